Context: an optimization exercise on an open-source flow, tuned for small area. The choices shown serve that exercise and are no tape-out recipe. At most, simulation tests tie the RTL to the original design; equivalence was not proved. Order is by start time. A run may have started before the one above it ended, and the first run may already hold edits. Some runs may be left out. An edit can pass the tests and still lose a function that they never use. The RTL of runs 2 to 6 was laid out without a check of its function. Power and IR drop assume default switching activity.

## config.mk

```make
export PLATFORM = sky130hd
export DESIGN_NAME = top_stopwatch
export DESIGN_NICKNAME = top_stopwatch
export VERILOG_FILES = /design/flow/design.v
export SDC_FILE = /design/flow/constraint.sdc
export NUM_CORES = 4
export LEC_CHECK = 0
export CAP_MARGIN = 20
export CORE_MARGIN = 2
export CORE_UTILIZATION = 40
export SLEW_MARGIN = 20
```

## design.v

```verilog
module bcd_counter #(
  parameter integer MAX = 9
)(
  input wire clk,
  input wire rst,
  input wire en,
  output reg [3:0] q,
  output wire carry
);
  assign carry = en && (q==MAX);
  always @(posedge clk) begin
    if (rst) q <= 0;
    else if (en) q <= (q==MAX) ? 0 : (q+1'b1);
  end
endmodule
module clock_divider #(
  parameter integer DIV_1HZ = 100_000_000,
  parameter integer DIV_2HZ = 50_000_000,
  parameter integer DIV_FAST = 500_000,
  parameter integer DIV_BLINK = 33_333_333
)(
  input wire clk,
  input wire rst,
  output reg tick_1hz,
  output reg tick_2hz,
  output reg tick_fast,
  output reg tick_blink
);
  localparam W1=$clog2(DIV_1HZ), W2=$clog2(DIV_2HZ),
  WF=$clog2(DIV_FAST), WB=$clog2(DIV_BLINK);
  reg [W1-1:0] c1; reg [W2-1:0] c2; reg [WF-1:0] cf; reg [WB-1:0] cb;
  always @(posedge clk) begin
    if (rst) begin
      c1<=0; c2<=0; cf<=0; cb<=0;
      tick_1hz<=0; tick_2hz<=0; tick_fast<=0; tick_blink<=0;
    end else begin
      tick_1hz<=0; tick_2hz<=0; tick_fast<=0; tick_blink<=0;
      if (c1==DIV_1HZ-1) begin c1<=0; tick_1hz<=1; end else c1<=c1+1;
      if (c2==DIV_2HZ-1) begin c2<=0; tick_2hz<=1; end else c2<=c2+1;
      if (cf==DIV_FAST-1) begin cf<=0; tick_fast<=1; end else cf<=cf+1;
      if (cb==DIV_BLINK-1) begin cb<=0; tick_blink<=1; end else cb<=cb+1;
    end
  end
endmodule
module debounce_sync #(
  parameter integer STABLE_COUNT = 10
)(
  input wire clk,
  input wire rst,
  input wire tick_fast,
  input wire in_raw,
  output reg out_deb
);
  reg s1,s2;
  always @(posedge clk) begin
    if (rst) begin s1<=1'b0; s2<=1'b0; end
    else begin s1<=in_raw; s2<=s1; end
  end
  reg prev; reg [$clog2(STABLE_COUNT+1)-1:0] cnt;
  always @(posedge clk) begin
    if (rst) begin prev<=1'b0; cnt<=0; out_deb<=1'b0; end
    else if (tick_fast) begin
      if (s2!=prev) begin prev<=s2; cnt<=0; end
      else begin
        if (cnt<STABLE_COUNT) cnt<=cnt+1;
        if (cnt==STABLE_COUNT) out_deb<=s2;
      end
    end
  end
endmodule
module edge_detect(
  input wire clk,
  input wire rst,
  input wire in_level,
  output reg rise_pulse
);
  reg d;
  always @(posedge clk) begin
    if (rst) begin d<=0; rise_pulse<=0; end
    else begin rise_pulse <= in_level & ~d; d <= in_level; end
  end
endmodule
module control_fsm(
  input wire clk, rst,
  input wire adj,
  input wire sel,
  input wire pause_tog,
  output reg use_1hz,
  output reg use_2hz,
  output reg sel_minutes,
  output reg sel_seconds,
  output reg blink_enable,
  output reg count_enable
);
  localparam RUN=2'd0, PAUSE=2'd1, AMIN=2'd2, ASEC=2'd3;
  reg [1:0] cur, nxt;
  reg resume_to_pause;
  always @(posedge clk) begin
    if (rst) begin
      cur <= RUN;
      resume_to_pause <= 1'b0;
    end else begin
      cur <= nxt;
      if (cur==PAUSE && adj)
        resume_to_pause <= 1'b1;
      else if (cur==RUN && adj)
        resume_to_pause <= 1'b0;
      else if (cur==RUN && pause_tog)
        resume_to_pause <= 1'b1;
      else if (cur==PAUSE && pause_tog)
        resume_to_pause <= 1'b0;
    end
  end
  always @(*) begin
    nxt=cur;
    case(cur)
      RUN: begin
        if (pause_tog) nxt=PAUSE;
        else if (adj && ~sel) nxt=AMIN;
        else if (adj &&  sel) nxt=ASEC;
      end
      PAUSE: begin
        if (pause_tog) nxt=RUN;
        else if (adj && ~sel) nxt=AMIN;
        else if (adj &&  sel) nxt=ASEC;
      end
      AMIN: begin
        if (!adj) nxt = resume_to_pause ? PAUSE : RUN;
        else if (sel) nxt=ASEC;
      end
      ASEC: begin
        if (!adj) nxt = resume_to_pause ? PAUSE : RUN;
        else if (!sel) nxt=AMIN;
      end
    endcase
  end
  always @(*) begin
    use_1hz=0; use_2hz=0; sel_minutes=0; sel_seconds=0; blink_enable=0; count_enable=0;
    case(cur)
      RUN: begin
        use_1hz=1;
        count_enable = adj ? 1'b0 : 1'b1;
      end
      PAUSE: begin use_1hz=1; count_enable=1'b0; end
      AMIN: begin use_2hz=1; sel_minutes=1; blink_enable=1; count_enable=1'b0; end
      ASEC: begin use_2hz=1; sel_seconds=1; blink_enable=1; count_enable=1'b0; end
    endcase
  end
endmodule
module time_core(
  input  wire clk,
  input  wire rst,
  input  wire tick_active,
  input  wire count_enable,
  input  wire use_2hz,
  input  wire sel_minutes,
  input  wire sel_seconds,
  output wire [3:0] min_tens,
  output wire [3:0] min_ones,
  output wire [3:0] sec_tens,
  output wire [3:0] sec_ones
);
  reg base_sec_ones, base_min_ones;
  always @(posedge clk) begin
    if (rst) begin base_sec_ones<=0; base_min_ones<=0; end
    else begin
      base_sec_ones<=0; base_min_ones<=0;
      if (tick_active) begin
        if (!use_2hz) begin
          if (count_enable) base_sec_ones<=1;
        end else begin
          if (sel_seconds) base_sec_ones<=1;
          else if (sel_minutes) base_min_ones<=1;
        end
      end
    end
  end
  wire c_s_ones, c_s_tens, c_m_ones;
  bcd_counter #(.MAX(9)) u_so (.clk(clk), .rst(rst), .en(base_sec_ones),
    .q(sec_ones), .carry(c_s_ones));
  bcd_counter #(.MAX(5)) u_st (.clk(clk), .rst(rst), .en(c_s_ones),
    .q(sec_tens), .carry(c_s_tens));
  wire en_m_ones = base_min_ones | (c_s_tens & ~use_2hz);
  bcd_counter #(.MAX(9)) u_mo (.clk(clk), .rst(rst), .en(en_m_ones),
    .q(min_ones), .carry(c_m_ones));
  bcd_counter #(.MAX(5)) u_mt (.clk(clk), .rst(rst), .en(c_m_ones),
    .q(min_tens), .carry( ));
endmodule
module display_mux(
  input wire clk,
  input wire rst,
  input wire tick_fast,
  input wire blink_enable,
  input wire blink_state,
  input wire sel_minutes,
  input wire sel_seconds,
  input wire [3:0] mt, mo, st, so,
  output reg [6:0] seg,
  output reg [3:0] an,
  output reg dp
);
  reg [1:0] idx;
  always @(posedge clk) begin
    if (rst) idx<=0;
    else if (tick_fast) idx<=idx+1;
  end
  reg [3:0] bcd;
  always @(*) begin
    case(idx)
      2'd0: bcd=so;
      2'd1: bcd=st;
      2'd2: bcd=mo;
      2'd3: bcd=mt;
    endcase
  end
  wire is_min = (idx==2'd2)||(idx==2'd3);
  wire is_sec = (idx==2'd0)||(idx==2'd1);
  wire blank  = blink_enable && ~blink_state &&
                ((sel_minutes && is_min) || (sel_seconds && is_sec));
  reg [6:0] seg_n;
  always @(*) begin
    case (bcd)
      4'd0: seg_n=7'b1000000;
      4'd1: seg_n=7'b1111001;
      4'd2: seg_n=7'b0100100;
      4'd3: seg_n=7'b0110000;
      4'd4: seg_n=7'b0011001;
      4'd5: seg_n=7'b0010010;
      4'd6: seg_n=7'b0000010;
      4'd7: seg_n=7'b1111000;
      4'd8: seg_n=7'b0000000;
      4'd9: seg_n=7'b0010000;
      default: seg_n=7'b1111111;
    endcase
  end
  always @(*) begin
    case(idx)
      2'd0: an=4'b1110;
      2'd1: an=4'b1101;
      2'd2: an=4'b1011;
      2'd3: an=4'b0111;
    endcase
    seg = blank ? 7'b1111111 : seg_n;
    dp  = 1'b1;
  end
endmodule
module top_stopwatch(
  input wire clk_100mhz,
  input wire rst,
  input wire btn_reset_raw,
  input wire btn_pause_raw,
  input wire sw_adj_raw,
  input wire sw_sel_raw,
  output wire [6:0] seg,
  output wire [3:0] an,
  output wire dp,
  output wire [3:0] led
);
  wire tick_1hz, tick_2hz, tick_fast, tick_blink;
  wire sys_rst;
  wire sw_adj, sw_sel, btn_reset, btn_pause_deb;
  wire pause_tog;
  wire use_1hz, use_2hz, sel_minutes, sel_seconds, blink_enable, count_enable;
  wire [3:0] mt, mo, st, so;
  clock_divider #(
    .DIV_1HZ(10_000), .DIV_2HZ(5_000),
    .DIV_FAST(50), .DIV_BLINK(3_333)
  ) u_div (.clk(clk_100mhz), .rst(rst),
           .tick_1hz(tick_1hz), .tick_2hz(tick_2hz),
           .tick_fast(tick_fast), .tick_blink(tick_blink));
  debounce_sync #(.STABLE_COUNT(10)) u_db_adj
    (.clk(clk_100mhz), .rst(rst), .tick_fast(tick_fast), .in_raw(sw_adj_raw), .out_deb(sw_adj));
  debounce_sync #(.STABLE_COUNT(10)) u_db_sel
    (.clk(clk_100mhz), .rst(rst), .tick_fast(tick_fast), .in_raw(sw_sel_raw), .out_deb(sw_sel));
  debounce_sync #(.STABLE_COUNT(10)) u_db_rst
    (.clk(clk_100mhz), .rst(rst), .tick_fast(tick_fast), .in_raw(btn_reset_raw), .out_deb(btn_reset));
  debounce_sync #(.STABLE_COUNT(10)) u_db_pause
    (.clk(clk_100mhz), .rst(rst), .tick_fast(tick_fast), .in_raw(btn_pause_raw), .out_deb(btn_pause_deb));
  assign sys_rst = rst | btn_reset;
  edge_detect u_ed_pause (.clk(clk_100mhz), .rst(sys_rst), .in_level(btn_pause_deb), .rise_pulse(pause_tog));
  control_fsm u_fsm(
    .clk(clk_100mhz), .rst(sys_rst),
    .adj(sw_adj), .sel(sw_sel), .pause_tog(pause_tog),
    .use_1hz(use_1hz), .use_2hz(use_2hz),
    .sel_minutes(sel_minutes), .sel_seconds(sel_seconds),
    .blink_enable(blink_enable), .count_enable(count_enable)
  );
  wire tick_active = use_2hz ? tick_2hz : tick_1hz;
  time_core u_time(
    .clk(clk_100mhz), .rst(sys_rst),
    .tick_active(tick_active), .count_enable(count_enable),
    .use_2hz(use_2hz), .sel_minutes(sel_minutes), .sel_seconds(sel_seconds),
    .min_tens(mt), .min_ones(mo), .sec_tens(st), .sec_ones(so)
  );
  reg hb_1hz, hb_2hz, hb_blink;
  always @(posedge clk_100mhz) begin
    if (sys_rst) begin
      hb_1hz <= 1'b0;
      hb_2hz <= 1'b0;
      hb_blink <= 1'b0;
    end else begin
      if (tick_1hz) hb_1hz <= ~hb_1hz;
      if (tick_2hz) hb_2hz <= ~hb_2hz;
      if (tick_blink) hb_blink <= ~hb_blink;
    end
  end
  assign led[0] = hb_1hz;
  assign led[1] = hb_2hz;
  assign led[2] = hb_blink;
  assign led[3] = ~count_enable;
  reg blink_state;
  always @(posedge clk_100mhz) begin
    if (sys_rst) blink_state<=1'b0;
    else if (tick_blink) blink_state<=~blink_state;
  end
  display_mux u_disp(
    .clk(clk_100mhz), .rst(sys_rst), .tick_fast(tick_fast),
    .blink_enable(blink_enable), .blink_state(blink_state),
    .sel_minutes(sel_minutes), .sel_seconds(sel_seconds),
    .mt(mt), .mo(mo), .st(st), .so(so),
    .seg(seg), .an(an), .dp(dp)
  );
endmodule
```

## constraint.sdc

```tcl
create_clock -name core_clock -period 10.0 [get_ports {clk_100mhz}]
set_input_delay 2.0000 -clock core_clock [delete_from_list [all_inputs] [get_ports {clk_100mhz}]]
set_output_delay 2.0000 -clock core_clock [all_outputs]
set_load 0.01 [all_outputs]
```

## run.sh

```bash
#!/bin/bash
# synth_recipe.tcl (not shown) runs the flow's synth.tcl, then flattens the netlist and writes it again
# the make line also repeats each setting of config.mk as NAME=value (left out here)
make -C /OpenROAD-flow-scripts/flow DESIGN_CONFIG=/design/flow/config.mk WORK_HOME=/design/flow/orfs CLKGATE_MAP_FILE= SYNTH_SCRIPT=/design/flow/synth_recipe.tcl finish
```

==> impl_metrics.toml, run 1 <==
[global_route]
antenna_found_initial = 0
grt_max_degree = 44
overflow = 0
grt_pass1_wl_um = 16900
grtUsageTotal_pct = 14.4
grt_pass1_vias = 3873

[yosys]
ys_seq_area_share_pct = 42.7
synth-async-reset-ratio_pct = 0
syn-cell-area_mm2 = 0.00516
synth-main-ff-cell = "dfxtp_1"
synth-seq-cells = 110
ys_types = 52
postSynthAreaPerCell_um2 = 8.57
syn-num-nets = 631
ys_warn_count = 9
syn_inst = 602
synth-edff-count = 0

[setup_path]
cp.required_ns = 8.00
endpoint_kind = "primary output"
regToRegStartpoint = "u_div.c2[5]$_SDFF_PP0_"
crit_arrival_ns = 3.22
worst_path_max_delay_cell = "clkdlybuf4s50_1"
worstSetupStartpoint = "u_disp.idx[0]$_SDFFE_PP0P_"
startpoint_type = "register"
path_cells = "inv_1 -> ha_1 -> nor2b_1 -> a21oi_1 -> inv_1 -> ha_1 -> a211oi_1 -> a211oi_1 -> o21ai_0 -> clkdlybuf4s50_1"
cp_max_fo = 8
cp_slowest_stage_delay_ns = 0.55
critPathKind = "register to primary output"

[place]
gp_congestion = 0.820
dpl.cell_count = 774
io_buffer_count = 20
dpl.hpwl_um = 6780
preCtsSetupSlack_ns = 5.17

[clocking]
clk_latency_ns = 0.34
htreeDepth = 3
cts_made_buffers = 9
cts_max_path_buffers = 2
clk_pin_slew_ns = 0.07
ctsHoldBuffers = 0
post-cts-setup-buffers = 0
cts_resized = 0
cts.sinks = 110
cts_root_buffer = "clkbuf_16"
cts_tree = "yes"

[die]
start_util_pct = 40.9
die_y_um = 118
die_w_um = 118
coreArea_mm2 = 0.0126
ioPinCount = 22
die_area_mm2 = 0.0138
row_count = 41

[route]
drc = 0
avgRoutedWirePerCell_um = 12.1
drt-total-wl_um = 9570
via_per_inst = 5.12
vias = 4046
first_pass_iters = 4
drtIter0Drc = 228
postRouteAntennaNets = 0

[sta]
finClkSkew_ns = 0.00808
rsz0062_at_grt = "no"
fmax_mhz = 192
period_share_pct = 52.2
maxSlewViolCount = 0
tightestPinTransition_ns = 0.651
hold_viol_final = 0
setup_tns_ns = 0
setup_viol = 0
layout_min_cycle_time_ns = 5.22
worst_slack_ns = 4.78
relSlewSlack_pct = 56.6

[pwr]
netSwitchingPower_uw = 180
combPwrFrac_pct = 2.6
sequentialPowerShare_pct = 52.7
power_uw = 850
ir_drop_v = 0.000106
leakagePower_nw = 2.00
p_per_area_mw_per_mm2 = 146
internal-power_uw = 670
swShare_pct = 21.1
pwr-share-clk_pct = 44.7

[layout]
mostFrequentLayoutCell = "dfxtp_1"
mostFrequentLayoutCells = "dfxtp_1, nor2_1, xnor2_1"
fin_nets = 642
fin_util_pct = 46.0
instances_no_fill = 790
insertedDiodeCount = 0
areaGrowthSynthToFinish_pct = 12.6
drive_above_1_share_pct = 4.05

[min_path]
hold_class = "register to register"
hp-start = "u_ed_pause.d$_SDFF_PP0_"

[flow_run]
cap_violations = 0

[outcome]
status = "timing/DRC/antenna clean"
-- power groups by stage --
| stage | registers [mW] | clock network [mW] | logic [mW] |
|---|---|---|---|
| 4_1_cts | 0.448 | 0.393 | 0.0226 |
| 2_1_floorplan | 0.458 | 0 | 0.0174 |
| 3_3_place_gp | 0.458 | 0 | 0.0219 |
| 3_5_place_dp | 0.459 | 0 | 0.0225 |
| 5_1_grt | 0.449 | 0.412 | 0.0260 |
| 6_report | 0.448 | 0.380 | 0.0220 |
-- critical path, delay by kind of cell, from the launching register on --
kind / cells / cell delay, ns
buf+inv: 3 / 0.82
fa+ha+maj: 2 / 0.51
simple gates: 1 / 0.15
compound gates: 4 / 0.97
flops: 1 / 0.40
-- cell usage after synthesis, types with 3 or more instances --
library cell	count	area share, %
nand2b_1	6	0.73
dfxtp_1	110	43
o21ai_0	31	3.0
and2_1	5	0.61
nor2_1	93	6.8
xor2_1	16	2.7
a222oi_1	3	0.58
nor4b_1	4	0.68
nand2_1	28	2.0
nand4_1	19	2.3
nor4_1	8	0.97
nand4b_1	5	0.85
buf_4	4	0.58
a41oi_1	5	0.85
nor3_1	22	2.1
mux2i_1	11	2.1
clkbuf_1	13	0.95
a21oi_1	32	3.1
a31oi_1	4	0.49
buf_1	3	0.22
ha_1	23	5.6
a2bb2oi_1	4	0.68
nor2b_1	16	1.9
nand3_1	22	2.1
xnor2_1	38	6.5
a22oi_1	3	0.44
inv_1	37	2.7
a211oi_1	7	1.0
-- metal layers --
layer	wire length, um	vias to the layer above	GRT usage [%]
met3	405	6	4.55
met1	4450	1888	17.6
li1	-	2096	-
met4	46	0	4.22
met2	4670	56	24.3
met5	0	-	0
-- registers in the layout (all words and copies together) (netlist names), 2 cells and up --
| name | count |
|---|---|
| u_div.cb | 12 |
| u_div.cf | 6 |
| u_time.u_st.q | 4 |
| u_div.c2 | 13 |
| u_disp.idx | 2 |
| u_db_adj.cnt | 4 |
| u_db_rst.cnt | 4 |
| u_db_sel.cnt | 4 |
| u_time.u_mo.q | 4 |
| u_div.c1 | 14 |
| u_time.u_mt.q | 4 |
| u_db_pause.cnt | 4 |
| u_fsm.cur | 2 |
| u_time.u_so.q | 4 |
-- metrics by stage --
step	hold slack (ns)	cell area, um^2
6_report	0.403	5810
5_1_grt	0.419	5810
4_1_cts	0.416	5810
3_5_place_dp	0.404	5480
3_3_place_gp	0.400	5480
2_1_floorplan	0.367	5160
-- kinds of logic after synthesis --
group | share of synthesized area [%]
AOI/OAI and AO/OA | 12.1
xor gates and xnor gates | 9.17
adders and majority gates | 5.58
buffers and inverters | 4.83
DFF | 42.7
muxes | 2.35
other | 0.0727
and+or+nand+nor | 23.2
-- path summary, 6_finish.rpt --
path	end	slack [ns]	cells past startpoint
hold / removal	u_ed_pause.rise_pulse$_SDFF_PP0_	0.40	1
setup reg to reg	u_div.c2[6]$_SDFF_PP0_	8.17	4
setup / recovery	seg[4]	4.78	10
hold reg to reg	u_ed_pause.rise_pulse$_SDFF_PP0_	0.40	1
-- layout make-up --
class                           count  area, um^2
Clock buffer                       12         267
Clock inverter                      4        58.8
Fill cell                        1292        6810
Inverter                           38         143
Multi-Input combinational cell    432        2710
Sequential cell                   110        2200
Tap cell                          172         215
Timing Repair Buffer               22         215
==> inputs of run 2 (changes only) <==
==> design.v (replaced) <==
module top_stopwatch(
  input wire clk_100mhz,
  input wire rst,
  input wire btn_reset_raw,
  input wire btn_pause_raw,
  input wire sw_adj_raw,
  input wire sw_sel_raw,
  output wire [6:0] seg,
  output wire [3:0] an,
  output wire dp,
  output wire [3:0] led
);
  localparam [5:0] F_R = 6'b011011, F_S1 = 6'b001001, F_S2 = 6'b101101,
                   F_S48 = 6'b001110, F_S49 = 6'b100010, F_J = 6'b111011;
  localparam [6:0] L_R = 7'b0001001, L_S99 = 7'b0011011, L_J = 7'b1001001;
  localparam [11:0] B_R = 12'b011110100011, B_J = 12'b111110100011;
  reg [5:0] f;
  reg [6:0] l;
  reg h;
  reg [11:0] b;
  wire tick_fast = (f == F_J);
  wire upd       = (f == F_S48);               
  wire late      = (f == F_S49) | (f == F_J);  
  wire f1        = (f == F_S1);
  wire f2        = (f == F_S2);
  wire l99       = (l == L_S99);
  wire tick_2hz  = tick_fast & l99;
  wire tick_1hz  = tick_2hz & h;
  wire tick_blink = (b == B_J);
  wire after_2hz = f1 & (l == L_J);
  wire after_1hz = after_2hz & ~h;
  always @(posedge clk_100mhz) begin
    if (rst) begin
      f <= F_R; l <= L_R; h <= 1'b0; b <= B_R;
    end else begin
      f <= {~f[4:0], f[5] ^ f[0] ^ tick_fast};
      if (tick_fast) l <= {~l[5:0], l[6] ^ l[0] ^ (l == L_J)};
      if (tick_2hz) h <= ~h;
      b <= {~b[10:0], b[11] ^ b[2] ^ b[0] ^ tick_blink};
    end
  end
  localparam [3:0] C_S = 4'd12, C_JC = 4'd11, C_10 = 4'd10;
  function [3:0] c_next;
    input [3:0] c;
    input x;
    begin
      if (!x) c_next = C_S;
      else if (c == C_S || c == C_JC) c_next = 4'd0;
      else c_next = c + 4'd1;
    end
  endfunction
  reg o_adj, o_sel, o_rst, o_pau;
  reg [3:0] c_adj, c_sel, c_rst, c_pau;
  wire x_adj = sw_adj_raw ^ o_adj, x_sel = sw_sel_raw ^ o_sel;
  wire x_rst = btn_reset_raw ^ o_rst, x_pau = btn_pause_raw ^ o_pau;
  always @(posedge clk_100mhz) begin
    if (rst) begin
      o_adj <= 1'b0; o_sel <= 1'b0; o_rst <= 1'b0; o_pau <= 1'b0;
      c_adj <= C_S; c_sel <= C_S; c_rst <= C_S; c_pau <= C_S;
    end else if (upd) begin
      c_adj <= c_next(c_adj, x_adj); if (x_adj && c_adj == C_10) o_adj <= ~o_adj;
      c_sel <= c_next(c_sel, x_sel); if (x_sel && c_sel == C_10) o_sel <= ~o_sel;
      c_rst <= c_next(c_rst, x_rst); if (x_rst && c_rst == C_10) o_rst <= ~o_rst;
      c_pau <= c_next(c_pau, x_pau); if (x_pau && c_pau == C_10) o_pau <= ~o_pau;
    end
  end
  wire jc_adj = (c_adj == C_JC), jc_sel = (c_sel == C_JC);
  wire jc_rst = (c_rst == C_JC), jc_pau = (c_pau == C_JC);
  wire sw_adj    = o_adj ^ (late & jc_adj);
  wire sw_sel    = o_sel ^ (late & jc_sel);
  wire btn_reset = o_rst ^ (late & jc_rst);
  wire sys_rst   = rst | btn_reset;
  wire adj_before = o_adj ^ jc_adj;
  wire rst_before = o_rst ^ jc_rst;
  wire pause_tog = f2 & o_pau & ~o_rst & (jc_pau | jc_rst);
  localparam RUN=2'd0, PAUSE=2'd1, AMIN=2'd2, ASEC=2'd3;
  reg [1:0] cur;
  reg resume_to_pause;
  reg [1:0] nxt;
  always @(*) begin
    nxt = cur;
    case (cur)
      RUN, PAUSE: begin
        if (pause_tog) nxt = (cur == RUN) ? PAUSE : RUN;
        else if (sw_adj) nxt = sw_sel ? ASEC : AMIN;
      end
      AMIN: begin
        if (!sw_adj) nxt = resume_to_pause ? PAUSE : RUN;
        else if (sw_sel) nxt = ASEC;
      end
      ASEC: begin
        if (!sw_adj) nxt = resume_to_pause ? PAUSE : RUN;
        else if (!sw_sel) nxt = AMIN;
      end
    endcase
  end
  always @(posedge clk_100mhz) begin
    if (sys_rst) begin
      cur <= RUN; resume_to_pause <= 1'b0;
    end else begin
      cur <= nxt;
      if (cur == PAUSE && sw_adj) resume_to_pause <= 1'b1;
      else if (cur == RUN && sw_adj) resume_to_pause <= 1'b0;
      else if (cur == RUN && pause_tog) resume_to_pause <= 1'b1;
      else if (cur == PAUSE && pause_tog) resume_to_pause <= 1'b0;
    end
  end
  wire use_2hz = cur[1];
  wire sel_minutes = (cur == AMIN);
  wire sel_seconds = (cur == ASEC);
  wire is_run = (cur == RUN);
  wire count_enable = is_run & ~sw_adj;
  wire ok_before = f1 & ~rst_before;
  wire base_sec_ones = ok_before &
    (use_2hz ? (sel_seconds & after_2hz) : (is_run & ~adj_before & after_1hz));
  wire base_min_ones = ok_before & sel_minutes & after_2hz;
  reg [3:0] so, mo;
  reg [2:0] st, mt;
  wire c_so = base_sec_ones & (so == 4'd9);
  wire c_st = c_so & (st == 3'd5);
  wire en_mo = base_min_ones | (c_st & ~use_2hz);
  wire c_mo = en_mo & (mo == 4'd9);
  always @(posedge clk_100mhz) begin
    if (sys_rst) begin so <= 4'd0; st <= 3'd0; mo <= 4'd0; mt <= 3'd0; end
    else begin
      if (base_sec_ones) so <= (so == 4'd9) ? 4'd0 : so + 4'd1;
      if (c_so) st <= (st == 3'd5) ? 3'd0 : st + 3'd1;
      if (en_mo) mo <= (mo == 4'd9) ? 4'd0 : mo + 4'd1;
      if (c_mo) mt <= (mt == 3'd5) ? 3'd0 : mt + 3'd1;
    end
  end
  reg hb_1hz, hb_2hz, hb_blink;
  always @(posedge clk_100mhz) begin
    if (sys_rst) begin hb_1hz <= 1'b0; hb_2hz <= 1'b0; hb_blink <= 1'b0; end
    else begin
      if (tick_1hz) hb_1hz <= ~hb_1hz;
      if (tick_2hz) hb_2hz <= ~hb_2hz;
      if (tick_blink) hb_blink <= ~hb_blink;
    end
  end
  assign led = {~count_enable, hb_blink, hb_2hz, hb_1hz};
  reg [1:0] idx;
  always @(posedge clk_100mhz) begin
    if (sys_rst) idx <= 2'd0;
    else if (tick_fast) idx <= idx + 2'd1;
  end
  reg [3:0] bcd;
  always @(*) begin
    case (idx)
      2'd0: bcd = so;
      2'd1: bcd = {1'b0, st};
      2'd2: bcd = mo;
      default: bcd = {1'b0, mt};
    endcase
  end
  wire blank = use_2hz & ~hb_blink & (sel_minutes ? idx[1] : ~idx[1]);
  reg [6:0] seg_n;
  always @(*) begin
    case (bcd)
      4'd0: seg_n = 7'b1000000;
      4'd1: seg_n = 7'b1111001;
      4'd2: seg_n = 7'b0100100;
      4'd3: seg_n = 7'b0110000;
      4'd4: seg_n = 7'b0011001;
      4'd5: seg_n = 7'b0010010;
      4'd6: seg_n = 7'b0000010;
      4'd7: seg_n = 7'b1111000;
      4'd8: seg_n = 7'b0000000;
      4'd9: seg_n = 7'b0010000;
      default: seg_n = 7'b1111111;
    endcase
  end
  assign seg = blank ? 7'b1111111 : seg_n;
  assign an = ~(4'b0001 << idx);
  assign dp = 1'b1;
endmodule
--- a/config.mk
+++ b/config.mk
@@ -7,2 +7,3 @@
 export LEC_CHECK = 0
+export ABC_AREA = 1
 export CAP_MARGIN = 20
@@ -10,2 +11,4 @@
 export CORE_UTILIZATION = 40
+export CTS_BUF_LIST = sky130_fd_sc_hd__clkbuf_8
+export CTS_CLUSTER_SIZE = 20
 export SLEW_MARGIN = 20
==> run 2 against run 1 <==
  * Global-route usage grew 1.3 points
  * Clock power shrank 38%
  * Register-to-register slack lost 0.51 ns
  * Flip-flop and latch count shrank 42
  * Clock skew grew 0.00083 ns
  * Worst hold slack lost 0.0076 ns
  * Synthesized area shrank 28%
  * Synthesized cell count shrank 15%
  * Fmax grew 9.9%
  * Core utilization shrank 0.34 points
  * Critical path type unchanged
  * Critical endpoint is now seg[3]
  * Largest cell class unchanged
  * Largest power group unchanged
==> impl_metrics.toml, run 2 <==
[outcome]
status = "timing/DRC/antenna clean"

[yosys]
synth.top_cells.by_area = "dfxtp_1, nand2_1, ha_1"
synth-adder-area-share_pct = 7.42
synth_xor_area_share_pct = 3.78
yosysMostFrequentCell = "nand2_1"
ys_seq_area_share_pct = 36.7
yosys.area.top_type_share_pct = 36.7
ys_warn_count = 1
yosys.area.top_type = "dfxtp_1"
synth-main-ff-cell = "dfxtp_1"
syn-num-nets = 538
ys_types = 44
synth-edff-count = 0
syn_inst = 510
syn-cell-area_mm2 = 0.00371
synth_top_family_by_area = "simple AND/OR/NAND/NOR gates"
postSynthAreaPerCell_um2 = 7.27
synth_common_cells = "nand2_1, dfxtp_1, inv_1"
synth_compound_area_share_pct = 15.3
synth-async-reset-ratio_pct = 0
synthSimpleGateAreaFrac_pct = 26.3
synthMuxAreaShare_pct = 0.304
synth-seq-cells = 68

[die]
row_count = 35
coreArea_mm2 = 0.00911
start_util_pct = 40.7
die_y_um = 100
die_area_mm2 = 0.0101
ioPinCount = 22
die_w_um = 100

[sta]
maxSlewViolCount = 0
hold_viol_final = 0
layout_min_cycle_time_ns = 4.75
fmax_mhz = 211
rsz0062_at_grt = "no"
finClkSkew_ns = 0.00892
setup_viol = 0
setup_tns_ns = 0
tightestPinTransition_ns = 0.829
period_share_pct = 47.5
relSlewSlack_pct = 44.6

[global_route]
grt_pass1_wl_um = 13100
grt_pass1_vias = 2998
antenna_found_initial = 0
grtUsageTotal_pct = 15.7
overflow = 0
grt_max_degree = 27

[route]
vias = 3168
first_pass_iters = 4
avgRoutedWirePerCell_um = 11.5
drc = 0
via_per_inst = 4.94
postRouteAntennaNets = 0
drt-total-wl_um = 7360
drtIter0Drc = 119

[layout]
top_regs = "b: 12 flops, l: 7 flops, f: 6 flops"
regMostFlops = "b"
fin_nets = 553
areaGrowthSynthToFinish_pct = 12.2
drive_above_1_share_pct = 8.30
mostFrequentLayoutCells = "nand2_1, dfxtp_1, inv_1"
seq_area_mm2 = 0.00136
insertedDiodeCount = 0
num-fill-cells = 936
largest_register_ffs = 12
multiInputGateArea_mm2 = 0.00197
mostFrequentLayoutCell = "nand2_1"

[place]
dpl.hpwl_um = 5390
io_buffer_count = 20
gp_congestion = 0.870

[clocking]
post-cts-setup-buffers = 0
ctsHoldBuffers = 0
clk_latency_ns = 0.35
cts_resized = 0
cts_root_buffer = "clkbuf_8"
htreeDepth = 3
cts.sinks = 68
clk_pin_slew_ns = 0.08
cts_tree = "yes"
cts_max_path_buffers = 2
cts_made_buffers = 9

[setup_path]
path_cells = "inv_1 -> ha_1 -> inv_1 -> o21ai_0 -> nor2_1 -> a21oi_1 -> ha_1 -> or2_2 -> nand2_1 -> nand2_1 -> clkdlybuf4s50_1"
cp.required_ns = 8.00
crit_arrival_ns = 2.75
cp_max_fo = 5
endpoint_kind = "primary output"
critPathKind = "register to primary output"
cp_slowest_stage_delay_ns = 0.48
startpoint_type = "register"
worst_path_max_delay_cell = "clkdlybuf4s50_1"

[pwr]
ir_drop_v = 0.000106
p_per_area_mw_per_mm2 = 133
leakagePower_nw = 1.84
power_uw = 552

[flow_run]
cap_violations = 0

[min_path]
hold_class = "register to register"
==> run 2: cell types whose count changed in the layout (fill, tap and decap cells not counted), moves of 7 or more <==
cell	delta
nor2b_1	-16
dfxtp_1	-42
xnor2_1	-32
nor2_1	-43
inv_1	+30
nor4_1	-7
nand2_1	+62
clkbuf_16	-9
nand3_1	+18
nand4_1	-11
mux2i_1	-11
nor3_1	-16
==> run 2: through the flow <==
stage               util (%)  area (um^2)  hold slack, ns  std cells  setup slack (ns)
global route            45.7         4160           0.415        641              4.97
floorplan                  -         3710           0.366        510              6.21
detailed placement      43.4         3960           0.380        625              5.62
finish                  45.7         4160           0.396        641              5.25
global placement        43.4         3960           0.373        625              5.70
CTS                     45.7         4160           0.401        641              5.22
==> run 2: final cells by class <==
type | instances | share of cell area, %
Sequential cell | 68 | 32.7
Multi-Input combinational cell | 351 | 47.4
Inverter | 74 | 6.68
Timing Repair Buffer | 21 | 4.99
Clock inverter | 7 | 1.92
Tap cell | 111 | 3.34
Clock buffer | 9 | 2.98
==> run 2: final timing paths <==
| path | startpoint | slack [ns] | cells after the start | endpoint |
|---|---|---|---|---|
| worst max-delay path | idx[1]$_SDFFE_PP0P_ | 5.25 | 11 | seg[3] |
| worst min-delay path | b[7]$_SDFF_PP1_ | 0.40 | 1 | b[8]$_SDFF_PP1_ |
| worst max register to register | f[1]$_SDFF_PP1_ | 7.66 | 6 | c_rst[2]$_SDFFE_PP1P_ |
| worst min register to register | b[7]$_SDFF_PP1_ | 0.40 | 1 | b[8]$_SDFF_PP1_ |
==> run 2: layer usage <==
layer	vias up	GRT usage [%]	wire, um
met3	6	4.25	286
li1	1692	-	-
met5	-	0	0
met1	1429	20.6	3650
met4	0	3.69	72
met2	41	25.9	3350
==> run 2: worst max-delay path: cells and delay by family (launching register included) <==
kind	cells	cell delay, ns
buf+inv	3	0.67
simple gates	4	0.48
compound gates	2	0.38
flops	1	0.36
fa+ha+maj	2	0.50
==> run 2: cell families after synthesis <==
| family | Yosys count |
|---|---|
| mux | 1 |
| compound gates | 98 |
| xor+xnor | 16 |
| buf+inv | 91 |
| fa+ha+maj | 22 |
| simple gates | 213 |
| flops | 68 |
| other cells | 1 |
==> run 2: where the power goes <==
| part | switching (mW) | leakage (nW) | internal, mW |
|---|---|---|---|
| combinational | 0.0206 | 1.19 | 0.0131 |
| clock | 0.116 | 0.0973 | 0.119 |
| sequential | 0.00597 | 0.553 | 0.278 |
| total | 0.142 | 1.84 | 0.409 |
==> inputs of run 3 (changes only) <==
==> flow/run.sh (new file) <==
#!/bin/bash
# Own layout flow: the standard flow, with three changes:
#  1. after the standard synthesis (kept as is, registers untouched), the
#     combinational logic between the registers is re-mapped by ABC with an
#     area-oriented script (flip-flop instances, names and cells are kept);
#  2. ports are buffered with the smallest buffer (buf_1);
#  3. clock tree synthesis without dummy loads, with small clock buffers.
# Each tool's output goes to a log file of its own in the work folder.
set -euo pipefail
W=$(pwd)
R=$W/orfs/results/${FLOW_PLATFORM:-sky130hd}/top_stopwatch/base
LIB=$FLOW_HOME/platforms/sky130hd/lib/sky130_fd_sc_hd__tt_025C_1v80.lib
source $W/flow/knobs.sh

bash standard.sh synth > $W/log_1_standard_synth.log 2>&1

# cell functions of the combinational cells (sequential cells stay black boxes)
yosys -q -p "read_liberty -ignore_miss_func $LIB; write_verilog -noattr $W/cells_all.v" > $W/log_2_cells.log 2>&1
awk '/^module /{buf=""; keep=1} {buf=buf $0 "\n"} /always|reg /{keep=0} /^endmodule/{if(keep) printf "%s\n", buf; buf=""}' \
  $W/cells_all.v > $W/cells_comb.v
DU=$(sed -n '/DONT_USE_CELLS += /,/^#/p' $FLOW_HOME/platforms/sky130hd/config.mk | grep -o "sky130_fd_sc_hd__[a-z0-9_]*" | sed 's/^/-dont_use /' | tr '\n' ' ')
cp $R/1_2_yosys.v $W/synth_standard.v
cp $W/flow/remap.abc $W/remap.abc
yosys -p "read_liberty -lib $LIB; read_verilog -overwrite $W/cells_comb.v; read_verilog $W/synth_standard.v; \
  hierarchy -top $FLOW_TOP; flatten; proc; techmap; opt -fast -purge; \
  abc -liberty $LIB $DU -script $W/remap.abc; opt_clean -purge; \
  hilomap -singleton -hicell sky130_fd_sc_hd__conb_1 HI -locell sky130_fd_sc_hd__conb_1 LO; \
  splitnets; opt_clean -purge; stat -liberty $LIB; write_verilog -noattr -nohex -nodec $W/synth_remapped.v" \
  > $W/log_3_remap.log 2>&1
cp $W/synth_remapped.v $R/1_2_yosys.v
rm -f $R/1_synth.odb $R/1_synth.sdc

bash standard.sh > $W/log_4_standard_rest.log 2>&1
==> flow/knobs.sh (new file) <==
export BUFFER_PORTS_ARGS="-buffer_cell sky130_fd_sc_hd__buf_1"
export CTS_ARGS="-sink_clustering_enable -repair_clock_nets -sink_clustering_size 20 -buf_list sky130_fd_sc_hd__clkbuf_8 -dont_use_dummy_load"
==> flow/remap.abc (new file) <==
strash; &get -n; &fraig -x; &put; balance -l; resub -K 6 -l; rewrite -l; resub -K 6 -N 2 -l; refactor -l; resub -K 8 -l; balance -l; resub -K 8 -N 2 -l; rewrite -l; resub -K 10 -l; rewrite -z -l; resub -K 10 -N 2 -l; balance -l; resub -K 12 -l; refactor -z -l; resub -K 12 -N 2 -l; rewrite -z -l; balance -l; balance -l; resub -K 6 -l; rewrite -l; resub -K 6 -N 2 -l; refactor -l; resub -K 8 -l; balance -l; resub -K 8 -N 2 -l; rewrite -l; resub -K 10 -l; rewrite -z -l; resub -K 10 -N 2 -l; balance -l; resub -K 12 -l; refactor -z -l; resub -K 12 -N 2 -l; rewrite -z -l; balance -l; strash; &get -n; &dch -f; &nf -R 1000; &put
==> standard.sh (new file) <==
#!/bin/bash
# synth_recipe.tcl (not shown) runs the flow's synth.tcl, then flattens the netlist and writes it again
# the make line also repeats each setting of config.mk as NAME=value (left out here)
make -C /OpenROAD-flow-scripts/flow DESIGN_CONFIG=/design/flow/config.mk WORK_HOME=/design/flow/orfs CLKGATE_MAP_FILE= SYNTH_SCRIPT=/design/flow/synth_recipe.tcl "${@:-finish}"
--- a/config.mk
+++ b/config.mk
@@ -11,4 +11,2 @@
 export CORE_UTILIZATION = 40
-export CTS_BUF_LIST = sky130_fd_sc_hd__clkbuf_8
-export CTS_CLUSTER_SIZE = 20
 export SLEW_MARGIN = 20
removed: run.sh
==> run 3 against run 2 <==
  * Total power is 14% lower
  * Synthesized area is 19% lower
  * Core utilization is 0.26 points higher
  * Routed wire length is 20% lower
  * Combinational power is 28% lower
  * Critical path depth is 3 lower
  * Critical path type unchanged
  * Largest power group unchanged
==> impl_metrics.toml, run 3 <==
[outcome]
status = "timing/DRC/antenna clean"

[sta]
setup_viol = 0
hold_viol_final = 0
relSlewSlack_pct = 40.9
maxSlewViolCount = 0
worst_slack_ns = 5.26
fmax_mhz = 211
period_share_pct = 47.4
rsz0062_at_grt = "no"
tightestPinTransition_ns = 0.886
setup_tns_ns = 0
finClkSkew_ns = 0.0317
layout_min_cycle_time_ns = 4.74

[layout]
fin_nets = 382
insertedDiodeCount = 0
mostFrequentLayoutCells = "dfxtp_1, nor2_1, nand2_1"
areaGrowthSynthToFinish_pct = 11.4
mostFrequentLayoutCell = "dfxtp_1"
drive_above_1_share_pct = 4.28
top_regs = "b: 12 flops, l: 7 flops, f: 6 flops"
fin_util_pct = 45.9
largest_register_ffs = 12
regMostFlops = "b"

[clocking]
cts.sinks = 68
cts_root_buffer = "clkbuf_8"
cts_tree = "yes"
cts_max_path_buffers = 2
ctsHoldBuffers = 0
post-cts-setup-buffers = 0
clk_pin_slew_ns = 0.08
cts_resized = 0
cts_made_buffers = 9
clk_latency_ns = 0.35
htreeDepth = 3

[route]
postRouteAntennaNets = 0
wl_met2_um = 2630
drtIter0Drc = 67
drt-total-wl_um = 5900
via_per_inst = 5.26
drt-met1-wl_um = 3000
avgRoutedWirePerCell_um = 12.5
first_pass_iters = 4
vias = 2486
maxUsedRoutingLayer = "met4"
drc = 0
wl_met3_um = 169

[setup_path]
worst_path_max_delay_cell = "nor2_2"
reg2regPathDepth = 19
critPathTopFamily = "simple AND/OR/NAND/NOR gates"
startpoint_type = "register"
endpoint_kind = "primary output"
path_cells = "nor2b_1 -> nand3_1 -> nor2_2 -> clkinv_1 -> o41ai_1 -> mux2i_1 -> nand2_1 -> buf_1"
reg2reg_to = "mt[2]$_SDFFE_PP0P_"
critPathKind = "register to primary output"
r2r_setup_slack_ns = 6.48
regToRegStartpoint = "c_adj[3]$_SDFFE_PP1P_"
cp.required_ns = 8.00
cp_max_fo = 19
crit_buf_inv = 2
cp_slowest_stage_delay_ns = 0.57
crit_arrival_ns = 2.74

[pwr]
ir_drop_v = 0.0000732
p_per_area_mw_per_mm2 = 143
leakagePower_nw = 1.10
power_uw = 476

[global_route]
antenna_found_initial = 0
grt_pass1_vias = 2350
grt_max_degree = 47
grtUsageTotal_pct = 16.0
grt_pass1_wl_um = 10700
overflow = 0

[min_path]
min_path_cells = 1
hold_end = "b[5]$_SDFF_PP1_"
hp-start = "b[4]$_SDFF_PP0_"
hold_class = "register to register"

[yosys]
postSynthAreaPerCell_um2 = 8.70
syn-num-nets = 350
syn_inst = 344
syn-cell-area_mm2 = 0.00299
ys_warn_count = 1

[flow_run]
cap_violations = 0

[die]
die_w_um = 90.5
coreArea_mm2 = 0.00725
die_y_um = 90.5
start_util_pct = 41.2
ioPinCount = 22
die_area_mm2 = 0.00819
row_count = 31

[place]
preCtsSetupSlack_ns = 5.33
io_buffer_count = 20
gp_congestion = 0.799
dpl.hpwl_um = 4140
-- run 3: worst reg2reg max path, stage by stage, from the launching register on --
cell and delay, ns:
dfxtp_1 0.40, nand2_1 0.07, nor2_1 0.17, nand2_1 0.12, xnor2_1 0.24, nor4_1 0.08
a21oi_1 0.12, nor2_1 0.07, and2_0 0.23, a21oi_1 0.21, and2_0 0.27, nand2_1 0.11
nor2_1 0.13, nand3_1 0.09, o31ai_1 0.21, nor2b_1 0.27, and2_0 0.25, o21a_1 0.18
nor2_1 0.04, a211oi_1 0.18
-- run 3: where the power goes --
part	switching [mW]	internal, mW	total, mW
logic	0.0144	0.00991	0.0243
registers	0.00633	0.278	0.284
clock network	0.0880	0.0800	0.168
total	0.109	0.367	0.476
-- run 3: worst max path at each step --
| stage | from | endpoint | slack, ns | cells after the start |
|---|---|---|---|---|
| 3_3_place_gp | f[3]$_SDFF_PP1_ | led[3] | 5.41 | 8 |
| 3_5_place_dp | f[3]$_SDFF_PP1_ | led[3] | 5.33 | 8 |
| 6_report | f[3]$_SDFF_PP1_ | led[3] | 5.26 | 8 |
| 5_1_grt | f[3]$_SDFF_PP1_ | led[3] | 4.96 | 8 |
| 2_1_floorplan | f[3]$_SDFF_PP1_ | led[3] | 5.90 | 7 |
| 4_1_cts | f[3]$_SDFF_PP1_ | led[3] | 4.88 | 8 |
-- run 3: stage by stage --
stage	area (um^2)	cells	hold slack, ns
floorplan	2990	344	0.364
global placement	3210	464	0.377
detailed placement	3210	464	0.382
CTS	3330	473	0.401
global route	3330	473	0.414
finish	3330	473	0.400
-- run 3: final cells by class --
class,count,area [um^2]
clock buffers,9,124
multi-input cells,268,1610
fillers,715,3920
repair buffers,21,83.8
well taps,99,124
inverters,8,30.0
flip-flops and latches,68,1360
-- run 3: layer usage --
layer	GRT usage, %	vias up
met1	20.5	1131
met3	4.84	9
met4	5.77	0
met2	25.3	26
li1	-	1320
met5	0	-
==> inputs of run 4 (changes only) <==
--- a/design.v
+++ b/design.v
@@ -41,11 +41,19 @@
   end
-  localparam [3:0] C_S = 4'd12, C_JC = 4'd11, C_10 = 4'd10;
-  function [3:0] c_next;
+  localparam [3:0] C_S = 4'b1111;
+  function [3:0] c_adv;
     input [3:0] c;
-    input x;
     begin
-      if (!x) c_next = C_S;
-      else if (c == C_S || c == C_JC) c_next = 4'd0;
-      else c_next = c + 4'd1;
+      c_adv[0] = ~c[0];
+      c_adv[1] = c[1] ^ c[0];
+      c_adv[2] = ~c[3] & (c[2] ^ (c[1] & c[0]));
+      c_adv[3] = (c[2] & c[1] & c[0]) | (c[3] & ~(c[1] & c[0]));
     end
+  endfunction
+  function is_jc;
+    input [3:0] c;
+    is_jc = c[3] & ~c[2] & c[1] & c[0];
+  endfunction
+  function is_10;
+    input [3:0] c;
+    is_10 = c[3] & c[1] & ~c[0];
   endfunction
@@ -55,2 +63,4 @@
   wire x_rst = btn_reset_raw ^ o_rst, x_pau = btn_pause_raw ^ o_pau;
+  wire [3:0] a_adj = c_adv(c_adj), a_sel = c_adv(c_sel);
+  wire [3:0] a_rst = c_adv(c_rst), a_pau = c_adv(c_pau);
   always @(posedge clk_100mhz) begin
@@ -60,10 +70,10 @@
     end else if (upd) begin
-      c_adj <= c_next(c_adj, x_adj); if (x_adj && c_adj == C_10) o_adj <= ~o_adj;
-      c_sel <= c_next(c_sel, x_sel); if (x_sel && c_sel == C_10) o_sel <= ~o_sel;
-      c_rst <= c_next(c_rst, x_rst); if (x_rst && c_rst == C_10) o_rst <= ~o_rst;
-      c_pau <= c_next(c_pau, x_pau); if (x_pau && c_pau == C_10) o_pau <= ~o_pau;
+      c_adj <= x_adj ? a_adj : C_S; if (x_adj && is_10(c_adj)) o_adj <= ~o_adj;
+      c_sel <= x_sel ? a_sel : C_S; if (x_sel && is_10(c_sel)) o_sel <= ~o_sel;
+      c_rst <= x_rst ? a_rst : C_S; if (x_rst && is_10(c_rst)) o_rst <= ~o_rst;
+      c_pau <= x_pau ? a_pau : C_S; if (x_pau && is_10(c_pau)) o_pau <= ~o_pau;
     end
   end
-  wire jc_adj = (c_adj == C_JC), jc_sel = (c_sel == C_JC);
-  wire jc_rst = (c_rst == C_JC), jc_pau = (c_pau == C_JC);
+  wire jc_adj = is_jc(c_adj), jc_sel = is_jc(c_sel);
+  wire jc_rst = is_jc(c_rst), jc_pau = is_jc(c_pau);
   wire sw_adj    = o_adj ^ (late & jc_adj);
==> flow/knobs.sh (replaced) <==
export BUFFER_PORTS_ARGS="-buffer_cell sky130_fd_sc_hd__buf_1"
export CTS_ARGS="-sink_clustering_enable -repair_clock_nets -sink_clustering_size 35 -buf_list sky130_fd_sc_hd__clkbuf_16 -dont_use_dummy_load"
==> run 4 against run 3 <==
  * Routed wire length decreased by 2.7%
  * Clock skew decreased by 0.013 ns
  * Global-route usage increased by 0.47 points
  * Cell area increased by 1.4%
  * Combinational power decreased by 6%
==> impl_metrics.toml, run 4 <==
[outcome]
status = "timing/DRC/antenna clean"

[clocking]
cts.sinks = 68
clk_pin_slew_ns = 0.05
post-cts-setup-buffers = 0
cts_max_path_buffers = 2
ctsHoldBuffers = 0
cts_made_buffers = 9
htreeDepth = 3
cts_root_buffer = "clkbuf_16"
clk_latency_ns = 0.33
cts_resized = 0
cts_tree = "yes"

[setup_path]
crit_buf_inv = 1
cp_slowest_stage_delay_ns = 0.88
cp_max_fo = 20
path_cells = "nand4_1 -> nor3b_2 -> a31o_1 -> mux2i_1 -> nand3b_1 -> buf_1"
startpoint_type = "register"
reg2reg_to = "mt[2]$_SDFFE_PP0P_"
r2r_setup_slack_ns = 6.05
endpoint_kind = "primary output"
cp.required_ns = 8.00
critPathKind = "register to primary output"
regToRegStartpoint = "l[3]$_SDFFE_PP1P_"
critPathTopFamily = "simple AND/OR/NAND/NOR gates"
crit_arrival_ns = 2.83
reg2regPathDepth = 17
worst_path_max_delay_cell = "nor3b_2"

[pwr]
ir_drop_v = 0.0000914
leakagePower_nw = 1.21
netSwitchingPower_uw = 117
swShare_pct = 20.8
pwr-share-clk_pct = 45.2
sequentialPowerShare_pct = 50.7
internal-power_uw = 445
p_per_area_mw_per_mm2 = 166
combPwrFrac_pct = 4.1

[yosys]
ys_warn_count = 1
syn-cell-area_mm2 = 0.00292
syn_inst = 331
postSynthAreaPerCell_um2 = 8.83
syn-num-nets = 337

[sta]
period_share_pct = 48.3
setup_viol = 0
fmax_mhz = 207
maxSlewViolCount = 0
hold_viol_final = 0
rsz0062_at_grt = "no"
finClkSkew_ns = 0.0190
setup_tns_ns = 0
worst_slack_ns = 5.17
relSlewSlack_pct = 29.6
layout_min_cycle_time_ns = 4.83
tightestPinTransition_ns = 1.05

[layout]
largest_register_ffs = 12
fin_nets = 371
mostFrequentLayoutCells = "dfxtp_1, nor2_1, nand2_1"
top_regs = "b: 12 flops, l: 7 flops, f: 6 flops"
regMostFlops = "b"
drive_above_1_share_pct = 4.68
insertedDiodeCount = 0
areaGrowthSynthToFinish_pct = 15.7
mostFrequentLayoutCell = "dfxtp_1"

[die]
ioPinCount = 22
row_count = 31
die_w_um = 89.5
die_area_mm2 = 0.00800
start_util_pct = 40.7
coreArea_mm2 = 0.00718
die_y_um = 89.5

[place]
gp_congestion = 0.815
dpl.hpwl_um = 4010
preCtsSetupSlack_ns = 5.49
io_buffer_count = 20

[route]
drc = 0
via_per_inst = 5.19
first_pass_iters = 4
drt-total-wl_um = 5740
avgRoutedWirePerCell_um = 12.4
postRouteAntennaNets = 0
vias = 2399
drtIter0Drc = 76

[flow_run]
cap_violations = 0

[global_route]
grt_pass1_wl_um = 10000
overflow = 0
grtUsageTotal_pct = 16.4
grt_max_degree = 42
grt_pass1_vias = 2209
antenna_found_initial = 0

[min_path]
hold_end = "b[7]$_SDFF_PP1_"
hp-start = "b[6]$_SDFF_PP0_"
hold_class = "register to register"
min_path_cells = 1
run 4: power groups by stage:
stage                     sequential [mW]  clock, mW  combinational, mW
final                               0.285      0.254             0.0229
after global routing                0.286      0.273             0.0256
after CTS                           0.285      0.260             0.0231
after detailed placement            0.290          0             0.0229
after global placement              0.290          0             0.0228
after floorplan                     0.289          0             0.0156
run 4: layer usage:
metal	wire [um]	track usage (%)
met2	2540	25.1
met1	2830	20.5
met3	180	3.51
met5	0	0
met4	193	11.7
run 4: worst max path at each step:
stage	start	to	slack (ns)	depth (start not counted)
3_3_place_gp	f[4]$_SDFF_PP1_	led[3]	5.55	6
4_1_cts	f[4]$_SDFF_PP1_	led[3]	5.13	6
3_5_place_dp	f[4]$_SDFF_PP1_	led[3]	5.49	6
2_1_floorplan	f[4]$_SDFF_PP1_	led[3]	5.48	5
6_report	f[4]$_SDFF_PP1_	led[3]	5.17	6
5_1_grt	f[5]$_SDFF_PP0_	led[3]	4.87	6
run 4: final cells by class:
| class | count | area (um^2) |
|---|---|---|
| clock buffer | 9 | 225 |
| fill | 720 | 3800 |
| inverter | 6 | 22.5 |
| multi-input combinational | 257 | 1550 |
| sequential | 68 | 1360 |
| tap | 99 | 124 |
| timing repair buffer | 23 | 97.6 |
run 4: per-stage QoR:
stage | instance area [um^2] | std cells | util [%] | total power, mW | hold slack, ns
final | 3380 | 462 | 47.1 | 0.562 | 0.390
after detailed placement | 3150 | 453 | 44.0 | 0.313 | 0.378
after floorplan | 2920 | 331 | - | 0.304 | 0.364
after global placement | 3150 | 453 | 44.0 | 0.313 | 0.375
after global routing | 3380 | 462 | 47.1 | 0.584 | 0.410
after CTS | 3380 | 462 | 47.1 | 0.568 | 0.393
==> inputs of run 5 (changes only) <==
==> flow/knobs.sh (replaced) <==
export BUFFER_PORTS_ARGS="-buffer_cell sky130_fd_sc_hd__buf_1"
export CTS_ARGS="-sink_clustering_enable -repair_clock_nets -sink_clustering_size 30 -sink_clustering_max_diameter 100 -buf_list sky130_fd_sc_hd__clkbuf_8 -dont_use_dummy_load"
==> run 5 against run 4 <==
  * Synthesized area unchanged
  * Final cell count did not move
  * Synthesized cell count is the same
  * Clock skew rose by 0.0084 ns
  * Worst hold slack better by 0.0044 ns
  * Register-to-register slack is essentially flat
  * Sequential power about the same
  * Fmax fell by 0.12%
  * Still clean
  * Global-route usage down 0.56 points
  * Core utilization decreased by 1.4 points
  * Combinational power hardly changed
==> impl_metrics.toml, run 5 <==
[outcome]
status = "timing/DRC/antenna clean"

[die]
die_w_um = 89.5
start_util_pct = 40.7
coreArea_mm2 = 0.00718
ioPinCount = 22
die_y_um = 89.5
die_area_mm2 = 0.00800
row_count = 31

[setup_path]
cp_slowest_stage_delay_ns = 0.88
startpoint_type = "register"
regToRegStartpoint = "l[3]$_SDFFE_PP1P_"
path_cells = "nand4_1 -> nor3b_2 -> a31o_1 -> mux2i_1 -> nand3b_1 -> buf_1"
crit_arrival_ns = 2.84
reg2regPathDepth = 17
r2r_setup_slack_ns = 6.04
worst_path_max_delay_cell = "nor3b_2"
critPathKind = "register to primary output"
endpoint_kind = "primary output"
reg2reg_to = "mt[2]$_SDFFE_PP0P_"
cp_max_fo = 20
cp.required_ns = 8.00

[global_route]
grt_pass1_wl_um = 9810
grt_pass1_vias = 2201
antenna_found_initial = 0
overflow = 0
grtUsageTotal_pct = 15.9
grt_max_degree = 42

[layout]
mostFrequentLayoutCell = "dfxtp_1"
regMostFlops = "b"
drive_above_1_share_pct = 4.68
design_area_mm2 = 0.00328
top_regs = "b: 12 flops, l: 7 flops, f: 6 flops"
insertedDiodeCount = 0
largest_register_ffs = 12
areaGrowthSynthToFinish_pct = 12.2
mostFrequentLayoutCells = "dfxtp_1, nor2_1, nand2_1"
fin_nets = 371

[route]
maxUsedRoutingLayer = "met4"
drt-total-wl_um = 5640
postRouteAntennaNets = 0
drt-met1-wl_um = 2790
drc = 0
wl_met3_um = 217
drtIter0Drc = 93
first_pass_iters = 4
vias = 2401
avgRoutedWirePerCell_um = 12.2
wl_met2_um = 2500
via_per_inst = 5.20

[sta]
setup_viol = 0
maxSlewViolCount = 0
layout_min_cycle_time_ns = 4.84
rsz0062_at_grt = "no"
tightestPinTransition_ns = 1.05
setup_tns_ns = 0
relSlewSlack_pct = 29.5
finClkSkew_ns = 0.0274
fmax_mhz = 207
hold_viol_final = 0
period_share_pct = 48.4

[min_path]
min_path_cells = 1
hold_end = "b[7]$_SDFF_PP1_"
hp-start = "b[6]$_SDFF_PP0_"
hold_class = "register to register"

[pwr]
pwr-share-clk_pct = 35.0
internal-power_uw = 367
sequentialPowerShare_pct = 60.2
netSwitchingPower_uw = 105
combPwrFrac_pct = 4.8
leakagePower_nw = 1.17
ir_drop_v = 0.0000652
p_per_area_mw_per_mm2 = 144
swShare_pct = 22.2

[place]
io_buffer_count = 20
gp_congestion = 0.815
placed_cell_area_mm2 = 0.00315
dpl.hpwl_um = 4010

[clocking]
clk_latency_ns = 0.33
cts_max_path_buffers = 2
cts_tree = "yes"
ctsHoldBuffers = 0
cts_made_buffers = 9
cts_root_buffer = "clkbuf_8"
htreeDepth = 3
post-cts-setup-buffers = 0
clk_pin_slew_ns = 0.07
cts.sinks = 68
cts_resized = 0

[yosys]
ys_warn_count = 1
postSynthAreaPerCell_um2 = 8.83
syn-num-nets = 337
syn_inst = 331
syn-cell-area_mm2 = 0.00292

[flow_run]
cap_violations = 0
-- run 5: how the worst max path moves through the flow --
stage | slack [ns] | depth (start not counted) | start | end
final | 5.16 | 6 | f[4]$_SDFF_PP1_ | led[3]
after CTS | 5.12 | 6 | f[4]$_SDFF_PP1_ | led[3]
after global routing | 4.85 | 6 | f[5]$_SDFF_PP0_ | led[3]
after floorplan | 5.48 | 5 | f[4]$_SDFF_PP1_ | led[3]
after detailed placement | 5.49 | 6 | f[4]$_SDFF_PP1_ | led[3]
after global placement | 5.55 | 6 | f[4]$_SDFF_PP1_ | led[3]
-- run 5: layout make-up --
type | count | area, um^2
inverter | 6 | 22.5
tap | 99 | 124
sequential | 68 | 1360
timing repair buffer | 23 | 97.6
clock buffer | 9 | 124
fill | 737 | 3900
multi-input combinational | 257 | 1550
-- run 5: critical path, delay by kind of cell (launching register included) --
kind | cells | cell delay [ns]
muxes | 1 | 0.49
and+or+nand+nor | 3 | 1.17
AOI/OAI and AO/OA | 1 | 0.26
DFF | 1 | 0.44
buffers and inverters | 1 | 0.15
-- run 5: layer usage --
| metal | global-route usage, % | vias up |
|---|---|---|
| met1 | 20.1 | 1088 |
| li1 | - | 1267 |
| met4 | 8.41 | 0 |
| met2 | 25.0 | 35 |
| met5 | 0 | - |
| met3 | 3.79 | 11 |
-- run 5: power groups by stage --
stage	Clock, mW	Sequential (mW)	Combinational (mW)
after floorplan	0	0.289	0.0156
after global placement	0	0.290	0.0228
after detailed placement	0	0.290	0.0229
after CTS	0.171	0.284	0.0230
after global routing	0.183	0.286	0.0255
final	0.165	0.284	0.0228
-- run 5: per-stage QoR --
| step | setup WS, ns | cells | util [%] | hold slack [ns] | total power [mW] |
|---|---|---|---|---|---|
| after floorplan | 5.48 | 331 | - | 0.364 | 0.304 |
| after global placement | 5.55 | 453 | 44.0 | 0.375 | 0.313 |
| after detailed placement | 5.49 | 453 | 44.0 | 0.378 | 0.313 |
| after CTS | 5.12 | 462 | 45.7 | 0.397 | 0.479 |
| after global routing | 4.85 | 462 | 45.7 | 0.415 | 0.494 |
| final | 5.16 | 462 | 45.7 | 0.394 | 0.472 |
==> inputs of run 6 (changes only) <==
--- a/design.v
+++ b/design.v
@@ -48,3 +48,3 @@
       c_adv[2] = ~c[3] & (c[2] ^ (c[1] & c[0]));
-      c_adv[3] = (c[2] & c[1] & c[0]) | (c[3] & ~(c[1] & c[0]));
+      c_adv[3] = (~c[3] & c[2] & c[1] & c[0]) | (c[3] & ~(c[1] & c[0]));
     end
@@ -85,38 +85,16 @@
   wire pause_tog = f2 & o_pau & ~o_rst & (jc_pau | jc_rst);
-  localparam RUN=2'd0, PAUSE=2'd1, AMIN=2'd2, ASEC=2'd3;
-  reg [1:0] cur;
-  reg resume_to_pause;
-  reg [1:0] nxt;
-  always @(*) begin
-    nxt = cur;
-    case (cur)
-      RUN, PAUSE: begin
-        if (pause_tog) nxt = (cur == RUN) ? PAUSE : RUN;
-        else if (sw_adj) nxt = sw_sel ? ASEC : AMIN;
-      end
-      AMIN: begin
-        if (!sw_adj) nxt = resume_to_pause ? PAUSE : RUN;
-        else if (sw_sel) nxt = ASEC;
-      end
-      ASEC: begin
-        if (!sw_adj) nxt = resume_to_pause ? PAUSE : RUN;
-        else if (!sw_sel) nxt = AMIN;
-      end
-    endcase
-  end
+  reg m, s, p;
   always @(posedge clk_100mhz) begin
     if (sys_rst) begin
-      cur <= RUN; resume_to_pause <= 1'b0;
+      m <= 1'b0; s <= 1'b0; p <= 1'b0;
     end else begin
-      cur <= nxt;
-      if (cur == PAUSE && sw_adj) resume_to_pause <= 1'b1;
-      else if (cur == RUN && sw_adj) resume_to_pause <= 1'b0;
-      else if (cur == RUN && pause_tog) resume_to_pause <= 1'b1;
-      else if (cur == PAUSE && pause_tog) resume_to_pause <= 1'b0;
+      m <= sw_adj & (m | ~pause_tog);
+      s <= sw_sel;
+      if (~m & pause_tog) p <= ~p;
     end
   end
-  wire use_2hz = cur[1];
-  wire sel_minutes = (cur == AMIN);
-  wire sel_seconds = (cur == ASEC);
-  wire is_run = (cur == RUN);
+  wire use_2hz = m;
+  wire sel_minutes = m & ~s;
+  wire sel_seconds = m & s;
+  wire is_run = ~m & ~p;
   wire count_enable = is_run & ~sw_adj;
@@ -165,3 +143,3 @@
   end
-  wire blank = use_2hz & ~hb_blink & (sel_minutes ? idx[1] : ~idx[1]);
+  wire blank = m & ~hb_blink & (s ? ~idx[1] : idx[1]);
   reg [6:0] seg_n;
==> flow/knobs.sh (replaced) <==
export BUFFER_PORTS_ARGS="-buffer_cell sky130_fd_sc_hd__buf_1"
export CTS_ARGS="-sink_clustering_enable -repair_clock_nets -buf_list sky130_fd_sc_hd__clkbuf_2 -root_buf sky130_fd_sc_hd__clkbuf_4 -dont_use_dummy_load"
==> run 6 against run 5 <==
  * Fmax is 6.6% higher
  * Critical path type unchanged
  * Synthesized cell count is 1.2% higher
  * Combinational power shrank 5%
  * Largest power group unchanged
  * Still clean on timing, DRC and antenna
  * Register-to-register slack gained 1.1 ns
  * Die area decreased by 0.61%
  * Critical path depth grew 4
  * Via count rose by 2.4%
  * Cell area shrank 2.7%
  * Clock-buffer cell count did not move
==> impl_metrics.toml, run 6 <==
[outcome]
status = "timing/DRC/antenna clean"

[route]
drtIter0Drc = 130
drt-total-wl_um = 5810
drc = 0
vias = 2459
postRouteAntennaNets = 0
first_pass_iters = 4
avgRoutedWirePerCell_um = 12.5
via_per_inst = 5.29

[layout]
design_area_mm2 = 0.00319
areaGrowthSynthToFinish_pct = 9.87
top_regs = "b: 12 flops, l: 7 flops, f: 6 flops"
num-fill-cells = 755
mostFrequentLayoutCells = "dfxtp_1, nor2_1, nand2_1"
multiInputGateArea_mm2 = 0.00151
fin_util_pct = 44.7
largest_register_ffs = 12
regMostFlops = "b"
drive_above_1_share_pct = 3.55
mostFrequentLayoutCell = "dfxtp_1"
insertedDiodeCount = 0
seq_area_mm2 = 0.00136
instances_no_fill = 465
fin_nets = 374

[die]
ioPinCount = 22
die_y_um = 89.2
coreArea_mm2 = 0.00714
die_w_um = 89.2
row_count = 31
die_area_mm2 = 0.00795
start_util_pct = 40.7

[clocking]
clk_latency_ns = 0.40
htreeDepth = 3
cts.sinks = 68
cts_resized = 0
cts_root_buffer = "clkbuf_4"
post-cts-setup-buffers = 0
ctsHoldBuffers = 0
cts_max_path_buffers = 2
cts_made_buffers = 9
clk_pin_slew_ns = 0.10
cts_tree = "yes"

[pwr]
power_uw = 428
leakagePower_nw = 1.14
ir_drop_v = 0.0000712
p_per_area_mw_per_mm2 = 134

[setup_path]
critPathTopFamily = "simple AND/OR/NAND/NOR gates"
reg2regPathDepth = 9
cp_max_fo = 9
cp_slowest_stage_delay_ns = 0.47
worst_path_max_delay_cell = "dfxtp_1"
crit_buf_inv = 1
crit_arrival_ns = 2.54
regToRegStartpoint = "l[5]$_SDFFE_PP0N_"
path_cells = "nor2b_1 -> a22oi_1 -> nand2_1 -> o21ai_0 -> nor2b_1 -> a21boi_0 -> nand2_1 -> o21ai_0 -> nand2b_1 -> buf_1"
r2r_setup_slack_ns = 7.14
cp.required_ns = 8.00
startpoint_type = "register"
endpoint_kind = "primary output"
critPathKind = "register to primary output"
reg2reg_to = "st[2]$_SDFFE_PP0P_"

[place]
dpl.cell_count = 456
gp_congestion = 0.779
preCtsSetupSlack_ns = 5.92
dpl.hpwl_um = 3970
placed_cell_area_mm2 = 0.00312
io_buffer_count = 20

[sta]
layout_min_cycle_time_ns = 4.54
relSlewSlack_pct = 40.2
rsz0062_at_grt = "no"
finClkSkew_ns = 0.0159
fin_hold_ws_ns = 0.383
worst_slack_ns = 5.46
fmax_mhz = 220
hold_viol_final = 0
tightestPinTransition_ns = 0.885
maxSlewViolCount = 0
setup_viol = 0
period_share_pct = 45.4
setup_tns_ns = 0

[global_route]
grt_max_degree = 44
antenna_found_initial = 0
overflow = 0
grt_pass1_vias = 2196
grt_pass1_wl_um = 9760
grtUsageTotal_pct = 15.8

[yosys]
postSynthAreaPerCell_um2 = 8.67
syn-cell-area_mm2 = 0.00290
syn-num-nets = 341
ys_warn_count = 1
syn_inst = 335

[min_path]
hold_class = "register to register"
hp-start = "b[9]$_SDFF_PP1_"
hold_end = "b[10]$_SDFF_PP1_"
min_path_cells = 1

[flow_run]
cap_violations = 0
run 6: cell types whose count changed in the layout (fill, tap and decap cells not counted), moves of 3 or more:
cell	previous run	this run
a221o_1	0	4
clkbuf_4	0	9
clkbuf_8	9	0
clkinv_1	6	11
nand3_1	12	16
nand4b_1	2	5
nor2_1	38	45
nor2b_1	10	5
nor3_1	19	9
o21ai_0	14	20
run 6: worst max-delay path by stage:
stage,from,end,slack (ns),cells after the start
after floorplan,f[5]$_SDFF_PP0_,led[3],5.87,6
after global placement,idx[0]$_SDFFE_PP0N_,seg[4],6.03,10
after detailed placement,idx[0]$_SDFFE_PP0N_,seg[4],5.92,10
after CTS,idx[0]$_SDFFE_PP0N_,seg[4],5.44,10
after global routing,idx[0]$_SDFFE_PP0N_,seg[4],5.05,10
final,idx[0]$_SDFFE_PP0N_,seg[4],5.46,10
run 6: final cells by class:
class,instances,share of cell area (%)
inverter,11,1.29
multi-input combinational,256,47.2
clock buffer,9,2.12
timing repair buffer,22,2.82
tap,99,3.88
sequential,68,42.7
run 6: report_power, final:
part	internal [mW]	switching [mW]	leakage (nW)	total [mW]
logic	0.00911	0.0126	0.550	0.0217
clock network	0.0418	0.0813	0.0414	0.123
registers	0.277	0.00601	0.554	0.283
total	0.328	0.0999	1.14	0.428
run 6: layer usage:
metal	track usage [%]	vias up	share of wire, %
met5	0	-	0
met4	6.78	0	1.7
met3	5.54	10	4.3
met2	24.2	44	44
met1	20.1	1126	50
li1	-	1279	-
==> inputs of run 7 (changes only) <==
--- a/design.v
+++ b/design.v
@@ -157,3 +157,8 @@
       4'd9: seg_n = 7'b0010000;
-      default: seg_n = 7'b1111111;
+      4'd10: seg_n = 7'b0100100;
+      4'd11: seg_n = 7'b0110000;
+      4'd12: seg_n = 7'b0011001;
+      4'd13: seg_n = 7'b0010010;
+      4'd14: seg_n = 7'b0000010;
+      default: seg_n = 7'b1111000;
     endcase
==> run 7 against run 6 <==
  * Clock-buffer cell count is the same
  * Clock skew grew 0.026 ns
  * Worst setup slack gained 0.064 ns
  * Die area grew 1.2%
  * Cell area grew 1.0%
  * Worst hold slack gained 0.024 ns
  * Combinational power grew 5%
  * Sequential share of layout area shrank 0.43 points
  * First-iteration DRC count shrank 11%
==> impl_metrics.toml, run 7 <==
[outcome]
status = "timing/DRC/antenna clean"

[sta]
tightestPinTransition_ns = 0.930
finClkSkew_ns = 0.0416
hold_viol_final = 0
fin_hold_ws_ns = 0.407
layout_min_cycle_time_ns = 4.48
worst_slack_ns = 5.52
relSlewSlack_pct = 37.2
setup_tns_ns = 0
fmax_mhz = 223
maxSlewViolCount = 0
setup_viol = 0
period_share_pct = 44.8
rsz0062_at_grt = "no"

[clocking]
htreeDepth = 3
clk_pin_slew_ns = 0.12
cts_made_buffers = 9
cts.sinks = 68
cts_tree = "yes"
ctsHoldBuffers = 0
cts_resized = 0
clk_latency_ns = 0.41
post-cts-setup-buffers = 0
cts_root_buffer = "clkbuf_4"
cts_max_path_buffers = 2

[die]
coreArea_mm2 = 0.00718
die_area_mm2 = 0.00805
row_count = 31
ioPinCount = 22
die_y_um = 89.7
start_util_pct = 41.0
die_w_um = 89.7

[setup_path]
crit_buf_inv = 2
worst_path_max_delay_cell = "dfxtp_1"
cp_max_fo = 9
reg2reg_to = "mo[1]$_SDFFE_PP0P_"
cp.required_ns = 8.00
regToRegStartpoint = "f[3]$_SDFF_PP1_"
reg2regPathDepth = 11
endpoint_kind = "primary output"
startpoint_type = "register"
path_cells = "nor2b_1 -> a22oi_1 -> a21oi_1 -> clkinv_1 -> a211oi_1 -> a31oi_1 -> a21o_1 -> buf_1"
r2r_setup_slack_ns = 7.13
crit_arrival_ns = 2.48
critPathKind = "register to primary output"
critPathTopFamily = "compound AO/OA/AOI/OAI gates"
cp_slowest_stage_delay_ns = 0.52

[pwr]
ir_drop_v = 0.0000986
combPwrFrac_pct = 5.3
swShare_pct = 23.9
netSwitchingPower_uw = 103
sequentialPowerShare_pct = 65.7
internal-power_uw = 328
leakagePower_nw = 1.14
pwr-share-clk_pct = 29.0
p_per_area_mw_per_mm2 = 134

[route]
first_pass_iters = 4
via_per_inst = 5.30
vias = 2505
avgRoutedWirePerCell_um = 12.3
drtIter0Drc = 116
postRouteAntennaNets = 0
drc = 0
drt-total-wl_um = 5830

[global_route]
grt_pass1_wl_um = 10400
overflow = 0
grtUsageTotal_pct = 15.4
grt_max_degree = 43
grt_pass1_vias = 2254
antenna_found_initial = 0

[layout]
instances_no_fill = 473
mostFrequentLayoutCells = "dfxtp_1, nor2_1, nand2_1"
fin_util_pct = 44.9
drive_above_1_share_pct = 3.21
top_regs = "b: 12 flops, l: 7 flops, f: 6 flops"
regMostFlops = "b"
fin_nets = 382
mostFrequentLayoutCell = "dfxtp_1"
insertedDiodeCount = 0
areaGrowthSynthToFinish_pct = 9.57
num-fill-cells = 722
largest_register_ffs = 12

[min_path]
min_path_cells = 1
hold_class = "register to register"
hp-start = "b[5]$_SDFF_PP1_"
hold_end = "b[6]$_SDFF_PP0_"

[place]
dpl.hpwl_um = 4100
dpl.cell_count = 464
io_buffer_count = 20
gp_congestion = 0.843
preCtsSetupSlack_ns = 5.97

[flow_run]
cap_violations = 0

[yosys]
syn_inst = 343
syn-cell-area_mm2 = 0.00294
ys_warn_count = 1
syn-num-nets = 349
postSynthAreaPerCell_um2 = 8.57
## run 7: cell type report
class,count,area [um^2],share of cell area (%)
clock buffer,9,67.6,2.10
sequential,68,1360,42.3
tap,99,124,3.84
inverter,12,45.0,1.40
timing repair buffer,22,90.1,2.80
multi-input combinational,263,1530,47.6
## run 7: per-layer routing
metal	wire length, um	vias to the layer above	track usage, %
li1	-	1308	-
met1	3080	1145	21.6
met2	2470	39	22.7
met3	169	13	3.10
met4	112	0	7.31
met5	0	-	0
## run 7: worst max-delay path by stage
stage	cells after the start	endpoint	from
after detailed placement	8	seg[3]	idx[1]$_SDFFE_PP0N_
final	8	seg[3]	idx[1]$_SDFFE_PP0N_
after CTS	8	seg[3]	idx[1]$_SDFFE_PP0N_
after global placement	8	seg[3]	idx[1]$_SDFFE_PP0N_
after global routing	8	seg[3]	idx[1]$_SDFFE_PP0N_
after floorplan	7	led[3]	f[3]$_SDFF_PP1_
## run 7: power groups by stage
stage	Sequential (mW)	Clock [mW]	Combinational (mW)
floorplan	0.288	0	0.0156
global placement	0.289	0	0.0224
detailed placement	0.289	0	0.0228
CTS	0.283	0.130	0.0229
global route	0.284	0.143	0.0257
finish	0.283	0.125	0.0227
## run 7: per-stage QoR
step / total power [mW] / instance area [um^2]
final: 0.431 / 3220
after CTS: 0.436 / 3220
after floorplan: 0.304 / 2940
after global routing: 0.453 / 3220
after global placement: 0.312 / 3150
after detailed placement: 0.312 / 3150
==> inputs of run 8 (changes only) <==
--- a/design.v
+++ b/design.v
@@ -21,5 +21,5 @@
   wire tick_fast = (f == F_J);
-  wire upd       = (f == F_S48);               
-  wire late      = (f == F_S49) | (f == F_J);  
-  wire f1        = (f == F_S1);
+  wire upd       = ~f[5] & ~f[4] & f[2] & f[1];  
+  wire late      = (f[5] & ~f[3] & ~f[2] & f[1] & ~f[0]) | tick_fast;  
+  wire f1        = ~f[5] & ~f[4] & f[3] & ~f[2] & ~f[1];  
   wire f2        = (f == F_S2);
@@ -28,3 +28,3 @@
   wire tick_1hz  = tick_2hz & h;
-  wire tick_blink = (b == B_J);
+  wire tick_blink = &{b[11:7], ~b[6], b[5], ~b[4], ~b[3], b[0]};  
   wire after_2hz = f1 & (l == L_J);
@@ -42,9 +42,10 @@
   localparam [3:0] C_S = 4'b1111;
-  function [3:0] c_adv;
+  function [3:0] c_nxt;
     input [3:0] c;
+    input x;
     begin
-      c_adv[0] = ~c[0];
-      c_adv[1] = c[1] ^ c[0];
-      c_adv[2] = ~c[3] & (c[2] ^ (c[1] & c[0]));
-      c_adv[3] = (~c[3] & c[2] & c[1] & c[0]) | (c[3] & ~(c[1] & c[0]));
+      c_nxt[0] = ~(c[0] & x);
+      c_nxt[1] = ~x | (c[0] & ~c[1]) | (~c[0] & c[1]);
+      c_nxt[2] = ~x | (~c[0] & c[2]) | (~c[1] & c[2]) | (c[0] & c[1] & ~c[2] & ~c[3]);
+      c_nxt[3] = ~x | (~c[1] & c[3]) | (~c[0] & c[3]) | (c[0] & c[1] & c[2] & ~c[3]);
     end
@@ -63,4 +64,4 @@
   wire x_rst = btn_reset_raw ^ o_rst, x_pau = btn_pause_raw ^ o_pau;
-  wire [3:0] a_adj = c_adv(c_adj), a_sel = c_adv(c_sel);
-  wire [3:0] a_rst = c_adv(c_rst), a_pau = c_adv(c_pau);
+  wire [3:0] n_adj = c_nxt(c_adj, x_adj), n_sel = c_nxt(c_sel, x_sel);
+  wire [3:0] n_rst = c_nxt(c_rst, x_rst), n_pau = c_nxt(c_pau, x_pau);
   always @(posedge clk_100mhz) begin
@@ -70,6 +71,6 @@
     end else if (upd) begin
-      c_adj <= x_adj ? a_adj : C_S; if (x_adj && is_10(c_adj)) o_adj <= ~o_adj;
-      c_sel <= x_sel ? a_sel : C_S; if (x_sel && is_10(c_sel)) o_sel <= ~o_sel;
-      c_rst <= x_rst ? a_rst : C_S; if (x_rst && is_10(c_rst)) o_rst <= ~o_rst;
-      c_pau <= x_pau ? a_pau : C_S; if (x_pau && is_10(c_pau)) o_pau <= ~o_pau;
+      c_adj <= n_adj; if (x_adj && is_10(c_adj)) o_adj <= ~o_adj;
+      c_sel <= n_sel; if (x_sel && is_10(c_sel)) o_sel <= ~o_sel;
+      c_rst <= n_rst; if (x_rst && is_10(c_rst)) o_rst <= ~o_rst;
+      c_pau <= n_pau; if (x_pau && is_10(c_pau)) o_pau <= ~o_pau;
     end
--- a/config.mk
+++ b/config.mk
@@ -8,5 +8,6 @@
 export ABC_AREA = 1
-export CAP_MARGIN = 20
+export CAP_MARGIN = 0
 export CORE_MARGIN = 2
 export CORE_UTILIZATION = 40
-export SLEW_MARGIN = 20
+export GPL_TIMING_DRIVEN = 0
+export SLEW_MARGIN = 0
==> run 8 against run 7 <==
  * Still clean on timing, DRC and antenna
  * Combinational power is 18% higher
  * Core utilization up 0.78 points
  * Non-clock buffer count is 2 lower
  * Sequential power up 2%
  * Critical path depth did not move
  * Clock power is essentially flat
==> impl_metrics.toml, run 8 <==
[layout]
instances_no_fill = 454
num-fill-cells = 694
multiInputGateArea_mm2 = 0.00145
mostFrequentLayoutCells = "dfxtp_1, nor2_1, nand2_1"
fin_util_pct = 45.7
design_area_mm2 = 0.00312
largest_register_ffs = 12
fin_nets = 366
regMostFlops = "b"
drive_above_1_share_pct = 3.07
areaGrowthSynthToFinish_pct = 9.43
top_regs = "b: 12 flops, l: 7 flops, f: 6 flops"
insertedDiodeCount = 0
seq_area_mm2 = 0.00136
mostFrequentLayoutCell = "dfxtp_1"

[clocking]
ctsHoldBuffers = 0
cts_tree = "yes"
clk_pin_slew_ns = 0.10
cts_root_buffer = "clkbuf_4"
cts_resized = 0
htreeDepth = 3
cts.sinks = 68
clk_latency_ns = 0.40
cts_max_path_buffers = 2
cts_made_buffers = 9
post-cts-setup-buffers = 0

[pwr]
leakagePower_nw = 1.10
power_uw = 439
p_per_area_mw_per_mm2 = 141
ir_drop_v = 0.0000598

[outcome]
status = "timing/DRC/antenna clean"

[die]
die_w_um = 88.4
die_y_um = 88.4
start_util_pct = 41.7
coreArea_mm2 = 0.00683
row_count = 30
die_area_mm2 = 0.00782
ioPinCount = 22

[setup_path]
startpoint_type = "register"
crit_arrival_ns = 2.91
cp_slowest_stage_delay_ns = 0.57
cp_max_fo = 6
r2r_setup_slack_ns = 6.23
worst_path_max_delay_cell = "a21boi_0"
cp.required_ns = 8.00
endpoint_kind = "primary output"
path_cells = "nor2b_1 -> a222oi_1 -> a21boi_0 -> o21ai_0 -> or2_0 -> a31oi_1 -> o21bai_1 -> buf_1"
critPathKind = "register to primary output"
critPathTopFamily = "compound AO/OA/AOI/OAI gates"
crit_buf_inv = 1

[yosys]
syn-num-nets = 335
ys_warn_count = 1
syn-cell-area_mm2 = 0.00285
syn_inst = 329
postSynthAreaPerCell_um2 = 8.67

[sta]
relSlewSlack_pct = 30.5
tightestPinTransition_ns = 1.03
setup_tns_ns = 0
hold_viol_final = 0
layout_min_cycle_time_ns = 4.91
rsz0062_at_grt = "no"
setup_viol = 0
maxSlewViolCount = 0
period_share_pct = 49.1
fmax_mhz = 204
fin_hold_ws_ns = 0.380
finClkSkew_ns = 0.0207
worst_slack_ns = 5.09

[route]
via_per_inst = 5.22
first_pass_iters = 5
avgRoutedWirePerCell_um = 12.2
vias = 2371
drt-total-wl_um = 5550
drc = 0
postRouteAntennaNets = 0
drtIter0Drc = 131

[place]
preCtsSetupSlack_ns = 5.61
dpl.cell_count = 445
dpl.hpwl_um = 3770
io_buffer_count = 20
gp_congestion = 0.804
placed_cell_area_mm2 = 0.00305

[min_path]
hold_class = "register to register"

[global_route]
overflow = 0
grt_max_degree = 42
grt_pass1_vias = 2035
grt_pass1_wl_um = 9090
grtUsageTotal_pct = 14.9
antenna_found_initial = 0

[flow_run]
cap_violations = 0
## run 8: layout make-up
cell class	count	share of cell area (%)
flip-flops and latches	68	43.6
multi-input cells	250	46.6
inverters	11	1.32
repair buffers	20	2.45
clock buffers	9	2.17
well taps	96	3.85
## run 8: path summary, 6_finish.rpt
kind                         start                  to  cells after the start
max            idx[1]$_SDFFE_PP0N_              seg[3]                      8
min                b[1]$_SDFF_PP1_     b[2]$_SDFF_PP0_                      1
max reg2reg  c_adj[0]$_SDFFE_PP1P_  mt[2]$_SDFFE_PP0P_                     15
min reg2reg        b[1]$_SDFF_PP1_     b[2]$_SDFF_PP0_                      1
## run 8: report_power, final
group	leakage, nW	internal (mW)	switching [mW]
Clock	0.0414	0.0418	0.0823
Sequential	0.554	0.279	0.00824
Combinational	0.508	0.0111	0.0157
## run 8: layer usage
layer | track usage [%] | routed length [um]
met1 | 20.2 | 2960
met2 | 21.8 | 2300
met3 | 3.26 | 180
met4 | 8.40 | 114
met5 | 0 | 0
==> inputs of run 9 (changes only) <==
--- a/flow/run.sh
+++ b/flow/run.sh
@@ -1,6 +1,7 @@
 #!/bin/bash
-# Own layout flow: the standard flow, with three changes:
-#  1. after the standard synthesis (kept as is, registers untouched), the
-#     combinational logic between the registers is re-mapped by ABC with an
-#     area-oriented script (flip-flop instances, names and cells are kept);
+# Own layout flow: the standard flow (standard.sh) with three changes:
+#  1. after the standard synthesis (kept as is: registers, their names and
+#     cells untouched), the combinational logic between the registers is
+#     re-mapped by ABC with area-oriented scripts (flow/r*.abc); the smallest
+#     result is kept;
 #  2. ports are buffered with the smallest buffer (buf_1);
@@ -22,10 +23,18 @@
 cp $R/1_2_yosys.v $W/synth_standard.v
-cp $W/flow/remap.abc $W/remap.abc
-yosys -p "read_liberty -lib $LIB; read_verilog -overwrite $W/cells_comb.v; read_verilog $W/synth_standard.v; \
-  hierarchy -top $FLOW_TOP; flatten; proc; techmap; opt -fast -purge; \
-  abc -liberty $LIB $DU -script $W/remap.abc; opt_clean -purge; \
-  hilomap -singleton -hicell sky130_fd_sc_hd__conb_1 HI -locell sky130_fd_sc_hd__conb_1 LO; \
-  splitnets; opt_clean -purge; stat -liberty $LIB; write_verilog -noattr -nohex -nodec $W/synth_remapped.v" \
-  > $W/log_3_remap.log 2>&1
-cp $W/synth_remapped.v $R/1_2_yosys.v
+best=""; best_area=""
+for s in $W/flow/r*.abc; do
+  n=$(basename $s .abc)
+  cp $s $W/remap_$n.abc
+  yosys -p "read_liberty -lib $LIB; read_verilog -overwrite $W/cells_comb.v; read_verilog $W/synth_standard.v; \
+    hierarchy -top $FLOW_TOP; flatten; proc; techmap; opt -fast -purge; \
+    abc -liberty $LIB $DU -script $W/remap_$n.abc; opt_clean -purge; \
+    hilomap -singleton -hicell sky130_fd_sc_hd__conb_1 HI -locell sky130_fd_sc_hd__conb_1 LO; \
+    splitnets; opt_clean -purge; stat -liberty $LIB; write_verilog -noattr -nohex -nodec $W/synth_remap_$n.v" \
+    > $W/log_3_remap_$n.log 2>&1 || continue
+  a=$(grep "Chip area" $W/log_3_remap_$n.log | tail -1 | awk '{print $NF}')
+  echo "$n $a" >> $W/remap_areas.txt
+  if [[ -z "$best" ]] || awk -v a="$a" -v b="$best_area" 'BEGIN{exit !(a<b)}'; then best=$n; best_area=$a; fi
+done
+echo "chosen $best $best_area" >> $W/remap_areas.txt
+cp $W/synth_remap_$best.v $R/1_2_yosys.v
 rm -f $R/1_synth.odb $R/1_synth.sdc
==> flow/r1.abc (new file) <==
strash; dc2; balance -l; resub -K 6 -l; rewrite -l; resub -K 6 -N 2 -l; refactor -l; resub -K 8 -l; balance -l; resub -K 8 -N 2 -l; rewrite -l; resub -K 10 -l; rewrite -z -l; resub -K 10 -N 2 -l; balance -l; resub -K 12 -l; refactor -z -l; resub -K 12 -N 2 -l; rewrite -z -l; balance -l; dc2; balance -l; resub -K 6 -l; rewrite -l; resub -K 6 -N 2 -l; refactor -l; resub -K 8 -l; balance -l; resub -K 8 -N 2 -l; rewrite -l; resub -K 10 -l; rewrite -z -l; resub -K 10 -N 2 -l; balance -l; resub -K 12 -l; refactor -z -l; resub -K 12 -N 2 -l; rewrite -z -l; balance -l; strash; &get -n; &dch -f; &nf -R 1000; &put; strash; dc2; balance -l; resub -K 6 -l; rewrite -l; resub -K 6 -N 2 -l; refactor -l; resub -K 8 -l; balance -l; resub -K 8 -N 2 -l; rewrite -l; resub -K 10 -l; rewrite -z -l; resub -K 10 -N 2 -l; balance -l; resub -K 12 -l; refactor -z -l; resub -K 12 -N 2 -l; rewrite -z -l; balance -l; &get -n; &dch -f; &nf -R 1000; &put
==> flow/r2.abc (new file) <==
strash; dc2; balance -l; resub -K 6 -l; rewrite -l; resub -K 6 -N 2 -l; refactor -l; resub -K 8 -l; balance -l; resub -K 8 -N 2 -l; rewrite -l; resub -K 10 -l; rewrite -z -l; resub -K 10 -N 2 -l; balance -l; resub -K 12 -l; refactor -z -l; resub -K 12 -N 2 -l; rewrite -z -l; balance -l; dc2; balance -l; resub -K 6 -l; rewrite -l; resub -K 6 -N 2 -l; refactor -l; resub -K 8 -l; balance -l; resub -K 8 -N 2 -l; rewrite -l; resub -K 10 -l; rewrite -z -l; resub -K 10 -N 2 -l; balance -l; resub -K 12 -l; refactor -z -l; resub -K 12 -N 2 -l; rewrite -z -l; balance -l; dc2; balance -l; resub -K 6 -l; rewrite -l; resub -K 6 -N 2 -l; refactor -l; resub -K 8 -l; balance -l; resub -K 8 -N 2 -l; rewrite -l; resub -K 10 -l; rewrite -z -l; resub -K 10 -N 2 -l; balance -l; resub -K 12 -l; refactor -z -l; resub -K 12 -N 2 -l; rewrite -z -l; balance -l; strash; &get -n; &dch -f; &nf -R 1000; &put; strash; dc2; balance -l; resub -K 6 -l; rewrite -l; resub -K 6 -N 2 -l; refactor -l; resub -K 8 -l; balance -l; resub -K 8 -N 2 -l; rewrite -l; resub -K 10 -l; rewrite -z -l; resub -K 10 -N 2 -l; balance -l; resub -K 12 -l; refactor -z -l; resub -K 12 -N 2 -l; rewrite -z -l; balance -l; &get -n; &dch -f; &nf -R 1000; &put; strash; dc2; balance -l; resub -K 6 -l; rewrite -l; resub -K 6 -N 2 -l; refactor -l; resub -K 8 -l; balance -l; resub -K 8 -N 2 -l; rewrite -l; resub -K 10 -l; rewrite -z -l; resub -K 10 -N 2 -l; balance -l; resub -K 12 -l; refactor -z -l; resub -K 12 -N 2 -l; rewrite -z -l; balance -l; &get -n; &dch -f; &nf -R 1000; &put; strash; dc2; balance -l; resub -K 6 -l; rewrite -l; resub -K 6 -N 2 -l; refactor -l; resub -K 8 -l; balance -l; resub -K 8 -N 2 -l; rewrite -l; resub -K 10 -l; rewrite -z -l; resub -K 10 -N 2 -l; balance -l; resub -K 12 -l; refactor -z -l; resub -K 12 -N 2 -l; rewrite -z -l; balance -l; &get -n; &dch -f; &nf -R 1000; &put
==> flow/r3.abc (new file) <==
strash; ifraig; dc2; balance -l; resub -K 6 -l; rewrite -l; resub -K 6 -N 2 -l; refactor -l; resub -K 8 -l; balance -l; resub -K 8 -N 2 -l; rewrite -l; resub -K 10 -l; rewrite -z -l; resub -K 10 -N 2 -l; balance -l; resub -K 12 -l; refactor -z -l; resub -K 12 -N 2 -l; rewrite -z -l; balance -l; dc2; balance -l; resub -K 6 -l; rewrite -l; resub -K 6 -N 2 -l; refactor -l; resub -K 8 -l; balance -l; resub -K 8 -N 2 -l; rewrite -l; resub -K 10 -l; rewrite -z -l; resub -K 10 -N 2 -l; balance -l; resub -K 12 -l; refactor -z -l; resub -K 12 -N 2 -l; rewrite -z -l; balance -l; strash; &get -n; &dch -f; &nf -R 1000; &put; strash; ifraig; dc2; balance -l; resub -K 6 -l; rewrite -l; resub -K 6 -N 2 -l; refactor -l; resub -K 8 -l; balance -l; resub -K 8 -N 2 -l; rewrite -l; resub -K 10 -l; rewrite -z -l; resub -K 10 -N 2 -l; balance -l; resub -K 12 -l; refactor -z -l; resub -K 12 -N 2 -l; rewrite -z -l; balance -l; &get -n; &dch -f; &nf -R 1000; &put
==> flow/r4.abc (new file) <==
strash; &get -n; &fraig -x; &put; balance -l; resub -K 6 -l; rewrite -l; resub -K 6 -N 2 -l; refactor -l; resub -K 8 -l; balance -l; resub -K 8 -N 2 -l; rewrite -l; resub -K 10 -l; rewrite -z -l; resub -K 10 -N 2 -l; balance -l; resub -K 12 -l; refactor -z -l; resub -K 12 -N 2 -l; rewrite -z -l; balance -l; balance -l; resub -K 6 -l; rewrite -l; resub -K 6 -N 2 -l; refactor -l; resub -K 8 -l; balance -l; resub -K 8 -N 2 -l; rewrite -l; resub -K 10 -l; rewrite -z -l; resub -K 10 -N 2 -l; balance -l; resub -K 12 -l; refactor -z -l; resub -K 12 -N 2 -l; rewrite -z -l; balance -l; strash; &get -n; &dch -f; &nf -R 1000; &put; strash; balance -l; resub -K 6 -l; rewrite -l; resub -K 6 -N 2 -l; refactor -l; resub -K 8 -l; balance -l; resub -K 8 -N 2 -l; rewrite -l; resub -K 10 -l; rewrite -z -l; resub -K 10 -N 2 -l; balance -l; resub -K 12 -l; refactor -z -l; resub -K 12 -N 2 -l; rewrite -z -l; balance -l; &get -n; &dch -f; &nf -R 1000; &put; strash; balance -l; resub -K 6 -l; rewrite -l; resub -K 6 -N 2 -l; refactor -l; resub -K 8 -l; balance -l; resub -K 8 -N 2 -l; rewrite -l; resub -K 10 -l; rewrite -z -l; resub -K 10 -N 2 -l; balance -l; resub -K 12 -l; refactor -z -l; resub -K 12 -N 2 -l; rewrite -z -l; balance -l; &get -n; &dch -f; &nf -R 1000; &put; strash; balance -l; resub -K 6 -l; rewrite -l; resub -K 6 -N 2 -l; refactor -l; resub -K 8 -l; balance -l; resub -K 8 -N 2 -l; rewrite -l; resub -K 10 -l; rewrite -z -l; resub -K 10 -N 2 -l; balance -l; resub -K 12 -l; refactor -z -l; resub -K 12 -N 2 -l; rewrite -z -l; balance -l; &get -n; &dch -f; &nf -R 1000; &put
removed: flow/remap.abc
==> run 9 against run 8 <==
  * Still clean
  * Register-to-register slack lost 0.17 ns
  * Via count shrank 1.4%
  * Worst hold slack lost 0.0022 ns
  * Flip-flop and latch count is the same
  * Final cell count grew 0.66%
  * Core utilization shrank 0.17 points
  * Critical path depth shrank 1
  * Clock power is essentially flat
  * Cell area shrank 0.92%
  * Global-route usage grew 0.50 points
  * Routed wire length shrank 2.9%
  * Sequential power is essentially flat
  * Critical path type unchanged
==> impl_metrics.toml, run 9 <==
[layout]
drive_above_1_share_pct = 3.32
fin_util_pct = 45.5
largest_register_ffs = 12
mostFrequentLayoutCells = "dfxtp_1, nand2_1, nor2_1"
seq_area_mm2 = 0.00136
fin_nets = 369
multiInputGateArea_mm2 = 0.00142
num-fill-cells = 693
areaGrowthSynthToFinish_pct = 10.4
mostFrequentLayoutCell = "dfxtp_1"
instances_no_fill = 457
insertedDiodeCount = 0
top_regs = "b: 12 flops, l: 7 flops, f: 6 flops"
regMostFlops = "b"

[sta]
finClkSkew_ns = 0.0351
relSlewSlack_pct = 36.3
fmax_mhz = 221
maxSlewViolCount = 0
setup_tns_ns = 0
setup_viol = 0
worst_slack_ns = 5.47
tightestPinTransition_ns = 0.948
period_share_pct = 45.3
hold_viol_final = 0
rsz0062_at_grt = "no"
layout_min_cycle_time_ns = 4.53

[setup_path]
startpoint_type = "register"
cp.required_ns = 8.00
worst_path_max_delay_cell = "dfxtp_1"
endpoint_kind = "primary output"
reg2regPathDepth = 13
critPathKind = "register to primary output"
cp_max_fo = 10
path_cells = "nor2_1 -> a221o_1 -> a31oi_1 -> nor2_1 -> a21boi_0 -> o21ai_0 -> buf_1"
cp_slowest_stage_delay_ns = 0.53
path_common_cell = "nor2_1"
crit_arrival_ns = 2.53

[route]
drc = 0
drtIter0Drc = 89
avgRoutedWirePerCell_um = 11.8
drt-total-wl_um = 5390
vias = 2338
via_per_inst = 5.12
postRouteAntennaNets = 0
first_pass_iters = 4

[clocking]
clk_latency_ns = 0.42
htreeDepth = 3
cts_resized = 0
ctsHoldBuffers = 0
cts.sinks = 68
post-cts-setup-buffers = 0
cts_tree = "yes"
cts_max_path_buffers = 2
cts_made_buffers = 9
clk_pin_slew_ns = 0.12
cts_root_buffer = "clkbuf_4"

[yosys]
ys_warn_count = 1
postSynthAreaPerCell_um2 = 8.46
syn_inst = 331
syn-num-nets = 337
syn-cell-area_mm2 = 0.00280

[place]
io_buffer_count = 20
gp_congestion = 0.826
dpl.hpwl_um = 3810
dpl.cell_count = 448
preCtsSetupSlack_ns = 5.68

[global_route]
grtUsageTotal_pct = 15.4
grt_pass1_vias = 2114
grt_max_degree = 37
grt_pass1_wl_um = 9200
overflow = 0
antenna_found_initial = 0

[die]
die_w_um = 87.7
row_count = 30
ioPinCount = 22
start_util_pct = 41.2
die_area_mm2 = 0.00769
die_y_um = 87.7
coreArea_mm2 = 0.00679

[pwr]
leakagePower_nw = 1.12
p_per_area_mw_per_mm2 = 143
power_uw = 442
ir_drop_v = 0.0000561

[min_path]
min_path_cells = 1
hold_class = "register to register"

[outcome]
status = "timing/DRC/antenna clean"

[flow_run]
cap_violations = 0
-- run 9: path summary, 6_finish.rpt --
kind | startpoint | end | slack, ns
max | idx[1]$_SDFFE_PP0N_ | seg[5] | 5.47
min | b[9]$_SDFF_PP1_ | b[10]$_SDFF_PP1_ | 0.38
max reg2reg | l[2]$_SDFFE_PP0N_ | mt[2]$_SDFFE_PP0P_ | 6.06
min reg2reg | b[9]$_SDFF_PP1_ | b[10]$_SDFF_PP1_ | 0.38
-- run 9: metrics by stage --
stage	hold WS, ns	instance area (um^2)
global route	0.393	3090
detailed placement	0.371	3020
floorplan	0.363	2800
finish	0.377	3090
CTS	0.382	3090
global placement	0.369	3000
-- run 9: power by group --
group	leakage [nW]	internal (mW)	switching, mW
Combinational	0.525	0.0122	0.0176
Sequential	0.555	0.279	0.00889
Clock	0.0414	0.0418	0.0817
Total	1.12	0.333	0.108
-- run 9: layout make-up --
type / instances / share of cell area, %
Sequential cell: 68 / 44.0
Clock buffer: 9 / 2.19
Tap cell: 96 / 3.89
Inverter: 9 / 1.09
Multi-Input combinational cell: 254 / 46.0
Timing Repair Buffer: 21 / 2.83
-- run 9: worst max-delay path, delay by kind of cell, from the launching register on --
family                 cells  cell delay [ns]
DFF                        1             0.53
and+or+nand+nor            2             0.26
AOI/OAI and AO/OA          4             1.16
buffers and inverters      1             0.15
-- run 9: layer usage --
layer	vias up	global-route usage (%)	wire (um)
li1	1234	-	-
met1	1062	19.9	2670
met2	30	22.8	2410
met3	12	3.77	172
met4	0	10.1	131
met5	-	0	0
==> inputs of run 10 (changes only) <==
--- a/design.v
+++ b/design.v
@@ -89,6 +89,5 @@
     if (sys_rst) begin
-      m <= 1'b0; s <= 1'b0; p <= 1'b0;
+      m <= 1'b0; p <= 1'b0;
     end else begin
       m <= sw_adj & (m | ~pause_tog);
-      s <= sw_sel;
       if (~m & pause_tog) p <= ~p;
@@ -96,2 +95,3 @@
   end
+  always @(posedge clk_100mhz) s <= sw_sel;
   wire use_2hz = m;
@@ -145,23 +145,15 @@
   wire blank = m & ~hb_blink & (s ? ~idx[1] : idx[1]);
-  reg [6:0] seg_n;
-  always @(*) begin
-    case (bcd)
-      4'd0: seg_n = 7'b1000000;
-      4'd1: seg_n = 7'b1111001;
-      4'd2: seg_n = 7'b0100100;
-      4'd3: seg_n = 7'b0110000;
-      4'd4: seg_n = 7'b0011001;
-      4'd5: seg_n = 7'b0010010;
-      4'd6: seg_n = 7'b0000010;
-      4'd7: seg_n = 7'b1111000;
-      4'd8: seg_n = 7'b0000000;
-      4'd9: seg_n = 7'b0010000;
-      4'd10: seg_n = 7'b0100100;
-      4'd11: seg_n = 7'b0110000;
-      4'd12: seg_n = 7'b0011001;
-      4'd13: seg_n = 7'b0010010;
-      4'd14: seg_n = 7'b0000010;
-      default: seg_n = 7'b1111000;
-    endcase
-  end
+  function [6:0] seg7;
+    input [3:0] d;
+    begin
+      seg7[0] = (~d[0] & ~d[1] & d[2]) | (d[0] & ~d[1] & ~d[2] & ~d[3]);
+      seg7[1] = (~d[0] & d[1] & d[2]) | (d[0] & ~d[1] & d[2]);
+      seg7[2] = (~d[0] & d[1] & ~d[2]);
+      seg7[3] = (~d[0] & ~d[1] & d[2]) | (d[0] & d[1] & d[2]) | (d[0] & ~d[1] & ~d[2] & ~d[3]);
+      seg7[4] = (d[0]) | (~d[1] & d[2]);
+      seg7[5] = (d[1] & ~d[2]) | (d[0] & d[1]) | (d[0] & ~d[2] & ~d[3]);
+      seg7[6] = (~d[1] & ~d[2] & ~d[3]) | (d[0] & d[1] & d[2]);
+    end
+  endfunction
+  wire [6:0] seg_n = seg7(bcd);
   assign seg = blank ? 7'b1111111 : seg_n;
--- a/flow/run.sh
+++ b/flow/run.sh
@@ -4,4 +4,4 @@
 #     cells untouched), the combinational logic between the registers is
-#     re-mapped by ABC with area-oriented scripts (flow/r*.abc); the smallest
-#     result is kept;
+#     re-mapped by ABC with area-oriented scripts (flow/r*.abc, most of them
+#     ABC's &deepsyn with different seeds); the smallest result is kept;
 #  2. ports are buffered with the smallest buffer (buf_1);
@@ -23,6 +23,5 @@
 cp $R/1_2_yosys.v $W/synth_standard.v
-best=""; best_area=""
-for s in $W/flow/r*.abc; do
-  n=$(basename $s .abc)
-  cp $s $W/remap_$n.abc
+remap() {
+  local n=$1
+  cp $W/flow/$n.abc $W/remap_$n.abc
   yosys -p "read_liberty -lib $LIB; read_verilog -overwrite $W/cells_comb.v; read_verilog $W/synth_standard.v; \
@@ -32,4 +31,18 @@
     splitnets; opt_clean -purge; stat -liberty $LIB; write_verilog -noattr -nohex -nodec $W/synth_remap_$n.v" \
-    > $W/log_3_remap_$n.log 2>&1 || continue
+    > $W/log_3_remap_$n.log 2>&1 || true
+}
+# the scripts run NUM_CORES at a time
+k=0
+for s in $W/flow/r*.abc; do
+  remap $(basename $s .abc) &
+  k=$((k + 1))
+  if (( k % ${NUM_CORES:-4} == 0 )); then wait; fi
+done
+wait
+best=""; best_area=""
+for s in $W/flow/r*.abc; do
+  n=$(basename $s .abc)
+  [[ -s $W/synth_remap_$n.v ]] || continue
   a=$(grep "Chip area" $W/log_3_remap_$n.log | tail -1 | awk '{print $NF}')
+  [[ -n "$a" ]] || continue
   echo "$n $a" >> $W/remap_areas.txt
==> flow/r0.abc (new file) <==
strash; dc2; balance -l; resub -K 6 -l; rewrite -l; resub -K 6 -N 2 -l; refactor -l; resub -K 8 -l; balance -l; resub -K 8 -N 2 -l; rewrite -l; resub -K 10 -l; rewrite -z -l; resub -K 10 -N 2 -l; balance -l; resub -K 12 -l; refactor -z -l; resub -K 12 -N 2 -l; rewrite -z -l; balance -l; dc2; balance -l; resub -K 6 -l; rewrite -l; resub -K 6 -N 2 -l; refactor -l; resub -K 8 -l; balance -l; resub -K 8 -N 2 -l; rewrite -l; resub -K 10 -l; rewrite -z -l; resub -K 10 -N 2 -l; balance -l; resub -K 12 -l; refactor -z -l; resub -K 12 -N 2 -l; rewrite -z -l; balance -l; dc2; balance -l; resub -K 6 -l; rewrite -l; resub -K 6 -N 2 -l; refactor -l; resub -K 8 -l; balance -l; resub -K 8 -N 2 -l; rewrite -l; resub -K 10 -l; rewrite -z -l; resub -K 10 -N 2 -l; balance -l; resub -K 12 -l; refactor -z -l; resub -K 12 -N 2 -l; rewrite -z -l; balance -l; strash; &get -n; &dch -f; &nf -R 1000; &put; strash; dc2; balance -l; resub -K 6 -l; rewrite -l; resub -K 6 -N 2 -l; refactor -l; resub -K 8 -l; balance -l; resub -K 8 -N 2 -l; rewrite -l; resub -K 10 -l; rewrite -z -l; resub -K 10 -N 2 -l; balance -l; resub -K 12 -l; refactor -z -l; resub -K 12 -N 2 -l; rewrite -z -l; balance -l; &get -n; &dch -f; &nf -R 1000; &put; strash; dc2; balance -l; resub -K 6 -l; rewrite -l; resub -K 6 -N 2 -l; refactor -l; resub -K 8 -l; balance -l; resub -K 8 -N 2 -l; rewrite -l; resub -K 10 -l; rewrite -z -l; resub -K 10 -N 2 -l; balance -l; resub -K 12 -l; refactor -z -l; resub -K 12 -N 2 -l; rewrite -z -l; balance -l; &get -n; &dch -f; &nf -R 1000; &put; strash; dc2; balance -l; resub -K 6 -l; rewrite -l; resub -K 6 -N 2 -l; refactor -l; resub -K 8 -l; balance -l; resub -K 8 -N 2 -l; rewrite -l; resub -K 10 -l; rewrite -z -l; resub -K 10 -N 2 -l; balance -l; resub -K 12 -l; refactor -z -l; resub -K 12 -N 2 -l; rewrite -z -l; balance -l; &get -n; &dch -f; &nf -R 1000; &put
==> flow/r1.abc (replaced) <==
strash; &get -n; &deepsyn -T 20 -S 1; &put; strash; amap
==> flow/r2.abc (replaced) <==
strash; &get -n; &deepsyn -T 20 -S 2; &put; strash; amap
==> flow/r3.abc (replaced) <==
strash; &get -n; &deepsyn -T 20 -S 3; &put; strash; amap
==> flow/r4.abc (replaced) <==
strash; &get -n; &deepsyn -T 20 -S 3 -t; &put; strash; amap
==> flow/r5.abc (new file) <==
strash; &get -n; &deepsyn -T 20 -S 4; &put; strash; amap
==> flow/r6.abc (new file) <==
strash; &get -n; &deepsyn -T 20 -S 5 -t; &put; strash; amap
==> flow/r7.abc (new file) <==
strash; &get -n; &deepsyn -T 20 -S 7; &put; strash; amap
==> flow/r8.abc (new file) <==
strash; &get -n; &deepsyn -T 20 -S 8 -o; &put; strash; amap
==> run 10 against run 9 <==
  * Still clean
  * Sequential power fell by 1%
  * Routed wire length fell by 1.4%
  * Clock skew fell by 0.0070 ns
  * Largest cell class is now flip-flops and latches
==> impl_metrics.toml, run 10 <==
[sta]
hold_viol_final = 0
tightestPinTransition_ns = 1.24
setup_viol = 0
finClkSkew_ns = 0.0281
fmax_mhz = 237
layout_min_cycle_time_ns = 4.23
period_share_pct = 42.3
maxSlewViolCount = 0
setup_tns_ns = 0
relSlewSlack_pct = 16.8
rsz0062_at_grt = "no"

[global_route]
grtUsageTotal_pct = 16.0
antenna_found_initial = 0
grt_pass1_vias = 2116
grt_pass1_wl_um = 9270
grt_max_degree = 19
overflow = 0

[die]
start_util_pct = 41.8
row_count = 29
die_w_um = 85.9
die_area_mm2 = 0.00738
ioPinCount = 22
die_y_um = 85.9
coreArea_mm2 = 0.00642

[setup_path]
cp_slowest_stage_delay_ns = 0.36
crit_buf_inv = 2
startpoint_type = "register"
reg2regPathDepth = 17
cp_max_fo = 5
cp.required_ns = 8.00
endpoint_kind = "primary output"
cp.depth = 9
critPathTopFamily = "compound AO/OA/AOI/OAI gates"
crit_arrival_ns = 2.23
worst_path_max_delay_cell = "dfxtp_1"
critPathKind = "register to primary output"
path_cells = "clkinv_1 -> nand2_1 -> o221ai_1 -> o221ai_1 -> o21ai_0 -> nor2_1 -> nor2_1 -> or2_0 -> buf_1"

[pwr]
netSwitchingPower_uw = 106
ir_drop_v = 0.0000765
internal-power_uw = 330
pwr-share-clk_pct = 28.2
combPwrFrac_pct = 6.8
swShare_pct = 24.3
sequentialPowerShare_pct = 65.0
power_uw = 437
leakagePower_nw = 1.04
p_per_area_mw_per_mm2 = 149

[clocking]
clk_pin_slew_ns = 0.11
cts_max_path_buffers = 2
ctsHoldBuffers = 0
cts_tree = "yes"
post-cts-setup-buffers = 0
htreeDepth = 3
cts.sinks = 68
clk_latency_ns = 0.40
cts_root_buffer = "clkbuf_4"
cts_resized = 0
cts_made_buffers = 9

[layout]
top_regs = "b: 12 flops, l: 7 flops, f: 6 flops"
fin_nets = 370
mostFrequentLayoutCell = "dfxtp_1"
insertedDiodeCount = 0
regMostFlops = "b"
num-fill-cells = 659
fin_util_pct = 45.6
drive_above_1_share_pct = 2.76
areaGrowthSynthToFinish_pct = 9.19
largest_register_ffs = 12
mostFrequentLayoutCells = "dfxtp_1, nor2_1, clkinv_1"

[route]
drtIter0Drc = 64
avgRoutedWirePerCell_um = 12.1
via_per_inst = 5.21
drt-total-wl_um = 5310
first_pass_iters = 6
postRouteAntennaNets = 0
vias = 2286
drc = 0

[flow_run]
cap_violations = 0

[yosys]
ys_warn_count = 1
syn-cell-area_mm2 = 0.00268
syn-num-nets = 338
syn_inst = 332
postSynthAreaPerCell_um2 = 8.08

[min_path]
hold_class = "register to register"
min_path_cells = 1

[place]
gp_congestion = 0.793
io_buffer_count = 20
dpl.hpwl_um = 4000

[outcome]
status = "timing/DRC/antenna clean"
==> run 10: stage by stage <==
step	cells	setup WS, ns	cell area [um^2]	hold slack, ns
floorplan	332	6.29	2680	0.358
finish	439	5.77	2930	0.394
detailed placement	430	5.99	2860	0.367
global route	439	5.45	2930	0.396
global placement	429	5.43	2850	0.366
CTS	439	5.73	2930	0.390
==> run 10: path summary, 6_finish.rpt <==
check | from | endpoint | slack [ns]
setup / recovery | idx[1]$_SDFFE_PP0N_ | seg[3] | 5.77
hold / removal | b[1]$_SDFF_PP1_ | b[2]$_SDFF_PP0_ | 0.39
setup reg to reg | c_adj[1]$_SDFFE_PP1P_ | mt[1]$_SDFFE_PP0P_ | 6.11
hold reg to reg | b[1]$_SDFF_PP1_ | b[2]$_SDFF_PP0_ | 0.39
==> run 10: layer usage <==
layer,wire length [um],track usage (%),vias to the layer above
met5,0,0,-
li1,-,-,1236
met3,187,6.64,7
met1,2570,19.5,1017
met2,2500,25.9,26
met4,53,4.76,0
==> run 10: cell type report <==
type | instances | area (um^2) | share of cell area [%]
clock buffer | 9 | 67.6 | 2.31
inverter | 50 | 188 | 6.41
multi-input combinational | 214 | 1130 | 38.7
sequential | 68 | 1360 | 46.5
tap | 77 | 96.3 | 3.29
timing repair buffer | 21 | 82.6 | 2.82
==> run 10: power groups by stage <==
stage                     Combinational, mW  Sequential, mW  Clock (mW)
after floorplan                      0.0214           0.289           0
after global placement               0.0295           0.290           0
after detailed placement             0.0303           0.290           0
after CTS                            0.0303           0.284       0.130
after global routing                 0.0348           0.285       0.142
final                                0.0299           0.284       0.123
==> run 10: worst register-to-register path: cells and delay by family (launching register included) <==
| kind | cells | cell delay [ns] |
|---|---|---|
| AO/OA/AOI/OAI | 4 | 0.48 |
| flip-flops | 1 | 0.35 |
| AND/OR/NAND/NOR | 12 | 2.90 |
| buffers and inverters | 1 | 0.09 |
==> inputs of run 11 (changes only) <==
--- a/design.v
+++ b/design.v
@@ -86,12 +86,12 @@
   wire pause_tog = f2 & o_pau & ~o_rst & (jc_pau | jc_rst);
-  reg m, s, p;
+  wire f_r = (f == F_R);                  
+  wire adj_prev = sw_adj ^ (f1 & jc_adj);
+  wire rst_prev = btn_reset ^ (f1 & jc_rst);
+  wire m = adj_prev & ~rst_prev & ~f_r;
+  wire s = sw_sel ^ (f1 & jc_sel);
+  reg p;
   always @(posedge clk_100mhz) begin
-    if (sys_rst) begin
-      m <= 1'b0; p <= 1'b0;
-    end else begin
-      m <= sw_adj & (m | ~pause_tog);
-      if (~m & pause_tog) p <= ~p;
-    end
+    if (sys_rst) p <= 1'b0;
+    else if (~m & pause_tog) p <= ~p;
   end
-  always @(posedge clk_100mhz) s <= sw_sel;
   wire use_2hz = m;
==> run 11 against run 10 <==
  * Global-route usage rose by 0.17 points
  * Clock skew fell by 0.0042 ns
  * Combinational power fell by 9.4%
  * Cell area fell by 0.51%
==> impl_metrics.toml, run 11 <==
[outcome]
status = "timing/DRC/antenna clean"

[route]
vias = 2327
drt-total-wl_um = 5460
postRouteAntennaNets = 0
drtIter0Drc = 74
via_per_inst = 5.32
drc = 0
first_pass_iters = 4
avgRoutedWirePerCell_um = 12.5

[sta]
fmax_mhz = 180
maxSlewViolCount = 0
hold_viol_final = 0
setup_tns_ns = 0
period_share_pct = 55.6
tightestPinTransition_ns = 1.12
relSlewSlack_pct = 24.2
rsz0062_at_grt = "no"
worst_slack_ns = 4.44
finClkSkew_ns = 0.0239
setup_viol = 0
layout_min_cycle_time_ns = 5.56

[flow_run]
cap_violations = 0

[layout]
insertedDiodeCount = 0
drive_above_1_share_pct = 2.78
mostFrequentLayoutCell = "dfxtp_1"
num-fill-cells = 654
mostFrequentLayoutCells = "dfxtp_1, nor2_1, clkinv_1"
areaGrowthSynthToFinish_pct = 9.39
fin_nets = 368
largest_register_ffs = 12
top_regs = "b: 12 flops, l: 7 flops, f: 6 flops"
fin_util_pct = 45.6
regMostFlops = "b"

[yosys]
postSynthAreaPerCell_um2 = 8.07
syn-num-nets = 336
syn_inst = 330
syn-cell-area_mm2 = 0.00266
ys_warn_count = 1

[pwr]
pwr-share-clk_pct = 28.9
internal-power_uw = 321
combPwrFrac_pct = 6.4
ir_drop_v = 0.0000930
leakagePower_nw = 0.992
swShare_pct = 24.5
p_per_area_mw_per_mm2 = 146
netSwitchingPower_uw = 104
sequentialPowerShare_pct = 64.8

[setup_path]
path_common_cell = "nor2_1"
cp.required_ns = 8.00
path_cells = "nand3_1 -> o21a_1 -> nor2_1 -> nor2_1 -> nor2_1 -> nand2_1 -> o21ai_0 -> o311ai_0 -> a2111oi_0 -> clkinv_1 -> o41ai_1 -> nor2_1 -> o21ai_0 -> buf_1"
crit_arrival_ns = 3.56
worst_path_max_delay_cell = "a2111oi_0"
endpoint_kind = "primary output"
cp_slowest_stage_delay_ns = 0.73
cp_max_fo = 7
critPathKind = "register to primary output"
startpoint_type = "register"

[global_route]
grt_pass1_vias = 2115
antenna_found_initial = 0
grt_pass1_wl_um = 9380
overflow = 0
grt_max_degree = 17
grtUsageTotal_pct = 16.2

[clocking]
cts_made_buffers = 9
cts_tree = "yes"
cts_root_buffer = "clkbuf_4"
htreeDepth = 3
cts.sinks = 66
cts_resized = 0
clk_latency_ns = 0.40
post-cts-setup-buffers = 0
clk_pin_slew_ns = 0.10
cts_max_path_buffers = 2
ctsHoldBuffers = 0

[die]
die_y_um = 85.6
row_count = 29
ioPinCount = 22
coreArea_mm2 = 0.00639
start_util_pct = 41.7
die_w_um = 85.6
die_area_mm2 = 0.00733

[place]
gp_congestion = 0.830
dpl.hpwl_um = 3930
preCtsSetupSlack_ns = 4.90
io_buffer_count = 20

[min_path]
hold_class = "register to register"
==> run 11: cell types whose count changed in the layout (fill, tap and decap cells not counted), moves of 5 or more <==
cell | previous run | this run
a21oi_1 | 17 | 22
clkinv_1 | 50 | 45
nand2_1 | 39 | 34
nand4_1 | 4 | 9
nor3_1 | 17 | 10
==> run 11: worst max-delay path, delay by kind of cell, from the launching register on <==
kind            cells  cell delay [ns]
simple gates        6             0.69
buf+inv             2             0.44
flops               1             0.42
compound gates      6             1.62
==> run 11: worst paths after layout <==
path,cells past startpoint,from,slack [ns],end
max,14,f[0]$_SDFF_PP1_,4.44,seg[5]
min,1,b[1]$_SDFF_PP1_,0.38,b[2]$_SDFF_PP0_
max reg2reg,21,f[0]$_SDFF_PP1_,5.53,mt[1]$_SDFFE_PP0P_
min reg2reg,1,b[1]$_SDFF_PP1_,0.38,b[2]$_SDFF_PP0_
==> run 11: per-layer routing <==
metal  GRT usage [%]  wire length (um)
met1            20.5              2720
met4            5.92                70
met2            25.2              2490
met3            6.16               185
met5               0                 0
==> run 11: stage by stage <==
step           instances  total power [mW]  hold WS, ns  instance area (um^2)
2_1_floorplan        330             0.300        0.361                  2660
6_report             437             0.426        0.384                  2910
3_3_place_gp         427             0.308        0.365                  2840
4_1_cts              437             0.433        0.389                  2910
3_5_place_dp         428             0.309        0.371                  2850
5_1_grt              437             0.452        0.415                  2910
==> run 11: area by class of cell <==
class | instances | area [um^2] | area share (%)
Sequential cell | 66 | 1320 | 45.3
Multi-Input combinational cell | 219 | 1170 | 40.3
Inverter | 45 | 169 | 5.80
Tap cell | 77 | 96.3 | 3.31
Timing Repair Buffer | 21 | 86.3 | 2.96
Clock buffer | 9 | 67.6 | 2.32
==> run 11: power by group through the flow <==
stage	sequential, mW	clock, mW	combinational [mW]
3_3_place_gp	0.282	0	0.0260
3_5_place_dp	0.282	0	0.0271
4_1_cts	0.276	0.130	0.0272
2_1_floorplan	0.281	0	0.0189
5_1_grt	0.277	0.144	0.0308
6_report	0.276	0.123	0.0271
==> inputs of run 12 (changes only) <==
--- a/design.v
+++ b/design.v
@@ -41,3 +41,2 @@
   end
-  localparam [3:0] C_S = 4'b1111;
   function [3:0] c_nxt;
@@ -46,6 +45,6 @@
     begin
-      c_nxt[0] = ~(c[0] & x);
-      c_nxt[1] = ~x | (c[0] & ~c[1]) | (~c[0] & c[1]);
-      c_nxt[2] = ~x | (~c[0] & c[2]) | (~c[1] & c[2]) | (c[0] & c[1] & ~c[2] & ~c[3]);
-      c_nxt[3] = ~x | (~c[1] & c[3]) | (~c[0] & c[3]) | (c[0] & c[1] & c[2] & ~c[3]);
+      c_nxt[0] = ~((~x) | (c[2] & c[3]) | (c[0] & ~c[2] & ~c[3]) | (~c[0] & ~c[1] & ~c[2]));
+      c_nxt[1] = ~((c[0] & x));
+      c_nxt[2] = (~c[1] & x);
+      c_nxt[3] = ~((c[2] & x));
     end
@@ -54,3 +53,3 @@
     input [3:0] c;
-    is_jc = c[3] & ~c[2] & c[1] & c[0];
+    is_jc = (~c[0] & ~c[2] & ~c[3]);
   endfunction
@@ -58,4 +57,5 @@
     input [3:0] c;
-    is_10 = c[3] & c[1] & ~c[0];
+    is_10 = (c[1] & c[2] & c[3]);
   endfunction
+  localparam [3:0] C_S = 4'd10;
   reg o_adj, o_sel, o_rst, o_pau;
@@ -107,6 +107,23 @@
   reg [2:0] st, mt;
-  wire c_so = base_sec_ones & (so == 4'd9);
-  wire c_st = c_so & (st == 3'd5);
+  function [3:0] inc10;
+    input [3:0] d;
+    begin
+      inc10[0] = ~d[0];
+      inc10[1] = ~d[3] & (d[1] ^ d[0]);
+      inc10[2] = d[2] ^ (d[1] & d[0]);
+      inc10[3] = (d[3] & ~d[0]) | (d[2] & d[1] & d[0]);
+    end
+  endfunction
+  function [2:0] inc6;
+    input [2:0] d;
+    begin
+      inc6[0] = ~d[0];
+      inc6[1] = ~d[2] & (d[1] ^ d[0]);
+      inc6[2] = (d[2] & ~d[0]) | (d[1] & d[0]);
+    end
+  endfunction
+  wire c_so = base_sec_ones & so[3] & so[0];
+  wire c_st = c_so & st[2] & st[0];
   wire en_mo = base_min_ones | (c_st & ~use_2hz);
-  wire c_mo = en_mo & (mo == 4'd9);
+  wire c_mo = en_mo & mo[3] & mo[0];
   always @(posedge clk_100mhz) begin
@@ -114,6 +131,6 @@
     else begin
-      if (base_sec_ones) so <= (so == 4'd9) ? 4'd0 : so + 4'd1;
-      if (c_so) st <= (st == 3'd5) ? 3'd0 : st + 3'd1;
-      if (en_mo) mo <= (mo == 4'd9) ? 4'd0 : mo + 4'd1;
-      if (c_mo) mt <= (mt == 3'd5) ? 3'd0 : mt + 3'd1;
+      if (base_sec_ones) so <= inc10(so);
+      if (c_so) st <= inc6(st);
+      if (en_mo) mo <= inc10(mo);
+      if (c_mo) mt <= inc6(mt);
     end
==> flow/r10.abc (new file) <==
strash; &get -n; &deepsyn -T 20 -S 10 -t; &put; strash; amap
==> flow/r11.abc (new file) <==
strash; &get -n; &deepsyn -T 20 -S 11; &put; strash; amap
==> flow/r12.abc (new file) <==
strash; &get -n; &deepsyn -T 20 -S 12 -t; &put; strash; amap
==> flow/r13.abc (new file) <==
strash; &get -n; &deepsyn -T 20 -S 13; &put; strash; amap
==> flow/r14.abc (new file) <==
strash; &get -n; &deepsyn -T 20 -S 14 -o; &put; strash; amap
==> flow/r15.abc (new file) <==
strash; &get -n; &deepsyn -T 20 -S 6 -t; &put; strash; amap
==> flow/r9.abc (new file) <==
strash; &get -n; &deepsyn -T 20 -S 9; &put; strash; amap
==> run 12 against run 11 <==
  * Clock-buffer cell count unchanged
  * Synthesized area is 0.80% lower
  * Clock skew decreased by 0.0074 ns
  * Highest routed layer unchanged
  * Sequential share of layout area rose by 0.51 points
  * Clock power is essentially flat
  * Die area decreased by 0.76%
  * Global-route usage fell by 0.85 points
  * Fmax fell by 12%
  * Total power down 2.6%
  * Non-clock buffer count down 1
  * Core utilization down 0.51 points
  * Worst hold slack is essentially flat
==> impl_metrics.toml, run 12 <==
[layout]
mostFrequentLayoutCell = "dfxtp_1"
areaGrowthSynthToFinish_pct = 9.04
drive_above_1_share_pct = 2.58
fin_nets = 357
largest_register_ffs = 12
instances_no_fill = 426
insertedDiodeCount = 0
fin_util_pct = 45.1
top_regs = "b: 12 flops, l: 7 flops, f: 6 flops"
mostFrequentLayoutCells = "dfxtp_1, nor2_1, clkinv_1"
design_area_mm2 = 0.00288
num-fill-cells = 644
regMostFlops = "b"

[setup_path]
crit_arrival_ns = 4.31
endpoint_kind = "primary output"
reg2regPathDepth = 24
startpoint_type = "register"
critPathKind = "register to primary output"
path_cells = "clkinv_1 -> nor2_1 -> nand3_1 -> nor3_1 -> a31oi_1 -> nor2_1 -> nor2_1 -> a21oi_1 -> nor2_1 -> a2111oi_0 -> clkinv_1 -> a2111o_1 -> o211ai_1 -> o21a_1 -> or2_0 -> buf_1"
cp.required_ns = 8.00
crit_buf_inv = 3
worst_path_max_delay_cell = "a2111oi_0"
path_common_cell = "nor2_1"
cp_max_fo = 5
critPathTopFamily = "compound AO/OA/AOI/OAI gates"
cp.depth = 16
cp_slowest_stage_delay_ns = 0.87

[clocking]
ctsHoldBuffers = 0
clk_latency_ns = 0.39
cts_tree = "yes"
clk_pin_slew_ns = 0.10
cts_max_path_buffers = 2
cts_root_buffer = "clkbuf_4"
htreeDepth = 3
post-cts-setup-buffers = 0
cts.sinks = 66
cts_made_buffers = 9
cts_resized = 0

[pwr]
power_uw = 415
leakagePower_nw = 0.956
ir_drop_v = 0.0000698
p_per_area_mw_per_mm2 = 144

[global_route]
antenna_found_initial = 0
grtUsageTotal_pct = 15.3
grt_pass1_vias = 1882
overflow = 0
grt_max_degree = 18
grt_pass1_wl_um = 8760

[place]
placed_cell_area_mm2 = 0.00281
io_buffer_count = 20
dpl.hpwl_um = 3840
preCtsSetupSlack_ns = 4.24
dpl.cell_count = 417
gp_congestion = 0.914

[sta]
maxSlewViolCount = 0
setup_tns_ns = 0
period_share_pct = 63.1
setup_viol = 0
fmax_mhz = 158
tightestPinTransition_ns = 1.13
fin_hold_ws_ns = 0.384
layout_min_cycle_time_ns = 6.31
worst_slack_ns = 3.69
relSlewSlack_pct = 23.9
rsz0062_at_grt = "no"
finClkSkew_ns = 0.0165
hold_viol_final = 0

[min_path]
min_path_cells = 1
hold_class = "register to register"

[flow_run]
cap_violations = 0

[die]
die_y_um = 85.3
die_w_um = 85.3
ioPinCount = 22
start_util_pct = 41.4
coreArea_mm2 = 0.00639
die_area_mm2 = 0.00727
row_count = 29

[route]
drtIter0Drc = 97
avgRoutedWirePerCell_um = 12.4
vias = 2270
first_pass_iters = 4
drt-total-wl_um = 5290
postRouteAntennaNets = 0
via_per_inst = 5.33
drc = 0

[yosys]
syn-num-nets = 326
syn-cell-area_mm2 = 0.00264
postSynthAreaPerCell_um2 = 8.26
ys_warn_count = 1
syn_inst = 320

[outcome]
status = "timing/DRC/antenna clean"
## run 12: metal layers
metal  vias up  global-route usage, %  wire (um)
li1       1206                      -          -
met1      1020                   20.1       2640
met2        40                   23.2       2320
met3         4                   6.03        267
met4         0                   5.19         61
met5         -                      0          0
## run 12: final timing paths
| check | from | end | slack (ns) |
|---|---|---|---|
| worst min register to register | b[1]$_SDFF_PP1_ | b[2]$_SDFF_PP0_ | 0.38 |
| worst min-delay path | b[1]$_SDFF_PP1_ | b[2]$_SDFF_PP0_ | 0.38 |
| worst max register to register | f[1]$_SDFF_PP1_ | mt[1]$_SDFFE_PP0P_ | 5.09 |
| worst max-delay path | f[1]$_SDFF_PP1_ | seg[3] | 3.69 |
## run 12: report_power, final
group          total, mW  switching (mW)  leakage (nW)  internal (mW)
logic             0.0228          0.0155         0.377        0.00735
registers          0.272         0.00387         0.537          0.268
clock network      0.120          0.0778        0.0414         0.0418
## run 12: worst reg2reg max path: stages, from the launching register on
cell	delay, ns
dfxtp_1	0.36
clkinv_1	0.11
nor2_1	0.17
nand3_1	0.12
nor3_1	0.31
a31oi_1	0.14
nor2_1	0.16
nor2_1	0.05
a21oi_1	0.20
nor2_1	0.07
a2111oi_0	0.87
clkinv_1	0.36
nor2_1	0.17
nor3_1	0.10
nand2_1	0.14
nor2_1	0.09
nand2_1	0.12
clkinv_1	0.12
a31oi_1	0.26
clkinv_1	0.13
nand2_1	0.16
nor2_1	0.09
nand2_1	0.11
nor2_1	0.06
a2111oi_0	0.30
## run 12: area by class of cell
type	count	area, um^2	area share [%]
sequential	66	1320	45.9
tap	77	96.3	3.34
multi-input combinational	209	1150	40.0
inverter	45	169	5.86
timing repair buffer	20	75.1	2.61
clock buffer	9	67.6	2.34
==> inputs of run 13 (changes only) <==
--- a/config.mk
+++ b/config.mk
@@ -10,4 +10,5 @@
 export CORE_MARGIN = 2
-export CORE_UTILIZATION = 40
+export CORE_UTILIZATION = 65
 export GPL_TIMING_DRIVEN = 0
+export PLACE_DENSITY = 0.8
 export SLEW_MARGIN = 0
==> run 13 against run 12 <==
  * Sequential share of layout area is 0.38 points higher
  * Final cell count is 4.7% lower
  * Via count is 2.3% higher
  * Worst hold slack worse by 0.0016 ns
  * Clock-buffer cell count stayed put
  * Core utilization is 27 points higher
  * First-iteration DRC count is 54% higher
  * Total power is 0.65% higher
  * Clock skew is 0.0063 ns higher
  * Sequential power hardly changed
  * Synthesized area hardly changed
  * Still clean
==> impl_metrics.toml, run 13 <==
[route]
avgRoutedWirePerCell_um = 13.0
drc = 0
postRouteAntennaNets = 0
first_pass_iters = 4
drt-total-wl_um = 5290
vias = 2323
via_per_inst = 5.72
drtIter0Drc = 149

[layout]
multiInputGateArea_mm2 = 0.00114
num-fill-cells = 332
mostFrequentLayoutCell = "dfxtp_1"
areaGrowthSynthToFinish_pct = 8.20
top_regs = "b: 12 flops, l: 7 flops, f: 6 flops"
largest_register_ffs = 12
fin_nets = 364
seq_area_mm2 = 0.00132
regMostFlops = "b"
mostFrequentLayoutCells = "dfxtp_1, nor2_1, clkinv_1"
drive_above_1_share_pct = 2.81
insertedDiodeCount = 0

[global_route]
grt_max_degree = 20
grt.met2_usage_pct = 41.4
overflow = 0
use_met3_pct = 6.00
grt_pass1_wl_um = 8680
grtUsageTotal_pct = 25.5
antenna_found_initial = 0
gr-usage-met1_pct = 31.8
grt_pass1_vias = 2006
grt.busiest_layer = "met2"

[place]
gp_congestion = 0.870
preCtsSetupSlack_ns = 5.11
io_buffer_count = 20
dpl.hpwl_um = 3840

[clocking]
clk_latency_ns = 0.39
cts_tree = "yes"
cts.sinks = 66
cts_resized = 0
post-cts-setup-buffers = 0
clk_pin_slew_ns = 0.10
htreeDepth = 3
ctsHoldBuffers = 0
cts_root_buffer = "clkbuf_4"
cts_made_buffers = 9
cts_max_path_buffers = 2

[sta]
relSlewSlack_pct = 41.5
fmax_mhz = 182
setup_viol = 0
worst_slack_ns = 4.51
rsz0062_at_grt = "no"
hold_viol_final = 0
layout_min_cycle_time_ns = 5.49
finClkSkew_ns = 0.0228
tightestPinTransition_ns = 0.877
maxSlewViolCount = 0
period_share_pct = 54.9
fin_hold_ws_ns = 0.383
setup_tns_ns = 0

[setup_path]
cp_max_fo = 6
critPathTopFamily = "compound AO/OA/AOI/OAI gates"
cp_slowest_stage_delay_ns = 0.47
worstSetupStartpoint = "f[1]$_SDFF_PP1_"
regToRegStartpoint = "f[1]$_SDFF_PP1_"
worst_path_max_delay_cell = "o21ai_0"
r2r_setup_slack_ns = 5.88
crit_arrival_ns = 3.49
critPathKind = "register to primary output"
endpoint_kind = "primary output"
path_cells = "clkinv_1 -> nor2_1 -> nand3_1 -> nor3_1 -> clkinv_1 -> nand2_1 -> nor2_1 -> nor4_1 -> a21oi_1 -> o21ai_0 -> o41ai_1 -> a31oi_1 -> o21ai_0 -> buf_1"
startpoint_type = "register"
cp.required_ns = 8.00
crit_buf_inv = 3

[pwr]
swShare_pct = 23.7
combPwrFrac_pct = 6.1
internal-power_uw = 318
netSwitchingPower_uw = 99.0
pwr-share-clk_pct = 28.7
ir_drop_v = 0.0000972
leakagePower_nw = 0.994
p_per_area_mw_per_mm2 = 146
sequentialPowerShare_pct = 65.2

[die]
start_util_pct = 67.0
die_y_um = 67.7
ioPinCount = 22
die_area_mm2 = 0.00459
row_count = 23
die_w_um = 67.7
coreArea_mm2 = 0.00394

[yosys]
syn-num-nets = 332
ys_warn_count = 1
postSynthAreaPerCell_um2 = 8.10
syn-cell-area_mm2 = 0.00264
syn_inst = 326

[min_path]
hold_class = "register to register"
hp-start = "b[1]$_SDFF_PP1_"

[outcome]
status = "timing/DRC/antenna clean"

[flow_run]
cap_violations = 0
-- run 13: changes by cell type in the layout (fill, tap and decap cells not counted), moves of 2 or more --
cell | before | now
a21oi_1 | 11 | 16
o2111ai_1 | 0 | 2
o22a_1 | 12 | 7
nor2_1 | 56 | 63
clkinv_1 | 45 | 47
a31oi_1 | 4 | 2
nor3_1 | 15 | 12
o21ai_0 | 8 | 11
xnor2_1 | 0 | 2
o221a_1 | 2 | 0
-- run 13: power by group through the flow --
stage / combinational [mW] / sequential (mW) / clock, mW
detailed placement: 0.0250 / 0.278 / 0
CTS: 0.0251 / 0.272 / 0.123
global route: 0.0287 / 0.273 / 0.132
finish: 0.0253 / 0.272 / 0.120
global placement: 0.0240 / 0.278 / 0
floorplan: 0.0169 / 0.278 / 0
-- run 13: metrics by stage --
| step | instances | util (%) | cell area [um^2] | total power, mW |
|---|---|---|---|---|
| 3_3_place_gp | 396 | 70.5 | 2780 | 0.302 |
| 4_1_cts | 406 | 72.5 | 2860 | 0.420 |
| 6_report | 406 | 72.5 | 2860 | 0.417 |
| 2_1_floorplan | 326 | - | 2640 | 0.294 |
| 5_1_grt | 406 | 72.5 | 2860 | 0.434 |
| 3_5_place_dp | 397 | 70.8 | 2790 | 0.303 |
-- run 13: layout make-up --
cell class,instances,share of cell area (%)
sequential,66,46.2
inverter,47,6.17
tap,50,2.19
timing repair buffer,21,3.02
multi-input combinational,213,40.0
clock buffer,9,2.36
-- run 13: metal layers --
layer | share of wire [%] | vias to the layer above
li1 | - | 1211
met1 | 48 | 1052
met2 | 46 | 52
met3 | 4.5 | 8
met4 | 1.5 | 0
met5 | 0 | -
-- run 13: path summary, 6_finish.rpt --
path / to / depth (start not counted)
worst max register to register: mt[1]$_SDFFE_PP0P_ / 23
worst min register to register: b[2]$_SDFF_PP0_ / 1
worst min-delay path: b[2]$_SDFF_PP0_ / 1
worst max-delay path: seg[5] / 14
==> inputs of run 14 (changes only) <==
--- a/flow/run.sh
+++ b/flow/run.sh
@@ -4,4 +4,4 @@
 #     cells untouched), the combinational logic between the registers is
-#     re-mapped by ABC with area-oriented scripts (flow/r*.abc, most of them
-#     ABC's &deepsyn with different seeds); the smallest result is kept;
+#     re-mapped by ABC with area-oriented scripts (flow/r0.abc, and ABC's
+#     &deepsyn with 32 seeds); the smallest result is kept;
 #  2. ports are buffered with the smallest buffer (buf_1);
@@ -25,3 +25,3 @@
   local n=$1
-  cp $W/flow/$n.abc $W/remap_$n.abc
+  cp $W/flow_$n.abc $W/remap_$n.abc
   yosys -p "read_liberty -lib $LIB; read_verilog -overwrite $W/cells_comb.v; read_verilog $W/synth_standard.v; \
@@ -33,6 +33,12 @@
 }
-# the scripts run NUM_CORES at a time
+# ABC scripts: flow/r0.abc, and &deepsyn (5 s) with seeds 1..32 followed by
+# amap; they run NUM_CORES at a time
+for i in $(seq 1 32); do
+  echo "strash; &get -n; &deepsyn -T 5 -S $i; &put; strash; amap" > $W/flow_ds$i.abc
+done
+names="r0"; for i in $(seq 1 32); do names="$names ds$i"; done
+cp $W/flow/r0.abc $W/flow_r0.abc
 k=0
-for s in $W/flow/r*.abc; do
-  remap $(basename $s .abc) &
+for n in $names; do
+  remap $n &
   k=$((k + 1))
@@ -42,4 +48,3 @@
 best=""; best_area=""
-for s in $W/flow/r*.abc; do
-  n=$(basename $s .abc)
+for n in $names; do
   [[ -s $W/synth_remap_$n.v ]] || continue
--- a/config.mk
+++ b/config.mk
@@ -10,5 +10,4 @@
 export CORE_MARGIN = 2
-export CORE_UTILIZATION = 65
+export CORE_UTILIZATION = 40
 export GPL_TIMING_DRIVEN = 0
-export PLACE_DENSITY = 0.8
 export SLEW_MARGIN = 0
removed: flow/r1.abc
removed: flow/r10.abc
removed: flow/r11.abc
removed: flow/r12.abc
removed: flow/r13.abc
removed: flow/r14.abc
removed: flow/r15.abc
removed: flow/r2.abc
removed: flow/r3.abc
removed: flow/r4.abc
removed: flow/r5.abc
removed: flow/r6.abc
removed: flow/r7.abc
removed: flow/r8.abc
removed: flow/r9.abc
==> run 14 against run 13 <==
  * Still clean
  * Fmax is 0.30% higher
  * Worst setup slack improved by 0.016 ns
  * Flip-flop and latch count is the same
  * Global-route usage down 9.5 points
  * Die area rose by 58%
  * Total power shrank 0.37%
  * Cell area up 0.35%
  * Routed wire length rose by 0.87%
  * Combinational power is 4% lower
  * Final cell count is 4.4% higher
  * Non-clock buffer count down 1
  * Core utilization decreased by 27 points
  * Largest cell class unchanged
  * Highest routed layer unchanged
==> impl_metrics.toml, run 14 <==
[yosys]
syn-num-nets = 324
syn-cell-area_mm2 = 0.00263
syn_inst = 318
ys_warn_count = 1
postSynthAreaPerCell_um2 = 8.27

[pwr]
p_per_area_mw_per_mm2 = 145
netSwitchingPower_uw = 97.6
ir_drop_v = 0.0000977
swShare_pct = 23.5
power_uw = 416
combPwrFrac_pct = 5.9
internal-power_uw = 318
sequentialPowerShare_pct = 65.5
leakagePower_nw = 0.948
pwr-share-clk_pct = 28.6

[setup_path]
reg2regPathDepth = 23
endpoint_kind = "primary output"
startpoint_type = "register"
r2r_setup_slack_ns = 5.69
crit_buf_inv = 4
cp_slowest_stage_delay_ns = 0.38
cp_max_fo = 5
crit_path_end = "seg[5]"
cp.depth = 14
regToRegStartpoint = "f[1]$_SDFF_PP1_"
path_common_cell = "clkinv_1"
critPathKind = "register to primary output"
cp.required_ns = 8.00
worstSetupStartpoint = "f[1]$_SDFF_PP1_"
path_cells = "clkinv_1 -> nor2_1 -> nand3_1 -> nor3_1 -> a31oi_1 -> nor2b_1 -> nor2_1 -> o21ai_0 -> o311ai_0 -> clkinv_1 -> o211ai_1 -> clkinv_1 -> or3_1 -> buf_1"
crit_arrival_ns = 3.47
worst_path_max_delay_cell = "dfxtp_1"
reg2reg_to = "mt[1]$_SDFFE_PP0P_"
critPathTopFamily = "simple AND/OR/NAND/NOR gates"

[die]
ioPinCount = 22
start_util_pct = 41.4
die_y_um = 85.1
die_w_um = 85.1
row_count = 29
coreArea_mm2 = 0.00635
die_area_mm2 = 0.00724

[sta]
period_share_pct = 54.7
setup_viol = 0
rsz0062_at_grt = "no"
relSlewSlack_pct = 35.6
finClkSkew_ns = 0.0182
fmax_mhz = 183
setup_tns_ns = 0
hold_viol_final = 0
fin_hold_ws_ns = 0.386
layout_min_cycle_time_ns = 5.47
maxSlewViolCount = 0
tightestPinTransition_ns = 0.954

[layout]
mostFrequentLayoutCell = "dfxtp_1"
mostFrequentLayoutCells = "dfxtp_1, nor2_1, clkinv_1"
insertedDiodeCount = 0
areaGrowthSynthToFinish_pct = 9.09
seq_area_mm2 = 0.00132
fin_util_pct = 45.2
largest_register_ffs = 12
drive_above_1_share_pct = 2.59
regMostFlops = "b"
multiInputGateArea_mm2 = 0.00115
fin_nets = 355
top_regs = "b: 12 flops, l: 7 flops, f: 6 flops"
instances_no_fill = 424
num-fill-cells = 631

[route]
vias = 2292
via_per_inst = 5.41
postRouteAntennaNets = 0
drtIter0Drc = 84
first_pass_iters = 4
drt-met1-wl_um = 2700
maxUsedRoutingLayer = "met4"
wl_met2_um = 2380
wl_met3_um = 215
drt-total-wl_um = 5330
avgRoutedWirePerCell_um = 12.6
drc = 0

[place]
dpl.hpwl_um = 3910
dpl.cell_count = 415
gp_congestion = 0.863
io_buffer_count = 20

[min_path]
hold_class = "register to register"

[clocking]
cts_max_path_buffers = 2
clk_latency_ns = 0.39
cts_tree = "yes"
cts_made_buffers = 9
cts.sinks = 66
ctsHoldBuffers = 0
post-cts-setup-buffers = 0
clk_pin_slew_ns = 0.10
htreeDepth = 3
cts_root_buffer = "clkbuf_4"
cts_resized = 0

[global_route]
grtUsageTotal_pct = 16.0
grt_pass1_wl_um = 9250
grt_pass1_vias = 2078
antenna_found_initial = 0
grt_max_degree = 22
overflow = 0

[flow_run]
cap_violations = 0

[outcome]
status = "timing/DRC/antenna clean"
-- run 14: how the worst min path moves through the flow --
stage          cells past startpoint       startpoint               to  slack [ns]
6_report                           1  b[1]$_SDFF_PP1_  b[2]$_SDFF_PP0_        0.39
2_1_floorplan                      1  b[1]$_SDFF_PP1_  b[2]$_SDFF_PP0_        0.36
4_1_cts                            1  b[1]$_SDFF_PP1_  b[2]$_SDFF_PP0_        0.39
5_1_grt                            1  f[3]$_SDFF_PP1_  f[4]$_SDFF_PP1_        0.41
3_5_place_dp                       1  b[6]$_SDFF_PP0_  b[7]$_SDFF_PP1_        0.37
3_3_place_gp                       1  b[1]$_SDFF_PP1_  b[2]$_SDFF_PP0_        0.37
-- run 14: through the flow --
stage	instance area [um^2]	setup slack, ns
floorplan	2630	5.59
global placement	2800	4.99
detailed placement	2800	4.95
CTS	2870	4.49
global route	2870	4.08
finish	2870	4.53
-- run 14: area by class of cell --
class	count	area share [%]
Sequential cell	66	46.1
Inverter	43	5.63
Tap cell	77	3.36
Clock buffer	9	2.36
Timing Repair Buffer	20	2.62
Multi-Input combinational cell	209	40.0
-- run 14: power groups by stage --
stage	combinational (mW)	clock (mW)	sequential [mW]
floorplan	0.0171	0	0.278
global placement	0.0242	0	0.278
detailed placement	0.0245	0	0.279
CTS	0.0246	0.127	0.272
global route	0.0280	0.136	0.273
finish	0.0244	0.119	0.272
-- run 14: per-layer routing --
layer  up-vias  track usage [%]
met4         0             5.63
met3         2             5.64
met2        34             24.9
li1       1203                -
met5         -                0
met1      1053             20.8
==> inputs of run 15 (changes only) <==
--- a/design.v
+++ b/design.v
@@ -22,3 +22,2 @@
   wire upd       = ~f[5] & ~f[4] & f[2] & f[1];  
-  wire late      = (f[5] & ~f[3] & ~f[2] & f[1] & ~f[0]) | tick_fast;  
   wire f1        = ~f[5] & ~f[4] & f[3] & ~f[2] & ~f[1];  
@@ -55,6 +54,2 @@
   endfunction
-  function is_10;
-    input [3:0] c;
-    is_10 = (c[1] & c[2] & c[3]);
-  endfunction
   localparam [3:0] C_S = 4'd10;
@@ -66,2 +61,4 @@
   wire [3:0] n_rst = c_nxt(c_rst, x_rst), n_pau = c_nxt(c_pau, x_pau);
+  wire jc_adj = is_jc(c_adj), jc_sel = is_jc(c_sel);
+  wire jc_rst = is_jc(c_rst), jc_pau = is_jc(c_pau);
   always @(posedge clk_100mhz) begin
@@ -70,14 +67,17 @@
       c_adj <= C_S; c_sel <= C_S; c_rst <= C_S; c_pau <= C_S;
-    end else if (upd) begin
-      c_adj <= n_adj; if (x_adj && is_10(c_adj)) o_adj <= ~o_adj;
-      c_sel <= n_sel; if (x_sel && is_10(c_sel)) o_sel <= ~o_sel;
-      c_rst <= n_rst; if (x_rst && is_10(c_rst)) o_rst <= ~o_rst;
-      c_pau <= n_pau; if (x_pau && is_10(c_pau)) o_pau <= ~o_pau;
+    end else begin
+      if (upd) begin
+        c_adj <= n_adj; c_sel <= n_sel; c_rst <= n_rst; c_pau <= n_pau;
+      end
+      if (tick_fast) begin
+        if (jc_adj) o_adj <= ~o_adj;
+        if (jc_sel) o_sel <= ~o_sel;
+        if (jc_rst) o_rst <= ~o_rst;
+        if (jc_pau) o_pau <= ~o_pau;
+      end
     end
   end
-  wire jc_adj = is_jc(c_adj), jc_sel = is_jc(c_sel);
-  wire jc_rst = is_jc(c_rst), jc_pau = is_jc(c_pau);
-  wire sw_adj    = o_adj ^ (late & jc_adj);
-  wire sw_sel    = o_sel ^ (late & jc_sel);
-  wire btn_reset = o_rst ^ (late & jc_rst);
+  wire sw_adj    = o_adj;
+  wire sw_sel    = o_sel;
+  wire btn_reset = o_rst;
   wire sys_rst   = rst | btn_reset;
==> run 15 against run 14 <==
  * Still clean on timing, DRC and antenna
  * Die area down 1.4%
  * Synthesized area decreased by 1.4%
  * Combinational power down 14%
  * Critical path depth decreased by 2
  * Flip-flop and latch count unchanged
  * Non-clock buffer count unchanged
  * Routed wire length fell by 4.4%
  * Critical path type unchanged
  * Largest power group unchanged
==> impl_metrics.toml, run 15 <==
[die]
die_area_mm2 = 0.00714
die_y_um = 84.5
row_count = 29
coreArea_mm2 = 0.00631
die_w_um = 84.5
start_util_pct = 41.0
ioPinCount = 22

[clocking]
cts_root_buffer = "clkbuf_4"
cts_tree = "yes"
clk_pin_slew_ns = 0.10
cts.sinks = 66
clk_latency_ns = 0.39
cts_resized = 0
cts_made_buffers = 9
ctsHoldBuffers = 0
cts_max_path_buffers = 2
htreeDepth = 3
post-cts-setup-buffers = 0

[setup_path]
worstSetupStartpoint = "c_rst[0]$_SDFFE_PP0P_"
reg2reg_to = "mt[1]$_SDFFE_PP0P_"
crit_arrival_ns = 3.21
crit_buf_inv = 4
r2r_setup_slack_ns = 6.09
startpoint_type = "register"
path_cells = "clkinv_1 -> o21ai_0 -> nor2_1 -> o21ai_0 -> a21oi_1 -> nor4_1 -> clkinv_1 -> a2111o_1 -> o211ai_1 -> clkinv_1 -> o21ai_0 -> buf_1"
cp_slowest_stage_delay_ns = 0.41
cp.required_ns = 8.00
cp_max_fo = 4
critPathKind = "register to primary output"
reg2regPathDepth = 18
regToRegStartpoint = "c_rst[0]$_SDFFE_PP0P_"
worst_path_max_delay_cell = "nor4_1"
critPathTopFamily = "compound AO/OA/AOI/OAI gates"
endpoint_kind = "primary output"

[pwr]
netSwitchingPower_uw = 94.5
p_per_area_mw_per_mm2 = 145
sequentialPowerShare_pct = 66.1
pwr-share-clk_pct = 28.8
swShare_pct = 23.0
leakagePower_nw = 0.969
internal-power_uw = 317
ir_drop_v = 0.000105
combPwrFrac_pct = 5.1

[place]
dpl.hpwl_um = 3840
io_buffer_count = 20
dpl.cell_count = 411
preCtsSetupSlack_ns = 5.22
gp_congestion = 0.801

[layout]
drive_above_1_share_pct = 2.62
instances_no_fill = 420
fin_nets = 351
insertedDiodeCount = 0
areaGrowthSynthToFinish_pct = 9.22
fin_util_pct = 44.8
mostFrequentLayoutCells = "dfxtp_1, nor2_1, clkinv_1"
mostFrequentLayoutCell = "dfxtp_1"
top_regs = "b: 12 flops, l: 7 flops, f: 6 flops"
regMostFlops = "b"
largest_register_ffs = 12

[sta]
rsz0062_at_grt = "no"
fin_hold_ws_ns = 0.383
setup_viol = 0
fmax_mhz = 192
worst_slack_ns = 4.79
period_share_pct = 52.1
finClkSkew_ns = 0.0222
layout_min_cycle_time_ns = 5.21
maxSlewViolCount = 0
hold_viol_final = 0
tightestPinTransition_ns = 0.855
relSlewSlack_pct = 43.0
setup_tns_ns = 0

[global_route]
grt_pass1_vias = 2092
grtUsageTotal_pct = 15.7
overflow = 0
antenna_found_initial = 0
grt_max_degree = 17
grt_pass1_wl_um = 8950

[route]
avgRoutedWirePerCell_um = 12.1
drtIter0Drc = 72
drc = 0
postRouteAntennaNets = 0
first_pass_iters = 4
drt-total-wl_um = 5100
via_per_inst = 5.26
vias = 2209

[min_path]
hold_end = "b[2]$_SDFF_PP0_"
hp-start = "b[1]$_SDFF_PP1_"
hold_class = "register to register"
min_path_cells = 1

[yosys]
syn-cell-area_mm2 = 0.00259
ys_warn_count = 1
syn-num-nets = 320
syn_inst = 314
postSynthAreaPerCell_um2 = 8.25

[outcome]
status = "timing/DRC/antenna clean"

[flow_run]
cap_violations = 0
run 15: how the worst max path moves through the flow:
stage	cells after the start	to	slack (ns)
after floorplan	11	seg[5]	5.55
after global placement	12	seg[5]	5.26
after detailed placement	12	seg[5]	5.22
after CTS	12	seg[5]	4.76
after global routing	12	seg[3]	4.36
final	12	seg[5]	4.79
run 15: worst register-to-register path, delay by kind of cell (launching register included):
kind | cells | cell delay, ns
AND/OR/NAND/NOR | 11 | 2.04
AO/OA/AOI/OAI | 5 | 1.23
flip-flops | 1 | 0.35
buffers and inverters | 2 | 0.18
run 15: power by group through the flow:
stage	combinational (mW)	clock, mW	sequential [mW]
floorplan	0.0146	0	0.277
global placement	0.0208	0	0.278
detailed placement	0.0211	0	0.278
CTS	0.0212	0.125	0.272
global route	0.0241	0.137	0.273
finish	0.0209	0.119	0.272
run 15: area by class of cell:
cell class | count | area (um^2)
clock buffers | 9 | 67.6
fillers | 678 | 3480
inverters | 44 | 165
multi-input cells | 204 | 1100
flip-flops and latches | 66 | 1320
well taps | 77 | 96.3
repair buffers | 20 | 75.1
run 15: per-layer routing:
layer  part of all wire [%]  up-vias  GRT usage, %
met3                    3.8        7          5.90
met4                    1.5        0          5.34
met1                     46     1010          18.3
met5                      0        -             0
li1                       -     1165             -
met2                     48       27          26.6
run 15: metrics by stage:
step	power, mW	cell area (um^2)
3_3_place_gp	0.299	2760
4_1_cts	0.419	2830
2_1_floorplan	0.292	2590
5_1_grt	0.434	2830
6_report	0.412	2830
3_5_place_dp	0.299	2760
==> inputs of run 16 (changes only) <==
--- a/design.v
+++ b/design.v
@@ -44,6 +44,6 @@
     begin
-      c_nxt[0] = ~((~x) | (c[2] & c[3]) | (c[0] & ~c[2] & ~c[3]) | (~c[0] & ~c[1] & ~c[2]));
-      c_nxt[1] = ~((c[0] & x));
+      c_nxt[0] = (c[2] & c[3] & x) | (~c[1] & ~c[2] & ~c[3] & x);
+      c_nxt[1] = ~((~c[0] & x));
       c_nxt[2] = (~c[1] & x);
-      c_nxt[3] = ~((c[2] & x));
+      c_nxt[3] = ~((~c[2] & x));
     end
@@ -52,3 +52,3 @@
     input [3:0] c;
-    is_jc = (~c[0] & ~c[2] & ~c[3]);
+    is_jc = (c[1] & ~c[2] & ~c[3]);
   endfunction
==> run 16 against run 15 <==
  * Clock power is essentially flat
  * Via count is 0.86% lower
  * Fmax is 5.9% higher
  * Cell area fell by 1.8%
  * Sequential power about the same
  * Non-clock buffer count unchanged
  * Core utilization shrank 0.30 points
  * Final cell count shrank 2.9%
  * Largest power group unchanged
  * Die area decreased by 1.9%
  * Still clean on timing, DRC and antenna
  * Clock skew increased by 0.012 ns
  * Highest routed layer unchanged
==> impl_metrics.toml, run 16 <==
[outcome]
status = "timing/DRC/antenna clean"

[min_path]
hp-start = "b[9]$_SDFF_PP1_"
hold_end = "b[10]$_SDFF_PP1_"
hold_class = "register to register"
min_path_cells = 1

[pwr]
leakagePower_nw = 0.956
power_uw = 417
ir_drop_v = 0.0000967
p_per_area_mw_per_mm2 = 150

[setup_path]
reg2regPathDepth = 17
reg2reg_to = "mt[1]$_SDFFE_PP0P_"
cp.required_ns = 8.00
cp_max_fo = 6
startpoint_type = "register"
r2r_setup_slack_ns = 6.16
regToRegStartpoint = "f[2]$_SDFF_PP0_"
crit_arrival_ns = 2.92
endpoint_kind = "primary output"
critPathKind = "register to primary output"

[sta]
maxSlewViolCount = 0
setup_viol = 0
tightestPinTransition_ns = 0.885
layout_min_cycle_time_ns = 4.92
hold_viol_final = 0
rsz0062_at_grt = "no"
setup_tns_ns = 0
fmax_mhz = 203
relSlewSlack_pct = 40.2
period_share_pct = 49.2
finClkSkew_ns = 0.0340

[global_route]
grt_pass1_vias = 2009
grt_pass1_wl_um = 8890
overflow = 0
grt_max_degree = 18
grtUsageTotal_pct = 15.8
antenna_found_initial = 0
grt.met2_usage_pct = 24.2
gr-usage-met1_pct = 20.6
use_met3_pct = 6.43
grt.busiest_layer = "met2"

[layout]
mostFrequentLayoutCell = "dfxtp_1"
design_area_mm2 = 0.00278
insertedDiodeCount = 0
fin_nets = 339
regMostFlops = "b"
areaGrowthSynthToFinish_pct = 9.41
drive_above_1_share_pct = 2.72
fin_util_pct = 44.5
mostFrequentLayoutCells = "dfxtp_1, nor2_1, clkinv_1"
largest_register_ffs = 12
top_regs = "b: 12 flops, l: 7 flops, f: 6 flops"

[flow_run]
cap_violations = 0

[route]
drc = 0
vias = 2190
drtIter0Drc = 105
drt-total-wl_um = 5080
first_pass_iters = 4
postRouteAntennaNets = 0
via_per_inst = 5.37
avgRoutedWirePerCell_um = 12.5

[clocking]
htreeDepth = 3
cts_tree = "yes"
ctsHoldBuffers = 0
clk_pin_slew_ns = 0.11
cts.sinks = 66
cts_resized = 0
cts_max_path_buffers = 2
cts_made_buffers = 9
clk_latency_ns = 0.41
cts_root_buffer = "clkbuf_4"
post-cts-setup-buffers = 0

[yosys]
postSynthAreaPerCell_um2 = 8.41
ys_warn_count = 1
syn-num-nets = 308
syn_inst = 302
syn-cell-area_mm2 = 0.00254

[die]
coreArea_mm2 = 0.00624
ioPinCount = 22
die_w_um = 83.7
start_util_pct = 40.7
row_count = 29
die_y_um = 83.7
die_area_mm2 = 0.00700

[place]
dpl.hpwl_um = 3760
gp_congestion = 0.856
io_buffer_count = 20
placed_cell_area_mm2 = 0.00271
-- run 16: changes by cell type in the layout (fill, tap and decap cells not counted), sizes merged, moves of 3 or more --
cell	previous run	this run
nand4	0	3
a211oi	3	9
o221ai	2	7
o22a	15	9
or2	6	1
nor2	52	45
clkinv	44	40
a221oi	3	0
-- run 16: how the worst max path moves through the flow --
stage	depth (start not counted)	slack, ns	from	endpoint
2_1_floorplan	11	5.82	c_rst[2]$_SDFFE_PP0P_	seg[5]
3_3_place_gp	7	5.22	rst	c_pau[1]$_SDFFE_PP1P_
3_5_place_dp	7	5.20	rst	c_sel[1]$_SDFFE_PP1P_
4_1_cts	8	5.06	f[2]$_SDFF_PP0_	seg[5]
5_1_grt	12	4.78	c_rst[2]$_SDFFE_PP0P_	seg[3]
6_report	8	5.08	f[2]$_SDFF_PP0_	seg[5]
-- run 16: routing by layer --
| layer | up-vias | share of wire [%] |
|---|---|---|
| met5 | - | 0 |
| met4 | 0 | 1.3 |
| met3 | 6 | 4.8 |
| met2 | 36 | 44 |
| met1 | 1010 | 50 |
| li1 | 1138 | - |
-- run 16: critical path: stages (launching register included) --
cell      delay (ns)
dfxtp_1         0.33
nand2b_1        0.15
nor4_1          0.56
o221ai_1        0.41
a2111o_1        0.46
o211ai_1        0.15
clkinv_1        0.14
o21ai_0         0.16
buf_1           0.16
-- run 16: layout make-up --
cell class | count | area (um^2)
Fill cell | 650 | 3460
Tap cell | 77 | 96.3
Multi-Input combinational cell | 196 | 1070
Inverter | 40 | 150
Sequential cell | 66 | 1320
Clock buffer | 9 | 67.6
Timing Repair Buffer | 20 | 75.1
-- run 16: where the power goes --
part / internal (mW) / total (mW) / switching [mW]
registers: 0.269 / 0.273 / 0.00435
clock network: 0.0418 / 0.119 / 0.0774
logic: 0.00791 / 0.0244 / 0.0165
-- run 16: metrics by stage --
stage / instances / setup WS [ns] / hold WS, ns
floorplan: 302 / 5.82 / 0.361
global placement: 399 / 5.22 / 0.366
detailed placement: 399 / 5.20 / 0.376
CTS: 408 / 5.06 / 0.385
global route: 408 / 4.78 / 0.411
finish: 408 / 5.08 / 0.374
==> inputs of run 17 (changes only) <==
--- a/flow/run.sh
+++ b/flow/run.sh
@@ -5,3 +5,3 @@
 #     re-mapped by ABC with area-oriented scripts (flow/r0.abc, and ABC's
-#     &deepsyn with 32 seeds); the smallest result is kept;
+#     &deepsyn with 56 seeds); the smallest result is kept;
 #  2. ports are buffered with the smallest buffer (buf_1);
@@ -33,8 +33,14 @@
 }
-# ABC scripts: flow/r0.abc, and &deepsyn (5 s) with seeds 1..32 followed by
-# amap; they run NUM_CORES at a time
-for i in $(seq 1 32); do
+# ABC scripts: flow/r0.abc, &deepsyn (5 s) with seeds 1..40 followed by
+# amap, and the same after a first mapping with &nf (seeds 41..56), for a
+# different starting structure; they run NUM_CORES at a time
+names="r0"
+for i in $(seq 1 40); do
   echo "strash; &get -n; &deepsyn -T 5 -S $i; &put; strash; amap" > $W/flow_ds$i.abc
+  names="$names ds$i"
 done
-names="r0"; for i in $(seq 1 32); do names="$names ds$i"; done
+for i in $(seq 41 56); do
+  echo "strash; &get -n; &dch -f; &nf -R 1000; &put; strash; &get -n; &deepsyn -T 5 -S $i; &put; strash; amap" > $W/flow_ds$i.abc
+  names="$names ds$i"
+done
 cp $W/flow/r0.abc $W/flow_r0.abc
==> run 17 against run 16 <==
  * Fmax is the same
  * Synthesized cell count unchanged
  * Final cell count stayed put
  * Total power stayed put
  * Combinational power about the same
  * Critical endpoint unchanged
  * Highest routed layer unchanged
  * Sequential share of layout area unchanged
  * Cell area is the same
  * Die area unchanged
  * Still clean on timing, DRC and antenna
  * Synthesized area unchanged
  * Non-clock buffer count unchanged
  * Clock power is essentially flat
  * Core utilization did not move
==> impl_metrics.toml, run 17 <==
[outcome]
status = "timing/DRC/antenna clean"

[clocking]
post-cts-setup-buffers = 0
clk_latency_ns = 0.41
cts_max_path_buffers = 2
clk_pin_slew_ns = 0.11
cts_tree = "yes"
cts_made_buffers = 9
cts_root_buffer = "clkbuf_4"
cts_resized = 0
ctsHoldBuffers = 0
htreeDepth = 3
cts.sinks = 66

[setup_path]
crit_arrival_ns = 2.92
reg2regPathDepth = 17
cp_max_fo = 6
cp.required_ns = 8.00
regToRegStartpoint = "f[2]$_SDFF_PP0_"
startpoint_type = "register"
critPathKind = "register to primary output"
reg2reg_to = "mt[1]$_SDFFE_PP0P_"
endpoint_kind = "primary output"
r2r_setup_slack_ns = 6.16

[sta]
rsz0062_at_grt = "no"
maxSlewViolCount = 0
finClkSkew_ns = 0.0340
layout_min_cycle_time_ns = 4.92
fmax_mhz = 203
period_share_pct = 49.2
tightestPinTransition_ns = 0.885
setup_viol = 0
worst_slack_ns = 5.08
relSlewSlack_pct = 40.2
hold_viol_final = 0
setup_tns_ns = 0

[place]
preCtsSetupSlack_ns = 5.20
dpl.hpwl_um = 3760
io_buffer_count = 20
gp_congestion = 0.856

[layout]
regMostFlops = "b"
multiInputGateArea_mm2 = 0.00107
mostFrequentLayoutCells = "dfxtp_1, nor2_1, clkinv_1"
insertedDiodeCount = 0
drive_above_1_share_pct = 2.72
seq_area_mm2 = 0.00132
fin_nets = 339
largest_register_ffs = 12
num-fill-cells = 650
top_regs = "b: 12 flops, l: 7 flops, f: 6 flops"
mostFrequentLayoutCell = "dfxtp_1"
areaGrowthSynthToFinish_pct = 9.41

[global_route]
antenna_found_initial = 0
grt_max_degree = 18
grt.busiest_layer = "met2"
grt.met2_usage_pct = 24.2
grt_pass1_vias = 2009
grt_pass1_wl_um = 8890
use_met3_pct = 6.43
overflow = 0
grtUsageTotal_pct = 15.8
gr-usage-met1_pct = 20.6

[route]
first_pass_iters = 4
via_per_inst = 5.37
avgRoutedWirePerCell_um = 12.5
drtIter0Drc = 105
drc = 0
vias = 2190
drt-total-wl_um = 5080
postRouteAntennaNets = 0

[die]
coreArea_mm2 = 0.00624
row_count = 29
die_y_um = 83.7
ioPinCount = 22
start_util_pct = 40.7
die_area_mm2 = 0.00700
die_w_um = 83.7

[yosys]
syn-num-nets = 308
postSynthAreaPerCell_um2 = 8.41
ys_warn_count = 1
syn_inst = 302
syn-cell-area_mm2 = 0.00254

[pwr]
leakagePower_nw = 0.956
p_per_area_mw_per_mm2 = 150
ir_drop_v = 0.0000967

[min_path]
min_path_cells = 1
hold_end = "b[10]$_SDFF_PP1_"
hold_class = "register to register"
hp-start = "b[9]$_SDFF_PP1_"

[flow_run]
cap_violations = 0
==> run 17: worst max-delay path by stage <==
stage / slack [ns] / to / cells past startpoint / start
after floorplan: 5.82 / seg[5] / 11 / c_rst[2]$_SDFFE_PP0P_
after global placement: 5.22 / c_pau[1]$_SDFFE_PP1P_ / 7 / rst
after detailed placement: 5.20 / c_sel[1]$_SDFFE_PP1P_ / 7 / rst
after CTS: 5.06 / seg[5] / 8 / f[2]$_SDFF_PP0_
after global routing: 4.78 / seg[3] / 12 / c_rst[2]$_SDFFE_PP0P_
final: 5.08 / seg[5] / 8 / f[2]$_SDFF_PP0_
==> run 17: final cells by class <==
class | instances | share of cell area [%]
clock buffers | 9 | 2.43
inverters | 40 | 5.40
multi-input cells | 196 | 38.5
flip-flops and latches | 66 | 47.5
well taps | 77 | 3.47
repair buffers | 20 | 2.70
==> run 17: metal layers <==
metal / vias to the layer above / part of all wire, %
met1: 1010 / 50
met5: - / 0
met4: 0 / 1.3
met2: 36 / 44
li1: 1138 / -
met3: 6 / 4.8
==> run 17: stage by stage <==
step                hold slack (ns)  utilization (%)  power (mW)  cells  instance area, um^2
floorplan                     0.361                -       0.295    302                 2540
detailed placement            0.376             43.4       0.304    399                 2710
finish                        0.374             44.5       0.417    408                 2780
CTS                           0.385             44.5       0.424    408                 2780
global placement              0.366             43.4       0.303    399                 2710
global route                  0.411             44.5       0.440    408                 2780
==> run 17: worst max-delay path, stage by stage (launching register included) <==
cell      delay (ns)
dfxtp_1         0.33
nand2b_1        0.15
nor4_1          0.56
o221ai_1        0.41
a2111o_1        0.46
o211ai_1        0.15
clkinv_1        0.14
o21ai_0         0.16
buf_1           0.16
==> run 17: power by group <==
part           switching (mW)  internal (mW)
registers             0.00435          0.269
clock network          0.0774         0.0418
logic                  0.0165        0.00791
total                  0.0983          0.318
==> inputs of run 18 (changes only) <==
--- a/design.v
+++ b/design.v
@@ -86,11 +86,10 @@
   wire pause_tog = f2 & o_pau & ~o_rst & (jc_pau | jc_rst);
-  wire f_r = (f == F_R);                  
-  wire adj_prev = sw_adj ^ (f1 & jc_adj);
-  wire rst_prev = btn_reset ^ (f1 & jc_rst);
-  wire m = adj_prev & ~rst_prev & ~f_r;
   wire s = sw_sel ^ (f1 & jc_sel);
-  reg p;
+  reg m, p;
   always @(posedge clk_100mhz) begin
-    if (sys_rst) p <= 1'b0;
-    else if (~m & pause_tog) p <= ~p;
+    if (sys_rst) begin m <= 1'b0; p <= 1'b0; end
+    else begin
+      m <= sw_adj;
+      if (~m & pause_tog) p <= ~p;
+    end
   end
==> run 18 against run 17 <==
  * Worst setup slack gained 0.16 ns
  * Flip-flop and latch count increased by 1
  * Sequential power up 1%
  * Global-route usage decreased by 0.096 points
  * Clock-buffer cell count unchanged
  * Core utilization about the same
  * Still clean on timing, DRC and antenna
  * Sequential share of layout area grew 0.74 points
  * Register-to-register slack improved by 0.40 ns
  * Die area about the same
==> impl_metrics.toml, run 18 <==
[global_route]
grtUsageTotal_pct = 15.7
antenna_found_initial = 0
grt_max_degree = 19
grt_pass1_vias = 2012
overflow = 0
grt_pass1_wl_um = 8810

[sta]
rsz0062_at_grt = "no"
finClkSkew_ns = 0.0335
setup_viol = 0
relSlewSlack_pct = 51.7
period_share_pct = 47.6
tightestPinTransition_ns = 0.725
layout_min_cycle_time_ns = 4.76
fin_hold_ws_ns = 0.381
hold_viol_final = 0
setup_tns_ns = 0
maxSlewViolCount = 0
fmax_mhz = 210

[die]
die_area_mm2 = 0.00700
row_count = 29
die_w_um = 83.7
ioPinCount = 22
coreArea_mm2 = 0.00624
die_y_um = 83.7
start_util_pct = 40.7

[setup_path]
cp_max_fo = 4
endpoint_kind = "primary output"
r2r_setup_slack_ns = 6.56
startpoint_type = "register"
critPathKind = "register to primary output"
crit_arrival_ns = 2.76
regToRegStartpoint = "f[1]$_SDFF_PP1_"
reg2reg_to = "mt[1]$_SDFFE_PP0P_"
reg2regPathDepth = 19
cp.required_ns = 8.00

[route]
drt-total-wl_um = 4990
drc = 0
first_pass_iters = 4
postRouteAntennaNets = 0
via_per_inst = 5.11
avgRoutedWirePerCell_um = 12.3
drtIter0Drc = 83
vias = 2080

[clocking]
clk_pin_slew_ns = 0.09
cts.sinks = 67
cts_root_buffer = "clkbuf_4"
ctsHoldBuffers = 0
post-cts-setup-buffers = 0
clk_latency_ns = 0.40
cts_made_buffers = 9
cts_resized = 0
htreeDepth = 3
cts_max_path_buffers = 2
cts_tree = "yes"

[layout]
insertedDiodeCount = 0
regMostFlops = "b"
seq_area_mm2 = 0.00134
mostFrequentLayoutCells = "dfxtp_1, nor2_1, clkinv_1"
mostFrequentLayoutCell = "dfxtp_1"
top_regs = "b: 12 flops, l: 7 flops, f: 6 flops"
fin_util_pct = 44.5
largest_register_ffs = 12
num-fill-cells = 622
areaGrowthSynthToFinish_pct = 9.41
fin_nets = 338
drive_above_1_share_pct = 2.73
multiInputGateArea_mm2 = 0.00107

[outcome]
status = "timing/DRC/antenna clean"

[place]
dpl.hpwl_um = 3670
io_buffer_count = 20
gp_congestion = 0.839

[min_path]
hold_end = "b[2]$_SDFF_PP0_"
hold_class = "register to register"
min_path_cells = 1
hp-start = "b[1]$_SDFF_PP1_"

[pwr]
p_per_area_mw_per_mm2 = 151
ir_drop_v = 0.0000837
leakagePower_nw = 0.936

[flow_run]
cap_violations = 0

[yosys]
syn_inst = 301
syn-cell-area_mm2 = 0.00254
syn-num-nets = 307
ys_warn_count = 1
postSynthAreaPerCell_um2 = 8.43
[run 18: worst max-delay path by stage]
stage                  end  depth (start not counted)  slack, ns            start
global placement    seg[5]                         11       5.70  f[1]$_SDFF_PP1_
detailed placement  seg[5]                         11       5.63  f[1]$_SDFF_PP1_
CTS                 seg[5]                         11       5.18  f[1]$_SDFF_PP1_
finish              seg[5]                         11       5.24  f[1]$_SDFF_PP1_
global route        seg[5]                         11       4.93  f[1]$_SDFF_PP1_
floorplan           seg[5]                          9       5.90  f[1]$_SDFF_PP1_
[run 18: report_power, final]
part	switching [mW]	internal (mW)
Combinational	0.0153	0.00822
Sequential	0.00420	0.273
Clock	0.0778	0.0418
[run 18: worst max-delay path, stage by stage (launching register included)]
cell and delay [ns]:
dfxtp_1 0.34, nand2b_1 0.17, or4_1 0.45, nor2_1 0.16
nor2_1 0.06, a21oi_1 0.21, a211oi_1 0.11, o21ai_0 0.21
o41ai_1 0.20, a31oi_1 0.23, o21ai_0 0.12, buf_1 0.13
[run 18: routing by layer]
layer / track usage (%) / vias to the layer above / routed length (um)
li1: - / 1110 / -
met1: 18.9 / 927 / 2410
met2: 25.2 / 36 / 2270
met3: 5.44 / 7 / 234
met4: 7.33 / 0 / 78
met5: 0 / - / 0
[run 18: layout make-up]
cell class                 instances  area share [%]
multi-input combinational        201            38.6
sequential                        67            48.3
clock buffer                       9            2.43
timing repair buffer              20            2.70
tap                               77            3.47
inverter                          33            4.46
[run 18: stage by stage]
stage	area, um^2	worst slack (ns)	power [mW]	instances
detailed placement	2710	5.63	0.307	398
CTS	2780	5.18	0.427	407
floorplan	2540	5.90	0.299	301
global placement	2710	5.70	0.307	398
global route	2780	4.93	0.441	407
finish	2780	5.24	0.420	407

[what the ideal ports hide]
In the flow no input, the clock included, has a driving cell. The finished layouts below were timed again as built, in two steps. Step 1 (the two cells are an assumption about what drives the block):
set clk [get_ports {clk_100mhz}]
set_driving_cell -lib_cell sky130_fd_sc_hd__clkbuf_16 $clk
set_driving_cell -lib_cell sky130_fd_sc_hd__buf_2 [delete_from_list [all_inputs] $clk]
Step 2 moves the port delays by t, midway between the first and last clock arrival at a register: inputs arrive t later, outputs are due t later. That takes back most of the time a late clock gives input paths. a / b / c = no drivers / after step 1 / after step 2; a / b = the first two.
| run | t (ns) | setup slack, ns | worst setup path after step 2 |
|---|---|---|---|
| run 1 | 0.378 | 4.784 / 4.746 / 5.123 | register to output |
| run 2 | 0.373 | 5.254 / 5.225 / 5.599 | register to output |
| run 3 | 0.361 | 5.260 / 5.232 / 5.593 | register to output |
| run 4 | 0.353 | 5.166 / 5.131 / 5.484 | register to output |
| run 5 | 0.348 | 5.160 / 5.132 / 5.480 | register to output |
| run 6 | 0.420 | 5.458 / 5.429 / 5.849 | register to output |
| run 7 | 0.413 | 5.521 / 5.495 / 5.908 | register to output |
| run 8 | 0.415 | 5.089 / 5.062 / 5.478 | register to output |
| run 9 | 0.434 | 5.472 / 5.443 / 5.877 | register to output |
| run 10 | 0.414 | 5.772 / 5.745 / 6.016 | input to register |
| run 11 | 0.417 | 4.445 / 4.419 / 4.836 | register to output |
| run 12 | 0.408 | 3.687 / 3.662 / 4.070 | register to output |
| run 13 | 0.407 | 4.514 / 4.487 / 4.895 | register to output |
| run 14 | 0.412 | 4.530 / 4.504 / 4.916 | register to output |
| run 15 | 0.408 | 4.788 / 4.760 / 5.168 | register to output |
| run 16 | 0.415 | 5.080 / 5.054 / 5.223 | input to register |
| run 17 | 0.415 | 5.080 / 5.054 / 5.223 | input to register |
| run 18 | 0.406 | 5.238 / 5.211 / 5.617 | register to output |
After both steps setup and hold are still met in every run listed.
